This design comes from an exercise in tuning for small area on the open sky130 flow, not from production work.
RTL that was checked went through simulation tests only; none was proved equivalent to the original.
The runs stand in the order in which they began. Some may have run side by side, so a run need not build on the results above it, and the first need not be the original design.
Some runs may be left out. An edit can pass the tests and still lose a function that they never use.
Function not checked in runs 2, 3, 8 and 12: the RTL went through the layout flow alone.

==> design.v <==
module ALU (
    input wire alu_en,
    input wire [4:0] opcode,   
    input wire [15:0] operand_1,
    input wire [15:0] operand_2,
    input wire bit_in,
    input wire [3:0] bit_position,   
    input wire [7:0] immediate, 
    input wire [15:0] current_flags,
    input wire [2:0] rd,   
    output reg [15:0] result_0,   
    output reg [15:0] result_1,   
    output reg alu_en_out,
    output reg [15:0] next_flags
);
  reg [31:0] mul_temp;
  reg [15:0] div_temp;
  reg [16:0] add_temp;
  function automatic parity;
    input [15:0] value;
    begin
      parity = ~^value;   
    end
  endfunction
  task set_common_flags;
    input [15:0] value;
    begin
      next_flags[7] = (value == 16'b0);
      next_flags[6] = value[15];
      next_flags[5] = parity(value);
    end
  endtask
  always @* begin
    result_0 = 16'h0000;
    result_1 = 16'h0000;
    next_flags = current_flags;
    add_temp = 17'h00000;
    mul_temp = 32'h00000000;
    if (!alu_en) begin
      case (opcode)
        5'b10110: result_0 = {operand_1[15:8], immediate};   
        5'b10111: result_0 = {immediate, operand_1[7:0]};   
        5'b11000: result_0 = operand_1;              
        default: result_0 = 16'h0000;            
      endcase
      result_1 = 16'h0000;
      next_flags = current_flags;
      alu_en_out = 1'b0;
    end
    else begin
      alu_en_out = 1'b1;
      case (opcode)
        5'b11001: begin
          add_temp = {1'b0, operand_1} + {1'b0, operand_2};
          result_0 = add_temp[15:0];
          next_flags[0] = add_temp[16];
          next_flags[1] = (operand_1[15] == operand_2[15]) && (result_0[15] != operand_1[15]);
          set_common_flags(result_0);
        end
        5'b00001: begin
          mul_temp = operand_1 * operand_2;
          result_0 = mul_temp[15:0];
          result_1 = mul_temp[31:16];
          next_flags[0] = 0;
        end
        5'b00010: begin
          result_0 = operand_1 - operand_2;
          next_flags[0] = (operand_1 < operand_2);
          next_flags[1] = (operand_1[15] != operand_2[15]) && (result_0[15] == operand_2[15]);
          next_flags[3] = (result_0 == 16'b0) ? 1 : 0;  
          set_common_flags(result_0);
        end
        5'b00011: begin
          if (operand_2 != 0) begin
            result_0 = operand_1 / operand_2;
            result_1 = operand_1 % operand_2;
            set_common_flags(result_0);
          end else begin
            result_0 = 16'hFFFF;
            next_flags[1] = 1'b1;
          end
        end
        5'b00100: begin
          result_0 = ~operand_1;
          set_common_flags(result_0);
        end
        5'b00101: begin
          result_0 = operand_1 & operand_2;
          set_common_flags(result_0);
        end
        5'b00110: begin
          result_0 = operand_1 | operand_2;
          set_common_flags(result_0);
        end
        5'b00111: begin
          result_0 = operand_1 ^ operand_2;
          set_common_flags(result_0);
        end
        5'b01000: begin
          add_temp = {1'b0, operand_1} + 16'b1;
          result_0 = add_temp[15:0];
          next_flags[0] = add_temp[16];
          next_flags[1] = (operand_1[15] == 1'b0) && (result_0[15] == 1'b1);
          set_common_flags(result_0);
        end
        5'b01001: begin
          add_temp = {1'b0, operand_1 - operand_2};
          next_flags[2] = (operand_1 > operand_2);
          next_flags[3] = (operand_1 == operand_2);
          next_flags[0] = (operand_1 < operand_2);
          set_common_flags(add_temp);
        end
        5'b01010: begin
          result_0 = {operand_1[0], operand_1[15:1]};
          set_common_flags(result_0);
        end
        5'b01011: begin
          result_0 = {operand_1[14:0], operand_1[15]};
          set_common_flags(result_0);
        end
        5'b01100: begin
          result_0 = operand_1 | (16'h0001 << bit_position);
          set_common_flags(result_0);
        end
        5'b01101: begin
          result_0 = operand_1 & ~(16'b1 << bit_position);
          set_common_flags(result_0);
        end
        5'b01110: begin
          result_0 = operand_1 ^ (16'b1 << bit_position);
          set_common_flags(result_0);
        end
        5'b01111: begin
          next_flags[bit_position] = 1'b1;
        end
        5'b10000: begin
          next_flags[bit_position] = 1'b0;
        end
        5'b10001: begin 
          next_flags[bit_position] = ~current_flags[bit_position];
        end
        5'b11110: begin
          next_flags[bit_position] = bit_in;
        end
        default: begin
        end
      endcase
    end
  end
endmodule
module Flag_Register(
  input wire clk,
  input wire reset,
  input wire flag_reg_en,
  input wire [15:0] next_flags,
  output wire [15:0] current_flags
);
  reg [15:0] stored_flags;
  always @(posedge clk or posedge reset) begin
    if (reset)
      stored_flags <= 16'b0;
    else if (flag_reg_en)
      stored_flags <= next_flags;
  end
  assign current_flags = flag_reg_en ? next_flags : stored_flags;
endmodule
module branch_register(
    input wire clk,
    input wire reset,
    input wire [10:0] branch_addr_in,
    input wire branch_en,
    output wire [10:0] branch_addr_out
);
    reg [10:0] stored_addr;
    always @(posedge clk or posedge reset) begin
        if (reset)
            stored_addr <= 11'b0;
        else if (branch_en)
            stored_addr <= branch_addr_in;
    end
    assign branch_addr_out = branch_en ? branch_addr_in : stored_addr;
endmodule
module control_unit (
    input wire clk,
    input wire [4:0] opcode,       
    input wire [15:0] flag_reg_values,
    input wire [3:0] flag_index,
    output reg alu_src,            
    output reg read_write,         
    output reg mem_write,          
    output reg mem_to_reg,         
    output reg branch_en,             
    output reg inc_pc,             
    output reg jump,               
    output reg mem_read,           
    output reg alu_op,             
    output reg io_op,              
    output reg [1:0] write_mode    
);
  reg flag_value;
  reg [1:0] branch_cooldown;
  always @(*) begin
    alu_src = 1'b0;       
    read_write = 1'b0;   
    mem_write = 1'b0;     
    mem_to_reg = 1'b0;    
    branch_en = 1'b0;        
    alu_op = 1'b0; 
    inc_pc = 1'b1;        
    jump = 1'b0;          
    mem_read = 1'b0;      
    write_mode = 2'b00;   
    io_op = 1'b0;
    flag_value = 1'b0;
    case (opcode)
      5'b11001,5'b00010, 5'b00011, 5'b00100, 5'b00101, 5'b00110, 5'b00111, 5'b01000, 5'b01010, 5'b01011, 5'b01100, 5'b01101, 5'b01110: begin
        read_write = 1'b1;
        alu_src = 1'b0;
        alu_op = 1'b1;
        write_mode = 2'b01;
      end
      5'b01001: begin
        read_write = 1'b0;
        alu_src = 1'b0;
        alu_op = 1'b1;
        write_mode = 2'b00;
      end
      5'b00001: begin
        read_write = 1'b1;
        alu_src = 1'b0;
        alu_op = 1'b1;
        write_mode = 2'b11;
      end
      5'b01111, 5'b10000, 5'b10001: begin
        flag_value = flag_reg_values [flag_index];
        alu_op = 1'b1;
      end
      5'b10100: begin
        read_write = 1'b1;
        mem_to_reg = 1'b1;
        mem_read = 1'b1;
        write_mode = 2'b11; 
        alu_op = 1'b0;
      end
      5'b10101: begin
        read_write = 1'b0;
        mem_write = 1'b1;
        alu_op = 1'b0;
      end
      5'b10110: begin
        read_write = 1'b1;
        alu_src = 1'b1;
        write_mode = 2'b01;
        alu_op = 1'b0;
      end
      5'b10111: begin
        read_write = 1'b1;
        alu_src = 1'b1;
        write_mode = 2'b01;
        alu_op = 1'b0;
      end
      5'b11000: begin
        read_write = 1'b1;
        alu_src = 1'b0;
        write_mode = 2'b01;
        alu_op = 1'b0;
      end
      5'b10011: begin
        alu_src = 1'b0;
        read_write = 1'b0;
        mem_write = 1'b0;
        mem_to_reg = 1'b0;
        branch_en = 1'b0;
        inc_pc = 1'b1;
        jump = 1'b0;
        mem_read = 1'b0;
        alu_op = 1'b0;
        write_mode = 2'b00;
        flag_value = flag_reg_values[flag_index];
        if (flag_value) begin
            branch_en = 1'b1;
            jump = 1'b1;
            inc_pc = 1'b0;
            alu_op = 1'b0; 
        end
      end
      5'b10010: begin
        read_write = 1'b0;
        write_mode = 2'b00;
        alu_op = 1'b0;
      end
      5'b00000: begin
      end
      5'b11101: begin
        read_write = 1'b1;
        write_mode = 2'b01;
        io_op = 1'b1;
      end
      5'b11100: begin
        read_write = 1'b0;
        write_mode = 2'b00;
        io_op = 1'b0;
      end
      5'b11110: begin
        alu_op = 1'b1;
        alu_src = 1'b1;
        io_op = 1'b1;
      end
      5'b11111: begin
        inc_pc = 1'b0;   
      end
      default: begin
        alu_op = 1'b0;
      end
    endcase
  end
endmodule
`timescale 1ps/1ps
module HAZARD_Unit(
  input wire clk,                          
  input wire alu_en_in,                       
  input wire [4:0] opcode_D,               
  input wire [4:0] opcode_E,               
  input wire [4:0] opcode_W,
  input wire [2:0] rd_D,                   
  input wire [2:0] source_reg1_D,          
  input wire [2:0] source_reg2_D,          
  input wire [2:0] rd_E,                   
  input wire [2:0] source_reg1_E,          
  input wire [2:0] source_reg2_E,          
  input wire [2:0] rd_W,                   
  input wire [2:0] source_reg1_W,          
  input wire [2:0] source_reg2_W,          
  input wire mem_read_E,                   
  input wire branch_en,                       
  input wire jump_hzd,                     
  input wire reg_write_D, 
  input wire reg_write_E,                  
  input wire reg_write_W,                  
  output reg stall_F,                      
  output reg stall_D,                      
  output reg stall_E,                      
  output reg flush_F,                      
  output reg flush_D,                      
  output reg flush_E,                      
  output reg [1:0] forward_A,              
  output reg [1:0] forward_B,               
  output reg forward_decode_A,   
  output reg forward_decode_B,   
  output reg alu_en_out
);
  always @(*) begin
    forward_A = 2'b00;
    forward_B = 2'b00;
    forward_decode_A = 1'b0;
    forward_decode_B = 1'b0;
    if (reg_write_W) begin
      if (rd_W == source_reg1_E) begin
        forward_A = 2'b10;
      end
      if (rd_W == source_reg2_E) begin
        forward_B = 2'b10;
      end
      if (rd_W == source_reg1_D) begin
        forward_decode_A = 1'b1;  
      end
      if (rd_W == source_reg2_D) begin
        forward_decode_B = 1'b1;  
      end
      if (reg_write_W && (opcode_D == 5'b10100) && (rd_W == source_reg1_D)) begin
        forward_decode_A = 1'b1;   
      end
    end
  end
  wire raw_hazard;
  wire lbh_lbl_hazard;              
  assign lbh_lbl_hazard = (
    ((opcode_E == 5'b10111 || opcode_E == 5'b10110)) && 
    (reg_write_E) && 
    ((rd_E == source_reg1_D) || (rd_E == source_reg2_D))
  );
  assign raw_hazard = reg_write_E && reg_write_W &&
                  ((rd_E == source_reg1_D) || (rd_E == source_reg2_D));
  wire control_hazard;
  assign control_hazard = branch_en && ((opcode_W == 5'b01111) || (opcode_W == 5'b10001));
  always @(*) begin
    stall_F = 1'b0;
    stall_D = 1'b0;
    stall_E = 1'b0;
    flush_F = 1'b0;
    flush_D = 1'b0;
    flush_E = 1'b0;
    alu_en_out = 1'b0; 
    if (branch_en) begin
        flush_F = 1'b1;
        flush_D = 1'b1;
        stall_F = 1'b1;  
        stall_D = 1'b1; 
        stall_E = 1'b1; 
        alu_en_out = 1'b0;
    end
  end
endmodule
`timescale 1ps/1ps
module FD_Register (
    input wire clk,
    input wire reset,
    input wire stall_F,
    input wire flush_F,
    input wire [15:0] instruction_in,
    input wire [10:0] pc_in,
    output reg [15:0] instruction_out,
    output reg [10:0] pc_out
);
    always @(posedge clk or posedge reset) begin
        if (reset) begin
            instruction_out <= 16'b0;
            pc_out <= 11'b0;
        end
        else if (flush_F) begin
            instruction_out <= 16'b0;
            pc_out <= 11'b0;
        end
        else if (!stall_F) begin
            instruction_out <= instruction_in;
            pc_out <= pc_in;
        end
    end
endmodule
module DE_Register (
    input wire clk,
    input wire reset,
    input wire stall_D,
    input wire flush_D,
    input wire [4:0] opcode_in,
    input wire [2:0] reg_write_addr_in,  
    input wire [2:0] source_reg1_in,  
    input wire [2:0] source_reg2_in,  
    input wire [15:0] reg_data_1_in,
    input wire [15:0] reg_data_2_in,
    input wire [7:0] immediate_in,
    input wire [3:0] bit_position_in,
    input wire [10:0] pc_in,
    input wire [15:0] flags_in,
    input wire [10:0] branch_addr_in,
    input wire alu_src_in,
    input wire [1:0] reg_write_in,
    input wire mem_write_in,
    input wire mem_to_reg_in,
    input wire mem_read_in,
    input wire read_write_in,
    input wire alu_op_in,
    input wire branch_en_in,
    input wire io_op_in, 
    output reg [4:0] opcode_out,
    output reg [2:0] reg_write_addr_out,  
    output reg [2:0] source_reg1_out,  
    output reg [2:0] source_reg2_out,  
    output reg [15:0] reg_data_1_out,
    output reg [15:0] reg_data_2_out,
    output reg [7:0] immediate_out,
    output reg [3:0] bit_position_out,
    output reg [10:0] pc_out,
    output reg [15:0] flags_out,
    output reg [10:0] branch_addr_out,
    output reg [10:0] mem_read_addr_out,
    output reg [3:0] bit_pos_E,
    output reg alu_src_out,
    output reg read_write_out,
    output reg mem_write_out,
    output reg mem_to_reg_out,
    output reg [1:0] write_mode_out,
    output reg mem_read_out,
    output reg alu_op_out,
    output reg io_op_out,
    output reg branch_en_out
);
    always @(posedge clk or posedge reset) begin
        if (reset) begin
            opcode_out <= 5'b0;
            reg_write_addr_out <= 3'b0;
            source_reg1_out <= 3'b0;
            source_reg2_out <= 3'b0;
            reg_data_1_out <= 16'b0;
            reg_data_2_out <= 16'b0;
            immediate_out <= 8'b0;
            bit_position_out <= 4'b0;
            pc_out <= 11'b0;
            flags_out <= 16'b0;
            branch_addr_out <= 11'b0;
            mem_read_addr_out <= 11'b0;
            alu_src_out <= 1'b0;
            read_write_out <= 1'b0;
            mem_read_out <= 1'b0;
            mem_write_out <= 1'b0;
            mem_to_reg_out <= 1'b0;
            write_mode_out <= 2'b00;
            alu_op_out <= 1'b0;
            io_op_out <= 1'b0;
            branch_en_out <= 1'b0;
            bit_pos_E <= 4'b0;
        end
        else if (flush_D) begin
            opcode_out <= 5'b0;
            reg_write_addr_out <= 3'b0;
            source_reg1_out <= 3'b0;
            source_reg2_out <= 3'b0;
            reg_data_1_out <= 16'b0;
            reg_data_2_out <= 16'b0;
            immediate_out <= 8'b0;
            bit_position_out <= 4'b0;
            pc_out <= 11'b0;
            flags_out <= 16'b0;
            branch_addr_out <= 11'b0;
            mem_read_addr_out <= 11'b0;
            alu_src_out <= 1'b0;
            read_write_out <= 1'b0;
            mem_read_out <= 1'b0;
            mem_write_out <= 1'b0;
            mem_to_reg_out <= 1'b0;
            write_mode_out <= 2'b00;
            alu_op_out <= 1'b0;
            io_op_out <= 1'b0;
            branch_en_out <= 1'b0;
            bit_pos_E <= 4'b0;
        end
        else if (!stall_D) begin
            opcode_out <= opcode_in;
            reg_write_addr_out <= reg_write_addr_in;
            source_reg1_out <= source_reg1_in;
            source_reg2_out <= source_reg2_in;
            reg_data_1_out <= reg_data_1_in;
            reg_data_2_out <= reg_data_2_in;
            immediate_out <= immediate_in;
            bit_pos_E <= io_op_in? bit_position_in : 4'b0000;
            bit_position_out <= io_op_in? 4'b0100 : bit_position_in;
            pc_out <= pc_in;
            flags_out <= flags_in;
            branch_addr_out <= branch_addr_in;
            mem_read_addr_out <= reg_data_1_in [10:0];
            alu_src_out <= alu_src_in;
            mem_read_out <= mem_read_in;
            mem_write_out <= mem_write_in;
            mem_to_reg_out <= mem_to_reg_in;
            write_mode_out <= reg_write_in;
            read_write_out <= read_write_in;
            alu_op_out <= alu_op_in;
            io_op_out <= io_op_in;
            branch_en_out <= branch_en_in;
        end
    end
endmodule
module EW_Register (
    input wire clk,
    input wire reset,
    input wire [4:0] opcode_in,
    input wire [2:0] reg_write_addr_in,  
    input wire [2:0] source_reg1_in,  
    input wire [2:0] source_reg2_in,  
    input wire [15:0] alu_result_0_in,
    input wire [15:0] alu_result_1_in,
    input wire [15:0] prev_alu_result_0,
    input wire [15:0] mem_data_in,
    input wire [15:0] flags_in,
    input wire [10:0] branch_addr_in,
    input wire [15:0] input_port_in,
    input wire [15:0] store_addr_in,
    input wire [15:0] store_data_in,
    input wire read_write_in,
    input wire [1:0] write_mode_in,
    input wire flag_reg_en_in,
    input wire mem_to_reg_in,
    input wire mem_write_in,
    input wire io_op_in,
    input wire flush_E,
    input wire stall_E,
    output reg [4:0] opcode_out,
    output reg [2:0] reg_write_addr_out,  
    output reg [2:0] source_reg1_out,  
    output reg [2:0] source_reg2_out,  
    output reg [15:0] reg_write_data_0_out,
    output reg [15:0] reg_write_data_1_out,
    output reg [15:0] flags_out,
    output reg [10:0] branch_addr_out,
    output reg [10:0] mem_addr_out,
    output reg [15:0] mem_write_data_out,
    output reg mem_write_out,
    output reg read_write_out,
    output reg [1:0] write_mode_out,
    output reg flag_reg_en_out,
    output reg io_op_out,
    output reg mem_to_reg_out
);
    always @(posedge clk or posedge reset) begin
        if (reset) begin
            opcode_out <= 5'b0;
            reg_write_addr_out <= 3'b0;
            source_reg1_out <= 3'b0;
            source_reg2_out <= 3'b0;
            reg_write_data_0_out <= 16'b0;
            reg_write_data_1_out <= 16'b0;
            flags_out <= 16'b0;
            mem_addr_out <= 11'b0;
            mem_write_data_out <= 16'b0;
            mem_write_out <= 1'b0;
            branch_addr_out <= 11'b0;
            read_write_out <= 1'b0;
            write_mode_out <= 2'b00;
            flag_reg_en_out <= 1'b0;
            io_op_out <= 1'b0;
            mem_to_reg_out <= 1'b0;
        end
        else if (flush_E) begin
            opcode_out <= 5'b0;
            reg_write_addr_out <= 3'b0;
            source_reg1_out <= 3'b0;
            source_reg2_out <= 3'b0;
            reg_write_data_0_out <= 16'b0;
            reg_write_data_1_out <= 16'b0;
            flags_out <= 16'b0;
            mem_addr_out <= 11'b0;
            mem_write_data_out <= 16'b0;
            mem_write_out <= 1'b0;
            branch_addr_out <= 11'b0;
            read_write_out <= 1'b0;
            write_mode_out <= 2'b00;
            flag_reg_en_out <= 1'b0;
            io_op_out <= 1'b0;
            mem_to_reg_out <= 1'b0;
        end
        else if (!stall_E) begin
            opcode_out <= opcode_in;
            reg_write_addr_out <= io_op_in ? source_reg1_in : reg_write_addr_in;
            source_reg1_out <= source_reg1_in;
            source_reg2_out <= source_reg2_in;
            reg_write_data_0_out <= mem_to_reg_in ? mem_data_in : io_op_in ? input_port_in:  alu_result_0_in;
            reg_write_data_1_out <= alu_result_1_in;
            flags_out <= flags_in;
            branch_addr_out <= branch_addr_in;
            mem_addr_out <= store_addr_in[10:0];
            mem_write_data_out <= store_data_in;
            mem_write_out <= mem_write_in;
            read_write_out <= read_write_in;
            write_mode_out <= write_mode_in;
            flag_reg_en_out <= flag_reg_en_in;
            io_op_out <= io_op_in;
            mem_to_reg_out <= mem_to_reg_in;
        end
    end
endmodule
`timescale 1ps / 1ps
module program_counter (
  input wire clk,
  input wire rst,
  input wire inc,
  input wire branch_en,
  input wire halt, 
  input wire [10:0] branch_addr,
  output reg [10:0] current_addr
);
  always @(posedge clk or posedge rst) begin
    if (rst) begin
      current_addr <= 11'b0;
    end else begin
      if (halt) begin
        current_addr <= current_addr; 
      end else if (branch_en) begin
        current_addr <= branch_addr;
      end else if (inc) begin
        current_addr <= current_addr + 11'b1;
      end else begin
      end
    end
  end
endmodule
module reg_file (
    input wire clk,
    input wire rst,
    input wire [2:0] read_addr_0,
    input wire [2:0] read_addr_1,
    output wire [15:0] read_data_0,
    output wire [15:0] read_data_1,
    input wire reg_write_en,            
    input wire [1:0] write_mode,        
    input wire [2:0] reg_write_addr_0,  
    input wire [2:0] reg_write_addr_1,  
    input wire [15:0] data_in_0,        
    input wire [15:0] data_in_1         
);
  reg [15:0] registers[0:7];
  always @(posedge clk or posedge rst) begin
    if (rst) begin
      registers[0] <= 16'b0;
      registers[1] <= 16'b0;
      registers[2] <= 16'b0;
      registers[3] <= 16'b0;
      registers[4] <= 16'b0;
      registers[5] <= 16'b0;
      registers[6] <= 16'b0;
      registers[7] <= 16'b0;
    end
   else if (reg_write_en) begin
        case (write_mode)
            2'b01: registers[reg_write_addr_0] <= data_in_0;
            2'b11: begin
                registers[reg_write_addr_0] <= data_in_0; 
                registers[reg_write_addr_1] <= data_in_1; 
            end
            default: begin
            end 
        endcase
    end
  end
  assign read_data_0 = registers[read_addr_0];
  assign read_data_1 = registers[read_addr_1];
endmodule
`timescale 1ps/1ps
module pipelined_processor(
  input wire clk,
  input wire rst,
  input wire [15:0] input_reg,
  output reg [15:0] output_reg,
  output wire [10:0] imem_addr,
  input wire [15:0] imem_rdata,
  output wire dmem_re,
  output wire [10:0] dmem_raddr,
  input wire [15:0] dmem_rdata,
  output wire dmem_we,
  output wire [10:0] dmem_waddr,
  output wire [15:0] dmem_wdata
);
  reg [15:0] prev_result_E;
  wire [10:0] PC_F;
  wire [15:0] instruction_F;
  wire [10:0] PC_D;
  wire [10:0] branch_addr_D;
  wire [15:0] instruction_D;
  wire [4:0] opcode_D;              
  wire [2:0] rs1_D;                 
  wire [2:0] rs2_D;                 
  wire [2:0] rd_D;                  
  wire [7:0] immediate_D;           
  wire [3:0] bit_pos_D;             
  wire [15:0] reg_data_1_D;         
  wire [15:0] reg_data_2_D;         
  wire [15:0] current_flags_D;      
  wire [15:0] next_flags_D;         
  wire stall_DE;                     
  wire flush_DE;                     
  wire stall_FD;                     
  wire flush_FD;                     
  wire jump_D;                      
  wire reg_write_D;                 
  wire alu_src_D;
  wire read_write_D;
  wire [1:0] write_mode_D;
  wire mem_write_D;
  wire mem_to_reg_D;
  wire branch_en_D;
  wire [10:0] branch_addr_in;
  wire inc_pc_D;                    
  wire IO_OP_D;
  wire [1:0] forward_A, forward_B;  
  wire [15:0] fwd_A, fwd_B;        
  wire [4:0] opcode_E;              
  wire [2:0] reg_write_addr_E;      
  wire [2:0] rs1_E;                 
  wire [2:0] rs2_E;                 
  wire [15:0] reg_data_1_E;         
  wire [15:0] reg_data_2_E;         
  wire [7:0] immediate_E;           
  wire [3:0] bit_position_E;        
  wire [15:0] flags_E;              
  wire [10:0] PC_E;                 
  wire ALU_EN_E;                    
  wire flag_reg_en_E;               
  wire alu_src_E;                   
  wire read_write_E;                
  wire [1:0] write_mode_E;          
  wire mem_read_E;                  
  wire mem_write_E;                 
  wire [10:0] mem_addr_E;           
  wire mem_to_reg_E;                
  wire [15:0] mem_data_E;           
  wire [15:0] next_flags_W;         
  wire mem_addr_D;                  
  wire [10:0] branch_addr_E;        
  wire branch_en_E;
  wire [15:0] next_flags_E;         
  wire [15:0] alu_operand_2;        
  wire flush_EW;                    
  wire stall_EW;                    
  wire IO_OP_E;
  wire forward_decode_A;
  wire forward_decode_B;
  wire [10:0] mem_addr_W;
  wire [15:0] mem_write_data_W;
  wire mem_to_reg_W;
  wire mem_write_W;
  wire [4:0] opcode_W;
  wire [2:0] reg_write_addr_W;
  wire [2:0] rs1_W;
  wire [2:0] rs2_W;
  wire [15:0] reg_write_data_0_W;
  wire [15:0] reg_write_data_1_W;
  wire read_write_W;
  wire [1:0] write_mode_W;
  wire flag_reg_en_W;  
  wire [15:0] flags_W;
  wire IO_OP_W;
  wire [10:0] branch_addr_W;
  wire [15:0] alu_result_0_E, alu_result_1_E;
  wire ALU_EN_D;
  wire alu_en_hzd;
  wire bit_in;
  wire [3:0] bit_pos_E;
  assign imem_addr = PC_F;
  assign instruction_F = imem_rdata;
  assign opcode_D = instruction_D[15:11];
  assign rd_D = instruction_D[10:8];        
  assign rs1_D = (opcode_D == 5'b01100 || opcode_D == 5'b01101 || opcode_D == 5'b01110 ||
                  opcode_D == 5'b10110 || opcode_D == 5'b10111) ? instruction_D[10:8] : instruction_D[7:5];        
  assign rs2_D = instruction_D[4:2];        
  assign immediate_D = instruction_D[7:0];  
  assign bit_pos_D = instruction_D[7:4];    
  assign branch_addr_in = instruction_D[10:0];
  assign bit_in = input_reg[bit_pos_E];
  assign fwd_A = (stall_EW || flush_EW)? reg_data_1_E: (forward_A == 2'b10) ? reg_write_data_0_W : reg_data_1_E;    
  assign fwd_B =  (stall_EW || flush_EW)? reg_data_2_E: (forward_B == 2'b10) ? 
               (stall_EW ? prev_result_E : reg_write_data_0_W) : 
               reg_data_2_E;
  wire [15:0] fwd_decode_A;
  wire [15:0] fwd_decode_B;
  assign fwd_decode_A = forward_decode_A ? reg_write_data_0_W : reg_data_1_D;
  assign fwd_decode_B = forward_decode_B ? reg_write_data_0_W : reg_data_2_D;
  assign alu_operand_2 = (alu_src_E) ? {8'h00, immediate_E} : fwd_B;
  assign dmem_re = mem_read_E;
  assign dmem_raddr = mem_addr_E;
  assign mem_data_E = dmem_rdata;
  assign dmem_we = mem_write_W;
  assign dmem_waddr = mem_addr_W;
  assign dmem_wdata = mem_write_data_W;
  program_counter PC (
    .clk(clk),
    .rst(rst),
    .inc(inc_pc_D & ~stall_FD),  
    .branch_en(branch_en_E),       
    .halt(~inc_pc_D),               
    .branch_addr(branch_addr_D),  
    .current_addr(PC_F)  
  );
  FD_Register FD_Reg (
    .clk(clk),
    .reset(rst),
    .stall_F(stall_FD),  
    .flush_F(flush_FD),  
    .instruction_in(instruction_F),  
    .pc_in(PC_F),  
    .instruction_out(instruction_D),  
    .pc_out(PC_D)  
  );
  branch_register Branch_Reg (
    .clk(clk),
    .reset(rst),
    .branch_addr_in(branch_addr_W),  
    .branch_en(branch_en_D),  
    .branch_addr_out(branch_addr_D)  
  );
  reg_file reg_file_unit (
    .clk(clk),
    .rst(rst),
    .read_addr_0(rs1_D),  
    .read_addr_1(rs2_D),  
    .read_data_0(reg_data_1_D),  
    .read_data_1(reg_data_2_D),  
    .reg_write_en(read_write_W),  
    .write_mode(write_mode_W),  
    .reg_write_addr_0(reg_write_addr_W),  
    .reg_write_addr_1(reg_write_addr_W == 3'b111 ? 3'b000 : reg_write_addr_W + 3'b001),  
    .data_in_0(reg_write_data_0_W),  
    .data_in_1(reg_write_data_1_W)  
  );
  Flag_Register flag_reg (
    .clk(clk),
    .reset(rst),
    .flag_reg_en(flag_reg_en_W),  
    .next_flags(next_flags_W),
    .current_flags(current_flags_D)  
  );
  control_unit control_unit (
    .opcode(opcode_D),  
    .flag_reg_values(current_flags_D),
    .flag_index(bit_pos_D),
    .alu_src(alu_src_D),  
    .read_write(read_write_D),  
    .mem_write(mem_write_D),  
    .mem_to_reg(mem_to_reg_D),  
    .branch_en(branch_en_D),  
    .inc_pc(inc_pc_D),  
    .jump(jump_D),  
    .mem_read(mem_addr_D),  
    .alu_op(ALU_EN_D),  
    .io_op(IO_OP_D),  
    .write_mode(write_mode_D)  
  );
  DE_Register DE_Reg (
    .clk(clk),
    .reset(rst),
    .stall_D(stall_DE),  
    .flush_D(flush_DE),  
    .opcode_in(opcode_D),  
    .reg_write_addr_in(rd_D),  
    .source_reg1_in(rs1_D),  
    .source_reg2_in(rs2_D),  
    .reg_data_1_in(fwd_decode_A),  
    .reg_data_2_in(fwd_decode_B),   
    .immediate_in(immediate_D),  
    .bit_position_in(bit_pos_D),  
    .pc_in(PC_D),  
    .flags_in(current_flags_D),  
    .branch_addr_in(branch_addr_in),  
    .alu_src_in(alu_src_D),
    .reg_write_in(write_mode_D),
    .mem_write_in(mem_write_D),
    .mem_to_reg_in(mem_to_reg_D),
    .mem_read_in(mem_addr_D),
    .read_write_in(read_write_D),
    .alu_op_in(ALU_EN_D),  
    .branch_en_in(branch_en_D),            
    .io_op_in(IO_OP_D),  
    .alu_src_out(alu_src_E),
    .read_write_out(read_write_E),
    .mem_write_out(mem_write_E),
    .mem_to_reg_out(mem_to_reg_E),
    .mem_read_out(mem_read_E),
    .write_mode_out(write_mode_E),
    .opcode_out(opcode_E),
    .reg_write_addr_out(reg_write_addr_E),
    .source_reg1_out(rs1_E), 
    .source_reg2_out(rs2_E),
    .reg_data_1_out(reg_data_1_E),
    .reg_data_2_out(reg_data_2_E),
    .immediate_out(immediate_E),
    .bit_pos_E(bit_pos_E),     
    .bit_position_out(bit_position_E),
    .pc_out(PC_E),
    .flags_out(flags_E),
    .branch_addr_out(branch_addr_E),
    .mem_read_addr_out(mem_addr_E),
    .alu_op_out(ALU_EN_E),  
    .io_op_out(IO_OP_E),
    .branch_en_out(branch_en_E)
  );
  ALU alu(
    .alu_en(ALU_EN_E),  
    .opcode(opcode_E),  
    .operand_1(fwd_A),  
    .operand_2(alu_operand_2),  
    .bit_in(bit_in),
    .bit_position(bit_position_E),  
    .immediate(immediate_E),  
    .current_flags(flags_E),  
    .rd(reg_write_addr_E),  
    .result_0(alu_result_0_E),  
    .result_1(alu_result_1_E),  
    .alu_en_out(flag_reg_en_E),  
    .next_flags(next_flags_E)   
    );
  EW_Register EW_Reg (
    .clk(clk),
    .reset(rst),
    .opcode_in(opcode_E),  
    .reg_write_addr_in(reg_write_addr_E),  
    .source_reg1_in(rs1_E),  
    .source_reg2_in(rs2_E),  
    .alu_result_0_in(alu_result_0_E),  
    .alu_result_1_in(alu_result_1_E),  
    .prev_alu_result_0(prev_result_E), 
    .mem_data_in(mem_data_E),  
    .flags_in(next_flags_E),  
    .branch_addr_in(branch_addr_E),  
    .input_port_in(input_reg),  
    .store_addr_in(fwd_A),  
    .store_data_in(fwd_B),  
    .stall_E(stall_EW),  
    .read_write_in(read_write_E),  
    .write_mode_in(write_mode_E),  
    .flag_reg_en_in(flag_reg_en_E),  
    .mem_to_reg_in(mem_to_reg_E),  
    .mem_write_in(mem_write_E),  
    .io_op_in(IO_OP_E),  
    .flush_E(flush_EW),  
    .opcode_out(opcode_W),  
    .reg_write_addr_out(reg_write_addr_W),  
    .source_reg1_out(rs1_W),  
    .source_reg2_out(rs2_W),  
    .reg_write_data_0_out(reg_write_data_0_W),  
    .reg_write_data_1_out(reg_write_data_1_W),  
    .read_write_out(read_write_W),  
    .write_mode_out(write_mode_W),  
    .flag_reg_en_out(flag_reg_en_W),  
    .flags_out(next_flags_W),  
    .branch_addr_out(branch_addr_W),  
    .mem_addr_out(mem_addr_W),  
    .mem_write_data_out(mem_write_data_W),  
    .mem_write_out(mem_write_W),  
    .io_op_out(IO_OP_W),   
    .mem_to_reg_out(mem_to_reg_W)  
  );
  HAZARD_Unit hazard_unit(
  .clk(clk),
  .alu_en_in(ALU_EN_D),                 
  .opcode_D(opcode_D),               
  .opcode_E(opcode_E),               
  .opcode_W(opcode_W),
  .rd_D(rd_D),                       
  .source_reg1_D(rs1_D),                     
  .source_reg2_D(rs2_D),                     
  .rd_E(reg_write_addr_E),           
  .source_reg1_E(rs1_E),                     
  .source_reg2_E(rs2_E),                     
  .rd_W(reg_write_addr_W),           
  .source_reg1_W(rs1_W),                     
  .source_reg2_W(rs2_W),                     
  .mem_read_E(mem_read_E),           
  .branch_en(branch_en_E),               
  .jump_hzd(jump_D),                     
  .reg_write_D(reg_write_D),          
  .reg_write_E(write_mode_E [0]),     
  .reg_write_W(write_mode_W[0]),     
  .stall_F(stall_FD),                 
  .stall_D(stall_DE),                 
  .stall_E(stall_EW),                 
  .flush_F(flush_FD),                 
  .flush_D(flush_DE),                 
  .flush_E(flush_EW),                 
  .forward_A(forward_A),             
  .forward_B(forward_B),              
  .forward_decode_A (forward_decode_A),
  .forward_decode_B (forward_decode_B),
  .alu_en_out(alu_en_hzd)   
);
always @(posedge clk or posedge rst) begin
  if (rst) begin
    prev_result_E <= 16'b0;
    output_reg <= 16'b0;
  end else if (flush_EW) begin 
    prev_result_E <= alu_result_0_E;
  end
  else if(opcode_E == 5'b11100) begin
    output_reg <= fwd_A;
  end
end
endmodule
==> run.sh <==
#!/bin/bash
# synth_recipe.tcl (not shown) runs the flow's synth.tcl, then flattens the netlist and writes it again
# the make line also repeats each setting of config.mk as NAME=value (left out here)
make -C /OpenROAD-flow-scripts/flow DESIGN_CONFIG=/design/flow/config.mk WORK_HOME=/design/flow/orfs CLKGATE_MAP_FILE= SYNTH_SCRIPT=/design/flow/synth_recipe.tcl finish
==> config.mk <==
export PLATFORM = sky130hd
export DESIGN_NAME = pipelined_processor
export DESIGN_NICKNAME = pipelined_processor
export VERILOG_FILES = /design/flow/design.v
export SDC_FILE = /design/flow/constraint.sdc
export NUM_CORES = 4
export LEC_CHECK = 0
export CAP_MARGIN = 20
export CORE_MARGIN = 2
export CORE_UTILIZATION = 40
export SLEW_MARGIN = 20
==> constraint.sdc <==
create_clock -name core_clock -period 50.0 [get_ports {clk}]
set_input_delay 10.0000 -clock core_clock [delete_from_list [all_inputs] [get_ports {clk}]]
set_output_delay 10.0000 -clock core_clock [all_outputs]
set_load 0.01 [all_outputs]
==> impl_results.md, run 1 <==
- Outcome: complete, no violations
- Crit path DAT: 46.00 ns
- Syn_nets: 6257
- Top cells by area, synth: dfrtp_1, ha_1, fa_1
- Fin. Hold Viols: 0
- Syn Inst Count: 5576
- Hold path depth: 1
- Die Ht: 337.3 um
- Worst r2r src: DE_Reg.branch_en_out$_DFF_PP0_
- DP HPWL: 143800 um
- Vias: 43910
- Syn-to-layout area delta: 9.140%
- RR Endpoint: EW_Reg.flags_out[5]$_DFFE_PP0N_
- Grt total ovfl: 0
- # setup viols final: 0
- Dominant cell by count in the synthesized netlist: nor2_1
- Clk latency of the worst-skew pair: 0.61 ns
- CTS clk-pin slew, worst paths: 0.07 ns
- R2R depth: 207
- Max_slew headroom: 16.92%
- Min-delay src: DE_Reg.mem_write_out$_DFF_PP0_
- Root Buffer: clkbuf_16
- Critical path fanouts, max: 57
- Fin crit share: 91.03%
- Max_cap viols: 0
- Hold buffers post-CTS: 0
- EDFF count, synth: 0
- Sequential area share after synthesis: 21.17%
- CP Class: flip-flop to flip-flop
- Total track usage: 33.56%
- Starting Density: 40.26%
- Worst path required time: 50.49 ns
- FP Rows: 122
- Yosys warns: 12
- Minimum clock period: 45.52 ns
- RD Place Congestion: 1.089
- Post-route setup TNS: 0 ns
- DR iter-0 viols: 5596
- Antenna violations before repair: 8
- DRT Wirelength: 194700 um
- Clock Skew: 0.04854 ns
- CTS Buf Count: 40
- Worst Hold Path EP: EW_Reg.mem_write_out$_DFFE_PP0N_
- Synth unique cells: 113
- RSZ-0062 raised after global routing: false
- Top cells by count, synth: nor2_1, nand2_1, a21oi_1
- Largest register FFs: 128
- Most flop-heavy register: reg_file_unit.registers
- CTS tree: done
- CP Launch Type: flip-flop
- Syn Area/Cell: 7.969 um^2
- Max Slew Vio Count: 0
- Wire length per cell: 27.66 um
- Post-synth top area cell: dfrtp_1
- First-pass GRT wire length: 283500 um
- Ports: 117
- H-tree depth: 2
- Core Box Area: 110400 um^2
- HP Class: flip-flop to flip-flop
- Fillcell total: 11139
- Port Buffers: 116
- CP most frequent cell: a21oi_1
- Ratio of cells with drive above 1 in the final layout: 6.887%
- Drt via density: 6.239
- Die ar.: 113800 um^2
- R2r setup slk: 4.48 ns
- Clk sink count: 376
- Final antenna-violating net count: 0
- Number of global-route vias before repair: 41892
- Predominant post-synthesis flop cell: dfrtp_1
- Drt drc: 0
- Layout net count: 6203
- Max Fclk: 21.97 MHz
- Critical Path Source: DE_Reg.branch_en_out$_DFF_PP0_
- TritonRoute pass-1 iters: 8
- Final Instance Area: 48500 um^2
- Post-Place Cell Area: 47200 um^2
- Critical-path top delay cell: a21oi_2
- Crit path largest cell delay: 0.80 ns
- Post-synth ARST share: 100.0%
- Post-Syn Area: 44440 um^2
- Bufs on Longest Clock Path: 3
- Largest net degree at the start of global routing: 112
- Die Span X: 337.3 um
- Synthesized flop and latch total: 376
- Worst Setup End Kind: flip-flop
- Area share of the largest cell type after synthesis: 21.17%
- Worst Tran Pin Value: 1.246 ns
## placed cells by master (no fill, tap or decap), drive strengths merged, types with 32 or more instances in the layout
cell           instances
nor2                 648
nand2                549
a21oi                527
inv                  436
ha                   434
dfrtp                376
o21ai                257
xnor2                244
o22ai                210
fa                   197
buf                  132
nor3                 122
clkdlybuf4s50        116
nand3                 98
mux2i                 95
nor2b                 75
xor2                  63
mux2                  62
a22oi                 60
a21o                  56
clkbuf                53
o21bai                50
a211oi                50
nand4                 49
and3                  43
o221ai                41
nand2b                40
and2                  32
## routing by layer
layer  part of all wire (%)  track usage (%)  wire length [um]  vias up
met5                  0.020                0                39        -
met4                    6.3            17.71             12200        6
met3                     11            8.919             21950      596
met2                     42            49.98             82110     2475
met1                     40            44.41             78400    21342
li1                       -                -                 -    19491
## how the worst max path moves through the flow
stage / endpoint / slack (ns) / cells after the start
finish: EW_Reg.flags_out[5]$_DFFE_PP0N_ / 4.48 / 207
global placement: EW_Reg.flags_out[5]$_DFFE_PP0N_ / 6.00 / 204
detailed placement: EW_Reg.flags_out[5]$_DFFE_PP0N_ / 5.05 / 203
global route: EW_Reg.flags_out[5]$_DFFE_PP0N_ / 0.28 / 209
CTS: EW_Reg.flags_out[5]$_DFFE_PP0N_ / 4.92 / 204
floorplan: EW_Reg.flags_out[5]$_DFFE_PP0N_ / 10.35 / 224
## cells by family (layout without fill, tap and decap cells)
logic type	Yosys count	in the layout	share of synthesized area, %
simple gates	1740	1740	17.50
compound gates	1540	1540	21.88
buf+inv	790	761	6.876
fa+ha+maj	637	637	21.23
flops	376	376	21.17
xor+xnor	307	307	6.068
mux	186	186	5.263
other cells	0	3	0
## critical path, delay by kind of cell, from the launching register on
family | cells | cell delay [ns]
and+or+nand+nor | 67 | 10.52
buffers and inverters | 22 | 5.99
adders and majority gates | 15 | 5.04
muxes | 2 | 0.85
AOI/OAI and AO/OA | 93 | 20.30
xor gates and xnor gates | 8 | 1.80
DFF | 1 | 0.79
## final cells by class
type	count	area [um^2]	share of cell area, %
diodes	3	7.507	0.01548
clock buffers	53	1120	2.309
clock inverters	14	122.6	0.2528
inverters	446	1689	3.483
multi-input cells	4410	32120	66.23
flip-flops and latches	376	9414	19.41
well taps	1488	1862	3.839
repair buffers	248	2163	4.461
## timing repair
action | in CTS | in global routing
resized for setup | 0 | 1
endpoints found under the setup margin | 0 | 1
buffers inserted | 0 | 0
## metrics by stage
stage | hold slack [ns] | utilization, % | worst slack, ns | instances
5_1_grt | 0.5023 | 43.94 | 0.2752 | 7035
6_report | 0.4761 | 43.94 | 4.483 | 7038
4_1_cts | 0.4817 | 43.89 | 4.919 | 7034
3_5_place_dp | 0.4671 | 42.77 | 5.053 | 6967
3_3_place_gp | 0.4634 | 42.76 | 5.999 | 6967
2_1_floorplan | 0.4385 | - | 10.35 | 5576
Power of run 1 is left out: the tool's default activity adds up to more than one toggle a clock period on the data nets, which glitch-free logic cannot reach.
==> inputs of run 2 (changes only) <==
==> design.v (replaced) <==
module muldiv (
    input  wire        mode,    
    input  wire [15:0] a,
    input  wire [15:0] b,
    output wire [31:0] prod,
    output wire [15:0] quo
);
  wire [15:0] x = mode ? a : ~b;
  wire [15:0] row [0:16];
  wire [15:0] tbits, cbits;
  wire [15:0] bz;
  assign bz[15] = 1'b1;
  genvar s, j;
  generate
    for (s = 14; s >= 0; s = s - 1) begin : g_bz
      assign bz[s] = bz[s+1] & ~b[s+1];
    end
  endgenerate
  assign row[0] = 16'h0000;
  generate
    for (s = 0; s < 16; s = s + 1) begin : g_row
      wire g = b[15-s] | ~mode;
      wire [16:0] c;
      wire [15:0] xin, sm, o;
      assign c[0] = ~mode;
      assign xin[0] = a[15-s] & ~mode;
      for (j = 1; j < 16; j = j + 1) begin : g_in
        assign xin[j] = row[s][j-1];
      end
      for (j = 0; j < 16; j = j + 1) begin : g_cell
        wire op = x[j] & g;
        assign sm[j] = xin[j] ^ op ^ c[j];
        assign c[j+1] = (xin[j] & op) | (xin[j] & c[j]) | (op & c[j]);
      end
      wire q = c[s+1] & bz[s];
      assign quo[15-s] = q;
      wire sel = mode | q;
      for (j = 0; j < 16; j = j + 1) begin : g_out
        if (j <= s && s < 15) begin : g_mux
          assign o[j] = sel ? sm[j] : xin[j];
        end else begin : g_nomux
          assign o[j] = sm[j];
        end
      end
      assign row[s+1] = o;
      assign tbits[15-s] = row[s][15];
      assign cbits[15-s] = c[16];
    end
  endgenerate
  assign prod[15:0] = row[16];
  wire [15:0] hk;
  assign hk[0] = 1'b0;
  generate
    for (j = 0; j < 15; j = j + 1) begin : g_hi
      assign prod[16+j] = tbits[j] ^ cbits[j] ^ hk[j];
      assign hk[j+1] = (tbits[j] & cbits[j]) | (tbits[j] & hk[j]) | (cbits[j] & hk[j]);
    end
  endgenerate
  assign prod[31] = hk[15];
endmodule
module ALU (
    input  wire [4:0]  opcode,
    input  wire [15:0] a,           
    input  wire [15:0] b,           
    input  wire [7:0]  imm,         
    input  wire [15:0] flags,       
    input  wire [15:0] input_reg,
    input  wire [15:0] dmem_rdata,
    output reg  [15:0] r0,          
    output reg  [15:0] r1,          
    output reg  [15:0] nf,          
    output reg         fen,         
    output reg         we0,         
    output reg         dbl          
);
  wire [3:0] bp = imm[7:4];
  wire is_sub = (opcode == 5'b00010) | (opcode == 5'b01001);
  wire is_inc = (opcode == 5'b01000);
  wire [15:0] bb = is_inc ? 16'h0000 : (is_sub ? ~b : b);
  wire [16:0] ac;
  wire [15:0] sum;
  assign ac[0] = is_sub | is_inc;
  genvar j;
  generate
    for (j = 0; j < 16; j = j + 1) begin : g_add
      assign sum[j] = a[j] ^ bb[j] ^ ac[j];
      assign ac[j+1] = (a[j] & bb[j]) | (a[j] & ac[j]) | (bb[j] & ac[j]);
    end
  endgenerate
  wire cout = ac[16];
  wire ovf = (a[15] == bb[15]) & (sum[15] ^ a[15]);
  wire [31:0] prod;
  wire [15:0] quo;
  muldiv md (.mode(opcode == 5'b00001), .a(a), .b(b), .prod(prod), .quo(quo));
  wire [15:0] mask = 16'h0001 << bp;
  wire bit_in = input_reg[bp];
  wire bz = (b == 16'h0000);
  reg common;
  always @* begin
    r0 = a;
    r1 = 16'h0000;
    fen = 1'b0;
    we0 = 1'b0;
    dbl = 1'b0;
    common = 1'b0;
    nf = flags;
    case (opcode)
      5'b11001: begin r0 = sum; fen = 1'b1; we0 = 1'b1; common = 1'b1;
                  nf[0] = cout; nf[1] = ovf; end
      5'b00010: begin r0 = sum; fen = 1'b1; we0 = 1'b1; common = 1'b1;
                  nf[0] = ~cout; nf[1] = ovf; end
      5'b01001: begin r0 = sum; fen = 1'b1; common = 1'b1;
                  nf[0] = ~cout; nf[2] = cout & (sum != 16'h0000); end
      5'b01000: begin r0 = sum; fen = 1'b1; we0 = 1'b1; common = 1'b1;
                  nf[0] = cout; nf[1] = ovf; end
      5'b00001: begin r0 = prod[15:0]; r1 = prod[31:16]; fen = 1'b1; we0 = 1'b1;
                  dbl = 1'b1; nf[0] = 1'b0; end
      5'b00011: begin r0 = quo; fen = 1'b1; we0 = 1'b1; common = ~bz;
                  if (bz) nf[1] = 1'b1; end
      5'b00100: begin r0 = ~a; fen = 1'b1; we0 = 1'b1; common = 1'b1; end
      5'b00101: begin r0 = a & b; fen = 1'b1; we0 = 1'b1; common = 1'b1; end
      5'b00110:  begin r0 = a | b; fen = 1'b1; we0 = 1'b1; common = 1'b1; end
      5'b00111: begin r0 = a ^ b; fen = 1'b1; we0 = 1'b1; common = 1'b1; end
      5'b01010:  begin r0 = {a[0], a[15:1]}; fen = 1'b1; we0 = 1'b1; common = 1'b1; end
      5'b01011:  begin r0 = {a[14:0], a[15]}; fen = 1'b1; we0 = 1'b1; common = 1'b1; end
      5'b01100: begin r0 = a | mask; fen = 1'b1; we0 = 1'b1; common = 1'b1; end
      5'b01101: begin r0 = a & ~mask; fen = 1'b1; we0 = 1'b1; common = 1'b1; end
      5'b01110: begin r0 = a ^ mask; fen = 1'b1; we0 = 1'b1; common = 1'b1; end
      5'b01111: begin fen = 1'b1; nf[bp] = 1'b1; end
      5'b10000: begin fen = 1'b1; nf[bp] = 1'b0; end
      5'b10001: begin fen = 1'b1; nf[bp] = ~flags[bp]; end
      5'b11110: begin fen = 1'b1; nf[4] = bit_in; end
      5'b10110: begin r0 = {a[15:8], imm}; we0 = 1'b1; end
      5'b10111: begin r0 = {imm, a[7:0]}; we0 = 1'b1; end
      5'b11000: begin r0 = a; we0 = 1'b1; end
      5'b10101: begin r0 = a; r1 = b; end
      5'b10100: begin r0 = dmem_rdata; we0 = 1'b1; dbl = 1'b1; end
      5'b11101: begin r0 = input_reg; we0 = 1'b1; end
      default: ;
    endcase
    if (opcode == 5'b00010 || opcode == 5'b01001) nf[3] = (sum == 16'h0000);
    if (common) begin
      nf[7] = (r0 == 16'h0000);
      nf[6] = r0[15];
      nf[5] = ~^r0;
    end
  end
endmodule
`timescale 1ps/1ps
module pipelined_processor(
  input wire clk,
  input wire rst,
  input wire [15:0] input_reg,
  output reg [15:0] output_reg,
  output wire [10:0] imem_addr,
  input wire [15:0] imem_rdata,
  output wire dmem_re,
  output wire [10:0] dmem_raddr,
  input wire [15:0] dmem_rdata,
  output wire dmem_we,
  output wire [10:0] dmem_waddr,
  output wire [15:0] dmem_wdata
);
  reg [10:0] pc;
  reg [4:0]  opD;         
  reg [10:0] fD;
  reg [4:0]  opE;         
  reg [10:0] fE;
  reg        jmpE;        
  reg [10:0] breg;        
  reg [15:0] T;           
  reg [15:0] U;           
  reg [10:0] fW;          
  reg        weW;         
  reg        dblW;        
  reg        stW;         
  reg        mviW;        
  reg [15:0] W0;          
  reg [15:0] W1;          
  reg        pV;          
  reg [2:0]  pA;
  reg [15:0] pD;
  reg [127:0] rf;        
  reg [7:0]  rfv;         
  assign imem_addr = pc;
  wire jfD = (opD == 5'b10011) & T[fD[7:4]];
  wire holdD = jfD | (opD == 5'b11111);
  wire [10:0] baddr = jfD ? fW : breg;
  wire [10:0] pcinc;
  wire [11:0] ic;
  assign ic[0] = 1'b1;
  genvar k;
  generate
    for (k = 0; k < 11; k = k + 1) begin : g_inc
      assign pcinc[k] = pc[k] ^ ic[k];
      assign ic[k+1] = pc[k] & ic[k];
    end
  endgenerate
  always @(posedge clk or posedge rst) begin
    if (rst) begin
      pc <= 11'd0;
      opD <= 5'd0;
      opE <= 5'd0;
      jmpE <= 1'b0;
    end else begin
      if (!holdD) pc <= jmpE ? baddr : pcinc;
      opD <= jmpE ? 5'd0 : imem_rdata[15:11];
      opE <= jmpE ? 5'd0 : opD;
      jmpE <= ~jmpE & jfD;
    end
  end
  always @(posedge clk) begin
    fD <= jmpE ? 11'd0 : imem_rdata[10:0];
    fE <= jmpE ? 11'd0 : fD;
    if (jfD) breg <= fW;
  end
  wire rdsrc = (opE == 5'b01100) | (opE == 5'b01101) | (opE == 5'b01110) |
               (opE == 5'b10110) | (opE == 5'b10111);
  wire [2:0] rs1 = rdsrc ? fE[10:8] : fE[7:5];
  wire [2:0] rs2 = fE[4:2];
  wire [2:0] rdW = mviW ? fW[7:5] : fW[10:8];
  reg [15:0] ra, rb;
  integer i;
  always @* begin
    ra = 16'h0000;
    rb = 16'h0000;
    for (i = 0; i < 8; i = i + 1) begin
      ra = ra | ({16{rfv[i] & (rs1 == i)}} & rf[16*i +: 16]);
      rb = rb | ({16{rfv[i] & (rs2 == i)}} & rf[16*i +: 16]);
    end
  end
  wire [15:0] a = (weW & (rdW == rs1)) ? W0 : ra;
  wire [15:0] b = (weW & (rdW == rs2)) ? W0 : rb;
  assign dmem_re = (opE == 5'b10100);
  assign dmem_raddr = ra[10:0];
  wire [15:0] r0, r1, nf;
  wire fen, we0, dbl;
  ALU alu (
    .opcode(opE), .a(a), .b(b), .imm(fE[7:0]), .flags(U),
    .input_reg(input_reg), .dmem_rdata(dmem_rdata),
    .r0(r0), .r1(r1), .nf(nf), .fen(fen), .we0(we0), .dbl(dbl)
  );
  always @(posedge clk or posedge rst) begin
    if (rst) begin
      T <= 16'h0000;
      weW <= 1'b0;
      dblW <= 1'b0;
      stW <= 1'b0;
      mviW <= 1'b0;
      output_reg <= 16'h0000;
      pV <= 1'b0;
      rfv <= 8'h00;
    end else begin
      if (fen) T <= nf;
      if (!jmpE) begin
        weW <= we0;
        dblW <= dbl;
        stW <= (opE == 5'b10101);
        mviW <= (opE == 5'b11101);
      end
      if (opE == 5'b11100) output_reg <= a;
      pV <= dblW;
      if (weW) rfv[rdW] <= 1'b1;
      if (pV) rfv[pA] <= 1'b1;
    end
  end
  always @(posedge clk) begin
    U <= T;
    if (!jmpE) begin
      fW <= fE;
      W0 <= r0;
      W1 <= r1;
    end
    pA <= rdW + 3'd1;
    pD <= W1;
  end
  always @(posedge clk) begin
    for (i = 0; i < 8; i = i + 1) begin
      if (weW && rdW == i) rf[16*i +: 16] <= W0;
      else if (pV && pA == i) rf[16*i +: 16] <= pD;
    end
  end
  assign dmem_we = stW;
  assign dmem_waddr = W0[10:0];
  assign dmem_wdata = W1;
endmodule
==> impl_results.md, run 2 <==
- Outcome: finished with violations
- Fail Reasons: negative setup slack
- CP Launch Type: flip-flop
- DR iter-0 viols: 3122 (-44%)
- Worst setup margin: -7.489 ns (-11.97 ns)
- Ratio of cells with drive above 1 in the final layout: 33.55% (+27 points)
- CTS Buf Count: 31 (-23%)
- Sequential area share after synthesis: 29.69% (+8.5 points)
- Placed cells: 4152 (-40%)
- H-tree depth: 1 (-1)
- GR Util met1: 42.24% (-2.2 points)
- Port Buffers: 116 (unchanged)
- HP Class: flip-flop to flip-flop
- Crit path DAT: 57.88 ns (+11.88 ns)
- Syn_nets: 3228 (-48%)
- Grt total ovfl: 0 (unchanged)
- Critical path fanouts, max: 4 (-93%)
- Top cells by count, synth: nor2_1, nand2_1, fa_1
- Fillcell total: 6276 (-44%)
- Worst Setup End Kind: flip-flop
- Most frequent cells in the layout: buf_4, nor2_1, nand2_1
- GRT met2 Usage: 51.91% (+1.9 points)
- EDFF count, synth: 171 (+171)
- Yosys warns: 3 (-9)
- Clk sink count: 306 (-19%)
- Syn Area/Cell: 9.597 um^2 (+20%)
- Post-layout util: 51.60% (+7.7 points)
- Predominant post-synthesis flop cell: edfxtp_1
- Fin Hold WS: 0.3755 ns (-0.1006 ns)
- Bufs on Longest Clock Path: 3 (unchanged)
- DP HPWL: 84510 um (-41%)
- CP delay by family, top: adder cells
- Synthesized flop and latch total: 306 (-19%)
- Max Slew Vio Count: 0 (unchanged)
- Wire length per cell: 26.41 um (-4.5%)
- Largest net degree at the start of global routing: 68 (-39%)
- Most flop-heavy register: rf
- Post-route setup TNS: -123.21 ns (-123.21 ns)
- Critical-path top delay cell: or4b_4
- Worst path required time: 50.39 ns (-0.10 ns)
- Crit path largest cell delay: 0.60 ns (-0.20 ns)
- Vias: 25971 (-41%)
- Busiest grt layer: met2
- M3 GR Usage: 3.530% (-5.4 points)
- DRT Wirelength: 112100 um (-42%)
- RSZ-0062 raised after global routing: true
- Number of global-route vias before repair: 26427 (-37%)
- # setup viols final: 31 (+31)
- Drt drc: 0 (unchanged)
- CP Class: flip-flop to flip-flop
- Core Box Area: 68350 um^2 (-38%)
- Minimum clock period: 57.49 ns (+11.97 ns)
- CTS tree: done
- RD Place Congestion: 0.9612 (-12%)
- Starting Density: 40.27% (about the same)
- Clk latency of the worst-skew pair: 0.59 ns (-0.02 ns)
- Most common cell after layout, fill and taps aside: buf_4
- Clock Skew: 0.03198 ns (-0.01657 ns)
- Min-delay src: dblW$_DFFE_PP0N_
- Max_cap viols: 0 (unchanged)
- Die ar.: 70930 um^2 (-38%)
- CP most frequent cell: fa_2
- Critical Path Source: mviW$_DFFE_PP0N_
- Layout net count: 3697 (-40%)
- Drt via density: 6.118 (-1.9%)
- Post-Syn Area: 27530 um^2 (-38%)
- Total track usage: 31.34% (-2.2 points)
- Fin crit share: 115.0% (+24 points)
- CTS clk-pin slew, worst paths: 0.07 ns (about the same)
- Dominant cell by count in the synthesized netlist: nor2_1
- Post-synth ARST share: 21.90% (-78 points)
- FP Rows: 96 (-21%)
- Final Non-Filler Cells: 4245 (-40%)
- Worst Tran Pin Value: 1.135 ns (-0.1113 ns)
- Syn Inst Count: 2868 (-49%)
- Ports: 117 (unchanged)
- Die Ht: 266.3 um (-21%)
- Max_slew headroom: 24.16% (+7.2 points)
- Largest register FFs: 128 (unchanged)
- Post-synth top area cell: edfxtp_1
- Crit path buf inv count: 20 (-9.1%)
- Root Buffer: clkbuf_16
- TritonRoute pass-1 iters: 10 (+2)
- First-pass GRT wire length: 166600 um (-41%)
- Die Span X: 266.3 um (-21%)
- Fin. Hold Viols: 0 (unchanged)
- Max Fclk: 17.39 MHz (-21%)
- Top cells by area, synth: edfxtp_1, fa_1, mux2_2
- Final antenna-violating net count: 0 (unchanged)
- Area share of the largest cell type after synthesis: 18.66% (-2.5 points)
- Antenna violations before repair: 3 (-5)
- Worst r2r src: mviW$_DFFE_PP0N_
- Synth unique cells: 98 (-13%)
- Hold buffers post-CTS: 0 (unchanged)
- Syn-to-layout area delta: 28.12%
## run 2: changes by cell type after synthesis, moves of 82 or more
cell	change
a21oi_1	-417
clkbuf_1	-82
dfrtp_1	-309
edfxtp_1	+171
ha_1	-379
inv_1	-284
mux2_2	+115
nand2_1	-266
nor2_1	-272
o21ai_0	-94
o22ai_1	-189
xnor2_1	-219
## run 2: worst paths after layout
check	to	slack (ns)	cells past startpoint
hold / removal	pV$_DFF_PP0_	0.38	0
setup reg to reg	W1[14]$_DFFE_PN_	-7.49	227
hold reg to reg	pV$_DFF_PP0_	0.38	0
setup / recovery	W1[14]$_DFFE_PN_	-7.49	227
max in group asynchronous	opE[4]$_DFF_PP0_	39.31	3
min in group asynchronous	pc[3]$_DFFE_PP0N_	10.03	3
## run 2: cells by family (layout without fill, tap and decap cells)
logic type               count (synthesis)  after routing  synth area share [%]
AND/OR/NAND/NOR                        980            980                 16.21
flip-flops                             306            306                 29.69
multiplexers                           262            262                 11.50
other                                    0              1                     0
AO/OA/AOI/OAI                          604            604                 14.98
XOR/XNOR                                38             38                 1.209
adder cells (fa/ha/maj)                310            310                 21.05
buffers and inverters                  368            862                 5.364
## run 2: routing by layer
metal  vias up  part of all wire, %
li1      11124                    -
met1     13121                   40
met2      1401                   47
met3       321                  8.2
met4         4                  4.4
met5         -                0.024
## run 2: repair_timing
item	4_1_cts	5_1_grt
pin swaps	25	27
endpoints found under the setup margin	33	35
setup buffers	8	25
resized for setup	37	82
## run 2: per-stage QoR
step	instance area (um^2)	setup slack, ns
global placement	33430	-6.865
detailed placement	33430	-7.979
global route	35270	-9.177
finish	35270	-7.489
CTS	34750	-7.611
floorplan	28140	-6.084
## run 2: area by class of cell
cell class / count / area (um^2) / share of cell area, %
diodes: 1 / 2.502 / 0.007096
clock buffers: 43 / 890.9 / 2.526
clock inverters: 15 / 201.4 / 0.5712
inverters: 143 / 536.8 / 1.522
flip-flops and latches: 306 / 8178 / 23.19
well taps: 882 / 1104 / 3.129
repair buffers: 661 / 5333 / 15.12
multi-input cells: 2194 / 19020 / 53.93
Power of run 2 is left out for the same reason.
==> inputs of run 3 (changes only) <==
--- a/design.v
+++ b/design.v
@@ -1,2 +1,2 @@
-module muldiv (
+module muldiv #(parameter LA = 8, parameter LAMIN = 8) (
     input  wire        mode,    
@@ -32,3 +32,19 @@
         assign sm[j] = xin[j] ^ op ^ c[j];
-        assign c[j+1] = (xin[j] & op) | (xin[j] & c[j]) | (op & c[j]);
+        if ((j % LA) == (LA - 1) && j <= s && s >= LAMIN) begin : g_la
+          wire [LA-1:0] gg, pp;
+          genvar i;
+          for (i = 0; i < LA; i = i + 1) begin : g_gp
+            assign gg[i] = xin[j-LA+1+i] & x[j-LA+1+i] & g;
+            assign pp[i] = xin[j-LA+1+i] | (x[j-LA+1+i] & g);
+          end
+          reg G;
+          integer m;
+          always @* begin
+            G = 1'b0;
+            for (m = 0; m < LA; m = m + 1) G = gg[m] | (pp[m] & G);
+          end
+          assign c[j+1] = G | ((&pp) & c[j-LA+1]);
+        end else begin : g_rc
+          assign c[j+1] = (xin[j] & op) | (xin[j] & c[j]) | (op & c[j]);
+        end
       end
--- a/config.mk
+++ b/config.mk
@@ -7,2 +7,3 @@
 export LEC_CHECK = 0
+export ABC_AREA = 1
 export CAP_MARGIN = 20
==> impl_results.md, run 3 <==
- Max_slew headroom: 24.11% (-0.049 points)
- Synthesized flop and latch total: 306 (unchanged)
- Grt total ovfl: 0 (unchanged)
- Post-route setup TNS: 0 ns (+123.21 ns)
- EDFF count, synth: 171 (unchanged)
- CP Class: flip-flop to flip-flop
- Syn_nets: 4413 (+37%)
- CP most frequent cell: fa_1
- First-pass GRT wire length: 182800 um (+9.7%)
- Root Buffer: clkbuf_16
- CTS clk-pin slew, worst paths: 0.08 ns (about the same)
- H-tree depth: 2 (+1)
- Drt via density: 5.729 (-6.4%)
- Wire length per cell: 24.40 um (-7.6%)
- Top cells by area, synth: edfxtp_1, fa_1, nand2_1
- CP Launch Type: flip-flop
- RD Place Congestion: 1.006 (+4.7%)
- Placed cells: 4979 (+20%)
- Die ar.: 77120 um^2 (+8.7%)
- Critical path fanouts, max: 20 (+16)
- Syn-to-layout area delta: 12.55%
- DR iter-0 viols: 3537 (+13%)
- Most frequent cells in the layout: nand2_1, inv_1, nor2_1
- Post-synth ARST share: 21.90% (unchanged)
- Critical-path top delay cell: nor4_1
- CTS Buf Count: 35 (+13%)
- DP HPWL: 93280 um (+10%)
- Crit path buf inv count: 44 (+120%)
- Most common cell after layout, fill and taps aside: nand2_1
- CTS tree: done
- Area share of the largest cell type after synthesis: 17.14% (-1.5 points)
- HP Class: flip-flop to flip-flop
- Worst path required time: 50.41 ns (+0.02 ns)
- Worst Tran Pin Value: 1.134 ns (-0.0007093 ns)
- Core Box Area: 74320 um^2 (+8.7%)
- Post-synth top area cell: edfxtp_1
- Hold buffers post-CTS: 0 (unchanged)
- Crit path DAT: 47.57 ns (-10.31 ns)
- Fin. Hold Viols: 0 (unchanged)
- Number of global-route vias before repair: 27926 (+5.7%)
- Sequential area share after synthesis: 27.27% (-2.4 points)
- Die Span X: 277.7 um (+4.3%)
- # setup viols final: 0 (-100%)
- Crit path largest cell delay: 0.49 ns (-0.11 ns)
- Max Slew Vio Count: 0 (unchanged)
- Most flop-heavy register: rf
- Total track usage: 31.66% (+0.32 points)
- Predominant post-synthesis flop cell: edfxtp_1
- Fin crit share: 94.32% (-21 points)
- Layout net count: 4482 (+21%)
- Port Buffers: 116 (unchanged)
- Ports: 117 (unchanged)
- Outcome: complete, no violations
- Final Non-Filler Cells: 5070 (+19%)
- Top cells by count, synth: nand2_1, inv_1, nor2_1
- Largest register FFs: 128 (unchanged)
- Antenna violations before repair: 3 (unchanged)
- Yosys warns: 3 (unchanged)
- Worst Setup End Kind: flip-flop
- Clk sink count: 306 (unchanged)
- TritonRoute pass-1 iters: 6 (-4)
- Clk latency of the worst-skew pair: 0.58 ns (about the same)
- Starting Density: 40.32% (+0.046 points)
- Synth unique cells: 73 (-26%)
- Max_cap viols: 0 (unchanged)
- Minimum clock period: 47.16 ns (-10.33 ns)
- Bufs on Longest Clock Path: 3 (unchanged)
- Drt drc: 0 (unchanged)
- Dominant cell by count in the synthesized netlist: nand2_1
- Die Ht: 277.7 um (+4.3%)
- Final antenna-violating net count: 0 (unchanged)
- Post-Syn Area: 29970 um^2 (+8.9%)
- Clock Skew: 0.03515 ns (+0.003170 ns)
- Syn Inst Count: 4004 (+40%)
- Syn Area/Cell: 7.484 um^2 (-22%)
- Largest net degree at the start of global routing: 68 (unchanged)
- FP Rows: 100 (+4.2%)
- Vias: 29046 (+12%)
- Max Fclk: 21.20 MHz (+22%)
- Ratio of cells with drive above 1 in the final layout: 9.780% (-24 points)
- DRT Wirelength: 123700 um (+10%)
- CP delay by family, top: adder cells
[run 3: changes by cell type after synthesis, sizes merged, moves of 72 or more]
cell   delta
mux2    -177
o22ai    +72
inv     +494
o21ai   +226
nand3   +153
nor2    +128
a22oi    -75
nand2   +583
[run 3: logic make-up after synthesis]
logic type / synth area share [%]
DFF: 27.27
buffers and inverters: 10.94
muxes: 0.2380
xor gates and xnor gates: 0.7599
AOI/OAI and AO/OA: 15.06
and+or+nand+nor: 24.75
adders and majority gates: 20.98
[run 3: final timing paths]
path	slack, ns	startpoint	endpoint	cells past startpoint
max	2.84	fE[4]$_SDFF_PP0_	W1[14]$_DFFE_PN_	243
min	0.36	T[9]$_DFFE_PP0P_	U[9]$_DFF_P_	0
max reg2reg	2.84	fE[4]$_SDFF_PP0_	W1[14]$_DFFE_PN_	243
min reg2reg	0.36	T[9]$_DFFE_PP0P_	U[9]$_DFF_P_	0
max in group asynchronous	39.24	rst	jmpE$_DFF_PP0_	3
min in group asynchronous	10.07	rst	opD[2]$_DFF_PP0_	3
[run 3: routing by layer]
metal / wire length [um] / track usage, % / up-vias / share of wire (%)
met5: 0 / 0 / - / 0
met4: 6207 / 13.92 / 0 / 5.0
met3: 12840 / 6.696 / 368 / 10
met2: 54710 / 49.55 / 1663 / 44
met1: 49940 / 42.20 / 13928 / 40
li1: - / - / 13087 / -
[run 3: worst reg2reg max path, delay by kind of cell (launching register included)]
kind,cells,cell delay (ns)
and+or+nand+nor,79,8.57
buffers and inverters,44,4.32
adders and majority gates,77,28.19
AOI/OAI and AO/OA,43,5.50
DFF,1,0.47
[run 3: timing repair]
item / CTS / global route
buffers inserted: 0 / 24
resized for setup: 0 / 82
endpoints found under the setup margin: 0 / 23
[run 3: cell type report]
type	instances	area, um^2
clock buffer	52	1065
timing repair buffer	209	1881
fill	7598	40600
multi-input combinational	2877	18800
clock inverter	12	112.6
tap	969	1212
timing repair inverter	1	5.005
sequential	306	8184
antenna	1	2.502
inverter	643	2469
[run 3: metrics by stage]
stage	setup slack [ns]	hold slack, ns	utilization [%]	instance area [um^2]
2_1_floorplan	7.164	0.3472	-	29970
3_3_place_gp	1.234	0.3499	43.10	32030
3_5_place_dp	0.5213	0.3554	43.10	32030
4_1_cts	0.3141	0.3644	44.69	33210
5_1_grt	-0.09117	0.3747	45.38	33720
6_report	2.839	0.3643	45.38	33730
Power of run 3 is left out for the same reason.
==> inputs of run 4 (changes only) <==
--- a/design.v
+++ b/design.v
@@ -270,8 +270,6 @@
       if (fen) T <= nf;
-      if (!jmpE) begin
-        weW <= we0;
-        dblW <= dbl;
-        stW <= (opE == 5'b10101);
-        mviW <= (opE == 5'b11101);
-      end
+      weW <= ~jmpE & we0;
+      dblW <= ~jmpE & dbl;
+      if (!jmpE) stW <= (opE == 5'b10101);
+      mviW <= (opE == 5'b11101);
       if (opE == 5'b11100) output_reg <= a;
@@ -284,5 +282,6 @@
     U <= T;
+    fW <= fE;
+    W0[15:11] <= r0[15:11];
     if (!jmpE) begin
-      fW <= fE;
-      W0 <= r0;
+      W0[10:0] <= r0[10:0];
       W1 <= r1;
@@ -292,7 +291,8 @@
   end
+  wire [7:0] s0 = weW ? (8'h01 << rdW) : 8'h00;
+  wire [7:0] s1 = pV ? ((8'h01 << pA) & ~s0) : 8'h00;
   always @(posedge clk) begin
-    for (i = 0; i < 8; i = i + 1) begin
-      if (weW && rdW == i) rf[16*i +: 16] <= W0;
-      else if (pV && pA == i) rf[16*i +: 16] <= pD;
-    end
+    for (i = 0; i < 8; i = i + 1)
+      rf[16*i +: 16] <= ({16{s0[i]}} & W0) | ({16{s1[i]}} & pD) |
+                        ({16{~(s0[i] | s1[i])}} & rf[16*i +: 16]);
   end
==> impl_results.md, run 4 <==
- R2R depth: 243 (unchanged)
- Bufs on Longest Clock Path: 3 (unchanged)
- Starting Density: 40.39% (+0.070 points)
- Crit path largest cell delay: 0.51 ns (+0.02 ns)
- Area share of the largest cell type after synthesis: 16.26% (-0.87 points)
- Ratio of cells with drive above 1 in the final layout: 10.14% (+0.36 points)
- Hold buffers post-CTS: 0 (unchanged)
- Syn-to-layout area delta: 12.13%
- Max_slew headroom: 16.89% (-7.2 points)
- H-tree depth: 2 (unchanged)
- TritonRoute pass-1 iters: 6 (unchanged)
- Ports: 117 (unchanged)
- Die ar.: 75730 um^2 (-1.8%)
- Clock Skew: 0.04764 ns (+0.01249 ns)
- Critical path fanouts, max: 38 (+90%)
- Fin crit share: 94.22% (-0.11 points)
- Post-Syn Area: 29420 um^2 (-1.8%)
- Predominant post-synthesis flop cell: dfxtp_1
- Placed cells: 5056 (+1.5%)
- Fin. Hold Viols: 0 (unchanged)
- Fillcell total: 7596 (-0.026%)
- Syn Area/Cell: 7.214 um^2 (-3.6%)
- Critical-path top delay cell: nand2_1
- Vias: 29821 (+2.7%)
- Drt drc: 0 (unchanged)
- Core Box Area: 72830 um^2 (-2.0%)
- CTS clk-pin slew, worst paths: 0.07 ns (about the same)
- Final antenna-violating net count: 0 (unchanged)
- RD Place Congestion: 1.046 (+4.0%)
- Minimum clock period: 47.11 ns (-0.05254 ns)
- Clk latency of the worst-skew pair: 0.57 ns (about the same)
- Synthesized flop and latch total: 306 (unchanged)
- Sequential area share after synthesis: 22.88% (-4.4 points)
- Die Span X: 275.2 um (-0.91%)
- Outcome: complete, no violations
- Max Slew Vio Count: 0 (unchanged)
- Top cells by area, synth: fa_1, dfxtp_1, nand2_1
- Antenna violations before repair: 2 (-1)
- DP Worst Slack: 1.260 ns (+0.7387 ns)
- Grt total ovfl: 0 (unchanged)
- Worst Setup End Kind: flip-flop
- Syn_nets: 4487 (+1.7%)
- Worst r2r src: fE[4]$_SDFF_PP0_
- Most frequent cells in the layout: nand2_1, inv_1, nor2_1
- EDFF count, synth: 27 (-84%)
- Drt via density: 5.786 (+0.99%)
- DR iter-0 viols: 3642 (+3.0%)
- CTS tree: done
- Yosys warns: 3 (unchanged)
- R2r setup slk: 2.89 ns (+0.05 ns)
- Synth unique cells: 74 (+1.4%)
- RR Endpoint: W1[14]$_DFFE_PN_
- First-pass GRT wire length: 184500 um (+0.94%)
- CP Class: flip-flop to flip-flop
- FP Rows: 99 (-1.0%)
- Max_cap viols: 0 (unchanged)
- CP Launch Type: flip-flop
- Post-synth top area cell: fa_1
- Largest net degree at the start of global routing: 68 (unchanged)
- Hold path depth: 0 (unchanged)
- Top cells by count, synth: nand2_1, inv_1, nor2_1
- Root Buffer: clkbuf_16
- CTS Buf Count: 36 (+2.9%)
- DRT Wirelength: 125600 um (+1.6%)
- Max Fclk: 21.23 MHz (+0.11%)
- Min-delay src: T[15]$_DFFE_PP0P_
- CP most frequent cell: fa_1
- Clk sink count: 306 (unchanged)
- DP HPWL: 93520 um (+0.26%)
- # setup viols final: 0 (unchanged)
- Most flop-heavy register: rf
- Worst Tran Pin Value: 1.244 ns (+0.1095 ns)
- Worst Hold Path EP: U[15]$_DFF_P_
- Worst setup margin: 2.892 ns (+0.05254 ns)
- Syn Inst Count: 4078 (+1.8%)
- Worst path required time: 50.38 ns (-0.03 ns)
- HP Class: flip-flop to flip-flop
- Die Ht: 275.2 um (-0.91%)
- Port Buffers: 116 (unchanged)
- Post-route setup TNS: 0 ns (unchanged)
- Crit path DAT: 47.49 ns (-0.08 ns)
- Layout net count: 4573 (+2.0%)
- Total track usage: 32.72% (+1.1 points)
- Final Non-Filler Cells: 5154 (+1.7%)
- Number of global-route vias before repair: 28542 (+2.2%)
- Post-synth ARST share: 21.90% (unchanged)
- Dominant cell by count in the synthesized netlist: nand2_1
- Largest register FFs: 128 (unchanged)
- Wire length per cell: 24.38 um (about the same)
- Most common cell after layout, fill and taps aside: nand2_1
run 4: changes by cell type after synthesis, sizes merged, moves of 19 or more:
cell and change:
nor2 +19, edfxtp -144, nand2 +72, o21ai -129, o22ai -27, nand3 +28, dfxtp +144, o221ai +132
run 4: kinds of logic after synthesis:
kind of cell | count (synthesis) | share of synthesized area, %
compound gates | 701 | 15.41
xor+xnor | 23 | 0.6847
fa+ha+maj | 359 | 21.37
buf+inv | 815 | 11.07
flops | 306 | 22.88
mux | 10 | 0.3403
simple gates | 1864 | 28.25
run 4: area by class of cell:
| class | count | area (um^2) | area share (%) |
|---|---|---|---|
| Antenna cell | 4 | 10.01 | 0.03034 |
| Clock buffer | 47 | 992.2 | 3.008 |
| Clock inverter | 18 | 193.9 | 0.5879 |
| Inverter | 656 | 2496 | 7.567 |
| Multi-Input combinational cell | 2958 | 19500 | 59.12 |
| Sequential cell | 306 | 6740 | 20.43 |
| Tap cell | 959 | 1200 | 3.638 |
| Timing Repair Buffer | 203 | 1834 | 5.561 |
| Timing Repair inverter | 3 | 17.52 | 0.05310 |
run 4: layer usage:
layer	wire, um	global-route usage [%]	up-vias
li1	-	-	13418
met1	50170	42.45	14172
met2	55660	51.96	1783
met3	12550	6.904	448
met4	7243	15.59	0
met5	0	0	-
run 4: worst max-delay path, delay by kind of cell (launching register included):
family | cells | cell delay (ns)
AO/OA/AOI/OAI | 35 | 4.44
adder cells (fa/ha/maj) | 75 | 27.42
buffers and inverters | 38 | 3.95
flip-flops | 1 | 0.32
AND/OR/NAND/NOR | 95 | 10.72
run 4: what timing repair did:
item	in CTS	in global routing
resized for setup	0	34
setup buffers	0	25
endpoints found under the setup margin	0	14
run 4: stage by stage:
step / instance area [um^2] / utilization, % / hold WS (ns)
finish: 32990 / 45.29 / 0.3655
global route: 32980 / 45.28 / 0.3701
CTS: 32660 / 44.84 / 0.3658
detailed placement: 31470 / 43.21 / 0.3530
global placement: 31470 / 43.21 / 0.3508
floorplan: 29420 / - / 0.3312
run 4: worst max-delay path by stage:
stage	start	endpoint	slack, ns	cells past startpoint
CTS	fE[5]$_SDFF_PP0_	W1[14]$_DFFE_PN_	1.13	242
global placement	fE[5]$_SDFF_PP0_	W1[14]$_DFFE_PN_	2.32	238
finish	fE[4]$_SDFF_PP0_	W1[14]$_DFFE_PN_	2.89	243
floorplan	opE[1]$_DFF_PP0_	W1[14]$_DFFE_PN_	7.90	226
global route	fE[4]$_SDFF_PP0_	W1[14]$_DFFE_PN_	-0.005	251
detailed placement	fE[5]$_SDFF_PP0_	W1[14]$_DFFE_PN_	1.26	242
Power of run 4 is left out for the same reason.
==> inputs of run 5 (changes only) <==
--- a/design.v
+++ b/design.v
@@ -31,4 +31,10 @@
         wire op = x[j] & g;
-        assign sm[j] = xin[j] ^ op ^ c[j];
-        if ((j % LA) == (LA - 1) && j <= s && s >= LAMIN) begin : g_la
+        if (s == 0 && j > 0) begin : g_s0
+          assign sm[j] = op;
+        end else begin : g_s
+          assign sm[j] = xin[j] ^ op ^ c[j];
+        end
+        if (s == 0 && j > 0) begin : g_r0
+          assign c[j+1] = 1'b0;
+        end else if ((j % LA) == (LA - 1) && j <= s && s >= LAMIN) begin : g_la
           wire [LA-1:0] gg, pp;
@@ -114,2 +120,3 @@
   reg common;
+  wire zero = (r0 == 16'h0000);
   always @* begin
@@ -128,3 +135,3 @@
       5'b01001: begin r0 = sum; fen = 1'b1; common = 1'b1;
-                  nf[0] = ~cout; nf[2] = cout & (sum != 16'h0000); end
+                  nf[0] = ~cout; nf[2] = cout & ~zero; end
       5'b01000: begin r0 = sum; fen = 1'b1; we0 = 1'b1; common = 1'b1;
@@ -156,5 +163,5 @@
     endcase
-    if (opcode == 5'b00010 || opcode == 5'b01001) nf[3] = (sum == 16'h0000);
+    if (opcode == 5'b00010 || opcode == 5'b01001) nf[3] = zero;
     if (common) begin
-      nf[7] = (r0 == 16'h0000);
+      nf[7] = zero;
       nf[6] = r0[15];
@@ -203,3 +210,2 @@
   wire holdD = jfD | (opD == 5'b11111);
-  wire [10:0] baddr = jfD ? fW : breg;
   wire [10:0] pcinc;
@@ -221,3 +227,3 @@
     end else begin
-      if (!holdD) pc <= jmpE ? baddr : pcinc;
+      if (!holdD) pc <= jmpE ? breg : pcinc;
       opD <= jmpE ? 5'd0 : imem_rdata[15:11];
@@ -230,3 +236,3 @@
     fE <= jmpE ? 11'd0 : fD;
-    if (jfD) breg <= fW;
+    breg <= fW;
   end
--- a/config.mk
+++ b/config.mk
@@ -11,2 +11,3 @@
 export CORE_UTILIZATION = 40
+export CTS_BUF_LIST = sky130_fd_sc_hd__clkbuf_4
 export SLEW_MARGIN = 20
==> impl_results.md, run 5 <==
- Die ar.: 74150 um^2 (-2.1%)
- DRT Wirelength: 122300 um (-2.7%)
- Met1 wire length: 48600 um (-3.1%)
- Port Buffers: 116 (unchanged)
- First-pass GRT wire length: 181600 um (-1.6%)
- CP Launch Type: flip-flop
- CTS Buf Count: 86 (+140%)
- Most flop-heavy register: rf
- Most common cell after layout, fill and taps aside: nand2_1
- Max_slew headroom: 16.00% (-0.89 points)
- Clk sink count: 306 (unchanged)
- Wire length per cell: 23.86 um (-2.1%)
- Syn_nets: 4343 (-3.2%)
- Ratio of cells with drive above 1 in the final layout: 12.04% (+1.9 points)
- Vias: 29367 (-1.5%)
- Worst r2r src: opE[4]$_DFF_PP0_
- Post-synth ARST share: 21.90% (unchanged)
- H-tree depth: 3 (+1)
- R2r setup slk: 2.79 ns (-0.10 ns)
- Syn Inst Count: 3948 (-3.2%)
- Fin crit share: 94.42% (+0.20 points)
- Post-synthesis adder-cell area fraction: 21.22% (-0.15 points)
- Final Instance Area: 32590 um^2 (-1.2%)
- Fin. Hold Viols: 0 (unchanged)
- Highest metal used: met5
- Area share of the largest cell type after synthesis: 16.62% (+0.35 points)
- WL met2: 53670 um (-3.6%)
- Bufs on Longest Clock Path: 3 (unchanged)
- Post-synthesis compound-gate area fraction: 16.49% (+1.1 points)
- Mux cell area share after synthesis: 0% (-0.34 points)
- Die Span X: 272.3 um (-1.0%)
- Antenna violations before repair: 5 (+3)
- RD Place Congestion: 1.040 (-0.60%)
- R2R depth: 240 (-1.2%)
- Root Buffer: clkbuf_4
- Yosys warns: 3 (unchanged)
- Final Non-Filler Cells: 5125 (-0.56%)
- Critical-path top delay cell: dfrtp_2
- Drt drc: 0 (unchanged)
- Crit path DAT: 47.87 ns (+0.38 ns)
- Worst Setup End Kind: flip-flop
- Simple-gate share of the synthesized area: 27.03% (-1.2 points)
- Layout net count: 4495 (-1.7%)
- Total track usage: 32.63% (-0.092 points)
- Grt total ovfl: 0 (unchanged)
- Post-Place Cell Area: 30960 um^2 (-1.6%)
- Outcome: complete, no violations
- CP most frequent cell: fa_1
- CTS clk-pin slew, worst paths: 0.07 ns (about the same)
- Largest net degree at the start of global routing: 68 (unchanged)
- Worst Tran Pin Value: 1.259 ns (+0.01504 ns)
- Worst path required time: 50.67 ns (+0.29 ns)
- Final antenna-violating net count: 0 (unchanged)
- Post-Syn Area: 28800 um^2 (-2.1%)
- CP Class: flip-flop to flip-flop
- Top cells by count, synth: nand2_1, inv_1, nor2_1
- Syn-to-layout area delta: 13.16%
- Sequential area share after synthesis: 23.38% (+0.49 points)
- Post-route setup TNS: 0 ns (unchanged)
- HP Class: flip-flop to flip-flop
- Synthesized flop and latch total: 306 (unchanged)
- Crit path largest cell delay: 0.52 ns (about the same)
- Top cells by area, synth: fa_1, dfxtp_1, nand2_1
- TritonRoute pass-1 iters: 19 (+13)
- DR iter-0 viols: 3463 (-4.9%)
- Synth Area in XOR/XNOR: 0.8212% (+0.14 points)
- Max Fclk: 21.18 MHz (-0.21%)
- Clock Skew: 0.08633 ns (+0.03869 ns)
- Drt via density: 5.730 (-0.97%)
- Clk latency of the worst-skew pair: 0.86 ns (+0.29 ns)
- CTS tree: done
- FP Rows: 98 (-1.0%)
- Max_cap viols: 0 (unchanged)
- Critical path fanouts, max: 16 (-58%)
- Syn Area/Cell: 7.294 um^2 (+1.1%)
- WL met3: 12690 um (+1.1%)
- Post-synth top area cell: fa_1
- EDFF count, synth: 27 (unchanged)
- Starting Density: 40.35% (about the same)
- Dominant cell by count in the synthesized netlist: nand2_1
- Synth unique cells: 75 (+1.4%)
- Number of global-route vias before repair: 28669 (+0.44%)
- Min-delay src: fW[0]$_DFF_P_
- Hold buffers post-CTS: 0 (unchanged)
- Placed cells: 4929 (-2.5%)
- Predominant post-synthesis flop cell: dfxtp_1
- Critical Path Source: opE[4]$_DFF_PP0_
- Minimum clock period: 47.21 ns (+0.1005 ns)
- Largest family of logic cells by synthesized area: simple AND/OR/NAND/NOR gates
- # setup viols final: 0 (unchanged)
- Hold path depth: 0 (unchanged)
- Largest register FFs: 128 (unchanged)
- Most frequent cells in the layout: nand2_1, inv_1, nor2_1
- Max Slew Vio Count: 0 (unchanged)
- Core Box Area: 71360 um^2 (-2.0%)
- RSZ-0062 raised after global routing: false
- Fin Hold WS: 0.3034 ns (-0.06209 ns)
- Ports: 117 (unchanged)
- Die Ht: 272.3 um (-1.0%)
- DP HPWL: 90530 um (-3.2%)
run 5: cell count changes after synthesis, sizes merged, moves of 5 or more:
cell / before / now
a221oi: 10 / 20
nand2: 938 / 898
nor3: 35 / 28
o2111ai: 18 / 12
o211ai: 17 / 30
o21ai: 262 / 275
inv: 629 / 614
nor4: 19 / 13
ha: 120 / 106
a31oi: 6 / 22
nor2: 523 / 469
a21oi: 124 / 102
mux2i: 10 / 0
o22ai: 66 / 61
run 5: layout make-up:
type	instances	area, um^2
antenna	4	10.01
fill	7424	38780
inverter	641	2457
multi-input combinational	2841	19030
timing repair buffer	223	2002
timing repair inverter	1	5.005
sequential	306	6739
clock buffer	137	1028
tap	950	1189
clock inverter	22	127.6
run 5: cell families after synthesis:
logic type | Yosys count
xor gates and xnor gates | 27
and+or+nand+nor | 1747
AOI/OAI and AO/OA | 722
adders and majority gates | 345
buffers and inverters | 801
DFF | 306
run 5: worst paths after layout:
| path | to |
|---|---|
| min reg2reg | breg[0]$_DFF_P_ |
| min | breg[0]$_DFF_P_ |
| max | W1[14]$_DFFE_PN_ |
| max reg2reg | W1[14]$_DFFE_PN_ |
| min in group asynchronous | pV$_DFF_PP0_ |
| max in group asynchronous | opE[4]$_DFF_PP0_ |
run 5: worst max-delay path: cells and delay by family, from the launching register on:
kind / cells / cell delay [ns]
AOI/OAI and AO/OA: 44 / 5.56
adders and majority gates: 80 / 29.03
buffers and inverters: 32 / 2.83
DFF: 1 / 0.52
and+or+nand+nor: 84 / 9.06
run 5: what timing repair did:
item,4_1_cts,5_1_grt
gates resized for setup,0,43
buffers inserted,0,32
setup endpoints to repair,0,22
run 5: through the flow:
step	util, %	worst slack, ns
6_report	45.66	2.791
5_1_grt	45.66	0.02605
4_1_cts	45.01	0.2709
3_5_place_dp	43.39	0.3736
3_3_place_gp	43.39	1.401
2_1_floorplan	-	7.491
run 5: metal layers:
metal	global-route usage, %	vias up
li1	-	13240
met5	0	-
met2	51.00	1753
met4	17.05	2
met1	42.41	13930
met3	6.938	442
Power of run 5 is left out for the same reason.
==> inputs of run 6 (changes only) <==
==> flow/run.sh (new file) <==
#!/bin/bash
set -o pipefail
export BUFFER_PORTS_ARGS="-buffer_cell sky130_fd_sc_hd__buf_1"
bash standard.sh > standard.log 2>&1
==> standard.sh (new file) <==
#!/bin/bash
# synth_recipe.tcl (not shown) runs the flow's synth.tcl, then flattens the netlist and writes it again
# the make line also repeats each setting of config.mk as NAME=value (left out here)
make -C /OpenROAD-flow-scripts/flow DESIGN_CONFIG=/design/flow/config.mk WORK_HOME=/design/flow/orfs CLKGATE_MAP_FILE= SYNTH_SCRIPT=/design/flow/synth_recipe.tcl "${@:-finish}"
removed: run.sh
==> impl_results.md, run 6 <==
- Crit path buf inv count: 32 (unchanged)
- EDFF count, synth: 27 (unchanged)
- Worst Hold Path EP: breg[8]$_DFF_P_
- Hold path depth: 0 (unchanged)
- Syn Area/Cell: 7.294 um^2 (unchanged)
- First-pass GRT wire length: 184000 um (+1.3%)
- Min-delay src: fW[8]$_DFF_P_
- Wire length per cell: 24.36 um (+2.1%)
- Post-Place Cell Area: 30230 um^2 (-2.4%)
- CTS Buf Count: 83 (-3.5%)
- Top cells by count, synth: nand2_1, inv_1, nor2_1
- Clock Skew: 0.1004 ns (+0.01410 ns)
- CTS clk-pin slew, worst paths: 0.07 ns (about the same)
- Minimum clock period: 47.04 ns (-0.1693 ns)
- Grt total ovfl: 0 (unchanged)
- Crit path largest cell delay: 0.62 ns (+0.10 ns)
- Post-synth ARST share: 21.90% (unchanged)
- CTS tree: done
- Bufs on Longest Clock Path: 3 (unchanged)
- Fin crit share: 94.08% (-0.34 points)
- Synth unique cells: 75 (unchanged)
- Critical path fanouts, max: 32 (+16)
- Drt via density: 5.779 (+0.85%)
- Max Fclk: 21.26 MHz (+0.36%)
- Predominant post-synthesis flop cell: dfxtp_1
- Largest register FFs: 128 (unchanged)
- DRT Wirelength: 124600 um (+1.9%)
- Syn Inst Count: 3948 (unchanged)
- Clk sink count: 306 (unchanged)
- Most flop-heavy register: rf
- Antenna violations before repair: 6 (+1)
- Total track usage: 33.15% (+0.52 points)
- Number of global-route vias before repair: 28429 (-0.84%)
- Worst Setup End Kind: flip-flop
- Outcome: complete, no violations
- Worst path required time: 50.66 ns (about the same)
- R2r setup slk: 2.96 ns (+0.17 ns)
- Worst Tran Pin Value: 1.285 ns (+0.02634 ns)
- H-tree depth: 3 (unchanged)
- Largest net degree at the start of global routing: 68 (unchanged)
- Synthesized flop and latch total: 306 (unchanged)
- Layout net count: 4490 (-0.11%)
- Dominant cell by count in the synthesized netlist: nand2_1
- R2R depth: 236 (-1.7%)
- Final Instance Area: 31740 um^2 (-2.6%)
- Max Slew Vio Count: 0 (unchanged)
- Drt drc: 0 (unchanged)
- Die ar.: 74150 um^2 (unchanged)
- Clk latency of the worst-skew pair: 0.86 ns (about the same)
- Sequential area share after synthesis: 23.38% (unchanged)
- Most frequent cells in the layout: nand2_1, inv_1, nor2_1
- CP Launch Type: flip-flop
- Placed cells: 4927 (-0.041%)
- Post-synth top area cell: fa_1
- CP delay by family, top: adder cells
- Post-Syn Area: 28800 um^2 (unchanged)
- Port Buffers: 116 (unchanged)
- Die Span X: 272.3 um (unchanged)
- CP Class: flip-flop to flip-flop
- Syn-to-layout area delta: 10.21%
- Core Box Area: 71360 um^2 (unchanged)
- Fin. Hold Viols: 0 (unchanged)
- Hold buffers post-CTS: 0 (unchanged)
- Max_cap viols: 0 (unchanged)
- Starting Density: 40.35% (unchanged)
- HP Class: flip-flop to flip-flop
- TritonRoute pass-1 iters: 9 (-10)
- Die Ht: 272.3 um (unchanged)
- Yosys warns: 3 (unchanged)
- Worst r2r src: fE[4]$_SDFF_PP0_
- Crit path DAT: 47.70 ns (-0.17 ns)
- CP most frequent cell: fa_1
- Top cells by area, synth: fa_1, dfxtp_1, nand2_1
- Final Non-Filler Cells: 5114 (-0.21%)
- DP HPWL: 91320 um (+0.88%)
- DR iter-0 viols: 3836 (+11%)
- Area share of the largest cell type after synthesis: 16.62% (unchanged)
- RR Endpoint: W1[14]$_DFFE_PN_
- Vias: 29552 (+0.63%)
- Syn_nets: 4343 (unchanged)
- Root Buffer: clkbuf_4
- Most common cell after layout, fill and taps aside: nand2_1
- RD Place Congestion: 1.029 (-1.0%)
- Final antenna-violating net count: 0 (unchanged)
- Ports: 117 (unchanged)
- Ratio of cells with drive above 1 in the final layout: 11.97% (-0.070 points)
- # setup viols final: 0 (unchanged)
- Max_slew headroom: 14.24% (-1.8 points)
- FP Rows: 98 (unchanged)
- Critical-path top delay cell: nor2_2
run 6: how the worst max path moves through the flow:
stage                           from          endpoint  slack (ns)  depth (start not counted)
global placement    fE[4]$_SDFF_PP0_  W1[14]$_DFFE_PN_        1.37                        238
detailed placement  fE[4]$_SDFF_PP0_  W1[14]$_DFFE_PN_        0.15                        238
CTS                 fE[3]$_SDFF_PP0_  W1[14]$_DFFE_PN_        0.13                        238
finish              fE[4]$_SDFF_PP0_  W1[14]$_DFFE_PN_        2.96                        236
floorplan           opE[4]$_DFF_PP0_  W1[14]$_DFFE_PN_        7.49                        227
global route          mviW$_DFF_PP0_  W1[14]$_DFFE_PN_       -0.03                        249
run 6: per-layer routing:
| metal | part of all wire [%] | track usage [%] |
|---|---|---|
| met1 | 40 | 42.73 |
| met2 | 45 | 52.03 |
| met3 | 10 | 7.679 |
| met4 | 5.7 | 16.74 |
| met5 | 0.065 | 0 |
run 6: stage by stage:
stage               setup TNS, ns  worst slack [ns]  hold slack [ns]  utilization (%)
floorplan                       0             7.491           0.3096                -
global placement                0             1.370           0.3119            42.36
detailed placement              0            0.1513           0.3128            42.36
CTS                             0            0.1325           0.2956            43.86
global route             -0.03329          -0.03329           0.3073            44.47
finish                          0             2.960           0.2974            44.47
run 6: cells by family (layout without fill, tap and decap cells):
| kind of cell | Yosys count | after routing | share of synthesized area [%] |
|---|---|---|---|
| AO/OA/AOI/OAI | 722 | 722 | 16.49 |
| XOR/XNOR | 27 | 27 | 0.8212 |
| AND/OR/NAND/NOR | 1747 | 1747 | 27.03 |
| adder cells (fa/ha/maj) | 345 | 345 | 21.22 |
| flip-flops | 306 | 306 | 23.38 |
| other | 0 | 2 | 0 |
| buffers and inverters | 801 | 1015 | 11.05 |
run 6: repair_timing:
| action | in CTS | in global routing |
|---|---|---|
| gates resized for setup | 0 | 44 |
| setup endpoints to repair | 0 | 21 |
| buffers inserted | 0 | 30 |
run 6: area by class of cell:
class	instances	area [um^2]
inverter	641	2464
antenna	2	5.005
timing repair buffer	219	1241
multi-input combinational	2841	19020
timing repair inverter	3	17.52
sequential	306	6735
clock inverter	25	112.6
tap	950	1189
clock buffer	127	953.4
fill	7510	39630
Power of run 6 is left out for the same reason.
==> inputs of run 7 (changes only) <==
==> flow/run.sh (replaced) <==
#!/bin/bash
set -o pipefail
export BUFFER_PORTS_ARGS="-buffer_cell sky130_fd_sc_hd__buf_1"
export CTS_ARGS="-sink_clustering_enable -repair_clock_nets -dont_use_dummy_load -buf_list sky130_fd_sc_hd__clkbuf_16"
bash standard.sh > standard.log 2>&1
--- a/config.mk
+++ b/config.mk
@@ -11,3 +11,2 @@
 export CORE_UTILIZATION = 40
-export CTS_BUF_LIST = sky130_fd_sc_hd__clkbuf_4
 export SLEW_MARGIN = 20
==> impl_results.md, run 7 <==
- Outcome: complete, no violations
- Worst path required time: 50.39 ns (-0.27 ns)
- Hold path depth: 0 (unchanged)
- CP delay by family, top: adder cells
- Max Slew Vio Count: 0 (unchanged)
- # setup viols final: 0 (unchanged)
- Starting Density: 40.35% (unchanged)
- Max_slew headroom: 16.84% (+2.6 points)
- Hold buffers post-CTS: 0 (unchanged)
- Total track usage: 33.02% (-0.13 points)
- Wire length per cell: 24.84 um (+2.0%)
- Grt total ovfl: 0 (unchanged)
- Final Non-Filler Cells: 4995 (-2.3%)
- GR Util met1: 42.79% (+0.059 points)
- Number of global-route vias before repair: 28022 (-1.4%)
- GRT met2 Usage: 51.83% (-0.20 points)
- Vias: 29269 (-0.96%)
- Clk sink count: 306 (unchanged)
- Busiest grt layer: met2
- Die Span X: 272.3 um (unchanged)
- Max_cap viols: 0 (unchanged)
- Crit path DAT: 47.42 ns (-0.28 ns)
- Final antenna-violating net count: 0 (unchanged)
- Post-route setup TNS: 0 ns (unchanged)
- Worst Setup End Kind: flip-flop
- Fin. Hold Viols: 0 (unchanged)
- Post-Place Cell Area: 30230 um^2 (unchanged)
- Syn Inst Count: 3948 (unchanged)
- Post-synth ARST share: 21.90% (unchanged)
- Critical path fanouts, max: 11 (-66%)
- Antenna violations before repair: 5 (-1)
- Drt drc: 0 (unchanged)
- Die ar.: 74150 um^2 (unchanged)
- Crit path buf inv count: 32 (unchanged)
- Crit path largest cell delay: 0.56 ns (-0.06 ns)
- Post-Syn Area: 28800 um^2 (unchanged)
- Port Buffers: 116 (unchanged)
- Layout net count: 4441 (-1.1%)
- Syn Area/Cell: 7.294 um^2 (unchanged)
- Critical-path top delay cell: nand4_1
- CTS clk-pin slew, worst paths: 0.06 ns (about the same)
- Dominant cell by count in the synthesized netlist: nand2_1
- Most flop-heavy register: rf
- EDFF count, synth: 27 (unchanged)
- Max Fclk: 21.26 MHz (about the same)
- DP HPWL: 91320 um (unchanged)
- Most common cell after layout, fill and taps aside: nand2_1
- Bufs on Longest Clock Path: 3 (unchanged)
- Syn-to-layout area delta: 9.472%
- Root Buffer: clkbuf_16
- Top cells by area, synth: fa_1, dfxtp_1, nand2_1
- Minimum clock period: 47.03 ns (-0.01013 ns)
- Clock Skew: 0.04467 ns (-0.05576 ns)
- Fillcell total: 7453 (-0.76%)
- Largest register FFs: 128 (unchanged)
- RR Endpoint: W1[14]$_DFFE_PN_
- Yosys warns: 3 (unchanged)
- Worst Hold Path EP: breg[0]$_DFF_P_
- FP Rows: 98 (unchanged)
- Worst r2r src: fE[3]$_SDFF_PP0_
- R2R depth: 239 (+1.3%)
- Placed cells: 4927 (unchanged)
- First-pass GRT wire length: 183200 um (-0.45%)
- Sequential area share after synthesis: 23.38% (unchanged)
- Core Box Area: 71360 um^2 (unchanged)
- CP Launch Type: flip-flop
- Die Ht: 272.3 um (unchanged)
- Largest net degree at the start of global routing: 68 (unchanged)
- DR iter-0 viols: 3435 (-10%)
- Critical Path Source: fE[3]$_SDFF_PP0_
- Drt via density: 5.860 (+1.4%)
- H-tree depth: 2 (-1)
- Syn_nets: 4343 (unchanged)
- Final Instance Area: 31520 um^2 (-0.67%)
- Most frequent cells in the layout: nand2_1, inv_1, nor2_1
- Stages on worst setup path: 239 (+1.3%)
- DRT Wirelength: 124100 um (-0.39%)
- Clk latency of the worst-skew pair: 0.56 ns (-0.30 ns)
- CP most frequent cell: fa_1
- Min-delay src: fW[0]$_DFF_P_
- CTS Buf Count: 35 (-58%)
- CP Class: flip-flop to flip-flop
- Area share of the largest cell type after synthesis: 16.62% (unchanged)
- Fin Hold WS: 0.3231 ns (+0.02575 ns)
- Top cells by count, synth: nand2_1, inv_1, nor2_1
- CTS tree: done
- Fin crit share: 94.06% (about the same)
- Post-synth top area cell: fa_1
- Predominant post-synthesis flop cell: dfxtp_1
- R2r setup slk: 2.97 ns (about the same)
- HP Class: flip-flop to flip-flop
- Ports: 117 (unchanged)
- Ratio of cells with drive above 1 in the final layout: 9.768% (-2.2 points)
- Worst Tran Pin Value: 1.246 ns (-0.03897 ns)
- Synth unique cells: 75 (unchanged)
- TritonRoute pass-1 iters: 8 (-1)
- Synthesized flop and latch total: 306 (unchanged)
- M3 GR Usage: 7.300% (-0.38 points)
- RD Place Congestion: 1.029 (unchanged)
==> run 7: cell counts after synthesis <==
No cell type changed its count.
==> run 7: timing repair <==
| item | 4_1_cts | 5_1_grt |
|---|---|---|
| gates resized for setup | 0 | 44 |
| setup endpoints to repair | 0 | 22 |
| buffers inserted | 0 | 29 |
==> run 7: final cells by class <==
type	count	area [um^2]	area share (%)
timing repair inverter	3	17.52	0.05557
multi-input combinational	2841	19010	60.32
clock buffer	35	875.8	2.778
timing repair buffer	218	1221	3.874
antenna	1	2.502	0.007938
sequential	306	6735	21.37
tap	950	1189	3.771
inverter	641	2469	7.831
==> run 7: logic make-up (layout without fill, tap and decap cells) <==
logic type,Yosys count,after routing,share of synthesized area [%]
flops,306,306,23.38
fa+ha+maj,345,345,21.22
buf+inv,801,897,11.05
xor+xnor,27,27,0.8212
other cells,0,1,0
simple gates,1747,1747,27.03
compound gates,722,722,16.49
==> run 7: how the worst max path moves through the flow <==
stage	to	slack (ns)
after floorplan	W1[14]$_DFFE_PN_	7.49
after global placement	W1[14]$_DFFE_PN_	1.37
after detailed placement	W1[14]$_DFFE_PN_	0.15
after CTS	W1[14]$_DFFE_PN_	0.12
after global routing	W1[14]$_DFFE_PN_	-0.03
final	W1[14]$_DFFE_PN_	2.97
==> run 7: routing by layer <==
layer | share of wire (%) | vias up | routed length [um]
met1 | 39 | 14091 | 49000
li1 | - | 13029 | -
met2 | 44 | 1699 | 55020
met5 | 0.067 | - | 83
met4 | 5.8 | 8 | 7257
met3 | 10 | 442 | 12730
==> run 7: metrics by stage <==
step | setup WS, ns | util, %
global route | -0.02534 | 44.17
global placement | 1.370 | 42.36
detailed placement | 0.1513 | 42.36
finish | 2.970 | 44.17
CTS | 0.1156 | 43.59
floorplan | 7.491 | -
Power of run 7 is left out for the same reason.
==> inputs of run 8 (changes only) <==
--- a/design.v
+++ b/design.v
@@ -1,2 +1,2 @@
-module muldiv #(parameter LA = 8, parameter LAMIN = 8) (
+module muldiv #(parameter LA = 8, parameter LAMIN = 11) (
     input  wire        mode,    
@@ -84,2 +84,3 @@
     input  wire [4:0]  opcode,
+    input  wire        mul,         
     input  wire [15:0] a,           
@@ -115,3 +116,3 @@
   wire [15:0] quo;
-  muldiv md (.mode(opcode == 5'b00001), .a(a), .b(b), .prod(prod), .quo(quo));
+  muldiv md (.mode(mul), .a(a), .b(b), .prod(prod), .quo(quo));
   wire [15:0] mask = 16'h0001 << bp;
@@ -192,2 +193,3 @@
   reg        jmpE;        
+  reg        mulE;        
   reg [10:0] breg;        
@@ -226,2 +228,3 @@
       jmpE <= 1'b0;
+      mulE <= 1'b0;
     end else begin
@@ -231,2 +234,3 @@
       jmpE <= ~jmpE & jfD;
+      mulE <= ~jmpE & (opD == 5'b00001);
     end
@@ -260,3 +264,3 @@
   ALU alu (
-    .opcode(opE), .a(a), .b(b), .imm(fE[7:0]), .flags(U),
+    .opcode(opE), .mul(mulE), .a(a), .b(b), .imm(fE[7:0]), .flags(U),
     .input_reg(input_reg), .dmem_rdata(dmem_rdata),
==> flow/run.sh (replaced) <==
#!/bin/bash
set -o pipefail
export BUFFER_PORTS_ARGS="-buffer_cell sky130_fd_sc_hd__buf_1"
export CTS_ARGS="-sink_clustering_enable -repair_clock_nets -dont_use_dummy_load -buf_list sky130_fd_sc_hd__clkbuf_4"
bash standard.sh > standard.log 2>&1
==> impl_results.md, run 8 <==
- Predominant post-synthesis flop cell: dfxtp_1
- Max_slew headroom: 13.34% (-3.5 points)
- Yosys warns: 3 (unchanged)
- Clock Skew: 0.07498 ns (+0.03031 ns)
- # setup viols final: 0 (unchanged)
- Max Slew Vio Count: 0 (unchanged)
- Minimum clock period: 47.70 ns (+0.6669 ns)
- Worst Setup End Kind: flip-flop
- Die Ht: 269.5 um (-1.0%)
- TritonRoute pass-1 iters: 8 (unchanged)
- Most common cell after layout, fill and taps aside: nand2_1
- Fin crit share: 95.39% (+1.3 points)
- Area share of the largest cell type after synthesis: 17.46% (+0.85 points)
- Worst setup margin: 2.304 ns (-0.6669 ns)
- Post-Place Cell Area: 30400 um^2 (+0.55%)
- Die ar.: 72640 um^2 (-2.0%)
- DRT Wirelength: 121700 um (-1.9%)
- Core Box Area: 69910 um^2 (-2.0%)
- Post-Syn Area: 28200 um^2 (-2.1%)
- Syn_nets: 4266 (-1.8%)
- Final Instance Area: 31730 um^2 (+0.64%)
- Dominant cell by count in the synthesized netlist: nand2_1
- RD Place Congestion: 1.050 (+2.0%)
- Wire length per cell: 24.06 um (-3.2%)
- CTS Buf Count: 81 (+130%)
- Die Span X: 269.5 um (-1.0%)
- Clk latency of the worst-skew pair: 0.82 ns (+0.26 ns)
- Post-route setup TNS: 0 ns (unchanged)
- Outcome: complete, no violations
- Syn-to-layout area delta: 12.50%
- Starting Density: 40.34% (about the same)
- DR iter-0 viols: 3599 (+4.8%)
- Top cells by count, synth: nand2_1, inv_1, nor2_1
- Post-synth ARST share: 22.15% (+0.25 points)
- Syn Area/Cell: 7.263 um^2 (-0.43%)
- Crit path largest cell delay: 0.45 ns (-0.11 ns)
- Ratio of cells with drive above 1 in the final layout: 14.64% (+4.9 points)
- Crit path buf inv count: 36 (+13%)
- Port Buffers: 116 (unchanged)
- Synth unique cells: 69 (-8.0%)
- CP Launch Type: flip-flop
- Antenna violations before repair: 6 (+1)
- Largest net degree at the start of global routing: 69 (+1.5%)
- Max Fclk: 20.97 MHz (-1.4%)
- Top cells by area, synth: fa_1, dfxtp_1, nand2_1
- HP Class: flip-flop to flip-flop
- Total track usage: 32.83% (-0.19 points)
- Grt total ovfl: 0 (unchanged)
- Drt drc: 0 (unchanged)
- Post-layout util: 45.38% (+1.2 points)
- Final antenna-violating net count: 0 (unchanged)
- Largest register FFs: 128 (unchanged)
- EDFF count, synth: 27 (unchanged)
- Most frequent cells in the layout: nand2_1, inv_1, nor2_1
- Most flop-heavy register: rf
- First-pass GRT wire length: 180400 um (-1.5%)
- CP most frequent cell: fa_2
- Crit path DAT: 48.28 ns (+0.86 ns)
- Critical-path top delay cell: fa_2
- CP Class: flip-flop to flip-flop
- FP Rows: 97 (-1.0%)
- DP Worst Slack: -0.7738 ns (-0.9251 ns)
- Synthesized flop and latch total: 307 (+0.33%)
- CTS clk-pin slew, worst paths: 0.06 ns (about the same)
- Vias: 29417 (+0.51%)
- CTS tree: done
- Worst Tran Pin Value: 1.297 ns (+0.05067 ns)
- CP delay by family, top: adder cells
- Ports: 117 (unchanged)
- Clk sink count: 307 (+0.33%)
- Drt via density: 5.814 (-0.79%)
- Post-synth top area cell: fa_1
- Max_cap viols: 0 (unchanged)
- Worst path required time: 50.58 ns (+0.19 ns)
- Root Buffer: clkbuf_4
- Layout net count: 4504 (+1.4%)
- Sequential area share after synthesis: 23.96% (+0.58 points)
- Bufs on Longest Clock Path: 3 (unchanged)
- DP HPWL: 90640 um (-0.75%)
- Number of global-route vias before repair: 28608 (+2.1%)
- Syn Inst Count: 3883 (-1.6%)
- Fin. Hold Viols: 0 (unchanged)
- Critical path fanouts, max: 14 (+3)
- H-tree depth: 3 (+1)
run 8: path summary, 6_finish.rpt:
| path | startpoint | end | slack, ns | depth (start not counted) |
|---|---|---|---|---|
| setup / recovery | fE[3]$_SDFF_PP0_ | W1[14]$_DFFE_PN_ | 2.30 | 247 |
| hold / removal | fW[3]$_DFF_P_ | breg[3]$_DFF_P_ | 0.31 | 0 |
| setup reg to reg | fE[3]$_SDFF_PP0_ | W1[14]$_DFFE_PN_ | 2.30 | 247 |
| hold reg to reg | fW[3]$_DFF_P_ | breg[3]$_DFF_P_ | 0.31 | 0 |
| max in group asynchronous | rst | opE[1]$_DFF_PP0_ | 39.81 | 3 |
| min in group asynchronous | rst | pc[1]$_DFFE_PP0N_ | 9.48 | 3 |
run 8: repair_timing:
action / CTS / global route
gates cloned: 0 / 3
setup buffers: 4 / 24
setup endpoints to repair: 4 / 22
hold buffers: 0 / 0
pin swaps: 3 / 31
resized for setup: 17 / 143
run 8: worst register-to-register path, delay by kind of cell, from the launching register on:
kind                       cells  cell delay, ns
DFF                            1            0.31
and+or+nand+nor               78            7.27
buffers and inverters         36            2.61
muxes                          1            0.16
adders and majority gates     92           32.53
AOI/OAI and AO/OA             40            4.63
run 8: layout make-up:
type | instances | area, um^2
Antenna cell | 1 | 2.502
Fill cell | 7336 | 38180
Timing Repair inverter | 1 | 7.507
Tap cell | 940 | 1176
Inverter | 631 | 2394
Timing Repair Buffer | 318 | 2042
Clock buffer | 81 | 608.1
Sequential cell | 307 | 6764
Multi-Input combinational cell | 2781 | 18730
run 8: cell families (layout without fill, tap and decap cells):
kind of cell	Yosys count	in the layout	synth area share (%)
buffers and inverters	796	1031	11.17
DFF	307	307	23.96
adders and majority gates	333	333	21.32
and+or+nand+nor	1742	1743	26.99
xor gates and xnor gates	15	15	0.4659
AOI/OAI and AO/OA	689	689	16.06
muxes	1	1	0.03550
other	0	1	0
run 8: through the flow:
step	hold slack, ns	std cells
final	0.3094	5060
after global routing	0.3325	5060
after CTS	0.3171	5031
after detailed placement	0.3121	4946
after global placement	0.3110	4946
after floorplan	0.3096	3883
run 8: routing by layer:
metal  global-route usage, %  wire length (um)  part of all wire (%)
met5                   1.711               191                  0.16
met4                   18.46              7535                   6.2
met3                   7.365             12860                    11
met2                   50.94             53720                    44
met1                   42.13             47430                    39
Power of run 8 is left out for the same reason.
==> inputs of run 9 (changes only) <==
--- a/design.v
+++ b/design.v
@@ -1,2 +1,2 @@
-module muldiv #(parameter LA = 8, parameter LAMIN = 11) (
+module muldiv #(parameter LA = 8, parameter LAMIN = 8) (
     input  wire        mode,    
@@ -84,3 +84,2 @@
     input  wire [4:0]  opcode,
-    input  wire        mul,         
     input  wire [15:0] a,           
@@ -116,3 +115,3 @@
   wire [15:0] quo;
-  muldiv md (.mode(mul), .a(a), .b(b), .prod(prod), .quo(quo));
+  muldiv md (.mode(opcode == 5'b00001), .a(a), .b(b), .prod(prod), .quo(quo));
   wire [15:0] mask = 16'h0001 << bp;
@@ -193,3 +192,2 @@
   reg        jmpE;        
-  reg        mulE;        
   reg [10:0] breg;        
@@ -228,3 +226,2 @@
       jmpE <= 1'b0;
-      mulE <= 1'b0;
     end else begin
@@ -234,3 +231,2 @@
       jmpE <= ~jmpE & jfD;
-      mulE <= ~jmpE & (opD == 5'b00001);
     end
@@ -264,3 +260,3 @@
   ALU alu (
-    .opcode(opE), .mul(mulE), .a(a), .b(b), .imm(fE[7:0]), .flags(U),
+    .opcode(opE), .a(a), .b(b), .imm(fE[7:0]), .flags(U),
     .input_reg(input_reg), .dmem_rdata(dmem_rdata),
==> impl_results.md, run 9 <==
- CTS Buf Count: 83 (+2.5%)
- Crit path buf inv count: 32 (-11%)
- Critical path fanouts, max: 16 (+2)
- Final antenna-violating net count: 0 (unchanged)
- DR iter-0 viols: 3677 (+2.2%)
- Worst Setup End Kind: flip-flop
- CP most frequent cell: fa_1
- DRT Wirelength: 124200 um (+2.0%)
- Die Span X: 272.3 um (+1.0%)
- Bufs on Longest Clock Path: 3 (unchanged)
- Syn Area/Cell: 7.294 um^2 (+0.43%)
- Fin crit share: 94.24% (-1.2 points)
- Synthesized flop and latch total: 306 (-0.33%)
- Critical-path top delay cell: nor2_4
- Dominant cell by count in the synthesized netlist: nand2_1
- Yosys warns: 3 (unchanged)
- Post-Syn Area: 28800 um^2 (+2.1%)
- Max Fclk: 21.22 MHz (+1.2%)
- Drt drc: 0 (unchanged)
- Starting Density: 40.35% (about the same)
- Predominant post-synthesis flop cell: dfxtp_1
- Max_slew headroom: 19.57% (+6.2 points)
- Largest family of logic cells by synthesized area: simple AND/OR/NAND/NOR gates
- Clk sink count: 306 (-0.33%)
- Most frequent cells in the layout: nand2_1, inv_1, nor2_1
- Fin Hold WS: 0.2608 ns (-0.04862 ns)
- # setup viols final: 0 (unchanged)
- Clock Skew: 0.1614 ns (+0.08637 ns)
- Total track usage: 33.12% (+0.28 points)
- Antenna violations before repair: 6 (unchanged)
- FP Rows: 98 (+1.0%)
- Post-synth top area cell: fa_1
- Area share of the largest cell type after synthesis: 16.62% (-0.85 points)
- DP HPWL: 91320 um (+0.76%)
- Root Buffer: clkbuf_4
- Minimum clock period: 47.12 ns (-0.5775 ns)
- Clk latency of the worst-skew pair: 0.86 ns (+0.04 ns)
- CP Launch Type: flip-flop
- Post-layout util: 43.83% (-1.6 points)
- Grt total ovfl: 0 (unchanged)
- Most common cell after layout, fill and taps aside: nand2_1
- HP Class: flip-flop to flip-flop
- Simple-gate share of the synthesized area: 27.03% (+0.046 points)
- H-tree depth: 3 (unchanged)
- Core Box Area: 71360 um^2 (+2.1%)
- Ports: 117 (unchanged)
- Placed cells: 4927 (-0.38%)
- Die Ht: 272.3 um (+1.0%)
- Post-synth ARST share: 21.90% (-0.25 points)
- Top cells by count, synth: nand2_1, inv_1, nor2_1
- TritonRoute pass-1 iters: 9 (+1)
- Most flop-heavy register: rf
- Largest register FFs: 128 (unchanged)
- Die ar.: 74150 um^2 (+2.1%)
- Wire length per cell: 24.62 um (+2.3%)
- CTS clk-pin slew, worst paths: 0.07 ns (about the same)
- CP delay by family, top: adder cells
- Outcome: complete, no violations
- Drt via density: 5.859 (+0.78%)
- Post-synthesis adder-cell area fraction: 21.22% (-0.10 points)
- Sequential area share after synthesis: 23.38% (-0.58 points)
- CP Class: flip-flop to flip-flop
- Synth Area in XOR/XNOR: 0.8212% (+0.36 points)
- Syn_nets: 4343 (+1.8%)
- EDFF count, synth: 27 (unchanged)
- Post-route setup TNS: 0 ns (unchanged)
- First-pass GRT wire length: 183700 um (+1.8%)
- Max Slew Vio Count: 0 (unchanged)
- Fin. Hold Viols: 0 (unchanged)
- Crit path largest cell delay: 0.48 ns (+0.03 ns)
- Number of global-route vias before repair: 28343 (-0.93%)
- Crit path DAT: 47.78 ns (-0.50 ns)
- Mux cell area share after synthesis: 0% (-0.035 points)
- RD Place Congestion: 1.029 (-2.0%)
- Final Non-Filler Cells: 5045 (-0.30%)
- Worst Tran Pin Value: 1.205 ns (-0.09156 ns)
- Max_cap viols: 0 (unchanged)
- Top cells by area, synth: fa_1, dfxtp_1, nand2_1
- Hold buffers post-CTS: 0 (unchanged)
- Synth unique cells: 75 (+8.7%)
- Layout net count: 4489 (-0.33%)
- Syn-to-layout area delta: 8.620%
- Ratio of cells with drive above 1 in the final layout: 10.83% (-3.8 points)
- Post-synthesis compound-gate area fraction: 16.49% (+0.43 points)
- Largest net degree at the start of global routing: 68 (-1.4%)
- Port Buffers: 116 (unchanged)
- Vias: 29559 (+0.48%)
- Worst path required time: 50.66 ns (+0.08 ns)
- Syn Inst Count: 3948 (+1.7%)
- CTS tree: done
[run 9: cell type report]
class,instances,area (um^2)
fill,7514,40080
multi-input combinational,2841,19010
sequential,306,6735
inverter,641,2464
timing repair buffer,218,1234
tap,950,1189
clock buffer,83,623.1
timing repair inverter,3,17.52
antenna,3,7.507
[run 9: worst register-to-register path, delay by kind of cell, from the launching register on]
family                     cells  cell delay, ns
AOI/OAI and AO/OA             44            5.45
adders and majority gates     78           28.46
buffers and inverters         32            2.83
DFF                            1            0.46
and+or+nand+nor               89            9.81
[run 9: final timing paths]
path                                  start  cells past startpoint                end  slack, ns
min in group asynchronous               rst                      3  pc[9]$_DFFE_PP0N_       9.41
max in group asynchronous               rst                      3   opE[4]$_DFF_PP0_      39.74
min reg2reg                fD[3]$_SDFF_PP0_                      2   fE[3]$_SDFF_PP0_       0.26
min                        fD[3]$_SDFF_PP0_                      2   fE[3]$_SDFF_PP0_       0.26
max reg2reg                opE[2]$_DFF_PP0_                    243   W1[14]$_DFFE_PN_       2.88
max                        opE[2]$_DFF_PP0_                    243   W1[14]$_DFFE_PN_       2.88
[run 9: metal layers]
metal / GRT usage [%] / vias up / part of all wire [%]
li1: - / 13149 / -
met2: 51.62 / 1781 / 44
met4: 17.03 / 8 / 5.7
met3: 7.829 / 434 / 10
met1: 42.76 / 14187 / 40
met5: 0 / - / 0.046
[run 9: stage by stage]
stage                     instance area, um^2  setup WS [ns]
after floorplan                         28800          7.491
after global placement                  30230          1.370
after detailed placement                30230         0.1513
after CTS                               30860         0.1305
after global routing                    31270       -0.01613
final                                   31280          2.881
[run 9: cells by family after synthesis]
logic type / count (synthesis)
AO/OA/AOI/OAI: 722
buffers and inverters: 801
AND/OR/NAND/NOR: 1747
flip-flops: 306
adder cells (fa/ha/maj): 345
XOR/XNOR: 27
[run 9: what timing repair did]
item / in CTS / in global routing
endpoints found under the setup margin: 0 / 21
setup buffers: 0 / 29
resized for setup: 0 / 42
Power of run 9 is left out for the same reason.
==> inputs of run 10 (changes only) <==
==> flow/run.sh (replaced) <==
#!/bin/bash
set -o pipefail
export BUFFER_PORTS_ARGS="-buffer_cell sky130_fd_sc_hd__buf_1"
export CTS_ARGS="-sink_clustering_enable -repair_clock_nets -dont_use_dummy_load -sink_clustering_size 30 -sink_clustering_max_diameter 80 -buf_list sky130_fd_sc_hd__clkbuf_16"
bash standard.sh > standard.log 2>&1
==> impl_results.md, run 10 <==
- Area share of the largest cell type after synthesis: 16.62% (unchanged)
- Fillcell total: 7502 (-0.16%)
- Max Fclk: 21.26 MHz (+0.16%)
- CTS Buf Count: 19 (-77%)
- Largest family of logic cells by synthesized area: simple AND/OR/NAND/NOR gates
- Diode count: 0 (-3)
- CTS tree: done
- Post-synth top area cell: fa_1
- Syn Inst Count: 3948 (unchanged)
- Max Slew Vio Count: 0 (unchanged)
- TritonRoute pass-1 iters: 9 (unchanged)
- CP Launch Type: flip-flop
- Final Instance Area: 31120 um^2 (-0.51%)
- Post-Syn Area: 28800 um^2 (unchanged)
- Top cells by count, synth: nand2_1, inv_1, nor2_1
- Most common cell after layout, fill and taps aside: nand2_1
- Most flop-heavy register: rf
- Max_cap viols: 0 (unchanged)
- Synth unique cells: 75 (unchanged)
- RD Place Congestion: 1.029 (unchanged)
- Largest register FFs: 128 (unchanged)
- Simple-gate share of the synthesized area: 27.03% (unchanged)
- Syn Area/Cell: 7.294 um^2 (unchanged)
- DRT Wirelength: 123400 um (-0.64%)
- Drt via density: 5.832 (-0.46%)
- Die Span X: 272.3 um (unchanged)
- Mux cell area share after synthesis: 0% (unchanged)
- DR iter-0 viols: 3435 (-6.6%)
- Root Buffer: clkbuf_16
- Post-synth ARST share: 21.90% (unchanged)
- HP Class: flip-flop to flip-flop
- Crit path largest cell delay: 0.55 ns (+0.07 ns)
- Predominant post-synthesis flop cell: dfxtp_1
- Yosys warns: 3 (unchanged)
- R2r setup slk: 2.95 ns (+0.07 ns)
- Drt drc: 0 (unchanged)
- Grt total ovfl: 0 (unchanged)
- Final Non-Filler Cells: 4977 (-1.3%)
- Fin. Hold Viols: 0 (unchanged)
- CTS clk-pin slew, worst paths: 0.11 ns (+0.04 ns)
- CP Class: flip-flop to flip-flop
- Die Ht: 272.3 um (unchanged)
- Sequential area share after synthesis: 23.38% (unchanged)
- Post-synthesis adder-cell area fraction: 21.22% (unchanged)
- Synth Area in XOR/XNOR: 0.8212% (unchanged)
- Total track usage: 32.74% (-0.38 points)
- Fin crit share: 94.09% (-0.15 points)
- Syn_nets: 4343 (unchanged)
- Ratio of cells with drive above 1 in the final layout: 9.387% (-1.4 points)
- H-tree depth: 1 (-2)
- Most frequent cells in the layout: nand2_1, inv_1, nor2_1
- Final antenna-violating net count: 0 (unchanged)
- Starting Density: 40.35% (unchanged)
- First-pass GRT wire length: 182000 um (-0.90%)
- Post-synthesis compound-gate area fraction: 16.49% (unchanged)
- Syn-to-layout area delta: 8.064%
- Clk latency of the worst-skew pair: 0.57 ns (-0.29 ns)
- Core Box Area: 71360 um^2 (unchanged)
- Clock Skew: 0.08500 ns (-0.07636 ns)
- Critical Path Source: fE[3]$_SDFF_PP0_
- Post-Place Cell Area: 30230 um^2 (unchanged)
- Layout net count: 4424 (-1.4%)
- Max_slew headroom: 16.18% (-3.4 points)
- Crit path DAT: 47.47 ns (-0.31 ns)
- DP HPWL: 91320 um (unchanged)
- Outcome: complete, no violations
- Min-delay src: fW[0]$_DFF_P_
- Synthesized flop and latch total: 306 (unchanged)
- Wire length per cell: 24.80 um (+0.72%)
- Ports: 117 (unchanged)
- Worst r2r src: fE[3]$_SDFF_PP0_
- Placed cells: 4927 (unchanged)
- Largest net degree at the start of global routing: 68 (unchanged)
- Critical path fanouts, max: 11 (-5)
- # setup viols final: 0 (unchanged)
- Die ar.: 74150 um^2 (unchanged)
- CP most frequent cell: fa_1
- Top cells by area, synth: fa_1, dfxtp_1, nand2_1
- Dominant cell by count in the synthesized netlist: nand2_1
- Worst setup margin: 2.955 ns (+0.07341 ns)
- Critical-path top delay cell: nand4_1
- DP Worst Slack: 0.1513 ns (unchanged)
- Port Buffers: 116 (unchanged)
- Clk sink count: 306 (unchanged)
- EDFF count, synth: 27 (unchanged)
- Vias: 29027 (-1.8%)
- FP Rows: 98 (unchanged)
- Minimum clock period: 47.05 ns (-0.07341 ns)
- Hold buffers post-CTS: 0 (unchanged)
- Worst Tran Pin Value: 1.256 ns (+0.05072 ns)
- Number of global-route vias before repair: 27859 (-1.7%)
- Antenna violations before repair: 5 (-1)
- Bufs on Longest Clock Path: 3 (unchanged)
- Worst path required time: 50.42 ns (-0.24 ns)
- Worst Setup End Kind: flip-flop
==> run 10: cell counts after synthesis <==
Identical to the previous run, type by type.
==> run 10: final timing paths <==
kind,endpoint,cells after the start
setup / recovery,W1[14]$_DFFE_PN_,239
hold / removal,breg[0]$_DFF_P_,0
setup reg to reg,W1[14]$_DFFE_PN_,239
hold reg to reg,breg[0]$_DFF_P_,0
max in group asynchronous,T[0]$_DFFE_PP0P_,3
min in group asynchronous,pc[4]$_DFFE_PP0N_,3
==> run 10: metrics by stage <==
step	hold WS (ns)	util, %	TNS, ns
detailed placement	0.3128	42.36	0
global route	0.3359	43.61	-0.004157
global placement	0.3119	42.36	0
floorplan	0.3096	-	0
finish	0.3329	43.61	0
CTS	0.3363	43.03	0
==> run 10: area by class of cell <==
cell class	count	area, um^2	area share, %
clock buffer	19	475.5	1.528
inverter	641	2469	7.933
multi-input combinational	2841	19010	61.10
sequential	306	6735	21.64
tap	950	1189	3.820
timing repair buffer	217	1219	3.916
timing repair inverter	3	17.52	0.05629
==> run 10: repair_timing <==
action	in CTS	in global routing
setup endpoints to repair	0	21
resized for setup	0	45
setup buffers	0	28
==> run 10: critical path, delay by kind of cell, from the launching register on <==
family / cells / cell delay (ns)
AO/OA/AOI/OAI: 44 / 5.38
adder cells (fa/ha/maj): 78 / 28.73
buffers and inverters: 32 / 2.85
AND/OR/NAND/NOR: 85 / 9.42
flip-flops: 1 / 0.51
==> run 10: logic make-up after synthesis <==
family,after synthesis
buffers and inverters,801
DFF,306
xor gates and xnor gates,27
AOI/OAI and AO/OA,722
adders and majority gates,345
and+or+nand+nor,1747
==> run 10: per-layer routing <==
| layer | GRT usage, % | part of all wire [%] | vias up | wire length (um) |
|---|---|---|---|---|
| met2 | 51.79 | 45 | 1663 | 54940 |
| li1 | - | - | 12996 | - |
| met1 | 42.61 | 40 | 13957 | 49330 |
| met5 | 0 | 0.050 | - | 62 |
| met4 | 15.95 | 5.7 | 8 | 7088 |
| met3 | 6.735 | 9.7 | 403 | 12010 |
Power of run 10 is left out for the same reason.
==> inputs of run 11 (changes only) <==
==> flow/run.sh (replaced) <==
#!/bin/bash
set -o pipefail
export BUFFER_PORTS_ARGS="-buffer_cell sky130_fd_sc_hd__buf_1"
export CTS_ARGS="-sink_clustering_enable -repair_clock_nets -dont_use_dummy_load -buf_list sky130_fd_sc_hd__clkbuf_4"
bash standard.sh > standard.log 2>&1
--- a/config.mk
+++ b/config.mk
@@ -10,3 +10,3 @@
 export CORE_MARGIN = 2
-export CORE_UTILIZATION = 40
+export CORE_UTILIZATION = 65
 export SLEW_MARGIN = 20
==> impl_results.md, run 11 <==
- Hold buffers post-CTS: 0 (unchanged)
- R2R depth: 235 (-1.7%)
- DP Worst Slack: 0.2402 ns (+0.08896 ns)
- Max_cap viols: 0 (unchanged)
- Worst Setup End Kind: flip-flop
- Clk sink count: 306 (unchanged)
- Layout net count: 4463 (+0.88%)
- Hold path depth: 0 (unchanged)
- R2r setup slk: 2.03 ns (-0.93 ns)
- CTS Buf Count: 79 (+60)
- Largest register FFs: 128 (unchanged)
- Root Buffer: clkbuf_4
- Mux cell area share after synthesis: 0% (unchanged)
- CP Launch Type: flip-flop
- Syn-to-layout area delta: 6.261%
- Syn Area/Cell: 7.294 um^2 (unchanged)
- Crit path DAT: 48.61 ns (+1.14 ns)
- Top cells by count, synth: nand2_1, inv_1, nor2_1
- Synthesized flop and latch total: 306 (unchanged)
- Post-synthesis adder-cell area fraction: 21.22% (unchanged)
- CTS tree: done
- Fin. Hold Viols: 0 (unchanged)
- Most flop-heavy register: rf
- Worst setup margin: 2.027 ns (-0.9271 ns)
- First-pass GRT wire length: 180300 um (-0.97%)
- Core Box Area: 43930 um^2 (-38%)
- Minimum clock period: 47.97 ns (+0.9271 ns)
- Wire length per cell: 25.83 um (+4.1%)
- Syn_nets: 4343 (unchanged)
- Critical Path Source: opE[4]$_DFF_PP0_
- Top cells by area, synth: fa_1, dfxtp_1, nand2_1
- Antenna violations before repair: 8 (+3)
- CP delay by family, top: adder cells
- CP most frequent cell: fa_1
- Drt drc: 0 (unchanged)
- Fin crit share: 95.95% (+1.9 points)
- Outcome: complete, no violations
- Ports: 117 (unchanged)
- Die ar.: 46000 um^2 (-38%)
- Post-synth ARST share: 21.90% (unchanged)
- Grt total ovfl: 0 (unchanged)
- Ratio of cells with drive above 1 in the final layout: 10.33% (+0.94 points)
- EDFF count, synth: 27 (unchanged)
- Setup crit end: W1[14]$_DFFE_PN_
- Crit path buf inv count: 32 (unchanged)
- Total track usage: 51.62% (+19 points)
- Synth unique cells: 75 (unchanged)
- Max Fclk: 20.85 MHz (-1.9%)
- Vias: 31334 (+7.9%)
- H-tree depth: 3 (+2)
- Max Slew Vio Count: 0 (unchanged)
- Dominant cell by count in the synthesized netlist: nand2_1
- Die Ht: 214.5 um (-21%)
- Bufs on Longest Clock Path: 3 (unchanged)
- Multi-input logic area: 18990 um^2 (-0.15%)
- RR Endpoint: W1[14]$_DFFE_PN_
- Worst path required time: 50.64 ns (+0.22 ns)
- DR iter-0 viols: 5022 (+46%)
- Crit path largest cell delay: 0.59 ns (+0.04 ns)
- Synth Area in XOR/XNOR: 0.8212% (unchanged)
- Simple-gate share of the synthesized area: 27.03% (unchanged)
- Post-Syn Area: 28800 um^2 (unchanged)
- Predominant post-synthesis flop cell: dfxtp_1
- Yosys warns: 3 (unchanged)
- Syn Inst Count: 3948 (unchanged)
- HP Class: flip-flop to flip-flop
- DRT Wirelength: 120400 um (-2.5%)
- RD Place Congestion: 1.121 (+9.0%)
- Post-synthesis compound-gate area fraction: 16.49% (unchanged)
- Post-synth top area cell: fa_1
- Largest net degree at the start of global routing: 71 (+4.4%)
- Most common cell after layout, fill and taps aside: nand2_1
- Final antenna-violating net count: 0 (unchanged)
- # setup viols final: 0 (unchanged)
- Fillcell total: 3730 (-50%)
- Critical path fanouts, max: 11 (unchanged)
- Starting Density: 65.55% (+25 points)
- Critical-path top delay cell: dfrtp_1
- Max_slew headroom: 10.56% (-5.6 points)
- Port Buffers: 116 (unchanged)
- Die Span X: 214.5 um (-21%)
- TritonRoute pass-1 iters: 7 (-2)
- Drt via density: 6.721 (+15%)
- Worst Tran Pin Value: 1.340 ns (+0.08423 ns)
- Worst r2r src: opE[4]$_DFF_PP0_
- Area share of the largest cell type after synthesis: 16.62% (unchanged)
- Most frequent cells in the layout: nand2_1, inv_1, nor2_1
- Clock Skew: 0.1724 ns (+0.08744 ns)
- CTS clk-pin slew, worst paths: 0.07 ns (-0.04 ns)
- Clk latency of the worst-skew pair: 0.88 ns (+0.31 ns)
- CP Class: flip-flop to flip-flop
- Stages on worst setup path: 235 (-1.7%)
- Fin Hold WS: 0.2536 ns (-0.07926 ns)
- DP HPWL: 87220 um (-4.5%)
- Sequential cell area: 6738 um^2 (about the same)
- Sequential area share after synthesis: 23.38% (unchanged)
- FP Rows: 77 (-21%)
- Largest family of logic cells by synthesized area: simple AND/OR/NAND/NOR gates
- Number of global-route vias before repair: 30521 (+9.6%)
[run 11: cell counts after synthesis]
Identical to the previous run, type by type.
[run 11: area by class of cell]
| type | instances | area share, % |
|---|---|---|
| Timing Repair inverter | 2 | 0.03271 |
| Antenna cell | 4 | 0.03271 |
| Sequential cell | 306 | 22.02 |
| Tap cell | 592 | 2.421 |
| Clock buffer | 79 | 1.938 |
| Inverter | 641 | 8.035 |
| Timing Repair Buffer | 197 | 3.476 |
| Multi-Input combinational cell | 2841 | 62.05 |
[run 11: timing repair]
item	4_1_cts	5_1_grt
buffers inserted	0	27
endpoints found under the hold margin	0	0
endpoints found under the setup margin	0	22
gates resized for setup	0	40
[run 11: routing by layer]
metal / up-vias / wire length, um / track usage [%]
li1: 13102 / - / -
met1: 14416 / 40660 / 62.06
met2: 2906 / 50170 / 76.50
met3: 902 / 18430 / 18.70
met4: 8 / 11090 / 37.52
met5: - / 54 / 0
[run 11: how the worst min path moves through the flow]
| stage | from | end | slack, ns |
|---|---|---|---|
| finish | fW[9]$_DFF_P_ | breg[9]$_DFF_P_ | 0.25 |
| global route | fW[0]$_DFF_P_ | breg[0]$_DFF_P_ | 0.27 |
| CTS | fW[0]$_DFF_P_ | breg[0]$_DFF_P_ | 0.26 |
| detailed placement | fW[1]$_DFF_P_ | breg[1]$_DFF_P_ | 0.31 |
| global placement | fW[2]$_DFF_P_ | breg[2]$_DFF_P_ | 0.31 |
| floorplan | fW[0]$_DFF_P_ | breg[0]$_DFF_P_ | 0.31 |
[run 11: logic make-up (layout without fill, tap and decap cells)]
kind of cell / after synthesis / in the layout
compound gates: 722 / 722
xor+xnor: 27 / 27
fa+ha+maj: 345 / 345
buf+inv: 801 / 919
flops: 306 / 306
other cells: 0 / 4
simple gates: 1747 / 1747
[run 11: worst register-to-register path: cells and delay by family, from the launching register on]
kind,cells,cell delay (ns)
flip-flops,1,0.59
AO/OA/AOI/OAI,40,5.54
AND/OR/NAND/NOR,83,9.61
adder cells (fa/ha/maj),80,29.35
buffers and inverters,32,2.89
[run 11: through the flow]
step                instance area, um^2  utilization, %  TNS (ns)  std cells
floorplan                         28800               -         0       3948
global placement                  29630           67.45         0       4550
detailed placement                29630           67.45         0       4550
CTS                               30230           68.80         0       4629
global route                      30590           69.64  -0.08231       4660
finish                            30600           69.65         0       4662
Power of run 11 is left out for the same reason.
==> inputs of run 12 (changes only) <==
--- a/design.v
+++ b/design.v
@@ -84,2 +84,3 @@
     input  wire [4:0]  opcode,
+    input  wire        mul,         
     input  wire [15:0] a,           
@@ -115,3 +116,3 @@
   wire [15:0] quo;
-  muldiv md (.mode(opcode == 5'b00001), .a(a), .b(b), .prod(prod), .quo(quo));
+  muldiv md (.mode(mul), .a(a), .b(b), .prod(prod), .quo(quo));
   wire [15:0] mask = 16'h0001 << bp;
@@ -151,5 +152,5 @@
       5'b01110: begin r0 = a ^ mask; fen = 1'b1; we0 = 1'b1; common = 1'b1; end
-      5'b01111: begin fen = 1'b1; nf[bp] = 1'b1; end
-      5'b10000: begin fen = 1'b1; nf[bp] = 1'b0; end
-      5'b10001: begin fen = 1'b1; nf[bp] = ~flags[bp]; end
+      5'b01111: fen = 1'b1;
+      5'b10000: fen = 1'b1;
+      5'b10001: fen = 1'b1;
       5'b11110: begin fen = 1'b1; nf[4] = bit_in; end
@@ -163,2 +164,5 @@
     endcase
+    if (opcode == 5'b01111 || opcode == 5'b10000 || opcode == 5'b10001)
+      nf = (flags & ~mask) |
+           (mask & {16{(opcode == 5'b01111) | ((opcode == 5'b10001) & ~flags[bp])}});
     if (opcode == 5'b00010 || opcode == 5'b01001) nf[3] = zero;
@@ -192,2 +196,3 @@
   reg        jmpE;        
+  reg        mulE;        
   reg [10:0] breg;        
@@ -226,2 +231,3 @@
       jmpE <= 1'b0;
+      mulE <= 1'b0;
     end else begin
@@ -231,2 +237,3 @@
       jmpE <= ~jmpE & jfD;
+      mulE <= ~jmpE & (opD == 5'b00001);
     end
@@ -260,3 +267,3 @@
   ALU alu (
-    .opcode(opE), .a(a), .b(b), .imm(fE[7:0]), .flags(U),
+    .opcode(opE), .mul(mulE), .a(a), .b(b), .imm(fE[7:0]), .flags(U),
     .input_reg(input_reg), .dmem_rdata(dmem_rdata),
==> flow/run.sh (replaced) <==
#!/bin/bash
set -o pipefail
export BUFFER_PORTS_ARGS="-buffer_cell sky130_fd_sc_hd__buf_1"
export CTS_ARGS="-sink_clustering_enable -repair_clock_nets -dont_use_dummy_load -sink_clustering_size 25 -sink_clustering_max_diameter 80 -buf_list sky130_fd_sc_hd__clkbuf_16"
bash standard.sh > standard.log 2>&1
--- a/config.mk
+++ b/config.mk
@@ -10,3 +10,3 @@
 export CORE_MARGIN = 2
-export CORE_UTILIZATION = 65
+export CORE_UTILIZATION = 40
 export SLEW_MARGIN = 20
==> impl_results.md, run 12 <==
- Fin. Hold Viols: 0 (unchanged)
- Crit path largest cell delay: 0.51 ns (-0.08 ns)
- Max Slew Vio Count: 0 (unchanged)
- Hold buffers post-CTS: 0 (unchanged)
- Max_cap viols: 0 (unchanged)
- Synthesized flop and latch total: 307 (+0.33%)
- Worst Hold Path EP: pD[7]$_DFF_P_
- Port Buffers: 116 (unchanged)
- CP most frequent cell: fa_1
- Syn Inst Count: 3846 (-2.6%)
- Total track usage: 31.79% (-20 points)
- Fin crit share: 94.60% (-1.4 points)
- Syn Area/Cell: 7.445 um^2 (+2.1%)
- Dominant cell by count in the synthesized netlist: nand2_1
- Max_slew headroom: 16.18% (+5.6 points)
- WL met2: 52770 um (+5.2%)
- Highest metal used: met5
- Largest net degree at the start of global routing: 69 (-2.8%)
- Met1 wire length: 47420 um (+17%)
- Worst Setup End Kind: flip-flop
- HP Class: flip-flop to flip-flop
- Syn-to-layout area delta: 9.110%
- Syn_nets: 4234 (-2.5%)
- Worst setup margin: 2.702 ns (+0.6750 ns)
- Die Span X: 271.6 um (+27%)
- Largest register FFs: 128 (unchanged)
- Hold path depth: 0 (unchanged)
- Crit path DAT: 47.68 ns (-0.93 ns)
- Max Fclk: 21.14 MHz (+1.4%)
- # setup viols final: 0 (unchanged)
- Top cells by count, synth: nand2_1, inv_1, nor2_1
- DRT Wirelength: 119900 um (-0.42%)
- Worst path required time: 50.38 ns (-0.26 ns)
- Drt drc: 0 (unchanged)
- Placed cells: 4827 (+6.1%)
- EDFF count, synth: 27 (unchanged)
- Worst Tran Pin Value: 1.256 ns (-0.08425 ns)
- Most frequent cells in the layout: nand2_1, inv_1, nor2_1
- Synth unique cells: 71 (-5.3%)
- Final antenna-violating net count: 0 (unchanged)
- Minimum clock period: 47.30 ns (-0.6750 ns)
- TritonRoute pass-1 iters: 6 (-1)
- Outcome: complete, no violations
- Area share of the largest cell type after synthesis: 16.71% (+0.094 points)
- Starting Density: 40.19% (-25 points)
- Number of global-route vias before repair: 27824 (-8.8%)
- CTS tree: done
- CP Launch Type: flip-flop
- RR Endpoint: W1[14]$_DFFE_PN_
- Ports: 117 (unchanged)
- Ratio of cells with drive above 1 in the final layout: 11.53% (+1.2 points)
- Min-delay src: W1[7]$_DFFE_PN_
- R2r setup slk: 2.70 ns (+0.68 ns)
- Core Box Area: 71240 um^2 (+62%)
- Bufs on Longest Clock Path: 3 (unchanged)
- Clk sink count: 307 (+0.33%)
- Critical-path top delay cell: nand4_2
- Layout net count: 4336 (-2.8%)
- Critical path fanouts, max: 17 (+6)
- Drt via density: 5.837 (-13%)
- Final Non-Filler Cells: 4898 (+5.1%)
- Post-synth ARST share: 22.15% (+0.25 points)
- Most common cell after layout, fill and taps aside: nand2_1
- Yosys warns: 3 (unchanged)
- Clock Skew: 0.09312 ns (-0.07932 ns)
- Die ar.: 73740 um^2 (+60%)
- Antenna violations before repair: 5 (-3)
- DP Worst Slack: 0.4952 ns (+0.2550 ns)
- First-pass GRT wire length: 178200 um (-1.2%)
- DP HPWL: 88820 um (+1.8%)
- Grt total ovfl: 0 (unchanged)
- Vias: 28589 (-8.8%)
- R2R depth: 251 (+6.8%)
- Post-Syn Area: 28630 um^2 (-0.56%)
- Sequential area share after synthesis: 23.60% (+0.22 points)
- H-tree depth: 1 (-2)
- DR iter-0 viols: 3496 (-30%)
- Clk latency of the worst-skew pair: 0.58 ns (-0.30 ns)
- CTS clk-pin slew, worst paths: 0.10 ns (+0.03 ns)
- Predominant post-synthesis flop cell: dfxtp_1
- CP Class: flip-flop to flip-flop
- Fillcell total: 7417 (+99%)
- Worst r2r src: fE[4]$_SDFF_PP0_
- Post-layout util: 43.86% (-26 points)
- FP Rows: 98 (+27%)
- Top cells by area, synth: fa_1, dfxtp_1, nand2_1
- Post-synth top area cell: fa_1
- WL met3: 12460 um (-32%)
- Wire length per cell: 24.48 um (-5.2%)
- Most flop-heavy register: rf
- Die Ht: 271.6 um (+27%)
- RD Place Congestion: 1.015 (-9.4%)
- Root Buffer: clkbuf_16
- CTS Buf Count: 22 (-72%)
-- run 12: cell count changes after synthesis, moves of 8 or more --
cell      delta
clkbuf_1    -13
o21ai_0     -22
a21oi_1     -29
o211ai_1     -8
nand2_1     -63
buf_1        +8
nor3_1      +13
o22ai_1      +8
nor2_1      -14
nand3_1     -23
buf_2       -10
a221oi_1    +11
nand2_2     +11
-- run 12: metrics by stage --
stage / cell area [um^2] / hold WS, ns / TNS (ns)
floorplan: 28640 / 0.3096 / 0
global placement: 30010 / 0.3111 / 0
detailed placement: 30010 / 0.3153 / 0
CTS: 30560 / 0.3365 / 0
global route: 31240 / 0.3412 / -0.06203
finish: 31240 / 0.3319 / 0
-- run 12: worst max path at each step --
stage                            end              from  slack, ns
floorplan           W1[14]$_DFFE_PN_    mviW$_DFF_PP0_       6.86
global placement    W1[14]$_DFFE_PN_  opE[4]$_DFF_PP0_       1.49
detailed placement  W1[14]$_DFFE_PN_  opE[4]$_DFF_PP0_       0.50
CTS                 W1[14]$_DFFE_PN_  opE[4]$_DFF_PP0_       0.36
global route        W1[14]$_DFFE_PN_  fE[6]$_SDFF_PP0_      -0.06
finish              W1[14]$_DFFE_PN_  fE[4]$_SDFF_PP0_       2.70
-- run 12: timing repair --
action | CTS | global route
setup buffers | 0 | 44
setup endpoints to repair | 0 | 24
resized for setup | 0 | 76
-- run 12: routing by layer --
layer	track usage, %	up-vias
met4	16.40	8
met2	49.52	1724
met3	7.315	431
met1	41.19	13679
met5	0	-
li1	-	12747
-- run 12: cell families (layout without fill, tap and decap cells) --
kind of cell	count (synthesis)	in the layout	synth area share (%)
adder cells (fa/ha/maj)	338	338	21.03
AO/OA/AOI/OAI	707	707	16.67
flip-flops	307	307	23.60
other	0	2	0
AND/OR/NAND/NOR	1681	1682	26.92
XOR/XNOR	22	22	0.6729
buffers and inverters	791	890	11.11
-- run 12: area by class of cell --
class	instances	area, um^2	area share [%]
Multi-Input combinational cell	2749	18960	60.69
Sequential cell	307	6764	21.65
Inverter	642	2474	7.917
Timing Repair Buffer	224	1287	4.121
Tap cell	950	1189	3.804
Clock buffer	22	550.5	1.762
Timing Repair inverter	2	12.51	0.04005
Antenna cell	2	5.005	0.01602
-- run 12: critical path, delay by kind of cell, from the launching register on --
kind            cells  cell delay, ns
buf+inv            41            3.98
flops               1            0.38
compound gates     58            7.81
simple gates       78            7.85
fa+ha+maj          74           27.04
Power of run 12 is left out for the same reason.
==> inputs of run 13 (changes only) <==
--- a/design.v
+++ b/design.v
@@ -84,3 +84,2 @@
     input  wire [4:0]  opcode,
-    input  wire        mul,         
     input  wire [15:0] a,           
@@ -116,3 +115,3 @@
   wire [15:0] quo;
-  muldiv md (.mode(mul), .a(a), .b(b), .prod(prod), .quo(quo));
+  muldiv md (.mode(opcode == 5'b00001), .a(a), .b(b), .prod(prod), .quo(quo));
   wire [15:0] mask = 16'h0001 << bp;
@@ -196,3 +195,2 @@
   reg        jmpE;        
-  reg        mulE;        
   reg [10:0] breg;        
@@ -231,3 +229,2 @@
       jmpE <= 1'b0;
-      mulE <= 1'b0;
     end else begin
@@ -237,3 +234,2 @@
       jmpE <= ~jmpE & jfD;
-      mulE <= ~jmpE & (opD == 5'b00001);
     end
@@ -267,3 +263,3 @@
   ALU alu (
-    .opcode(opE), .mul(mulE), .a(a), .b(b), .imm(fE[7:0]), .flags(U),
+    .opcode(opE), .a(a), .b(b), .imm(fE[7:0]), .flags(U),
     .input_reg(input_reg), .dmem_rdata(dmem_rdata),
--- a/config.mk
+++ b/config.mk
@@ -10,3 +10,3 @@
 export CORE_MARGIN = 2
-export CORE_UTILIZATION = 40
+export CORE_UTILIZATION = 55
 export SLEW_MARGIN = 20
==> impl_results.md, run 13 <==
- Core Box Area: 51300 um^2 (-28%)
- Fin crit share: 94.91% (+0.31 points)
- Die Ht: 231.9 um (-15%)
- DRT Wirelength: 119600 um (-0.27%)
- Number of global-route vias before repair: 28575 (+2.7%)
- Dominant cell by count in the synthesized netlist: nand2_1
- Final Non-Filler Cells: 4639 (-5.3%)
- Max_slew headroom: 22.13% (+5.9 points)
- Worst r2r src: fE[3]$_SDFF_PP0_
- Vias: 29451 (+3.0%)
- Root Buffer: clkbuf_16
- Outcome: complete, no violations
- Top cells by count, synth: nand2_1, inv_1, nor2_1
- CTS Buf Count: 16 (-27%)
- Post-layout util: 59.42% (+16 points)
- Ratio of cells with drive above 1 in the final layout: 9.833% (-1.7 points)
- Largest register FFs: 128 (unchanged)
- Worst Hold Path EP: breg[0]$_DFF_P_
- Yosys warns: 3 (unchanged)
- Die ar.: 53780 um^2 (-27%)
- Syn-to-layout area delta: 6.700%
- # setup viols final: 0 (unchanged)
- Bufs on Longest Clock Path: 3 (unchanged)
- Total track usage: 43.78% (+12 points)
- Area share of the largest cell type after synthesis: 16.75% (+0.038 points)
- Worst Setup End Kind: flip-flop
- Max Fclk: 21.07 MHz (-0.33%)
- CP most frequent cell: fa_1
- Post-synth ARST share: 21.90% (-0.25 points)
- TritonRoute pass-1 iters: 9 (+3)
- Port Buffers: 116 (unchanged)
- RD Place Congestion: 1.095 (+7.8%)
- CTS tree: done
- DR iter-0 viols: 3996 (+14%)
- Drt via density: 6.349 (+8.8%)
- Critical-path top delay cell: fa_1
- Max_cap viols: 0 (unchanged)
- First-pass GRT wire length: 176400 um (-0.96%)
- Top cells by area, synth: fa_1, dfxtp_1, nand2_1
- Syn Inst Count: 3889 (+1.1%)
- Wire length per cell: 25.78 um (+5.3%)
- Largest net degree at the start of global routing: 68 (-1.4%)
- Syn_nets: 4277 (+1.0%)
- DP HPWL: 87710 um (-1.3%)
- Synth unique cells: 72 (+1.4%)
- Ports: 117 (unchanged)
- Fin. Hold Viols: 0 (unchanged)
- Starting Density: 55.69% (+15 points)
- H-tree depth: 1 (unchanged)
- Hold buffers post-CTS: 0 (unchanged)
- CP Class: flip-flop to flip-flop
- Worst path required time: 50.38 ns (about the same)
- Hold path depth: 0 (unchanged)
- Clk latency of the worst-skew pair: 0.54 ns (-0.04 ns)
- RR Endpoint: W1[14]$_DFFE_PN_
- Sequential area share after synthesis: 23.56% (-0.034 points)
- Crit path largest cell delay: 0.50 ns (about the same)
- Most flop-heavy register: rf
- Layout net count: 4346 (+0.23%)
- Drt drc: 0 (unchanged)
- EDFF count, synth: 27 (unchanged)
- Clock Skew: 0.05171 ns (-0.04141 ns)
- Critical path fanouts, max: 15 (-2)
- R2R depth: 238 (-5.2%)
- CTS clk-pin slew, worst paths: 0.10 ns (about the same)
- Post-Syn Area: 28570 um^2 (-0.23%)
- Worst Tran Pin Value: 1.167 ns (-0.08912 ns)
- Clk sink count: 306 (-0.33%)
- CP Launch Type: flip-flop
- Antenna violations before repair: 4 (-1)
- Placed cells: 4590 (-4.9%)
- R2r setup slk: 2.55 ns (-0.16 ns)
- HP Class: flip-flop to flip-flop
- Predominant post-synthesis flop cell: dfxtp_1
- Minimum clock period: 47.45 ns (+0.1553 ns)
- Syn Area/Cell: 7.346 um^2 (-1.3%)
- Die Span X: 231.9 um (-15%)
- Most common cell after layout, fill and taps aside: nand2_1
- Final antenna-violating net count: 0 (unchanged)
- Most frequent cells in the layout: nand2_1, inv_1, nor2_1
- Synthesized flop and latch total: 306 (-0.33%)
- Crit path DAT: 47.83 ns (+0.15 ns)
- Post-synth top area cell: fa_1
- FP Rows: 83 (-15%)
- Min-delay src: fW[0]$_DFF_P_
- Grt total ovfl: 0 (unchanged)
- Max Slew Vio Count: 0 (unchanged)
run 13: cell types whose count changed in the layout (fill, tap and decap cells not counted), sizes merged, moves of 6 or more:
cell / before / now
nand2: 853 / 920
o21ai: 268 / 241
buf: 224 / 207
nor2: 458 / 470
o22ai: 69 / 57
a22oi: 7 / 18
nand3: 231 / 221
a221oi: 31 / 23
clkbuf: 22 / 16
run 13: worst max-delay path, delay by kind of cell (launching register included):
kind	cells	cell delay [ns]
compound gates	43	5.46
xor+xnor	2	0.38
fa+ha+maj	76	27.41
buf+inv	32	3.78
flops	1	0.44
simple gates	85	9.79
run 13: worst max-delay path by stage:
stage                      from                to  slack, ns  cells after the start
2_1_floorplan  opE[4]$_DFF_PP0_  W1[14]$_DFFE_PN_       7.34                    228
3_3_place_gp   fE[4]$_SDFF_PP0_  W1[14]$_DFFE_PN_       1.80                    237
3_5_place_dp   fE[4]$_SDFF_PP0_  W1[14]$_DFFE_PN_       0.17                    234
4_1_cts        fE[4]$_SDFF_PP0_  W1[14]$_DFFE_PN_       0.01                    234
5_1_grt          mviW$_DFF_PP0_  W1[14]$_DFFE_PN_      -0.06                    246
6_report       fE[3]$_SDFF_PP0_  W1[14]$_DFFE_PN_       2.55                    238
run 13: area by class of cell:
class,count,area [um^2]
timing repair inverter,2,10.01
fill,4904,20820
multi-input combinational,2785,18880
tap,680,850.8
timing repair buffer,207,1129
clock buffer,16,400.4
antenna,3,7.507
inverter,640,2455
sequential,306,6749
run 13: repair_timing:
| action | CTS | global route |
|---|---|---|
| setup endpoints to repair | 0 | 26 |
| gates resized for setup | 0 | 72 |
| setup buffers | 0 | 26 |
| endpoints found under the hold margin | 0 | 0 |
run 13: logic make-up (layout without fill, tap and decap cells):
logic type                 Yosys count  after routing  synth area share (%)
and+or+nand+nor                   1738           1739                 26.86
buffers and inverters              799            865                 11.21
adders and majority gates          338            338                 21.08
AOI/OAI and AO/OA                  683            683                 16.44
xor gates and xnor gates            25             25                0.8453
DFF                                306            306                 23.56
other                                0              3                     0
run 13: per-layer routing:
layer | vias up | track usage, % | wire [um]
met5 | - | 0 | 11
met4 | 2 | 30.39 | 10640
met3 | 621 | 10.09 | 13980
met2 | 2173 | 68.47 | 52100
met1 | 13916 | 53.57 | 42860
li1 | 12739 | - | -
run 13: stage by stage:
step | area [um^2] | setup WS [ns] | TNS [ns] | hold WS, ns
after detailed placement | 29570 | 0.1674 | 0 | 0.3147
after global routing | 30480 | -0.06282 | -0.06282 | 0.3422
final | 30480 | 2.547 | 0 | 0.3358
after floorplan | 28570 | 7.335 | 0 | 0.3096
after CTS | 29970 | 0.01262 | 0 | 0.3361
after global placement | 29570 | 1.801 | 0 | 0.3109
Power of run 13 is left out for the same reason.
==> inputs of run 14 (changes only) <==
--- a/config.mk
+++ b/config.mk
@@ -10,3 +10,3 @@
 export CORE_MARGIN = 2
-export CORE_UTILIZATION = 55
+export CORE_UTILIZATION = 40
 export SLEW_MARGIN = 20
==> impl_results.md, run 14 <==
- Outcome: complete, no violations
- Starting Density: 40.59% (-15 points)
- RD Place Congestion: 1.036 (-5.4%)
- Most flop-heavy register: rf
- Syn Area/Cell: 7.346 um^2 (unchanged)
- Ports: 117 (unchanged)
- Bufs on Longest Clock Path: 3 (unchanged)
- Crit path DAT: 47.31 ns (-0.52 ns)
- DR iter-0 viols: 3671 (-8.1%)
- Largest register FFs: 128 (unchanged)
- Top cells by count, synth: nand2_1, inv_1, nor2_1
- Crit path buf inv count: 30 (-6.3%)
- Post-layout util: 43.75% (-16 points)
- R2R depth: 240 (+0.84%)
- Syn Inst Count: 3889 (unchanged)
- Post-synth top area cell: fa_1
- # setup viols final: 0 (unchanged)
- Ratio of cells with drive above 1 in the final layout: 9.634% (-0.20 points)
- CP Launch Type: flip-flop
- Dominant cell by count in the synthesized netlist: nand2_1
- Hold path depth: 0 (unchanged)
- Sequential area share after synthesis: 23.56% (unchanged)
- CTS Buf Count: 20 (+4)
- Clk latency of the worst-skew pair: 0.57 ns (+0.03 ns)
- Wire length per cell: 24.14 um (-6.4%)
- Worst path required time: 50.37 ns (about the same)
- Post-Syn Area: 28570 um^2 (unchanged)
- Min-delay src: T[2]$_DFFE_PP0P_
- Critical-path top delay cell: fa_1
- Most frequent cells in the layout: nand2_1, inv_1, nor2_1
- Syn_nets: 4277 (unchanged)
- Syn-to-layout area delta: 7.782%
- R2r setup slk: 3.06 ns (+0.51 ns)
- CTS tree: done
- Antenna violations before repair: 1 (-3)
- Root Buffer: clkbuf_16
- Grt total ovfl: 0 (unchanged)
- Critical path fanouts, max: 13 (-2)
- TritonRoute pass-1 iters: 6 (-3)
- EDFF count, synth: 27 (unchanged)
- Clk sink count: 306 (unchanged)
- DRT Wirelength: 118400 um (-0.95%)
- Core Box Area: 70390 um^2 (+37%)
- Layout net count: 4355 (+0.21%)
- Max Fclk: 21.30 MHz (+1.1%)
- RR Endpoint: W1[14]$_DFFE_PN_
- CP delay by family, top: adder cells
- Max_slew headroom: 17.47% (-4.7 points)
- Top cells by area, synth: fa_1, dfxtp_1, nand2_1
- Post-route setup TNS: 0 ns (unchanged)
- Worst Setup End Kind: flip-flop
- CP Class: flip-flop to flip-flop
- Worst r2r src: opE[3]$_DFF_PP0_
- Synthesized flop and latch total: 306 (unchanged)
- Fin Hold WS: 0.3213 ns (-0.01454 ns)
- Final antenna-violating net count: 0 (unchanged)
- Drt via density: 5.807 (-8.5%)
- Fin crit share: 93.88% (-1.0 points)
- Total track usage: 31.30% (-12 points)
- HP Class: flip-flop to flip-flop
- Yosys warns: 3 (unchanged)
- Stages on worst setup path: 240 (+0.84%)
- Post-synth ARST share: 21.90% (unchanged)
- Largest net degree at the start of global routing: 68 (unchanged)
- FP Rows: 97 (+17%)
- Synth unique cells: 72 (unchanged)
- Max_cap viols: 0 (unchanged)
- H-tree depth: 1 (unchanged)
- Predominant post-synthesis flop cell: dfxtp_1
- Vias: 28495 (-3.2%)
- Die Ht: 271.3 um (+17%)
- Clock Skew: 0.08010 ns (+0.02839 ns)
- First-pass GRT wire length: 175000 um (-0.82%)
- Worst Hold Path EP: U[2]$_DFF_P_
- Minimum clock period: 46.94 ns (-0.5142 ns)
- Port Buffers: 116 (unchanged)
- Fillcell total: 7403 (+51%)
- Max Slew Vio Count: 0 (unchanged)
- Fin. Hold Viols: 0 (unchanged)
- Drt drc: 0 (unchanged)
- Worst Tran Pin Value: 1.229 ns (+0.06177 ns)
- CP most frequent cell: fa_1
- Most common cell after layout, fill and taps aside: nand2_1
- CTS clk-pin slew, worst paths: 0.10 ns (about the same)
- Die Span X: 271.3 um (+17%)
- Area share of the largest cell type after synthesis: 16.75% (unchanged)
- Number of global-route vias before repair: 27148 (-5.0%)
- Die ar.: 73580 um^2 (+37%)
- DP HPWL: 88840 um (+1.3%)
- Crit path largest cell delay: 0.48 ns (-0.02 ns)
## run 14: layout make-up
| type | count | area (um^2) | area share [%] |
|---|---|---|---|
| inverters | 640 | 2446 | 7.944 |
| clock buffers | 20 | 500.5 | 1.625 |
| diodes | 2 | 5.005 | 0.01625 |
| repair inverters | 2 | 10.01 | 0.03251 |
| flip-flops and latches | 306 | 6744 | 21.90 |
| multi-input cells | 2785 | 18750 | 60.88 |
| repair buffers | 212 | 1166 | 3.787 |
| well taps | 940 | 1176 | 3.819 |
## run 14: worst max-delay path by stage
stage / slack, ns / start / end
after CTS: 0.08 / fE[4]$_SDFF_PP0_ / W1[14]$_DFFE_PN_
after detailed placement: 0.32 / fE[4]$_SDFF_PP0_ / W1[14]$_DFFE_PN_
final: 3.06 / opE[3]$_DFF_PP0_ / W1[14]$_DFFE_PN_
after global routing: -0.05 / fE[7]$_SDFF_PP0_ / W1[14]$_DFFE_PN_
after global placement: 1.45 / fE[4]$_SDFF_PP0_ / W1[14]$_DFFE_PN_
after floorplan: 7.34 / opE[4]$_DFF_PP0_ / W1[14]$_DFFE_PN_
## run 14: stage by stage
stage,cells,cell area [um^2],worst slack [ns]
after floorplan,3889,28570,7.335
after global placement,4856,29930,1.446
after detailed placement,4857,29940,0.3237
after CTS,4877,30440,0.08362
after global routing,4905,30790,-0.05076
final,4907,30790,3.061
## run 14: kinds of logic (layout without fill, tap and decap cells)
family	Yosys count	in the layout	share of synthesized area [%]
simple gates	1738	1739	26.86
xor+xnor	25	25	0.8453
other cells	0	2	0
buf+inv	799	874	11.21
compound gates	683	683	16.44
fa+ha+maj	338	338	21.08
flops	306	306	23.56
## run 14: layer usage
metal	part of all wire, %	global-route usage [%]	vias to the layer above
met4	6.1	15.86	0
met5	0	0	-
li1	-	-	12758
met3	10	6.086	396
met1	40	41.35	13616
met2	44	48.81	1725
## run 14: repair_timing
item | 4_1_cts | 5_1_grt
resized for setup | 0 | 39
buffers inserted | 0 | 25
endpoints found under the setup margin | 0 | 24
hold buffers | 0 | 0
Power of run 14 is left out for the same reason.
==> inputs of run 15 (changes only) <==
--- a/config.mk
+++ b/config.mk
@@ -10,3 +10,3 @@
 export CORE_MARGIN = 2
-export CORE_UTILIZATION = 40
+export CORE_UTILIZATION = 65
 export SLEW_MARGIN = 20
==> impl_results.md, run 15 <==
- Sequential area share after synthesis: 23.56% (unchanged)
- Port Buffers: 116 (unchanged)
- Ratio of cells with drive above 1 in the final layout: 9.329% (-0.31 points)
- Syn Area/Cell: 7.346 um^2 (unchanged)
- CTS Buf Count: 16 (-20%)
- FP Rows: 76 (-22%)
- Worst r2r src: fE[4]$_SDFF_PP0_
- Largest register FFs: 128 (unchanged)
- Core Box Area: 43270 um^2 (-39%)
- EDFF count, synth: 27 (unchanged)
- Largest net degree at the start of global routing: 68 (unchanged)
- Post-Syn Area: 28570 um^2 (unchanged)
- Layout net count: 4324 (-0.71%)
- Top cells by count, synth: nand2_1, inv_1, nor2_1
- Die ar.: 45650 um^2 (-38%)
- Fin crit share: 95.50% (+1.6 points)
- Drt drc: 0 (unchanged)
- DP Worst Slack: 0.02252 ns (-0.3012 ns)
- Max Slew Vio Count: 0 (unchanged)
- Busiest grt layer: met2
- Post-synth ARST share: 21.90% (unchanged)
- Wire length per cell: 25.37 um (+5.1%)
- Root Buffer: clkbuf_16
- Crit path DAT: 48.14 ns (+0.83 ns)
- Grt total ovfl: 0 (unchanged)
- Critical path fanouts, max: 17 (+4)
- Synth unique cells: 72 (unchanged)
- Number of global-route vias before repair: 29098 (+7.2%)
- CP Class: flip-flop to flip-flop
- Clk sink count: 306 (unchanged)
- RR Endpoint: W1[14]$_DFFE_PN_
- CTS tree: done
- Die Ht: 213.7 um (-21%)
- Post-route setup TNS: 0 ns (unchanged)
- TritonRoute pass-1 iters: 7 (+1)
- DP HPWL: 84500 um (-4.9%)
- HP Class: flip-flop to flip-flop
- Final antenna-violating net count: 0 (unchanged)
- Yosys warns: 3 (unchanged)
- Worst path required time: 50.39 ns (+0.02 ns)
- Clock Skew: 0.05388 ns (-0.02622 ns)
- First-pass GRT wire length: 169800 um (-3.0%)
- Area share of the largest cell type after synthesis: 16.75% (unchanged)
- Worst Setup End Kind: flip-flop
- Starting Density: 66.03% (+25 points)
- Max Fclk: 20.94 MHz (-1.7%)
- GR Util met1: 60.29% (+19 points)
- Top cells by area, synth: fa_1, dfxtp_1, nand2_1
- Syn Inst Count: 3889 (unchanged)
- Fin Hold WS: 0.3344 ns (+0.01307 ns)
- Total track usage: 49.60% (+18 points)
- RD Place Congestion: 1.102 (+6.5%)
- Fin. Hold Viols: 0 (unchanged)
- Vias: 30187 (+5.9%)
- DR iter-0 viols: 4925 (+34%)
- Ports: 117 (unchanged)
- CP most frequent cell: fa_1
- Drt via density: 6.676 (+15%)
- Die Span X: 213.7 um (-21%)
- Most flop-heavy register: rf
- Critical-path top delay cell: nor2_2
- Setup crit end: W1[14]$_DFFE_PN_
- R2R depth: 232 (-3.3%)
- Max_slew headroom: 11.72% (-5.8 points)
- Dominant cell by count in the synthesized netlist: nand2_1
- Most frequent cells in the layout: nand2_1, inv_1, nor2_1
- Antenna violations before repair: 3 (+2)
- Clk latency of the worst-skew pair: 0.55 ns (-0.02 ns)
- Worst Tran Pin Value: 1.324 ns (+0.09573 ns)
- M3 GR Usage: 13.37% (+7.3 points)
- Syn-to-layout area delta: 5.286%
- Post-synth top area cell: fa_1
- Critical Path Source: fE[4]$_SDFF_PP0_
- Outcome: complete, no violations
- Max_cap viols: 0 (unchanged)
- Minimum clock period: 47.75 ns (+0.8138 ns)
- CTS clk-pin slew, worst paths: 0.10 ns (about the same)
- GRT met2 Usage: 74.57% (+26 points)
- H-tree depth: 1 (unchanged)
- Crit path largest cell delay: 0.64 ns (+0.16 ns)
- Predominant post-synthesis flop cell: dfxtp_1
- Worst setup margin: 2.248 ns (-0.8138 ns)
- Syn_nets: 4277 (unchanged)
- R2r setup slk: 2.25 ns (-0.81 ns)
- # setup viols final: 0 (unchanged)
- CP Launch Type: flip-flop
- Bufs on Longest Clock Path: 3 (unchanged)
- Synthesized flop and latch total: 306 (unchanged)
- Fillcell total: 3721 (-50%)
- Most common cell after layout, fill and taps aside: nand2_1
- DRT Wirelength: 114700 um (-3.1%)
[run 15: worst max-delay path, delay by kind of cell (launching register included)]
kind | cells | cell delay [ns]
DFF | 1 | 0.53
adders and majority gates | 75 | 27.28
buffers and inverters | 29 | 3.56
xor gates and xnor gates | 2 | 0.41
AOI/OAI and AO/OA | 43 | 6.16
and+or+nand+nor | 83 | 9.64
[run 15: worst min-delay path by stage]
stage / from / cells past startpoint / endpoint / slack [ns]
2_1_floorplan: fW[0]$_DFF_P_ / 0 / breg[0]$_DFF_P_ / 0.31
3_3_place_gp: fW[3]$_DFF_P_ / 0 / breg[3]$_DFF_P_ / 0.31
3_5_place_dp: fW[1]$_DFF_P_ / 0 / breg[1]$_DFF_P_ / 0.31
4_1_cts: fW[1]$_DFF_P_ / 0 / breg[1]$_DFF_P_ / 0.34
5_1_grt: fW[1]$_DFF_P_ / 0 / breg[1]$_DFF_P_ / 0.34
6_report: fW[1]$_DFF_P_ / 0 / breg[1]$_DFF_P_ / 0.33
[run 15: per-stage QoR]
stage	utilization, %	instances	area, um^2
global route	69.51	4519	30070
finish	69.52	4522	30080
floorplan	-	3889	28570
detailed placement	67.87	4484	29360
global placement	67.87	4484	29360
CTS	68.80	4500	29770
[run 15: kinds of logic after synthesis]
logic type,count (synthesis),synth area share [%]
AOI/OAI and AO/OA,683,16.44
xor gates and xnor gates,25,0.8453
adders and majority gates,338,21.08
buffers and inverters,799,11.21
DFF,306,23.56
and+or+nand+nor,1738,26.86
[run 15: area by class of cell]
class	count	area (um^2)	area share, %
Antenna cell	3	7.507	0.02496
Clock buffer	16	400.4	1.331
Inverter	640	2451	8.149
Multi-Input combinational cell	2785	18780	62.43
Sequential cell	306	6744	22.42
Tap cell	585	732.0	2.433
Timing Repair Buffer	186	960.9	3.195
Timing Repair inverter	1	5.005	0.01664
[run 15: timing repair]
item                       4_1_cts  5_1_grt
setup buffers                    0       17
hold buffers                     0        0
pin swaps                        1        7
gates resized for setup          2       51
setup endpoints to repair        1       23
gates cloned                     0        2
[run 15: routing by layer]
| layer | share of wire, % | wire (um) |
|---|---|---|
| met1 | 34 | 39300 |
| met2 | 42 | 47920 |
| met3 | 14 | 15540 |
| met4 | 10 | 11940 |
| met5 | 0.034 | 39 |
Power of run 15 is left out for the same reason.
==> inputs of run 16 (changes only) <==
==> flow/run.sh (replaced) <==
#!/bin/bash
set -o pipefail
export BUFFER_PORTS_ARGS="-buffer_cell sky130_fd_sc_hd__buf_1"
export CTS_ARGS="-sink_clustering_enable -repair_clock_nets -dont_use_dummy_load -sink_clustering_size 30 -sink_clustering_max_diameter 80 -buf_list sky130_fd_sc_hd__clkbuf_16"
bash standard.sh > standard.log 2>&1
==> impl_results.md, run 16 <==
- Fin crit share: 95.89% (+0.39 points)
- Antenna violations before repair: 6 (+3)
- RD Place Congestion: 1.102 (unchanged)
- Synth unique cells: 72 (unchanged)
- Max Slew Vio Count: 0 (unchanged)
- Post-route setup TNS: 0 ns (unchanged)
- Root Buffer: clkbuf_16
- Critical Path Source: fE[4]$_SDFF_PP0_
- CTS clk-pin slew, worst paths: 0.12 ns (+0.02 ns)
- DR iter-0 viols: 5092 (+3.4%)
- Clock Skew: 0.07275 ns (+0.01887 ns)
- Synthesized flop and latch total: 306 (unchanged)
- Critical path fanouts, max: 17 (unchanged)
- Crit path largest cell delay: 0.67 ns (+0.03 ns)
- Ratio of cells with drive above 1 in the final layout: 9.405% (+0.076 points)
- Die Ht: 213.7 um (unchanged)
- Starting Density: 66.03% (unchanged)
- DP HPWL: 84500 um (unchanged)
- Most flop-heavy register: rf
- Drt drc: 0 (unchanged)
- Syn Inst Count: 3889 (unchanged)
- TritonRoute pass-1 iters: 10 (+3)
- Max_cap viols: 0 (unchanged)
- Crit path DAT: 48.33 ns (+0.19 ns)
- Drt via density: 6.625 (-0.75%)
- Post-synth top area cell: fa_1
- Clk latency of the worst-skew pair: 0.55 ns (about the same)
- Syn_nets: 4277 (unchanged)
- HP Class: flip-flop to flip-flop
- CTS tree: done
- Minimum clock period: 47.95 ns (+0.1927 ns)
- Worst Setup End Kind: flip-flop
- H-tree depth: 1 (unchanged)
- DRT Wirelength: 114600 um (about the same)
- Fin. Hold Viols: 0 (unchanged)
- # setup viols final: 0 (unchanged)
- Placed cells: 4484 (unchanged)
- Layout net count: 4324 (unchanged)
- EDFF count, synth: 27 (unchanged)
- Outcome: complete, no violations
- Dominant cell by count in the synthesized netlist: nand2_1
- Grt total ovfl: 0 (unchanged)
- Bufs on Longest Clock Path: 3 (unchanged)
- Ports: 117 (unchanged)
- Syn Area/Cell: 7.346 um^2 (unchanged)
- Most frequent cells in the layout: nand2_1, inv_1, nor2_1
- Worst r2r src: fE[4]$_SDFF_PP0_
- Clk sink count: 306 (unchanged)
- Max_slew headroom: 24.21% (+12 points)
- Critical-path top delay cell: nor2_2
- Max Fclk: 20.86 MHz (-0.40%)
- Port Buffers: 116 (unchanged)
- Final Non-Filler Cells: 4520 (-0.044%)
- Worst path required time: 50.39 ns (about the same)
- Die Span X: 213.7 um (unchanged)
- Area share of the largest cell type after synthesis: 16.75% (unchanged)
- Wire length per cell: 25.36 um (about the same)
- Setup crit end: W1[14]$_DFFE_PN_
- Most common cell after layout, fill and taps aside: nand2_1
- Largest register FFs: 128 (unchanged)
- Hold path depth: 0 (unchanged)
- Top cells by area, synth: fa_1, dfxtp_1, nand2_1
- RR Endpoint: W1[14]$_DFFE_PN_
- Top cells by count, synth: nand2_1, inv_1, nor2_1
- Sequential area share after synthesis: 23.56% (unchanged)
- Worst Tran Pin Value: 1.133 ns (-0.1917 ns)
- R2r setup slk: 2.05 ns (-0.19 ns)
- Hold buffers post-CTS: 0 (unchanged)
- Die ar.: 45650 um^2 (unchanged)
- Final antenna-violating net count: 0 (unchanged)
- CP most frequent cell: fa_1
- R2R depth: 233 (+0.43%)
- Syn-to-layout area delta: 5.277% (about the same)
- CP Class: flip-flop to flip-flop
- Core Box Area: 43270 um^2 (unchanged)
- Predominant post-synthesis flop cell: dfxtp_1
- Post-synth ARST share: 21.90% (unchanged)
- CP Launch Type: flip-flop
- Post-Syn Area: 28570 um^2 (unchanged)
- CTS Buf Count: 15 (-1)
- Number of global-route vias before repair: 29009 (-0.31%)
- First-pass GRT wire length: 169700 um (about the same)
- Total track usage: 49.62% (about the same)
- Largest net degree at the start of global routing: 68 (unchanged)
- Yosys warns: 3 (unchanged)
- FP Rows: 76 (unchanged)
- Vias: 29946 (-0.80%)
## run 16: cells by family after synthesis
kind of cell | synth area share (%)
and+or+nand+nor | 26.86
xor gates and xnor gates | 0.8453
adders and majority gates | 21.08
DFF | 23.56
buffers and inverters | 11.21
AOI/OAI and AO/OA | 16.44
## run 16: layout make-up
cell class              count  area, um^2
repair inverters            1       5.005
inverters                 640        2451
fillers                  3708       13190
repair buffers            187       968.4
multi-input cells        2785       18800
well taps                 585       732.0
diodes                      1       2.502
clock buffers              15       375.4
flip-flops and latches    306        6744
## run 16: routing by layer
| layer | track usage, % | share of wire (%) | up-vias |
|---|---|---|---|
| met3 | 13.40 | 14 | 818 |
| met4 | 40.49 | 10 | 2 |
| met1 | 60.08 | 34 | 13817 |
| li1 | - | - | 12702 |
| met2 | 74.44 | 42 | 2607 |
| met5 | 0 | 0.056 | - |
## run 16: worst min path at each step
| stage | from | to |
|---|---|---|
| finish | fW[1]$_DFF_P_ | breg[1]$_DFF_P_ |
| global route | fW[1]$_DFF_P_ | breg[1]$_DFF_P_ |
| CTS | fW[1]$_DFF_P_ | breg[1]$_DFF_P_ |
| detailed placement | fW[1]$_DFF_P_ | breg[1]$_DFF_P_ |
| global placement | fW[3]$_DFF_P_ | breg[3]$_DFF_P_ |
| floorplan | fW[0]$_DFF_P_ | breg[0]$_DFF_P_ |
## run 16: critical path, delay by kind of cell (launching register included)
| kind | cells | cell delay (ns) |
|---|---|---|
| adder cells (fa/ha/maj) | 75 | 27.47 |
| XOR/XNOR | 2 | 0.40 |
| buffers and inverters | 29 | 3.52 |
| AO/OA/AOI/OAI | 43 | 6.02 |
| AND/OR/NAND/NOR | 84 | 9.76 |
| flip-flops | 1 | 0.53 |
## run 16: through the flow
stage	area (um^2)	util, %	setup slack [ns]	hold slack [ns]
detailed placement	29360	67.87	0.02252	0.3136
finish	30080	69.52	2.055	0.3403
global route	30080	69.51	-0.2510	0.3405
CTS	29740	68.74	0.2068	0.3394
floorplan	28570	-	7.335	0.3096
global placement	29360	67.87	1.836	0.3103
## run 16: repair_timing
action | in CTS | in global routing
pin swaps | 1 | 8
setup endpoints to repair | 1 | 25
cloned | 0 | 2
gates resized for setup | 2 | 55
buffers inserted | 0 | 18
Power of run 16 is left out for the same reason.

-- what the ideal ports hide --
The flow's constraints put no driver on any port. The routed layouts listed below were extracted and timed again, unchanged, in two steps.
Step 1 (the two cells are an assumption about what drives the block):
set clk [get_ports {clk}]
set_driving_cell -lib_cell sky130_fd_sc_hd__clkbuf_16 $clk
set_driving_cell -lib_cell sky130_fd_sc_hd__buf_2 [delete_from_list [all_inputs] $clk]
Step 2 times the ports against the registers' clock, not the clock port: input delays grow and output delays shrink by t, the midpoint of the rising clock arrivals with the driver on.
Slacks: ideal / step 1 / step 2; pairs: ideal / step 1.
| run | t, ns | setup WS [ns] | worst setup path after step 2 | latest minus earliest clock arrival (ns) |
|---|---|---|---|---|
| run 1 | 0.664 | 4.483 / 4.483 / 4.483 | register to register | 0.049 / 0.049 |
| run 2 | 0.624 | -7.489 / -7.489 / -7.489 | register to register | 0.032 / 0.032 |
| run 3 | 0.625 | 2.839 / 2.839 / 2.839 | register to register | 0.036 / 0.035 |
| run 4 | 0.617 | 2.892 / 2.892 / 2.892 | register to register | 0.048 / 0.047 |
| run 5 | 0.873 | 2.791 / 2.791 / 2.791 | register to register | 0.089 / 0.088 |
| run 6 | 0.869 | 2.960 / 2.960 / 2.960 | register to register | 0.100 / 0.101 |
| run 7 | 0.599 | 2.970 / 2.970 / 2.970 | register to register | 0.045 / 0.045 |
| run 8 | 0.843 | 2.304 / 2.304 / 2.304 | register to register | 0.075 / 0.075 |
| run 9 | 0.838 | 2.881 / 2.881 / 2.881 | register to register | 0.162 / 0.162 |
| run 10 | 0.598 | 2.955 / 2.955 / 2.955 | register to register | 0.085 / 0.085 |
| run 11 | 0.853 | 2.027 / 2.027 / 2.027 | register to register | 0.172 / 0.173 |
| run 12 | 0.598 | 2.702 / 2.702 / 2.702 | register to register | 0.093 / 0.093 |
| run 13 | 0.581 | 2.547 / 2.547 / 2.547 | register to register | 0.053 / 0.053 |
| run 14 | 0.605 | 3.061 / 3.061 / 3.061 | register to register | 0.081 / 0.081 |
| run 15 | 0.587 | 2.248 / 2.248 / 2.248 | register to register | 0.056 / 0.056 |
| run 16 | 0.582 | 2.055 / 2.055 / 2.055 | register to register | 0.073 / 0.073 |
